This is an optimization exercise on Yosys and OpenROAD, whose aim is small area, not a production implementation. RTL that was checked went through simulation tests only; none was proved equivalent to the original. Runs are listed by start time; runs that overlapped did not see each other's results, and the first one shown may already differ from the original design. Some runs may be left out. An edit can pass the tests and still lose a function that they never use. The RTL of runs 3, 4, 7, 9, 10, 17, 18 and 23 was laid out without a check of its function. The flow treats the clock pin as an ideal source, which a real chip does not have. No activity file was given, so power comes from the tool's default toggle rates.

--- flow/constraint.sdc ---
create_clock -name core_clock -period 10.0 [get_ports {clk}]
set_input_delay 2.0000 -clock core_clock [delete_from_list [all_inputs] [get_ports {clk}]]
set_output_delay 2.0000 -clock core_clock [all_outputs]
set_load 0.01 [all_outputs]
--- flow/run.sh ---
#!/bin/bash
# synth_recipe.tcl (not shown) runs the flow's synth.tcl, then flattens the netlist and writes it again
# the make line also repeats each setting of config.mk as NAME=value (left out here)
make -C /OpenROAD-flow-scripts/flow DESIGN_CONFIG=/design/flow/config.mk WORK_HOME=/design/flow/orfs CLKGATE_MAP_FILE= SYNTH_SCRIPT=/design/flow/synth_recipe.tcl finish
--- flow/config.mk ---
export PLATFORM = sky130hd
export DESIGN_NAME = mimaqi_hxh
export DESIGN_NICKNAME = mimaqi_hxh
export VERILOG_FILES = /design/flow/design.v
export SDC_FILE = /design/flow/constraint.sdc
export NUM_CORES = 4
export LEC_CHECK = 0
export CAP_MARGIN = 20
export CORE_MARGIN = 2
export CORE_UTILIZATION = 40
export SLEW_MARGIN = 20
--- flow/design.v ---
module jianpandujianma (
    input            clk,
    input            rst,
    input            scan_en,      
    input      [3:0] inrow,
    output     [3:0] outcol,
    output reg [4:0] key_value,
    output           key_ready
);
    localparam [15:0] KEY_HALF = 16'd6;    
    reg        clock;
    reg        key_flag;
    reg [3:0]  col;
    reg [3:0]  inrow_reg;
    reg [3:0]  outcol_reg;
    reg [2:0]  state;
    reg [15:0] count;
    always @(posedge clk)
        if (rst) begin
            count <= 16'd0;
            clock <= 1'b0;
        end else if (scan_en) begin
            count <= count + 16'd1;
            if (count >= KEY_HALF) begin
                clock <= ~clock;
                count <= 16'd0;
            end
        end
    wire tick = scan_en & (count >= KEY_HALF) & ~clock;    
    always @(posedge clk)
        if (rst) begin
            state      <= 3'd0;
            col        <= 4'b0000;
            key_flag   <= 1'b0;
            inrow_reg  <= 4'b1111;
            outcol_reg <= 4'b1111;
        end else if (tick) begin
            case (state)
            3'd0: begin
                col      <= 4'b0000;
                key_flag <= 1'b0;
                if (inrow != 4'b1111) begin
                    state <= 3'd1;
                    col   <= 4'b1110;
                end else state <= 3'd0;
            end
            3'd1: begin
                if (inrow != 4'b1111) state <= 3'd5;
                else begin
                    state <= 3'd2;
                    col   <= 4'b1101;
                end
            end
            3'd2: begin
                if (inrow != 4'b1111) state <= 3'd5;
                else begin
                    state <= 3'd3;
                    col   <= 4'b1011;
                end
            end
            3'd3: begin
                if (inrow != 4'b1111) state <= 3'd5;
                else begin
                    state <= 3'd4;
                    col   <= 4'b0111;
                end
            end
            3'd4: begin
                if (inrow != 4'b1111) state <= 3'd5;
                else state <= 3'd0;
            end
            3'd5: begin
                if (inrow != 4'b1111) begin
                    inrow_reg  <= inrow;
                    outcol_reg <= col;
                    key_flag   <= 1'b1;
                    state      <= 3'd5;
                end else state <= 3'd0;
            end
            default: ;
            endcase
        end
    always @(posedge clk)
        if (rst) key_value <= 5'd16;
        else if (tick && key_flag) begin
            case ({outcol_reg, inrow_reg})
            8'b1110_1110: key_value <= 5'd0;
            8'b1110_1101: key_value <= 5'd1;
            8'b1110_1011: key_value <= 5'd2;
            8'b1110_0111: key_value <= 5'd3;
            8'b1101_1110: key_value <= 5'd4;
            8'b1101_1101: key_value <= 5'd5;
            8'b1101_1011: key_value <= 5'd6;
            8'b1101_0111: key_value <= 5'd7;
            8'b1011_1110: key_value <= 5'd8;
            8'b1011_1101: key_value <= 5'd9;
            8'b1011_1011: key_value <= 5'd10;
            8'b1011_0111: key_value <= 5'd11;
            8'b0111_1110: key_value <= 5'd12;
            8'b0111_1101: key_value <= 5'd13;
            8'b0111_1011: key_value <= 5'd14;
            8'b0111_0111: key_value <= 5'd16;
            default:      key_value <= 5'd16;
            endcase
        end
    assign key_ready = key_flag;
    assign outcol    = col;
endmodule
module xianshiluoji (
    input        clk,
    input        rst,
    input        disp_en,        
    input        key_release,    
    input  [4:0] keycode,
    input        change_lemp,
    input        change_lemp1,
    input        flag_b,
    output [3:0] segData_1,
    output [3:0] segData_2,
    output [3:0] segData_3,
    output [3:0] segData_4
);
    reg [3:0]  segData_r1;
    reg [3:0]  segData_r2;
    reg [3:0]  segData_r3;
    reg [3:0]  segData_r4;
    reg [15:0] lednum;
    reg [1:0]  flagc;
    always @(posedge clk)
        if (rst) begin
            lednum <= 16'd0;
            flagc  <= 2'd0;
        end else if (key_release && keycode < 5'd10) begin
            if (flag_b == 1'b0)
                lednum <= {lednum[11:0], 4'd10};
            else if (flag_b == 1'b1 && change_lemp1 == 1'b0) begin
                case (flagc)
                2'b00: begin lednum <= {4'd13, 4'd13, 4'd13, keycode[3:0]}; flagc <= flagc + 2'd1; end
                2'b01: begin lednum[7:4]   <= keycode[3:0]; flagc <= flagc + 2'd1; end
                2'b10: begin lednum[11:8]  <= keycode[3:0]; flagc <= flagc + 2'd1; end
                2'b11: begin lednum[15:12] <= keycode[3:0]; flagc <= 2'd0; end
                endcase
            end else if (flag_b == 1'b1 && change_lemp == 1'b0)
                lednum <= {lednum[11:0], 4'd11};
        end
    always @(posedge clk)
        if (rst) begin
            segData_r1 <= 4'd0; segData_r2 <= 4'd0;
            segData_r3 <= 4'd0; segData_r4 <= 4'd0;
        end else if (disp_en) begin
            segData_r1 <= lednum[3:0];
            segData_r2 <= lednum[7:4];
            segData_r3 <= lednum[11:8];
            segData_r4 <= lednum[15:12];
        end
    assign segData_1 = segData_r1;
    assign segData_2 = segData_r2;
    assign segData_3 = segData_r3;
    assign segData_4 = segData_r4;
endmodule
module shumaguan (
    input            CLK,
    input            rst,
    output reg [7:0] segData,
    output reg [3:0] segCtl,
    input      [3:0] segData_1,
    input      [3:0] segData_2,
    input      [3:0] segData_3,
    input      [3:0] segData_4
);
    localparam [15:0] MS_HALF = 16'd9;    
    reg [7:0]  segDataReg;
    reg [3:0]  segCtlReg;
    reg [1:0]  segState;
    reg [15:0] cnt1ms;
    reg        clk1000Hz;
    always @(posedge CLK)
        if (rst) begin
            cnt1ms    <= 16'd0;
            clk1000Hz <= 1'b0;
        end else if (cnt1ms == MS_HALF) begin
            cnt1ms    <= 16'd0;
            clk1000Hz <= ~clk1000Hz;
        end else
            cnt1ms <= cnt1ms + 16'd1;
    wire ms_rise = (cnt1ms == MS_HALF) & ~clk1000Hz;
    always @(posedge CLK)
        if (rst) begin
            segState   <= 2'b00;
            segCtlReg  <= 4'b0000;
            segDataReg <= 8'd0;
        end else if (ms_rise) begin
            case (segState)
            2'b00: begin segCtlReg <= 4'b0001; segState <= segState + 2'b01; segDataReg <= {4'd0, segData_1}; end
            2'b01: begin segCtlReg <= 4'b0010; segState <= segState + 2'b01; segDataReg <= {4'd0, segData_2}; end
            2'b10: begin segCtlReg <= 4'b0100; segState <= segState + 2'b01; segDataReg <= {4'd0, segData_3}; end
            2'b11: begin segCtlReg <= 4'b1000; segState <= 2'b00;            segDataReg <= {4'd0, segData_4}; end
            endcase
        end
    always @(posedge CLK)
        if (rst) begin
            segCtl  <= 4'b0000;
            segData <= 8'b1111_1111;
        end else begin
            segCtl <= segCtlReg;
            case (segDataReg)
            8'd13: segData <= 8'b1111_0111;
            8'd12: segData <= 8'b1111_1111;
            8'd11: segData <= 8'b1100_0110;
            8'd10: segData <= 8'b0111_1111;
            8'd9:  segData <= 8'b1001_0000;
            8'd8:  segData <= 8'b1000_0000;
            8'd7:  segData <= 8'b1111_1000;
            8'd6:  segData <= 8'b1000_0010;
            8'd5:  segData <= 8'b1001_0010;
            8'd4:  segData <= 8'b1001_1001;
            8'd3:  segData <= 8'b1011_0000;
            8'd2:  segData <= 8'b1010_0100;
            8'd1:  segData <= 8'b1111_1001;
            8'd0:  segData <= 8'b1100_0000;
            default: ;
            endcase
        end
endmodule
module mimabaocunyanzheng (
    input            clk,
    input            rst,
    input            key_release,    
    input      [4:0] keycode,
    input            k1,
    output reg       flag_b,
    output reg       led_1,
    output reg       led_2,
    output reg       led_3,
    output reg       led_22,
    output reg       led_33,
    output reg       led_333,
    output reg       led_0,
    output reg       led_00,
    output reg       led_000,
    output reg       led_0000,
    output reg       led_00000,
    output reg       led_000000,
    output reg       led_0000000,
    output reg       change_lemp,
    output reg       change_lemp1,
    output reg [2:0] flag_time
);
    localparam [15:0] MS_HALF = 16'd9;    
    reg [4:0]  password_1;
    reg [4:0]  password_2;
    reg [4:0]  password_3;
    reg [4:0]  password_4;
    reg [15:0] count_15;
    reg        k2;
    reg [15:0] cnt1ms;
    reg        flagz;
    reg        clk1000Hz;
    always @(posedge clk)
        if (rst) begin
            cnt1ms    <= 16'd0;
            clk1000Hz <= 1'b0;
        end else if (cnt1ms == MS_HALF) begin
            cnt1ms    <= 16'd0;
            clk1000Hz <= ~clk1000Hz;
        end else
            cnt1ms <= cnt1ms + 16'd1;
    wire ms_rise = (cnt1ms == MS_HALF) & ~clk1000Hz;
    wire ms_fall = (cnt1ms == MS_HALF) &  clk1000Hz;
    reg [4:0] password_input_1;
    reg [4:0] password_input_2;
    reg [4:0] password_input_3;
    reg [4:0] password_input_4;
    reg [4:0] password_change_1;
    reg [4:0] password_change_2;
    reg [4:0] password_change_3;
    reg [4:0] password_change_4;
    reg [2:0] ft;
    reg       fb, cl, cl1, kk2, fz;
    always @(posedge clk) begin
        ft  = flag_time;
        fb  = flag_b;
        cl  = change_lemp;
        cl1 = change_lemp1;
        kk2 = k2;
        fz  = flagz;
        if (rst) begin
            flag_time    <= 3'd1;
            flag_b       <= 1'b0;
            change_lemp  <= 1'b0;
            change_lemp1 <= 1'b0;
            k2           <= 1'b0;
            flagz        <= 1'b0;
            password_1 <= 5'd8; password_2 <= 5'd8;
            password_3 <= 5'd8; password_4 <= 5'd8;
            password_input_1 <= 5'd0; password_input_2 <= 5'd0;
            password_input_3 <= 5'd0; password_input_4 <= 5'd0;
            password_change_1 <= 5'd0; password_change_2 <= 5'd0;
            password_change_3 <= 5'd0; password_change_4 <= 5'd0;
        end else if (key_release) begin
            if (count_15 == 16'd1) begin ft = ft + 3'd1; kk2 = 1'b1; end
            if (keycode < 5'd10) begin
                fz = 1'b0;
                password_input_4 <= keycode;
                password_input_3 <= password_input_4;
                password_input_2 <= password_input_3;
                password_input_1 <= password_input_2;
            end else if (keycode == 5'hc) begin           
                fb = ~fb;
                if (fb == 1'b0) begin
                    cl  = 1'b0;
                    ft  = 3'd1;
                    cl1 = 1'b0;
                    kk2 = 1'b0;
                    fz  = 1'b1;
                end
            end else if (k1 == 1'b1) begin
                ft = 3'd1;
            end else if (keycode == 5'ha && fb == 1'b0 && fz == 1'b0) begin
                if ((password_input_1 == password_1) && (password_input_2 == password_2) &&
                    (password_input_3 == password_3) && (password_input_4 == password_4))
                    fb = 1'b1;
                else begin
                    fb = 1'b0;
                    ft = ft + 3'd1;
                end
            end else if (keycode == 5'hb && fb == 1'b1) begin
                cl1 = 1'b1;
                password_change_1 <= password_input_1;
                password_change_2 <= password_input_2;
                password_change_3 <= password_input_3;
                password_change_4 <= password_input_4;
            end else if (keycode == 5'ha && fb == 1'b1) begin
                if ((password_change_1 == password_input_1) && (password_change_2 == password_input_2) &&
                    (password_change_3 == password_input_3) && (password_change_4 == password_input_4)) begin
                    cl = 1'b1;
                    password_1 <= password_change_1;
                    password_2 <= password_change_2;
                    password_3 <= password_change_3;
                    password_4 <= password_change_4;
                end
            end
            flag_time    <= ft;
            flag_b       <= fb;
            change_lemp  <= cl;
            change_lemp1 <= cl1;
            k2           <= kk2;
            flagz        <= fz;
        end
    end
    always @(posedge clk)
        if (rst) count_15 <= 16'd0;
        else if (ms_rise) begin
            if (k2 == 1'b1) count_15 <= 16'd0;
            else if ((flag_b == 1'b0) && (keycode == 5'hb)) count_15 <= 16'd15000;
            else if (count_15 != 16'd1) count_15 <= count_15 - 16'd1;
        end
    always @(posedge clk)
        if (rst) begin
            led_1 <= 1'b1; led_2 <= 1'b1; led_3 <= 1'b1;
            led_22 <= 1'b1; led_33 <= 1'b1; led_333 <= 1'b1;
            led_0 <= 1'b1; led_00 <= 1'b1; led_000 <= 1'b1; led_0000 <= 1'b1;
            led_00000 <= 1'b1; led_000000 <= 1'b1; led_0000000 <= 1'b1;
        end else if (ms_fall) begin
            if (flag_time == 3'd1) begin
                led_1 <= 1'b1; led_2 <= 1'b1; led_3 <= 1'b1;
                led_22 <= 1'b1; led_33 <= 1'b1; led_333 <= 1'b1;
                led_0 <= 1'b1; led_00 <= 1'b1; led_000 <= 1'b1; led_0000 <= 1'b1;
                led_00000 <= 1'b1; led_000000 <= 1'b1; led_0000000 <= 1'b1;
            end else if (flag_time == 3'd2) begin
                led_1 <= 1'b0; led_2 <= 1'b1; led_3 <= 1'b1;
            end else if (flag_time == 3'd3) begin
                led_1 <= 1'b0; led_2 <= 1'b0; led_22 <= 1'b0; led_3 <= 1'b1;
            end else begin
                led_1 <= ~led_1; led_2 <= ~led_2; led_3 <= ~led_3;
                led_33 <= ~led_33; led_333 <= ~led_333;
            end
        end
endmodule
module shengyin (
    input      [4:0] keycode,
    input            key_ready,
    input            clk,
    input            rst,
    input      [2:0] flag_time,
    output reg       k1,
    input            flag_b,
    output reg       bee
);
    localparam [15:0] MS_HALF = 16'd9;    
    reg [15:0] count_05;
    reg [15:0] count_20;
    reg [15:0] cnt1ms;
    reg        clk1000Hz;
    always @(posedge clk)
        if (rst) begin
            cnt1ms    <= 16'd0;
            clk1000Hz <= 1'b0;
        end else if (cnt1ms == MS_HALF) begin
            cnt1ms    <= 16'd0;
            clk1000Hz <= ~clk1000Hz;
        end else
            cnt1ms <= cnt1ms + 16'd1;
    wire ms_rise = (cnt1ms == MS_HALF) & ~clk1000Hz;
    always @(posedge clk)
        if (rst) begin
            count_05 <= 16'd0;
            count_20 <= 16'd0;
            k1       <= 1'b0;
            bee      <= 1'b1;
        end else if (ms_rise) begin
            if (key_ready == 1'b1) count_05 <= 16'd100;
            else if (count_05 != 16'd0) count_05 <= count_05 - 16'd1;
            if (count_20 != 16'd0) begin
                count_20 <= count_20 - 16'd1;
                k1       <= (count_20 != 16'd1);
            end else if ((flag_time[2] == 1'b1) && (k1 == 1'b0))
                count_20 <= 16'd10000;
            if ((count_20 != 16'd0) || (count_05 != 16'd0)) bee <= ~bee;
            else bee <= 1'b1;
        end
endmodule
module mimaqi_hxh (
        input         clk,
        input         rst,
        input  [3:0]  inrow,
        output [3:0]  outcol,
        output [7:0]  segData,
        output [3:0]  segCtl,
        output        led_1,
        output        led_2,
        output        led_3,
        output        led_22,
        output        led_33,
        output        led_333,
        output        led_0,
        output        led_00,
        output        led_000,
        output        led_0000,
        output        led_00000,
        output        led_000000,
        output        led_0000000,
        output        change_lemp,
        output        change_lemp1,
        output        flag_b,
        output        bee
    );
    wire [3:0] segData_1;
    wire [3:0] segData_2;
    wire [3:0] segData_3;
    wire [3:0] segData_4;
    wire [4:0] key_value;
    wire       key_ready;
    wire [2:0] flag_time;
    wire       k1;
    reg [6:0] cnt;
    always @(posedge clk)
        if (rst) cnt <= 7'd0;
        else     cnt <= cnt + 7'd1;
    wire scan_en = ~cnt[0];            
    wire disp_en = (cnt == 7'h3f);     
    reg key_ready_d;
    always @(posedge clk)
        if (rst) key_ready_d <= 1'b0;
        else     key_ready_d <= key_ready;
    wire key_release = key_ready_d & ~key_ready;
    xianshiluoji A1 (
        .clk(clk), .rst(rst), .disp_en(disp_en), .key_release(key_release),
        .keycode(key_value),
        .segData_1(segData_1), .segData_2(segData_2),
        .segData_3(segData_3), .segData_4(segData_4),
        .change_lemp(change_lemp), .change_lemp1(change_lemp1),
        .flag_b(flag_b)
    );
    jianpandujianma A3 (
        .clk(clk), .rst(rst), .scan_en(scan_en),
        .inrow(inrow), .outcol(outcol),
        .key_value(key_value), .key_ready(key_ready)
    );
    shumaguan A2 (
        .CLK(clk), .rst(rst),
        .segCtl(segCtl), .segData(segData),
        .segData_1(segData_1), .segData_2(segData_2),
        .segData_3(segData_3), .segData_4(segData_4)
    );
    mimabaocunyanzheng A5 (
        .clk(clk), .rst(rst), .key_release(key_release),
        .keycode(key_value),
        .change_lemp(change_lemp), .change_lemp1(change_lemp1),
        .flag_b(flag_b), .flag_time(flag_time), .k1(k1),
        .led_0(led_0), .led_00(led_00), .led_000(led_000), .led_0000(led_0000),
        .led_00000(led_00000), .led_000000(led_000000), .led_0000000(led_0000000),
        .led_1(led_1), .led_2(led_2), .led_3(led_3),
        .led_22(led_22), .led_33(led_33), .led_333(led_333)
    );
    shengyin A4 (
        .clk(clk), .rst(rst),
        .keycode(key_value), .key_ready(key_ready),
        .flag_time(flag_time), .flag_b(flag_b),
        .k1(k1), .bee(bee)
    );
endmodule
==> impl_metrics.yaml, run 1 <==
status:
  outcome: "no timing/DRC/antenna violations"
cells_and_area:
  final_nets: 1528
  register_area_mm2: 0.005545
  multi_input_area_mm2: 0.006684
  fillCellCount: 3050
  stdcell_area_mm2: 0.01434
  area.growth.synth_to_final_pct: 13.08
  insertedDiodeCount: 0
  layout-drive-gt1-share_pct: 5.937
detailed_routing:
  routedWlPerCell_um: 13.81
  wl_um: 26480
  num_vias: 9904
  postRouteAntennaNets: 0
  drt_iter0_drc: 630
  drcViolationCount: 0
  vias_per_cell: 5.164
  dr.pass1.iters: 5
cts:
  cts_max_level: 1
  cts_resized: 0
  postCtsHoldBufs: 0
  clk_path_buf_depth: 3
  cts_sinks: 277
  cts-root-buf: "clkbuf_16"
  post_cts_buffers: 0
  tritoncts: "yes"
  cts.clk_slew.worst_paths_ns: 0.06
  cts_buffers: 31
  clk_latency_ns: 0.55
run:
  max-cap-violations: 0
die:
  num_rows: 65
  ioPinCount: 39
  initial_utilization_pct: 40.41
  design.core.area_mm2: 0.03139
  dieWidth_um: 182.1
  die_area_mm2: 0.03315
  die_h_um: 182.1
synth:
  ys.flop_type: "dfxtp_1"
  synth_edf_count: 0
  synthesis.area_mm2: 0.01268
  async_flop_share_pct: 0
  ys_seq_area_share_pct: 43.72
  postSynthAreaPerCell_um2: 8.519
  syn_inst: 1489
  yosysWarnings: 6
  synth.distinct_cells: 75
  synth-seq-cells: 277
sta:
  post-route-period-util_pct: 39.68
  setup_violations: 0
  skew_ns: 0.01125
  hold_violations: 0
  worstMarginPinSlew_ns: 0.9412
  tns_ns: 0
  relSlewSlack_pct: 37.10
  rsz0062_at_grt: "false"
  slew_viol_final: 0
  fmax_ghz: 0.2520
  finalCriticalPeriod_ns: 3.968
worst_setup_path:
  crit_type: "reg2out"
  cp-end-kind: "primary output"
  cp.arrival_ns: 1.97
  r2r_start: "A3.key_value[1]"
  cp.required_ns: 8.00
  reg2reg_setup_slack_ns: 7.12
  max_stage_delay_ns: 0.73
  worst-path-max-fanout: 18
  r2r_end: "A1.lednum[12]"
  crit_start: "A5.flag_b"
  worst_path_max_delay_cell: "dfxtp_1"
  cp_num_buf_inv: 1
  path_delay_family: "flip-flops"
  crit_path_cell_trace: "clkdlybuf4s50_1"
  start_kind: "flop"
  reg2regPathDepth: 6
placement:
  routabilityCongestion: 0.7947
  io_buffers: 31
  placed_area_mm2: 0.01325
  dp_hpwl_um: 17510
hold_path:
  min-delay-path-class: "reg2reg"
  min_from: "A4.count_05[4]"
  min_to: "A4.count_05[4]"
  whs_path_depth: 2
grt:
  antenna_found_initial: 0
  grt_pass1_wl_um: 45270
  grt_usage_pct: 15.85
  grt_max_degree: 84
  grt_pass1_vias: 9400
  grt_overflow: 0
power:
  power_density_mw_per_mm2: 164.6
  vdd_drop_max_uv: 134.1
  p_leak_nw: 5.405
## tightest hold or removal path: cells and delay by family, from the launching register on
family	cells	cell delay, ns
AND/OR/NAND/NOR	1	0.05
AO/OA/AOI/OAI	1	0.05
flip-flops	1	0.30
## routing by layer
layer	routed length, µm	vias up	track usage [%]
met5	0	-	0
met4	417	0	3.484
met3	968	27	2.355
met2	11950	144	26.69
met1	13150	4601	21.56
li1	-	5132	-
## kinds of logic after synthesis
logic type / after synthesis / share of synthesized area, %
xor gates and xnor gates: 128 / 8.838
buffers and inverters: 114 / 3.857
AOI/OAI and AO/OA: 233 / 11.44
DFF: 277 / 43.72
muxes: 63 / 4.971
and+or+nand+nor: 642 / 24.09
other: 1 / 0.02956
adders and majority gates: 31 / 3.058
## layout make-up
class,count,area share [%]
Clock buffer,41,6.089
Clock inverter,17,1.535
Inverter,36,0.9421
Multi-Input combinational cell,1104,46.60
Sequential cell,277,38.66
Tap cell,402,3.507
Timing Repair Buffer,41,2.669
## layout by cell type, fill, tap and decap left out, types with 6 or more instances in the layout
cell / synthesis / final
a211oi_1: 14 / 14
a21oi_1: 102 / 102
a311o_1: 6 / 6
a31oi_1: 14 / 14
and3_1: 23 / 23
buf_4: 7 / 11
clkbuf_16: 0 / 31
clkbuf_8: 0 / 6
clkdlybuf4s50_1: 0 / 30
clkinv_2: 0 / 9
conb_1: 1 / 7
dfxtp_1: 277 / 277
ha_1: 31 / 31
inv_1: 35 / 35
mux2i_1: 63 / 63
nand2_1: 190 / 190
nand2b_1: 8 / 8
nand3_1: 45 / 45
nand3b_1: 6 / 6
nand4_1: 35 / 35
nand4b_1: 8 / 8
nor2_1: 212 / 212
nor2b_1: 18 / 18
nor3_1: 24 / 23
nor4_1: 17 / 17
nor4b_1: 10 / 10
o21ai_0: 43 / 43
or2_2: 6 / 6
or3_1: 10 / 10
or4_1: 6 / 6
xnor2_1: 42 / 42
xor2_1: 86 / 86
## synth_stat cells, types with 7 or more instances
master,count,area [µm²]
a211oi_1,14,105.1
a21oi_1,102,510.5
a31oi_1,14,87.58
and3_1,23,143.9
buf_2,9,45.04
buf_4,7,52.55
clkbuf_1,53,198.9
dfxtp_1,277,5545
ha_1,31,387.9
inv_1,35,131.4
mux2i_1,63,630.6
nand2_1,190,713.2
nand2b_1,8,50.05
nand3_1,45,225.2
nand4_1,35,219.0
nand4b_1,8,70.07
nor2_1,212,795.8
nor2b_1,18,112.6
nor3_1,24,120.1
nor4_1,17,106.4
nor4b_1,10,87.58
o21ai_0,43,215.2
or3_1,10,62.56
xnor2_1,42,367.9
xor2_1,86,753.2
## through the flow
stage,power [mW],hold WS [ns],util [%],std cells,setup slack [ns]
2_1_floorplan,1.175,0.4285,-,1495,6.872
3_3_place_gp,1.187,0.4394,42.21,1860,5.991
3_5_place_dp,1.188,0.4494,42.21,1860,5.967
4_1_cts,2.396,0.4580,45.69,1918,6.013
5_1_grt,2.445,0.4705,45.69,1918,5.911
6_report,2.361,0.4539,45.69,1918,6.032
## where the power goes
group	switching (mW)	internal, mW	total [mW]
Clock	0.458	0.741	1.20
Sequential	0.00858	1.11	1.12
Combinational	0.0298	0.0139	0.0437
## worst max-delay path by stage
stage | depth (start not counted) | slack [ns] | end
CTS | 1 | 6.01 | flag_b
finish | 1 | 6.03 | flag_b
detailed placement | 5 | 5.97 | A5.change_lemp
global placement | 5 | 5.99 | A5.change_lemp
floorplan | 5 | 6.87 | A3.key_flag
global route | 1 | 5.91 | flag_b
==> inputs of run 2 (changes only) <==
==> flow/design.v (replaced) <==
module mimaqi_hxh (
        input         clk,
        input         rst,
        input  [3:0]  inrow,
        output [3:0]  outcol,
        output [7:0]  segData,
        output [3:0]  segCtl,
        output        led_1,
        output        led_2,
        output        led_3,
        output        led_22,
        output        led_33,
        output        led_333,
        output        led_0,
        output        led_00,
        output        led_000,
        output        led_0000,
        output        led_00000,
        output        led_000000,
        output        led_0000000,
        output        change_lemp,
        output        change_lemp1,
        output        flag_b,
        output        bee
    );
    reg [6:0] cnt;
    reg [2:0] m7;
    reg [2:0] m5;
    always @(posedge clk)
        if (rst) begin
            cnt <= 7'd0;
            m7  <= 3'd0;
            m5  <= 3'd0;
        end else begin
            cnt <= cnt + 7'd1;
            m7  <= (m7 == 3'd6) ? 3'd0 : m7 + 3'd1;
            m5  <= (m5 == 3'd4) ? 3'd0 : m5 + 3'd1;
        end
    wire tick    = (cnt[1:0] == 2'd0) & (m7 == 3'd5);
    wire ms_rise = (cnt[1:0] == 2'd1) & (m5 == 3'd4);
    wire ms_fall = (cnt[1:0] == 2'd3) & (m5 == 3'd4);
    wire seg_upd = (cnt[1:0] == 2'd2) & (m5 == 3'd0);
    wire disp_en = (cnt == 7'h3f);
    reg [1:0] mode;
    reg [1:0] c;
    reg       key_flag;
    reg [3:0] pend;        
    reg [3:0] kc;          
    reg       key_flag_d;
    assign outcol = (mode == 2'd0) ? 4'b0000 : ~(4'b0001 << c);
    wire any = (inrow != 4'b1111);
    reg [1:0] row;
    reg       one;
    always @* begin
        one = 1'b1;
        row = 2'd0;
        case (inrow)
        4'b1110: row = 2'd0;
        4'b1101: row = 2'd1;
        4'b1011: row = 2'd2;
        4'b0111: row = 2'd3;
        default: one = 1'b0;
        endcase
    end
    wire [3:0] dec = (one && !(c == 2'd3 && row == 2'd3)) ? {c, row} : 4'd15;
    always @(posedge clk)
        if (rst) begin
            mode     <= 2'd0;
            c        <= 2'd0;
            key_flag <= 1'b0;
            pend     <= 4'd15;
            kc       <= 4'd15;
        end else if (tick) begin
            if (key_flag) kc <= pend;
            case (mode)
            2'd0, 2'd1: begin
                key_flag <= 1'b0;
                c        <= 2'd0;
                mode     <= any ? 2'd2 : 2'd0;
            end
            2'd2: begin
                if (any) mode <= 2'd3;
                else if (c == 2'd3) mode <= 2'd1;
                else c <= c + 2'd1;
            end
            2'd3: begin
                if (any) begin
                    pend     <= dec;
                    key_flag <= 1'b1;
                end else mode <= 2'd1;
            end
            endcase
        end
    always @(posedge clk)
        if (rst) key_flag_d <= 1'b0;
        else     key_flag_d <= key_flag;
    wire rel = key_flag_d & ~key_flag;
    wire is_dig = (kc < 4'd10);
    wire is_a   = (kc == 4'd10);
    wire is_b   = (kc == 4'd11);
    wire is_c   = (kc == 4'd12);
    reg [15:0] pw, pin, pch;
    reg [15:0] c15;
    reg [2:0]  ft;
    reg        fb, cl, cl1, k2, fz;
    reg        k1;
    assign flag_b       = fb;
    assign change_lemp  = cl;
    assign change_lemp1 = cl1;
    reg [2:0] nft;
    reg       nfb, ncl, ncl1, nk2, nfz;
    always @* begin
        nft = ft; nfb = fb; ncl = cl; ncl1 = cl1; nk2 = k2; nfz = fz;
        if (c15 == 16'd1) begin nft = nft + 3'd1; nk2 = 1'b1; end
        if (is_dig) nfz = 1'b0;
        else if (is_c) begin
            nfb = ~fb;
            if (fb) begin
                ncl = 1'b0; nft = 3'd1; ncl1 = 1'b0; nk2 = 1'b0; nfz = 1'b1;
            end
        end else if (k1) nft = 3'd1;
        else if (is_a && !fb && !fz) begin
            if (pin == pw) nfb = 1'b1;
            else nft = nft + 3'd1;
        end else if (is_b && fb) ncl1 = 1'b1;
        else if (is_a && fb) begin
            if (pch == pin) ncl = 1'b1;
        end
    end
    wire st_pch = !is_dig && !is_c && !k1 && is_b && fb;
    wire st_pw  = !is_dig && !is_c && !k1 && is_a && fb && (pch == pin);
    always @(posedge clk)
        if (rst) begin
            ft <= 3'd1; fb <= 1'b0; cl <= 1'b0; cl1 <= 1'b0; k2 <= 1'b0; fz <= 1'b0;
            pw  <= 16'h8888;
            pin <= 16'h0000;
            pch <= 16'h0000;
        end else if (rel) begin
            ft <= nft; fb <= nfb; cl <= ncl; cl1 <= ncl1; k2 <= nk2; fz <= nfz;
            if (is_dig) pin <= {pin[11:0], kc};
            if (st_pch) pch <= pin;
            if (st_pw)  pw  <= pch;
        end
    always @(posedge clk)
        if (rst) c15 <= 16'd0;
        else if (ms_rise) begin
            if (k2) c15 <= 16'd0;
            else if (!fb && is_b) c15 <= 16'd15000;
            else if (c15 != 16'd1) c15 <= c15 - 16'd1;
        end
    reg l1, l2, l3, l22, l33;
    always @(posedge clk)
        if (rst) begin
            l1 <= 1'b1; l2 <= 1'b1; l3 <= 1'b1; l22 <= 1'b1; l33 <= 1'b1;
        end else if (ms_fall) begin
            if (ft == 3'd1) begin
                l1 <= 1'b1; l2 <= 1'b1; l3 <= 1'b1; l22 <= 1'b1; l33 <= 1'b1;
            end else if (ft == 3'd2) begin
                l1 <= 1'b0; l2 <= 1'b1; l3 <= 1'b1;
            end else if (ft == 3'd3) begin
                l1 <= 1'b0; l2 <= 1'b0; l22 <= 1'b0; l3 <= 1'b1;
            end else begin
                l1 <= ~l1; l2 <= ~l2; l3 <= ~l3; l33 <= ~l33;
            end
        end
    assign led_1 = l1;
    assign led_2 = l2;
    assign led_3 = l3;
    assign led_22 = l22;
    assign led_33 = l33;
    assign led_333 = l33;
    assign led_0 = 1'b1;
    assign led_00 = 1'b1;
    assign led_000 = 1'b1;
    assign led_0000 = 1'b1;
    assign led_00000 = 1'b1;
    assign led_000000 = 1'b1;
    assign led_0000000 = 1'b1;
    reg [6:0]  c05;
    reg [13:0] c20;
    reg        bz;
    always @(posedge clk)
        if (rst) begin
            c05 <= 7'd0; c20 <= 14'd0; k1 <= 1'b0; bz <= 1'b1;
        end else if (ms_rise) begin
            if (key_flag) c05 <= 7'd100;
            else if (c05 != 7'd0) c05 <= c05 - 7'd1;
            if (c20 != 14'd0) begin
                c20 <= c20 - 14'd1;
                k1  <= (c20 != 14'd1);
            end else if (ft[2] && !k1) c20 <= 14'd10000;
            if (c20 != 14'd0 || c05 != 7'd0) bz <= ~bz;
            else bz <= 1'b1;
        end
    assign bee = bz;
    reg [15:0] lednum;
    reg [1:0]  flagc;
    always @(posedge clk)
        if (rst) begin
            lednum <= 16'd0;
            flagc  <= 2'd0;
        end else if (rel && is_dig) begin
            if (!fb) lednum <= {lednum[11:0], 4'd10};
            else if (!cl1) begin
                case (flagc)
                2'd0: lednum <= {4'd13, 4'd13, 4'd13, kc};
                2'd1: lednum[7:4]   <= kc;
                2'd2: lednum[11:8]  <= kc;
                2'd3: lednum[15:12] <= kc;
                endcase
                flagc <= flagc + 2'd1;
            end else if (!cl) lednum <= {lednum[11:0], 4'd11};
        end
    reg [15:0] snap;
    always @(posedge clk)
        if (rst) snap <= 16'd0;
        else if (disp_en) snap <= lednum;
    reg [3:0] ctl;
    reg [3:0] sg;
    wire [3:0] nctl = (ctl == 4'd0) ? 4'b0001 : {ctl[2:0], ctl[3]};
    wire [3:0] nsg  = ({4{nctl[0]}} & snap[3:0])  | ({4{nctl[1]}} & snap[7:4]) |
                      ({4{nctl[2]}} & snap[11:8]) | ({4{nctl[3]}} & snap[15:12]);
    always @(posedge clk)
        if (rst) begin
            ctl <= 4'd0;
            sg  <= 4'd12;
        end else if (seg_upd) begin
            ctl <= nctl;
            sg  <= nsg;
        end else if (sg == 4'd12)
            sg <= 4'd0;
    assign segCtl = ctl;
    assign segData =
        (sg == 4'd0)  ? 8'b1100_0000 :
        (sg == 4'd1)  ? 8'b1111_1001 :
        (sg == 4'd2)  ? 8'b1010_0100 :
        (sg == 4'd3)  ? 8'b1011_0000 :
        (sg == 4'd4)  ? 8'b1001_1001 :
        (sg == 4'd5)  ? 8'b1001_0010 :
        (sg == 4'd6)  ? 8'b1000_0010 :
        (sg == 4'd7)  ? 8'b1111_1000 :
        (sg == 4'd8)  ? 8'b1000_0000 :
        (sg == 4'd9)  ? 8'b1001_0000 :
        (sg == 4'd10) ? 8'b0111_1111 :
        (sg == 4'd11) ? 8'b1100_0110 :
        (sg == 4'd13) ? 8'b1111_0111 :
                        8'b1111_1111;
endmodule
==> run 2 against run 1 <==
Still clean; sequential power decreased by 38%; setup slack got worse by 0.076 ns; sequential share of layout area decreased by 2.4 points; clock-buffer cell count decreased by 22; final cell count decreased by 31%; fmax decreased by 1.9%; register-to-register slack got worse by 0.56 ns; largest cell class unchanged.
==> impl_metrics.yaml, run 2 <==
status:
  outcome: "no timing/DRC/antenna violations"
sta:
  slew_viol_final: 0
  worstMarginPinSlew_ns: 1.018
  setup_violations: 0
  finalCriticalPeriod_ns: 4.044
  whs_ns: 0.4548
  fmax_ghz: 0.2473
  hold_violations: 0
  tns_ns: 0
  skew_ns: 0.009758
  relSlewSlack_pct: 31.74
  post-route-period-util_pct: 40.44
  rsz0062_at_grt: "false"
worst_setup_path:
  path_delay_family: "buffers and inverters"
  cp.arrival_ns: 4.37
  cp-end-kind: "flop"
  worst_path_max_delay_cell: "clkinv_1"
  start_kind: "input port"
  crit_type: "in2reg"
  crit_path_cell_trace: "buf_4, clkinv_1, nand2_1, o21ba_2"
  cp.required_ns: 10.33
  worst-path-max-fanout: 60
  max_stage_delay_ns: 1.01
  cp_num_buf_inv: 2
  reg2reg_setup_slack_ns: 6.56
grt:
  grt_pass1_vias: 6619
  antenna_found_initial: 0
  grt_overflow: 0
  grt_usage_pct: 17.97
  grt_pass1_wl_um: 32750
  grt_max_degree: 65
hold_path:
  min-delay-path-class: "reg2reg"
detailed_routing:
  routedWlPerCell_um: 14.67
  drt_iter0_drc: 501
  postRouteAntennaNets: 0
  vias_per_cell: 5.443
  dr.pass1.iters: 5
  num_vias: 7212
  drcViolationCount: 0
  wl_um: 19440
cts:
  postCtsHoldBufs: 0
  cts.clk_slew.worst_paths_ns: 0.06
  cts_resized: 0
  clk_latency_ns: 0.43
  post_cts_buffers: 0
  cts_buffers: 17
  clk_path_buf_depth: 2
  cts_max_level: 4
  tritoncts: "yes"
  cts-root-buf: "clkbuf_16"
  cts_sinks: 169
synth:
  ys_seq_area_share_pct: 40.69
  synth_area_leaders: "dfxtp_1 41%, a21oi_1 7.4%, nand2_1 7.2%"
  synth_edf_count: 0
  yosysWarnings: 1
  synthesis.area_mm2: 0.008315
  syn_inst: 1044
  async_flop_share_pct: 0
  postSynthAreaPerCell_um2: 7.965
  synth-seq-cells: 169
  ys.flop_type: "dfxtp_1"
  yosysTopAreaCell: "dfxtp_1"
  synth.most_common_cell: "dfxtp_1"
  synth.distinct_cells: 65
  yosys-top-cells-count: "169 x dfxtp_1, 159 x nand2_1, 123 x a21oi_1"
  synth_top_cell_area_share_pct: 40.69
die:
  die_h_um: 148.2
  design.core.area_mm2: 0.02030
  num_rows: 52
  initial_utilization_pct: 40.96
  dieWidth_um: 148.2
  die_area_mm2: 0.02196
  ioPinCount: 39
cells_and_area:
  insertedDiodeCount: 0
  layout-drive-gt1-share_pct: 5.687
  final_nets: 1075
  register_area_mm2: 0.003383
  area.growth.synth_to_final_pct: 12.26
  fillCellCount: 2062
  fin_cells: 1325
  multi_input_area_mm2: 0.004578
  layout_commonest_cell: "dfxtp_1"
  final_cell_mix: "169 x dfxtp_1, 159 x nand2_1, 123 x a21oi_1, 83 x nor2_1, 55 x o21ai_0"
power:
  power.total_mw: 1.419
  power_density_mw_per_mm2: 152.0
  vdd_drop_max_uv: 97.78
  p_leak_nw: 3.365
run:
  max-cap-violations: 0
placement:
  placed_cells: 1293
  routabilityCongestion: 0.7795
  io_buffers: 31
  dp_hpwl_um: 12720
[run 2: cell count changes in the layout (fill, tap and decap cells not counted), moves of 26 or more]
cell and delta:
mux2i_1 -52, xor2_1 -64, nand2_1 -31, dfxtp_1 -108, nor2_1 -129, nand4_1 -26
[run 2: metrics by stage]
stage	cell area (µm²)	util, %	worst slack, ns
floorplan	8338	-	6.644
global placement	8771	43.21	5.415
detailed placement	8771	43.21	5.427
CTS	9334	45.98	5.858
global route	9335	45.99	5.659
finish	9335	45.99	5.956
[run 2: logic make-up (layout without fill, tap and decap cells)]
logic type                 Yosys count  in the layout  share of synthesized area [%]
buffers and inverters               95            100                          4.679
xor gates and xnor gates            45             45                          4.740
other                                1              7                        0.04510
muxes                               14             14                          1.730
AOI/OAI and AO/OA                  281            281                          20.66
and+or+nand+nor                    412            412                          23.40
adders and majority gates           27             27                          4.063
DFF                                169            169                          40.69
[run 2: path summary, 6_finish.rpt]
check               start  endpoint  cells past startpoint
setup / recovery      rst    c15[8]                      4
hold / removal    snap[3]   snap[3]                      2
setup reg to reg   c15[1]    c15[7]                      7
hold reg to reg   snap[3]   snap[3]                      2
[run 2: area by class of cell]
class / instances / share of cell area, %
inverters: 30 / 1.206
clock inverters: 13 / 1.287
clock buffers: 19 / 4.745
well taps: 270 / 3.619
repair buffers: 38 / 3.860
flip-flops and latches: 169 / 36.24
multi-input cells: 786 / 49.04
[run 2: report_power, final]
| group | switching (mW) | internal (mW) |
|---|---|---|
| Clock | 0.286 | 0.352 |
| Combinational | 0.0509 | 0.0376 |
| Sequential | 0.0119 | 0.681 |
| Total | 0.348 | 1.07 |
[run 2: worst min-delay path, cell delays in order, from the launching register on]
cell and delay, ns:
dfxtp_1 0.31, nand2_1 0.05, a21oi_1 0.05
[run 2: routing by layer]
| metal | part of all wire [%] | GRT usage, % |
|---|---|---|
| met1 | 49 | 25.05 |
| met2 | 46 | 28.73 |
| met3 | 4.6 | 3.466 |
| met4 | 0.85 | 4.476 |
| met5 | 0 | 0 |
==> inputs of run 3 (changes only) <==
--- a/flow/design.v
+++ b/flow/design.v
@@ -30,15 +30,19 @@
         if (rst) begin
             cnt <= 7'd0;
-            m7  <= 3'd0;
-            m5  <= 3'd0;
+            m7  <= 3'b001;
+            m5  <= 3'b000;
         end else begin
             cnt <= cnt + 7'd1;
-            m7  <= (m7 == 3'd6) ? 3'd0 : m7 + 3'd1;
-            m5  <= (m5 == 3'd4) ? 3'd0 : m5 + 3'd1;
-        end
-    wire tick    = (cnt[1:0] == 2'd0) & (m7 == 3'd5);
-    wire ms_rise = (cnt[1:0] == 2'd1) & (m5 == 3'd4);
-    wire ms_fall = (cnt[1:0] == 2'd3) & (m5 == 3'd4);
-    wire seg_upd = (cnt[1:0] == 2'd2) & (m5 == 3'd0);
+            m7  <= {m7[1:0], m7[2] ^ m7[1]};
+            m5  <= {m5[1:0], ~(m5[2] | m5[1])};
+        end
+    wire [1:0] ph = cnt[1:0];
+    wire m7_5 = m7[2] & m7[1] & ~m7[0];      
+    wire m5_4 = m5[2] & ~m5[1];              
+    wire m5_0 = ~m5[2] & ~m5[0];             
+    wire tick    = (ph == 2'd0) & m7_5;
+    wire ms_rise = (ph == 2'd1) & m5_4;
+    wire ms_fall = (ph == 2'd3) & m5_4;
+    wire seg_upd = (ph == 2'd2) & m5_0;
     wire disp_en = (cnt == 7'h3f);
     reg [1:0] mode;
@@ -65,9 +69,10 @@
     wire [3:0] dec = (one && !(c == 2'd3 && row == 2'd3)) ? {c, row} : 4'd15;
     always @(posedge clk)
+        if (tick && mode == 2'd3 && any) pend <= dec;
+    always @(posedge clk)
         if (rst) begin
             mode     <= 2'd0;
             c        <= 2'd0;
             key_flag <= 1'b0;
-            pend     <= 4'd15;
             kc       <= 4'd15;
         end else if (tick) begin
@@ -85,8 +90,6 @@
             end
             2'd3: begin
-                if (any) begin
-                    pend     <= dec;
-                    key_flag <= 1'b1;
-                end else mode <= 2'd1;
+                if (any) key_flag <= 1'b1;
+                else mode <= 2'd1;
             end
             endcase
@@ -101,16 +104,26 @@
     wire is_c   = (kc == 4'd12);
     reg [15:0] pw, pin, pch;
-    reg [15:0] c15;
+    reg [15:0] u15;        
     reg [2:0]  ft;
     reg        fb, cl, cl1, k2, fz;
     reg        k1;
+    reg        mw, mc;
     assign flag_b       = fb;
     assign change_lemp  = cl;
     assign change_lemp1 = cl1;
+    wire mis_w = (pin[3:0] != pw[3:0]);
+    wire mis_c = (pin[3:0] != pch[3:0]);
+    always @(posedge clk) begin
+        mw <= (ph == 2'd1) ? 1'b0 : (mw | mis_w);
+        mc <= (ph == 2'd1) ? 1'b0 : (mc | mis_c);
+    end
+    wire eq_w = ~(mw | mis_w);
+    wire eq_c = ~(mc | mis_c);
+    wire c15_1 = &u15;
     reg [2:0] nft;
     reg       nfb, ncl, ncl1, nk2, nfz;
     always @* begin
         nft = ft; nfb = fb; ncl = cl; ncl1 = cl1; nk2 = k2; nfz = fz;
-        if (c15 == 16'd1) begin nft = nft + 3'd1; nk2 = 1'b1; end
+        if (c15_1) begin nft = nft + 3'd1; nk2 = 1'b1; end
         if (is_dig) nfz = 1'b0;
         else if (is_c) begin
@@ -121,31 +134,36 @@
         end else if (k1) nft = 3'd1;
         else if (is_a && !fb && !fz) begin
-            if (pin == pw) nfb = 1'b1;
+            if (eq_w) nfb = 1'b1;
             else nft = nft + 3'd1;
         end else if (is_b && fb) ncl1 = 1'b1;
         else if (is_a && fb) begin
-            if (pch == pin) ncl = 1'b1;
+            if (eq_c) ncl = 1'b1;
         end
     end
-    wire st_pch = !is_dig && !is_c && !k1 && is_b && fb;
-    wire st_pw  = !is_dig && !is_c && !k1 && is_a && fb && (pch == pin);
+    wire sh_pin = rel && is_dig;
+    wire st_pch = rel && !k1 && is_b && fb;
+    wire st_pw  = rel && !k1 && is_a && fb && eq_c;
     always @(posedge clk)
         if (rst) begin
             ft <= 3'd1; fb <= 1'b0; cl <= 1'b0; cl1 <= 1'b0; k2 <= 1'b0; fz <= 1'b0;
+        end else if (rel) begin
+            ft <= nft; fb <= nfb; cl <= ncl; cl1 <= ncl1; k2 <= nk2; fz <= nfz;
+        end
+    always @(posedge clk)
+        if (rst) begin
             pw  <= 16'h8888;
             pin <= 16'h0000;
             pch <= 16'h0000;
-        end else if (rel) begin
-            ft <= nft; fb <= nfb; cl <= ncl; cl1 <= ncl1; k2 <= nk2; fz <= nfz;
-            if (is_dig) pin <= {pin[11:0], kc};
-            if (st_pch) pch <= pin;
-            if (st_pw)  pw  <= pch;
-        end
-    always @(posedge clk)
-        if (rst) c15 <= 16'd0;
+        end else begin
+            pin <= sh_pin ? {pin[15:12], kc, pin[7:0]} : {pin[3:0], pin[15:4]};
+            pch <= st_pch ? {pin[3:0], pin[15:4]} : {pch[3:0], pch[15:4]};
+            pw  <= st_pw  ? {pch[3:0], pch[15:4]} : {pw[3:0], pw[15:4]};
+        end
+    always @(posedge clk)
+        if (rst) u15 <= 16'd0;
         else if (ms_rise) begin
-            if (k2) c15 <= 16'd0;
-            else if (!fb && is_b) c15 <= 16'd15000;
-            else if (c15 != 16'd1) c15 <= c15 - 16'd1;
+            if (k2) u15 <= 16'd0;
+            else if (!fb && is_b) u15 <= 16'hC568;
+            else u15 <= u15 + {15'd0, ~c15_1};
         end
     reg l1, l2, l3, l22, l33;
@@ -177,18 +195,19 @@
     assign led_000000 = 1'b1;
     assign led_0000000 = 1'b1;
-    reg [6:0]  c05;
-    reg [13:0] c20;
+    reg [6:0]  v05;
+    reg [13:0] w20;
     reg        bz;
-    always @(posedge clk)
-        if (rst) begin
-            c05 <= 7'd0; c20 <= 14'd0; k1 <= 1'b0; bz <= 1'b1;
+    wire c05_0 = &v05;
+    wire c20_0 = &w20;
+    always @(posedge clk)
+        if (rst) begin
+            v05 <= 7'h7f; w20 <= 14'h3fff; k1 <= 1'b0; bz <= 1'b1;
         end else if (ms_rise) begin
-            if (key_flag) c05 <= 7'd100;
-            else if (c05 != 7'd0) c05 <= c05 - 7'd1;
-            if (c20 != 14'd0) begin
-                c20 <= c20 - 14'd1;
-                k1  <= (c20 != 14'd1);
-            end else if (ft[2] && !k1) c20 <= 14'd10000;
-            if (c20 != 14'd0 || c05 != 7'd0) bz <= ~bz;
+            if (key_flag) v05 <= 7'd27;
+            else v05 <= v05 + {6'd0, ~c05_0};
+            if (!c20_0) k1 <= (w20 != 14'h3ffe);
+            if (c20_0 && ft[2] && !k1) w20 <= 14'd6383;
+            else w20 <= w20 + {13'd0, ~c20_0};
+            if (!c20_0 || !c05_0) bz <= ~bz;
             else bz <= 1'b1;
         end
--- a/flow/config.mk
+++ b/flow/config.mk
@@ -8,4 +8,7 @@
 export CAP_MARGIN = 20
 export CORE_MARGIN = 2
-export CORE_UTILIZATION = 40
+export CORE_UTILIZATION = 50
+export CTS_BUF_LIST = sky130_fd_sc_hd__clkbuf_8
+export CTS_CLUSTER_DIAMETER = 60
+export CTS_CLUSTER_SIZE = 25
 export SLEW_MARGIN = 20
==> run 3 against run 2 <==
Die area decreased by 24%; clock skew about the same; clock-buffer cell count unchanged; critical path depth unchanged; core utilization increased by 10 points; design area decreased by 8.8%; wire length decreased by 16%; synthesized area decreased by 6.1%; clock power decreased by 23%; register-to-register slack improved by 0.85 ns; setup slack got worse by 0.040 ns.
==> impl_metrics.yaml, run 3 <==
detailed_routing:
  postRouteAntennaNets: 0
  routedWlPerCell_um: 14.21
  top_layer: "met4"
  route.met2.wl_um: 7520
  wl_met3_um: 598
  wl_met1_um: 7857
  vias_per_cell: 5.493
  num_vias: 6290
  drcViolationCount: 0
  wl_um: 16270
  dr.pass1.iters: 6
  drt_iter0_drc: 397
hold_path:
  whs_path_depth: 1
  min-delay-path-class: "reg2reg"
  min_from: "pw[15]"
  min_to: "pw[11]"
synth:
  synth-seq-cells: 171
  syn_inst: 948
  postSynthAreaPerCell_um2: 8.233
  yosysTopAreaCell: "dfxtp_1"
  synth.distinct_cells: 64
  ys_seq_area_share_pct: 44.37
  synth_edf_count: 4
  synth.most_common_cell: "dfxtp_1"
  synth_top_cell_area_share_pct: 42.83
  yosysWarnings: 1
  async_flop_share_pct: 0
  ys.flop_type: "dfxtp_1"
  yosys-top-cells-count: "167 x dfxtp_1, 166 x nand2_1, 99 x nor2_1"
  synth_area_leaders: "dfxtp_1 43%, nand2_1 8.0%, a21oi_1 6.0%"
  synthesis.area_mm2: 0.007805
cts:
  clk_path_buf_depth: 2
  cts.clk_slew.worst_paths_ns: 0.09
  cts_sinks: 171
  tritoncts: "yes"
  cts_buffers: 17
  postCtsHoldBufs: 0
  cts-root-buf: "clkbuf_8"
  cts_max_level: 4
  clk_latency_ns: 0.45
  cts_resized: 0
  post_cts_buffers: 0
power:
  p_sw_mw: 0.2948
  power.total_mw: 1.247
  p_sw_share_pct: 23.64
  p_seq_share_pct: 55.9
  comb_power_share_pct: 5.0
  p_clk_share_pct: 39.1
  intPower_mw: 0.9522
  p_leak_nw: 3.077
  power_density_mw_per_mm2: 146.5
  vdd_drop_max_uv: 79.30
sta:
  hold_violations: 0
  rsz0062_at_grt: "false"
  finalCriticalPeriod_ns: 4.084
  setup_ws_ns: 5.916
  skew_ns: 0.009736
  whs_ns: 0.4395
  fmax_ghz: 0.2449
  slew_viol_final: 0
  post-route-period-util_pct: 40.84
  worstMarginPinSlew_ns: 0.8964
  relSlewSlack_pct: 39.91
  tns_ns: 0
  setup_violations: 0
run:
  max-cap-violations: 0
die:
  die_h_um: 128.9
  dieWidth_um: 128.9
  num_rows: 45
  design.core.area_mm2: 0.01520
  die_area_mm2: 0.01663
  initial_utilization_pct: 51.34
  ioPinCount: 39
cells_and_area:
  stdcell_area_mm2: 0.008513
  multi_input_area_mm2: 0.003985
  layout-drive-gt1-share_pct: 5.852
  area.growth.synth_to_final_pct: 9.073
  insertedDiodeCount: 0
  final_cell_mix: "167 x dfxtp_1, 166 x nand2_1, 99 x nor2_1, 93 x a21oi_1, 31 x nand3_1"
  fin_cells: 1145
  fillCellCount: 1409
  register_area_mm2: 0.003463
  final_nets: 974
  fin_util_pct: 56.00
  layout_commonest_cell: "dfxtp_1"
worst_setup_path:
  cp.required_ns: 8.00
  worst-path-max-fanout: 13
  reg2regPathDepth: 9
  cp_num_buf_inv: 1
  cp.arrival_ns: 2.08
  max_stage_delay_ns: 0.55
  crit_path_cell_trace: "nor2b_1, a211oi_1, a31oi_1, clkdlybuf4s50_1"
  r2r_start: "u15[6]"
  path_delay_family: "flip-flops"
  r2r_end: "u15[13]"
  start_kind: "flop"
  worst_path_max_delay_cell: "dfxtp_1"
  crit_type: "reg2out"
  cp-end-kind: "primary output"
  reg2reg_setup_slack_ns: 7.41
grt:
  grt_usage_pct: 20.65
  grt_pass1_wl_um: 28150
  grt_pass1_vias: 5993
  antenna_found_initial: 0
  grt_overflow: 0
  grt_max_degree: 77
placement:
  dp_hpwl_um: 11060
  placed_area_mm2: 0.008100
  io_buffers: 31
  pre_cts_slack_ns: 6.057
  placed_cells: 1113
  routabilityCongestion: 0.7708
status:
  outcome: "no timing/DRC/antenna violations"
-- run 3: cell type report --
cell class,count,area share [%]
inverter,26,1.146
timing repair buffer,34,3.880
multi-input combinational,694,46.81
tap,188,2.763
sequential,171,40.68
clock buffer,19,3.072
clock inverter,13,1.646
-- run 3: logic make-up (layout without fill, tap and decap cells) --
family / after synthesis / after routing / synth area share (%)
AO/OA/AOI/OAI: 208 / 208 / 16.66
adder cells (fa/ha/maj): 24 / 24 / 3.847
buffers and inverters: 89 / 92 / 5.002
AND/OR/NAND/NOR: 402 / 402 / 23.85
other: 1 / 7 / 0.04805
multiplexers: 17 / 17 / 2.180
flip-flops: 171 / 171 / 44.37
XOR/XNOR: 36 / 36 / 4.040
-- run 3: worst reg2reg max path, delay by kind of cell (launching register included) --
kind | cells | cell delay (ns)
fa+ha+maj | 1 | 0.42
flops | 1 | 0.42
compound gates | 2 | 0.25
simple gates | 6 | 1.37
-- run 3: how the worst max path moves through the flow --
stage,start,to,slack [ns],depth (start not counted)
after CTS,sg[0],segData[0],5.87,5
after global routing,sg[0],segData[0],5.73,5
after detailed placement,rst,ft[2],6.06,5
after global placement,rst,ft[2],6.10,5
after floorplan,sg[0],segData[0],6.83,5
final,sg[2],segData[4],5.92,4
-- run 3: power groups by stage --
stage                     logic (mW)  registers, mW  clock network, mW
final                         0.0619          0.697              0.488
after global routing          0.0694          0.699              0.530
after CTS                     0.0625          0.697              0.503
after detailed placement      0.0624          0.713                  0
after global placement        0.0604          0.713                  0
after floorplan               0.0451          0.709                  0
-- run 3: layer usage --
metal  global-route usage [%]  up-vias
li1                         -     3237
met1                    27.24     2914
met2                    33.99      116
met3                    3.867       23
met4                    7.353        0
met5                        0        -
==> inputs of run 4 (changes only) <==
--- a/flow/config.mk
+++ b/flow/config.mk
@@ -8,7 +8,4 @@
 export CAP_MARGIN = 20
 export CORE_MARGIN = 2
-export CORE_UTILIZATION = 50
-export CTS_BUF_LIST = sky130_fd_sc_hd__clkbuf_8
-export CTS_CLUSTER_DIAMETER = 60
-export CTS_CLUSTER_SIZE = 25
+export CORE_UTILIZATION = 40
 export SLEW_MARGIN = 20
==> run 4 against run 3 <==
Combinational power down 0.6%; first-iteration DRC count fell by 15%; synthesized area stayed put.
==> impl_metrics.yaml, run 4 <==
status:
  outcome: "no timing/DRC/antenna violations"
grt:
  grt_pass1_vias: 5687
  grtUsageMet3_pct: 3.299
  grt_overflow: 0
  antenna_found_initial: 0
  grt_pass1_wl_um: 27490
  grt_util_met1_pct: 22.62
  grt_usage_pct: 16.44
  top_usage_layer: "met2"
  grt_max_degree: 85
  use_met2_pct: 25.81
run:
  max-cap-violations: 0
synth:
  synth_top_cell_area_share_pct: 42.83
  yosysTopAreaCell: "dfxtp_1"
  synthesis.area_mm2: 0.007805
  ys_seq_area_share_pct: 44.37
  synth.most_common_cell: "dfxtp_1"
  syn_inst: 948
  yosysWarnings: 1
  yosys-top-cells-count: "167 x dfxtp_1, 166 x nand2_1, 99 x nor2_1"
  synth.distinct_cells: 64
  postSynthAreaPerCell_um2: 8.233
  async_flop_share_pct: 0
  synth-seq-cells: 171
  ys.flop_type: "dfxtp_1"
  synth_area_leaders: "dfxtp_1 43%, nand2_1 8.0%, a21oi_1 6.0%"
  synth_edf_count: 4
power:
  intPower_mw: 1.118
  p_leak_nw: 3.176
  p_seq_share_pct: 48.4
  power.total_mw: 1.441
  power_density_mw_per_mm2: 163.5
  p_clk_share_pct: 47.3
  vdd_drop_max_uv: 112.0
  p_sw_mw: 0.3232
  comb_power_share_pct: 4.3
  p_sw_share_pct: 22.42
cts:
  cts_buffers: 17
  clk_latency_ns: 0.43
  cts_sinks: 171
  postCtsHoldBufs: 0
  cts_max_level: 4
  clk_path_buf_depth: 2
  post_cts_buffers: 0
  cts_resized: 0
  cts.clk_slew.worst_paths_ns: 0.06
  tritoncts: "yes"
  cts-root-buf: "clkbuf_16"
worst_setup_path:
  reg2reg_setup_slack_ns: 7.41
  worst-path-max-fanout: 13
  crit_type: "reg2out"
  start_kind: "flop"
  cp.required_ns: 8.00
  cp-end-kind: "primary output"
  cp.arrival_ns: 2.04
sta:
  relSlewSlack_pct: 36.93
  rsz0062_at_grt: "false"
  tns_ns: 0
  setup_violations: 0
  skew_ns: 0.01399
  post-route-period-util_pct: 40.35
  worstMarginPinSlew_ns: 0.9409
  fmax_ghz: 0.2478
  hold_violations: 0
  slew_viol_final: 0
  finalCriticalPeriod_ns: 4.035
cells_and_area:
  multi_input_area_mm2: 0.003985
  fin_util_pct: 45.60
  register_area_mm2: 0.003463
  layout_commonest_cell: "dfxtp_1"
  area.growth.synth_to_final_pct: 12.95
  layout-drive-gt1-share_pct: 5.747
  final_nets: 974
  final_cell_mix: "167 x dfxtp_1, 166 x nand2_1, 99 x nor2_1, 93 x a21oi_1, 31 x nand3_1"
  insertedDiodeCount: 0
  fillCellCount: 1894
detailed_routing:
  drcViolationCount: 0
  wl_um: 16100
  routedWlPerCell_um: 13.17
  drt_iter0_drc: 339
  postRouteAntennaNets: 0
  dr.pass1.iters: 5
  vias_per_cell: 5.054
  num_vias: 6176
die:
  num_rows: 51
  dieWidth_um: 143.7
  design.core.area_mm2: 0.01933
  initial_utilization_pct: 40.37
  ioPinCount: 39
  die_h_um: 143.7
  die_area_mm2: 0.02065
hold_path:
  min-delay-path-class: "reg2reg"
placement:
  io_buffers: 31
  routabilityCongestion: 0.7564
  dp_hpwl_um: 10650
## run 4: cell counts after synthesis
No cell type changed its count.
## run 4: power groups by stage
stage               Combinational (mW)  Clock (mW)  Sequential, mW
floorplan                       0.0451           0           0.709
global placement                0.0613           0           0.713
detailed placement              0.0620           0           0.713
CTS                             0.0622       0.697           0.698
global route                    0.0689       0.724           0.699
finish                          0.0615       0.682           0.698
## run 4: path summary, 6_finish.rpt
check / from / end / cells after the start
worst max-delay path: sg[2] / segData[4] / 4
worst min-delay path: pw[11] / pw[7] / 1
worst max register to register: u15[2] / u15[13] / 9
worst min register to register: pw[11] / pw[7] / 1
## run 4: cell type report
type                    count  area share, %
multi-input cells         694          45.20
clock inverters            13          1.873
repair buffers             34          3.747
inverters                  26          1.107
clock buffers              19          5.024
flip-flops and latches    171          39.28
well taps                 265          3.761
## run 4: worst max-delay path: stages, from the launching register on
cell	delay [ns]
dfxtp_1	0.54
nor2b_1	0.27
a211oi_1	0.10
a31oi_1	0.16
clkdlybuf4s50_1	0.55
## run 4: kinds of logic (layout without fill, tap and decap cells)
family	Yosys count	count (layout)	synth area share [%]
flip-flops	171	171	44.37
AND/OR/NAND/NOR	402	402	23.85
buffers and inverters	89	92	5.002
adder cells (fa/ha/maj)	24	24	3.847
AO/OA/AOI/OAI	208	208	16.66
other	1	7	0.04805
multiplexers	17	17	2.180
XOR/XNOR	36	36	4.040
## run 4: metal layers
| layer | wire [µm] | vias to the layer above |
|---|---|---|
| met2 | 7181 | 65 |
| li1 | - | 3247 |
| met1 | 8213 | 2850 |
| met4 | 238 | 0 |
| met3 | 464 | 14 |
| met5 | 0 | - |
## run 4: stage by stage
stage / instance area, µm² / setup slack (ns) / hold slack (ns) / instances
after detailed placement: 8202 / 6.025 / 0.4196 / 1190
final: 8816 / 5.965 / 0.4346 / 1222
after global routing: 8816 / 5.802 / 0.4548 / 1222
after global placement: 8197 / 6.025 / 0.4185 / 1190
after CTS: 8810 / 5.951 / 0.4341 / 1222
after floorplan: 7828 / 6.833 / 0.4120 / 954
==> inputs of run 5 (changes only) <==
--- a/flow/design.v
+++ b/flow/design.v
@@ -150,14 +150,15 @@
             ft <= nft; fb <= nfb; cl <= ncl; cl1 <= ncl1; k2 <= nk2; fz <= nfz;
         end
-    always @(posedge clk)
-        if (rst) begin
-            pw  <= 16'h8888;
-            pin <= 16'h0000;
-            pch <= 16'h0000;
-        end else begin
-            pin <= sh_pin ? {pin[15:12], kc, pin[7:0]} : {pin[3:0], pin[15:4]};
-            pch <= st_pch ? {pin[3:0], pin[15:4]} : {pch[3:0], pch[15:4]};
-            pw  <= st_pw  ? {pch[3:0], pch[15:4]} : {pw[3:0], pw[15:4]};
-        end
+    reg clr;
+    always @(posedge clk) clr <= rst | (clr & (ph != 2'd2));
+    wire zap = rst | clr;
+    wire [15:0] pin_n = sh_pin ? {pin[15:12], kc, pin[7:0]} : {pin[3:0], pin[15:4]};
+    wire [15:0] pch_n = st_pch ? {pin[3:0], pin[15:4]} : {pch[3:0], pch[15:4]};
+    wire [15:0] pw_n  = st_pw  ? {pch[3:0], pch[15:4]} : {pw[3:0], pw[15:4]};
+    always @(posedge clk) begin
+        pin <= {zap ? 4'd0 : pin_n[15:12], pin_n[11:0]};
+        pch <= {zap ? 4'd0 : pch_n[15:12], pch_n[11:0]};
+        pw  <= {zap ? 4'd8 : pw_n[15:12],  pw_n[11:0]};
+    end
     always @(posedge clk)
         if (rst) u15 <= 16'd0;
@@ -215,29 +216,33 @@
     reg [15:0] lednum;
     reg [1:0]  flagc;
-    always @(posedge clk)
-        if (rst) begin
-            lednum <= 16'd0;
-            flagc  <= 2'd0;
-        end else if (rel && is_dig) begin
-            if (!fb) lednum <= {lednum[11:0], 4'd10};
-            else if (!cl1) begin
-                case (flagc)
-                2'd0: lednum <= {4'd13, 4'd13, 4'd13, kc};
-                2'd1: lednum[7:4]   <= kc;
-                2'd2: lednum[11:8]  <= kc;
-                2'd3: lednum[15:12] <= kc;
-                endcase
-                flagc <= flagc + 2'd1;
-            end else if (!cl) lednum <= {lednum[11:0], 4'd11};
-        end
+    wire dop = rel && is_dig;
+    wire op_sh10 = dop && !fb;
+    wire op_wr   = dop && fb && !cl1;
+    wire op_sh11 = dop && fb && cl1 && !cl;
+    wire op_sh   = op_sh10 | op_sh11;
+    wire [3:0] shv = fb ? 4'd11 : 4'd10;
+    wire w0 = op_wr && flagc == 2'd0;
+    wire w1 = op_wr && flagc == 2'd1;
+    wire w2 = op_wr && flagc == 2'd2;
+    wire w3 = op_wr && flagc == 2'd3;
+    wire [3:0] l0 = lednum[3:0], l1s = lednum[7:4], l2s = lednum[11:8], l3s = lednum[15:12];
+    wire [3:0] n0 = op_sh ? l0  : w0 ? 4'd13 : w2 ? kc : l1s;
+    wire [3:0] n1 = op_sh ? l1s : w0 ? 4'd13 : w3 ? kc : l2s;
+    wire [3:0] n2 = op_sh ? shv : w0 ? kc    : l3s;
+    wire [3:0] n3 = op_sh ? l3s : w0 ? 4'd13 : w1 ? kc : l0;
+    always @(posedge clk) begin
+        lednum <= {zap ? 4'd0 : n3, n2, n1, n0};
+        if (rst) flagc <= 2'd0;
+        else if (op_wr) flagc <= flagc + 2'd1;
+    end
     reg [15:0] snap;
-    always @(posedge clk)
-        if (rst) snap <= 16'd0;
-        else if (disp_en) snap <= lednum;
+    wire [15:0] snap_n = disp_en ? {lednum[3:0], lednum[15:4]} : {snap[3:0], snap[15:4]};
+    always @(posedge clk)
+        snap <= {zap ? 4'd0 : snap_n[15:12], snap_n[11:0]};
     reg [3:0] ctl;
     reg [3:0] sg;
     wire [3:0] nctl = (ctl == 4'd0) ? 4'b0001 : {ctl[2:0], ctl[3]};
-    wire [3:0] nsg  = ({4{nctl[0]}} & snap[3:0])  | ({4{nctl[1]}} & snap[7:4]) |
-                      ({4{nctl[2]}} & snap[11:8]) | ({4{nctl[3]}} & snap[15:12]);
+    wire [3:0] nsg  = ({4{nctl[0]}} & snap[11:8]) | ({4{nctl[1]}} & snap[15:12]) |
+                      ({4{nctl[2]}} & snap[3:0])  | ({4{nctl[3]}} & snap[7:4]);
     always @(posedge clk)
         if (rst) begin
--- a/flow/config.mk
+++ b/flow/config.mk
@@ -8,4 +8,7 @@
 export CAP_MARGIN = 20
 export CORE_MARGIN = 2
-export CORE_UTILIZATION = 40
+export CORE_UTILIZATION = 50
+export CTS_BUF_LIST = sky130_fd_sc_hd__clkbuf_8 sky130_fd_sc_hd__clkbuf_16
+export CTS_CLUSTER_DIAMETER = 300
+export CTS_CLUSTER_SIZE = 60
 export SLEW_MARGIN = 20
==> run 5 against run 4 <==
Clock skew is 0.0041 ns lower; highest routed layer unchanged; wire length down 2.5%; combinational power decreased by 3.7%; design area down 3.5%; critical path type unchanged; clock power shrank 5.3%; largest power group unchanged; fmax grew 1.0%; critical endpoint is now segData[3].
==> impl_metrics.yaml, run 5 <==
synth:
  postSynthAreaPerCell_um2: 9.268
  synth.most_common_cell: "dfxtp_1"
  syn_inst: 813
  synth_top_cell_area_share_pct: 40.39
  ys_seq_area_share_pct: 48.36
  synth_area_leaders: "dfxtp_1 40%, edfxtp_1 8.0%, mux2_2 5.7%"
  yosysTopAreaCell: "dfxtp_1"
  async_flop_share_pct: 0
  synth_edf_count: 20
  yosys-top-cells-count: "152 x dfxtp_1, 99 x nand2_1, 87 x nor2_1"
  yosysWarnings: 1
  synth-seq-cells: 172
  synthesis.area_mm2: 0.007535
  synth.distinct_cells: 62
  ys.flop_type: "dfxtp_1"
cells_and_area:
  layout_commonest_cell: "dfxtp_1"
  layout-drive-gt1-share_pct: 10.57
  insertedDiodeCount: 0
  final_cell_mix: "152 x dfxtp_1, 99 x nand2_1, 87 x nor2_1, 50 x a21oi_1, 43 x nand3_1"
  final_nets: 859
  stdcell_area_mm2: 0.008511
  area.growth.synth_to_final_pct: 12.95
hold_path:
  whs_path_depth: 0
  min_from: "pin[10]"
  min-delay-path-class: "reg2reg"
  min_to: "pin[6]"
worst_setup_path:
  worst-path-max-fanout: 11
  crit_cells: 3
  crit_path_cell_trace: "or3_1, a31oi_1, clkdlybuf4s50_1"
  max_stage_delay_ns: 0.56
  path_delay_family: "buffers and inverters"
  reg2reg_setup_slack_ns: 7.17
  crit_type: "reg2out"
  r2r_start: "key_flag"
  reg2regPathDepth: 7
  start_kind: "flop"
  cp-end-kind: "primary output"
  cp_num_buf_inv: 1
  worst_path_max_delay_cell: "clkdlybuf4s50_1"
  cp.arrival_ns: 1.99
  cp.required_ns: 8.00
  r2r_end: "lednum[13]"
power:
  power_density_mw_per_mm2: 166.4
  vdd_drop_max_uv: 156.3
  p_leak_nw: 3.272
die:
  design.core.area_mm2: 0.01464
  die_h_um: 126.8
  ioPinCount: 39
  die_area_mm2: 0.01607
  dieWidth_um: 126.8
  initial_utilization_pct: 51.45
  num_rows: 44
sta:
  post-route-period-util_pct: 39.94
  worstMarginPinSlew_ns: 0.9852
  rsz0062_at_grt: "false"
  slew_viol_final: 0
  finalCriticalPeriod_ns: 3.994
  whs_ns: 0.4434
  fmax_ghz: 0.2504
  skew_ns: 0.009915
  hold_violations: 0
  relSlewSlack_pct: 33.81
  tns_ns: 0
  setup_violations: 0
detailed_routing:
  drcViolationCount: 0
  postRouteAntennaNets: 0
  routedWlPerCell_um: 15.29
  dr.pass1.iters: 5
  drt_iter0_drc: 373
  num_vias: 5758
  wl_um: 15690
  vias_per_cell: 5.612
placement:
  routabilityCongestion: 0.7979
  dp_hpwl_um: 10770
  placed_area_mm2: 0.007910
  io_buffers: 31
grt:
  antenna_found_initial: 0
  grt_max_degree: 46
  grt_usage_pct: 20.65
  grt_overflow: 0
  grt_pass1_vias: 5653
  grt_pass1_wl_um: 26940
cts:
  clk_latency_ns: 0.43
  postCtsHoldBufs: 0
  cts_max_level: 4
  cts_buffers: 17
  cts_sinks: 172
  cts-root-buf: "clkbuf_16"
  clk_path_buf_depth: 2
  cts.clk_slew.worst_paths_ns: 0.07
  cts_resized: 0
  tritoncts: "yes"
  post_cts_buffers: 0
status:
  outcome: "no timing/DRC/antenna violations"
run:
  max-cap-violations: 0
## run 5: cell count changes after synthesis, moves of 12 or more
cell	previous run	this run
edfxtp_1	4	20
dfxtp_1	167	152
nand2_1	166	99
mux2_2	0	38
a21oi_1	93	50
nor2_1	99	87
## run 5: routing by layer
metal	vias to the layer above	GRT usage, %	part of all wire (%)
met5	-	0	0
met3	22	4.850	3.4
met4	0	7.434	1.8
li1	2877	-	-
met2	94	33.58	47
met1	2765	27.05	48
## run 5: kinds of logic (layout without fill, tap and decap cells)
group	after synthesis	after routing	synth area share, %
XOR/XNOR	37	37	4.301
adder cells (fa/ha/maj)	24	24	3.985
other	1	7	0.04977
buffers and inverters	67	90	4.002
flip-flops	172	172	48.36
AND/OR/NAND/NOR	322	322	20.13
AO/OA/AOI/OAI	136	136	11.31
multiplexers	54	54	7.871
## run 5: report_power, final
part	leakage [nW]	switching [mW]	internal [mW]	total, mW
combinational	1.52	0.0320	0.0271	0.0592
clock	0.286	0.284	0.362	0.646
sequential	1.46	0.00829	0.703	0.711
## run 5: final cells by class
type                            instances  area [µm²]
Clock inverter                         14       135.1
Timing Repair Buffer                   35       347.8
Inverter                               23       86.33
Sequential cell                       172        3643
Fill cell                            1306        6133
Tap cell                              184       230.2
Clock buffer                           18       450.4
Multi-Input combinational cell        580        3617
## run 5: through the flow
step / util (%) / instances / power [mW] / setup WS [ns]
after floorplan: - / 819 / 0.7629 / 6.742
after global placement: 54.02 / 993 / 0.7839 / 5.996
after detailed placement: 54.02 / 993 / 0.7860 / 5.911
after CTS: 58.01 / 1025 / 1.432 / 5.978
after global routing: 58.12 / 1026 / 1.471 / 5.879
final: 58.12 / 1026 / 1.416 / 6.006
## run 5: worst max path at each step
stage                        start          to  slack (ns)
final                        sg[1]  segData[3]        6.01
after global routing         sg[3]  segData[0]        5.88
after CTS                    sg[1]  segData[3]        5.98
after detailed placement       rst      u15[9]        5.91
after global placement         rst     u15[12]        6.00
after floorplan           inrow[2]        c[0]        6.74
==> inputs of run 6 (changes only) <==
--- a/flow/config.mk
+++ b/flow/config.mk
@@ -9,6 +9,6 @@
 export CORE_MARGIN = 2
 export CORE_UTILIZATION = 50
-export CTS_BUF_LIST = sky130_fd_sc_hd__clkbuf_8 sky130_fd_sc_hd__clkbuf_16
-export CTS_CLUSTER_DIAMETER = 300
-export CTS_CLUSTER_SIZE = 60
+export CTS_BUF_LIST = sky130_fd_sc_hd__clkbuf_8
+export CTS_CLUSTER_DIAMETER = 200
+export CTS_CLUSTER_SIZE = 40
 export SLEW_MARGIN = 20
==> run 6 against run 5 <==
Synthesized cell count stayed put; still clean; setup slack got worse by 0.025 ns; critical endpoint unchanged; flip-flop and latch count stayed put; first-iteration DRC count down 11%.
==> impl_metrics.yaml, run 6 <==
hold_path:
  whs_path_depth: 0
  min_to: "pin[6]"
  min-delay-path-class: "reg2reg"
  min_from: "pin[10]"
cells_and_area:
  insertedDiodeCount: 0
  fillCellCount: 1343
  area.growth.synth_to_final_pct: 10.43
  final_cell_mix: "152 x dfxtp_1, 99 x nand2_1, 87 x nor2_1, 50 x a21oi_1, 43 x nand3_1"
  final_nets: 859
  layout_commonest_cell: "dfxtp_1"
  fin_util_pct: 56.82
  layout-drive-gt1-share_pct: 10.57
power:
  power_density_mw_per_mm2: 151.3
  power.total_mw: 1.259
  p_leak_nw: 3.185
  vdd_drop_max_uv: 140.6
synth:
  ys_seq_area_share_pct: 48.36
  synth.distinct_cells: 62
  synthesis.area_mm2: 0.007535
  synth.most_common_cell: "dfxtp_1"
  synth_edf_count: 20
  yosysTopAreaCell: "dfxtp_1"
  synth_area_leaders: "dfxtp_1 40%, edfxtp_1 8.0%, mux2_2 5.7%"
  synth_top_cell_area_share_pct: 40.39
  ys.flop_type: "dfxtp_1"
  yosys-top-cells-count: "152 x dfxtp_1, 99 x nand2_1, 87 x nor2_1"
  yosysWarnings: 1
  postSynthAreaPerCell_um2: 9.268
  syn_inst: 813
  synth-seq-cells: 172
  async_flop_share_pct: 0
run:
  max-cap-violations: 0
worst_setup_path:
  worst_path_max_delay_cell: "clkdlybuf4s50_1"
  crit_path_cell_trace: "or3_1, a31oi_1, clkdlybuf4s50_1"
  crit_type: "reg2out"
  reg2regPathDepth: 7
  cp.arrival_ns: 2.02
  reg2reg_setup_slack_ns: 7.16
  cp.required_ns: 8.00
  start_kind: "flop"
  cp-end-kind: "primary output"
  max_stage_delay_ns: 0.56
  crit_start: "sg[1]"
  worst-path-max-fanout: 11
  r2r_end: "lednum[13]"
  r2r_start: "key_flag"
detailed_routing:
  num_vias: 5762
  dr.pass1.iters: 5
  route.met2.wl_um: 7296
  postRouteAntennaNets: 0
  vias_per_cell: 5.616
  wl_um: 15700
  drt_iter0_drc: 333
  drcViolationCount: 0
  wl_met1_um: 7612
  top_layer: "met4"
  routedWlPerCell_um: 15.30
  wl_met3_um: 522
cts:
  cts-root-buf: "clkbuf_8"
  clk_latency_ns: 0.45
  cts.clk_slew.worst_paths_ns: 0.09
  clk_path_buf_depth: 2
  post_cts_buffers: 0
  cts_max_level: 4
  tritoncts: "yes"
  cts_sinks: 172
  cts_buffers: 17
  postCtsHoldBufs: 0
  cts_resized: 0
die:
  dieWidth_um: 126.8
  ioPinCount: 39
  design.core.area_mm2: 0.01464
  num_rows: 44
  initial_utilization_pct: 51.45
  die_h_um: 126.8
  die_area_mm2: 0.01607
status:
  outcome: "no timing/DRC/antenna violations"
sta:
  finalCriticalPeriod_ns: 4.019
  tns_ns: 0
  setup_violations: 0
  worstMarginPinSlew_ns: 0.9353
  post-route-period-util_pct: 40.19
  skew_ns: 0.01624
  rsz0062_at_grt: "false"
  relSlewSlack_pct: 37.17
  hold_violations: 0
  fmax_ghz: 0.2488
  setup_ws_ns: 5.981
  whs_ns: 0.4526
  slew_viol_final: 0
grt:
  grt_usage_pct: 20.39
  antenna_found_initial: 0
  grt_pass1_vias: 5655
  grt_overflow: 0
  grt_pass1_wl_um: 26810
  grt_max_degree: 46
placement:
  io_buffers: 31
  routabilityCongestion: 0.7979
  dp_hpwl_um: 10770
  pre_cts_slack_ns: 5.911
[run 6: cell counts after synthesis]
No cell type changed its count.
[run 6: final cells by class]
class	instances	area, µm²	share of cell area [%]
flip-flops and latches	172	3643	43.79
multi-input cells	580	3617	43.47
repair buffers	35	344.1	4.135
clock buffers	17	234.0	2.812
well taps	184	230.2	2.767
clock inverters	15	165.2	1.985
inverters	23	86.33	1.038
[run 6: where the power goes]
group          switching [mW]  leakage [nW]  internal, mW
registers             0.00827          1.46         0.702
clock network           0.262         0.201         0.227
logic                  0.0322          1.52        0.0272
total                   0.303          3.18         0.956
[run 6: kinds of logic after synthesis]
family	Yosys count	synth area share (%)
XOR/XNOR	37	4.301
adder cells (fa/ha/maj)	24	3.985
other	1	0.04977
AO/OA/AOI/OAI	136	11.31
buffers and inverters	67	4.002
multiplexers	54	7.871
AND/OR/NAND/NOR	322	20.13
flip-flops	172	48.36
[run 6: worst max-delay path by stage]
stage | to | slack (ns)
floorplan | c[0] | 6.74
finish | segData[3] | 5.98
detailed placement | u15[9] | 5.91
global route | segData[0] | 5.83
global placement | u15[12] | 6.00
CTS | segData[3] | 5.94
[run 6: through the flow]
stage	instance area, µm²	cells
final	8320	1026
after global routing	8320	1026
after CTS	8309	1025
after detailed placement	7910	993
after global placement	7910	993
after floorplan	7557	819
[run 6: routing by layer]
layer  vias up  global-route usage [%]
met5         -                       0
met4         0                   6.076
met3        16                   4.766
met2       100                   33.51
met1      2777                   26.95
li1       2869                       -
[run 6: critical path: cells and delay by family (launching register included)]
family                 cells  cell delay, ns
AND/OR/NAND/NOR            1            0.43
AO/OA/AOI/OAI              1            0.18
flip-flops                 1            0.41
buffers and inverters      1            0.56
==> inputs of run 7 (changes only) <==
--- a/flow/design.v
+++ b/flow/design.v
@@ -104,5 +104,5 @@
     wire is_c   = (kc == 4'd12);
     reg [15:0] pw, pin, pch;
-    reg [15:0] u15;        
+    reg [20:0] q15;        
     reg [2:0]  ft;
     reg        fb, cl, cl1, k2, fz;
@@ -120,5 +120,7 @@
     wire eq_w = ~(mw | mis_w);
     wire eq_c = ~(mc | mis_c);
-    wire c15_1 = &u15;
+    wire q15_lz = ~|q15[19:0];
+    wire c15_1  = q15_lz & ~q15[20];
+    wire q15_f  = q15[20] ^ q15[18] ^ (q15_lz & q15[20]);
     reg [2:0] nft;
     reg       nfb, ncl, ncl1, nk2, nfz;
@@ -162,10 +164,8 @@
     end
     always @(posedge clk)
-        if (rst) u15 <= 16'd0;
-        else if (ms_rise) begin
-            if (k2) u15 <= 16'd0;
-            else if (!fb && is_b) u15 <= 16'hC568;
-            else u15 <= u15 + {15'd0, ~c15_1};
-        end
+        if (rst) q15 <= 21'h00194a;                           
+        else if (ms_rise && k2) q15 <= 21'h021006;            
+        else if (ms_rise && !fb && is_b) q15 <= 21'h183940;   
+        else q15 <= {q15[19:0], q15_f};
     reg l1, l2, l3, l22, l33;
     always @(posedge clk)
@@ -197,17 +197,22 @@
     assign led_0000000 = 1'b1;
     reg [6:0]  v05;
-    reg [13:0] w20;
+    reg [17:0] q20;
     reg        bz;
-    wire c05_0 = &v05;
-    wire c20_0 = &w20;
-    always @(posedge clk)
-        if (rst) begin
-            v05 <= 7'h7f; w20 <= 14'h3fff; k1 <= 1'b0; bz <= 1'b1;
+    wire c05_0  = &v05;
+    wire q20_lz = ~|q20[16:0];
+    wire c20_0  = q20_lz & ~q20[17];
+    wire c20_1  = q20_lz & q20[17];
+    wire q20_f  = q20[17] ^ q20[10] ^ (q20_lz & q20[17]);
+    always @(posedge clk)
+        if (rst) q20 <= 18'd0;
+        else if (ms_rise && c20_0 && ft[2] && !k1) q20 <= 18'h22b08;    
+        else q20 <= {q20[16:0], q20_f};
+    always @(posedge clk)
+        if (rst) begin
+            v05 <= 7'h7f; k1 <= 1'b0; bz <= 1'b1;
         end else if (ms_rise) begin
             if (key_flag) v05 <= 7'd27;
             else v05 <= v05 + {6'd0, ~c05_0};
-            if (!c20_0) k1 <= (w20 != 14'h3ffe);
-            if (c20_0 && ft[2] && !k1) w20 <= 14'd6383;
-            else w20 <= w20 + {13'd0, ~c20_0};
+            if (!c20_0) k1 <= !c20_1;
             if (!c20_0 || !c05_0) bz <= ~bz;
             else bz <= 1'b1;
==> flow/flow/run.sh (new file) <==
#!/bin/bash
# Own layout flow: the standard synthesis, then an area-oriented re-mapping
# of the combinational logic only (every flip-flop instance, its name and its
# cell type stay as the standard synthesis made them), then the standard
# layout steps with a leaner clock tree (no dummy loads, larger sink clusters).
# Each tool's full output goes to a log file of its own in the work folder.
set -euo pipefail
W=$PWD
R=$W/orfs/results/$FLOW_PLATFORM/mimaqi_hxh/base

bash standard.sh synth > "$W/log_1_standard_synth.log" 2>&1

cp "$R/1_2_yosys.v" "$W/standard_1_2_yosys.v"
REMAP_LIB=$FLOW_HOME/platforms/$FLOW_PLATFORM/lib/sky130_fd_sc_hd__tt_025C_1v80.lib \
REMAP_IN=$W/standard_1_2_yosys.v \
REMAP_OUT=$R/1_2_yosys.v \
REMAP_STAT=$W/remap_stat.txt \
REMAP_TOP=$FLOW_TOP \
REMAP_DONT_USE="sky130_fd_sc_hd__probe_p_8 sky130_fd_sc_hd__probec_p_8 sky130_fd_sc_hd__lpflow_*" \
REMAP_SCRIPT=$W/flow/remap.abc \
  yosys -c "$W/flow/remap.tcl" > "$W/log_2_remap.log" 2>&1
touch "$R/1_2_yosys.v"

export CTS_ARGS="${OWN_CTS_ARGS:--sink_clustering_enable -repair_clock_nets -dont_use_dummy_load -sink_clustering_size 30 -sink_clustering_max_diameter 120 -buf_list sky130_fd_sc_hd__clkbuf_8}"
bash standard.sh > "$W/log_3_standard_layout.log" 2>&1
==> flow/flow/remap.abc (new file) <==
strash
dc2
dch -f
map -a
strash
dc2
dch -f
map -a
topo
==> flow/flow/remap.tcl (new file) <==
# Re-map the combinational logic of the standard synthesis for area. Flip-flops
# and tie cells are kept as they are (same instances, names and cell types).
yosys -import
set lib $::env(REMAP_LIB)
read_liberty -ignore_miss_func $lib
read_verilog $::env(REMAP_IN)
hierarchy -top $::env(REMAP_TOP)
setattr -mod -set keep_hierarchy 1 sky130_fd_sc_hd__*df* sky130_fd_sc_hd__conb_1
flatten
opt_clean -purge $::env(REMAP_TOP)
set dont {}
foreach c $::env(REMAP_DONT_USE) { lappend dont -dont_use $c }
abc -liberty $lib {*}$dont -script $::env(REMAP_SCRIPT) $::env(REMAP_TOP)
opt_clean -purge $::env(REMAP_TOP)
hilomap -singleton -hicell sky130_fd_sc_hd__conb_1 HI -locell sky130_fd_sc_hd__conb_1 LO $::env(REMAP_TOP)
insbuf -buf sky130_fd_sc_hd__buf_4 A X $::env(REMAP_TOP)
blackbox A:keep_hierarchy
tee -o $::env(REMAP_STAT) stat -liberty $lib -top $::env(REMAP_TOP)
write_verilog -noattr -nohex -nodec -selected $::env(REMAP_OUT)
==> flow/standard.sh (new file) <==
#!/bin/bash
# synth_recipe.tcl (not shown) runs the flow's synth.tcl, then flattens the netlist and writes it again
# the make line also repeats each setting of config.mk as NAME=value (left out here)
make -C /OpenROAD-flow-scripts/flow DESIGN_CONFIG=/design/flow/config.mk WORK_HOME=/design/flow/orfs CLKGATE_MAP_FILE= SYNTH_SCRIPT=/design/flow/synth_recipe.tcl "${@:-finish}"
--- a/flow/config.mk
+++ b/flow/config.mk
@@ -8,7 +8,4 @@
 export CAP_MARGIN = 20
 export CORE_MARGIN = 2
-export CORE_UTILIZATION = 50
-export CTS_BUF_LIST = sky130_fd_sc_hd__clkbuf_8
-export CTS_CLUSTER_DIAMETER = 200
-export CTS_CLUSTER_SIZE = 40
+export CORE_UTILIZATION = 40
 export SLEW_MARGIN = 20
removed: flow/run.sh
==> run 7 against run 6 <==
Still clean on timing, DRC and antenna; sequential share of layout area up 6.7 points; clock-buffer cell count is the same; setup slack lost 0.14 ns; sequential power rose by 5.4%; final cell count rose by 6.9%; wire length shrank 9.6%; register-to-register slack lost 0.76 ns; critical path depth up 4; global-route usage decreased by 3.5 points; fmax fell by 3.5%; highest routed layer unchanged.
==> impl_metrics.yaml, run 7 <==
hold_path:
  min_from: "q15[4]"
  whs_path_depth: 2
  min-delay-path-class: "reg2reg"
placement:
  io_buffers: 31
  pre_cts_slack_ns: 5.337
  dp_hpwl_um: 10130
  routabilityCongestion: 0.8286
  placed_area_mm2: 0.007341
sta:
  slew_viol_final: 0
  whs_ns: 0.4206
  setup_violations: 0
  tns_ns: 0
  relSlewSlack_pct: 33.95
  rsz0062_at_grt: "false"
  fmax_ghz: 0.2402
  finalCriticalPeriod_ns: 4.163
  skew_ns: 0.02171
  worstMarginPinSlew_ns: 0.9847
  post-route-period-util_pct: 41.63
  hold_violations: 0
  setup_ws_ns: 5.837
detailed_routing:
  wl_um: 14190
  vias_per_cell: 4.938
  drcViolationCount: 0
  postRouteAntennaNets: 0
  dr.pass1.iters: 4
  num_vias: 5417
  drt_iter0_drc: 376
  routedWlPerCell_um: 12.93
grt:
  antenna_found_initial: 0
  grt_pass1_vias: 4993
  grt_usage_pct: 16.86
  grt_pass1_wl_um: 24310
  grt_max_degree: 32
  grt_overflow: 0
synth:
  postSynthAreaPerCell_um2: 8.175
  syn_inst: 830
  yosysWarnings: 1
  synthesis.area_mm2: 0.006785
status:
  outcome: "no timing/DRC/antenna violations"
cts:
  clk_path_buf_depth: 2
  postCtsHoldBufs: 0
  cts-root-buf: "clkbuf_8"
  cts_sinks: 181
  cts.clk_slew.worst_paths_ns: 0.09
  cts_resized: 0
  post_cts_buffers: 0
  clk_latency_ns: 0.45
  cts_max_level: 4
  tritoncts: "yes"
  cts_buffers: 17
worst_setup_path:
  r2r_start: "kc[1]"
  crit_cells: 7
  worst-path-max-fanout: 31
  max_stage_delay_ns: 0.86
  cp-end-kind: "flop"
  reg2regPathDepth: 8
  start_kind: "input port"
  cpMostUsedCell: "clkinv_1"
  crit_start: "rst"
  cp.arrival_ns: 4.46
  crit_path_cell_trace: "clkdlybuf4s50_1, buf_4, clkinv_1, nand2_1, nor2_1, clkinv_1, o21ai_0"
  cp_num_buf_inv: 4
  crit_type: "in2reg"
  worst_path_max_delay_cell: "clkinv_1"
  cp.required_ns: 10.30
  path_delay_family: "buffers and inverters"
power:
  p_leak_nw: 2.815
  p_seq_share_pct: 64.1
  p_sw_mw: 0.2532
  power_density_mw_per_mm2: 154.0
  p_sw_share_pct: 21.69
  p_clk_share_pct: 31.3
  vdd_drop_max_uv: 84.16
  intPower_mw: 0.9143
  comb_power_share_pct: 4.6
cells_and_area:
  final_cell_mix: "161 x dfxtp_1, 143 x clkinv_1, 118 x nand2_1, 115 x nor2_1, 83 x o21ai_0"
  register_area_mm2: 0.003824
  multi_input_area_mm2: 0.002370
  fillCellCount: 1691
  insertedDiodeCount: 0
  biggestRegsByFlops: "q15 x21, q20 x18"
  final_nets: 885
  layout_commonest_cell: "dfxtp_1"
  regMostFlops: "q15"
  layout-drive-gt1-share_pct: 2.737
  area.growth.synth_to_final_pct: 11.71
  largest_reg_flops: 21
  stdcell_area_mm2: 0.007580
run:
  max-cap-violations: 0
die:
  design.core.area_mm2: 0.01658
  num_rows: 47
  die_h_um: 134.2
  dieWidth_um: 134.2
  ioPinCount: 39
  die_area_mm2: 0.01802
  initial_utilization_pct: 40.92
==> run 7: cell count changes in the layout (fill, tap and decap cells not counted), sizes merged, moves of 24 or more <==
cell	change
clkinv	+135
ha	-24
a21oi	+32
nor2	+28
o21ai	+54
mux2	-39
inv	-26
nand3	-29
==> run 7: area by class of cell <==
type / count / share of cell area, %
timing repair buffer: 35 / 4.490
inverter: 143 / 7.082
tap: 220 / 3.632
clock buffer: 17 / 3.087
sequential: 181 / 50.45
multi-input combinational: 501 / 31.26
==> run 7: per-layer routing <==
layer	share of wire, %	wire, µm	vias to the layer above	track usage [%]
met3	3.9	549	14	3.930
met4	1.2	164	0	5.556
li1	-	-	2820	-
met1	51	7197	2491	23.38
met5	0	0	-	0
met2	44	6278	92	25.99
==> run 7: stage by stage <==
| step | cells | power [mW] | utilization, % |
|---|---|---|---|
| after CTS | 1097 | 1.182 | 45.68 |
| after floorplan | 836 | 0.7961 | - |
| after detailed placement | 1080 | 0.8189 | 44.27 |
| after global placement | 1080 | 0.8189 | 44.27 |
| after global routing | 1097 | 1.218 | 45.71 |
| final | 1097 | 1.167 | 45.71 |
==> run 7: worst register-to-register path, cell delays in order, from the launching register on <==
cell,delay (ns)
dfxtp_1,0.37
o21ai_0,0.33
clkinv_1,0.15
nor2_1,0.51
clkinv_1,0.66
a21oi_1,0.53
clkinv_1,0.51
o21ai_0,0.30
a221oi_1,0.07
==> run 7: path summary, 6_finish.rpt <==
path	endpoint	slack, ns
max	q15[3]	5.84
max reg2reg	lednum[15]	6.40
min reg2reg	q15[5]	0.42
min	q15[5]	0.42
==> run 7: power groups by stage <==
stage | Sequential (mW) | Clock, mW | Combinational (mW)
floorplan | 0.763 | 0 | 0.0330
global placement | 0.765 | 0 | 0.0538
detailed placement | 0.765 | 0 | 0.0540
CTS | 0.748 | 0.380 | 0.0542
global route | 0.750 | 0.407 | 0.0603
finish | 0.748 | 0.365 | 0.0539
==> inputs of run 8 (changes only) <==
--- a/flow/design.v
+++ b/flow/design.v
@@ -104,5 +104,5 @@
     wire is_c   = (kc == 4'd12);
     reg [15:0] pw, pin, pch;
-    reg [20:0] q15;        
+    reg [15:0] u15;        
     reg [2:0]  ft;
     reg        fb, cl, cl1, k2, fz;
@@ -120,7 +120,5 @@
     wire eq_w = ~(mw | mis_w);
     wire eq_c = ~(mc | mis_c);
-    wire q15_lz = ~|q15[19:0];
-    wire c15_1  = q15_lz & ~q15[20];
-    wire q15_f  = q15[20] ^ q15[18] ^ (q15_lz & q15[20]);
+    wire c15_1 = &u15;
     reg [2:0] nft;
     reg       nfb, ncl, ncl1, nk2, nfz;
@@ -164,8 +162,10 @@
     end
     always @(posedge clk)
-        if (rst) q15 <= 21'h00194a;                           
-        else if (ms_rise && k2) q15 <= 21'h021006;            
-        else if (ms_rise && !fb && is_b) q15 <= 21'h183940;   
-        else q15 <= {q15[19:0], q15_f};
+        if (rst) u15 <= 16'd0;
+        else if (ms_rise) begin
+            if (k2) u15 <= 16'd0;
+            else if (!fb && is_b) u15 <= 16'hC568;
+            else u15 <= u15 + {15'd0, ~c15_1};
+        end
     reg l1, l2, l3, l22, l33;
     always @(posedge clk)
@@ -197,22 +197,17 @@
     assign led_0000000 = 1'b1;
     reg [6:0]  v05;
-    reg [17:0] q20;
+    reg [13:0] w20;
     reg        bz;
-    wire c05_0  = &v05;
-    wire q20_lz = ~|q20[16:0];
-    wire c20_0  = q20_lz & ~q20[17];
-    wire c20_1  = q20_lz & q20[17];
-    wire q20_f  = q20[17] ^ q20[10] ^ (q20_lz & q20[17]);
-    always @(posedge clk)
-        if (rst) q20 <= 18'd0;
-        else if (ms_rise && c20_0 && ft[2] && !k1) q20 <= 18'h22b08;    
-        else q20 <= {q20[16:0], q20_f};
-    always @(posedge clk)
-        if (rst) begin
-            v05 <= 7'h7f; k1 <= 1'b0; bz <= 1'b1;
+    wire c05_0 = &v05;
+    wire c20_0 = &w20;
+    always @(posedge clk)
+        if (rst) begin
+            v05 <= 7'h7f; w20 <= 14'h3fff; k1 <= 1'b0; bz <= 1'b1;
         end else if (ms_rise) begin
             if (key_flag) v05 <= 7'd27;
             else v05 <= v05 + {6'd0, ~c05_0};
-            if (!c20_0) k1 <= !c20_1;
+            if (!c20_0) k1 <= (w20 != 14'h3ffe);
+            if (c20_0 && ft[2] && !k1) w20 <= 14'd6383;
+            else w20 <= w20 + {13'd0, ~c20_0};
             if (!c20_0 || !c05_0) bz <= ~bz;
             else bz <= 1'b1;
==> run 8 against run 7 <==
Highest routed layer unchanged; fmax increased by 1.5%; non-clock buffer count increased by 3; via count increased by 5.6%; first-iteration DRC count increased by 6.4%; synthesized area increased by 1.9%; synthesized cell count increased by 8.3%; largest power group unchanged; still clean; critical path depth unchanged; sequential share of layout area decreased by 3.4 points; global-route usage increased by 0.27 points.
==> impl_metrics.yaml, run 8 <==
grt:
  antenna_found_initial: 0
  grt_pass1_wl_um: 24900
  grt_overflow: 0
  grt_usage_pct: 17.14
  grt_pass1_vias: 5299
  grt_max_degree: 32
sta:
  fmax_ghz: 0.2438
  tns_ns: 0
  finalCriticalPeriod_ns: 4.102
  hold_violations: 0
  slew_viol_final: 0
  skew_ns: 0.02297
  relSlewSlack_pct: 30.45
  rsz0062_at_grt: "false"
  worstMarginPinSlew_ns: 1.035
  post-route-period-util_pct: 41.02
  setup_violations: 0
cells_and_area:
  final_nets: 957
  layout_commonest_cell: "nor2_1"
  fin_util_pct: 45.25
  fin_cells: 1174
  insertedDiodeCount: 0
  final_cell_mix: "163 x nor2_1, 152 x dfxtp_1, 147 x clkinv_1, 117 x nand2_1, 102 x o21ai_0"
  area.growth.synth_to_final_pct: 12.00
  layout-drive-gt1-share_pct: 2.950
worst_setup_path:
  r2r_end: "lednum[15]"
  cp_num_buf_inv: 4
  crit_path_cell_trace: "clkinv_1, nor2_1, clkinv_1, nor2_1, clkinv_1, nand3_1, clkdlybuf4s50_1"
  cp.required_ns: 8.00
  crit_type: "reg2out"
  r2r_start: "kc[2]"
  cp-end-kind: "primary output"
  path_delay_family: "buffers and inverters"
  start_kind: "flop"
  reg2reg_setup_slack_ns: 6.04
  worst-path-max-fanout: 6
  cpMostUsedCell: "clkinv_1"
  reg2regPathDepth: 8
  worst_path_max_delay_cell: "clkdlybuf4s50_1"
  max_stage_delay_ns: 0.53
  cp.arrival_ns: 2.10
cts:
  cts_max_level: 4
  cts_sinks: 172
  cts_resized: 0
  postCtsHoldBufs: 0
  post_cts_buffers: 0
  clk_path_buf_depth: 2
  cts.clk_slew.worst_paths_ns: 0.09
  cts-root-buf: "clkbuf_8"
  cts_buffers: 17
  tritoncts: "yes"
  clk_latency_ns: 0.46
detailed_routing:
  routedWlPerCell_um: 12.53
  drcViolationCount: 0
  wl_um: 14710
  dr.pass1.iters: 5
  vias_per_cell: 4.871
  postRouteAntennaNets: 0
  num_vias: 5718
  drt_iter0_drc: 400
hold_path:
  whs_path_depth: 0
  min_from: "pin[10]"
  min-delay-path-class: "reg2reg"
  min_to: "pin[6]"
die:
  initial_utilization_pct: 40.40
  ioPinCount: 39
  design.core.area_mm2: 0.01712
  dieWidth_um: 135.5
  num_rows: 48
  die_area_mm2: 0.01836
  die_h_um: 135.5
synth:
  yosysWarnings: 1
  synthesis.area_mm2: 0.006915
  postSynthAreaPerCell_um2: 7.692
  syn_inst: 899
power:
  p_clk_share_pct: 32.1
  vdd_drop_max_uv: 100.1
  comb_power_share_pct: 4.8
  p_seq_share_pct: 63.1
  p_sw_mw: 0.2477
  power_density_mw_per_mm2: 144.9
  p_leak_nw: 2.866
  p_sw_share_pct: 22.06
  intPower_mw: 0.8749
run:
  max-cap-violations: 0
placement:
  io_buffers: 31
  dp_hpwl_um: 10600
  routabilityCongestion: 0.8306
  placed_cells: 1157
status:
  outcome: "no timing/DRC/antenna violations"
[run 8: how the worst max path moves through the flow]
| stage | from | end | cells past startpoint |
|---|---|---|---|
| 2_1_floorplan | pin[2] | pw[14] | 9 |
| 3_3_place_gp | rst | c[0] | 5 |
| 3_5_place_dp | rst | c[0] | 5 |
| 4_1_cts | sg[1] | segData[5] | 7 |
| 5_1_grt | kc[2] | lednum[14] | 8 |
| 6_report | sg[1] | segData[5] | 7 |
[run 8: routing by layer]
layer | track usage, % | share of wire, %
met5 | 0 | 0
met4 | 5.787 | 1.5
met3 | 4.377 | 3.4
met2 | 27.52 | 45
met1 | 22.56 | 51
[run 8: final cells by class]
cell class	count	area, µm²
clock buffers	17	234.0
fillers	1729	9371
inverters	147	551.8
multi-input cells	575	2671
flip-flops and latches	172	3643
well taps	225	281.5
repair buffers	38	362.8
[run 8: metrics by stage]
stage                     power [mW]  cell area, µm²  worst slack [ns]  hold slack (ns)
after floorplan               0.7550            6938             5.906           0.3975
after global placement        0.7781            7511             5.594           0.4099
after detailed placement      0.7782            7511             5.555           0.4117
after CTS                      1.136            7745             5.860           0.4079
after global routing           1.171            7745             5.631           0.4231
final                          1.123            7745             5.898           0.4053
[run 8: power by group through the flow]
stage                     Clock (mW)  Combinational [mW]  Sequential [mW]
after floorplan                    0              0.0327            0.722
after CTS                      0.374              0.0545            0.708
after global placement             0              0.0541            0.724
after detailed placement           0              0.0543            0.724
after global routing           0.401              0.0608            0.709
final                          0.361              0.0540            0.708
==> inputs of run 9 (changes only) <==
--- a/flow/design.v
+++ b/flow/design.v
@@ -104,5 +104,5 @@
     wire is_c   = (kc == 4'd12);
     reg [15:0] pw, pin, pch;
-    reg [15:0] u15;        
+    reg [20:0] q15;        
     reg [2:0]  ft;
     reg        fb, cl, cl1, k2, fz;
@@ -120,5 +120,7 @@
     wire eq_w = ~(mw | mis_w);
     wire eq_c = ~(mc | mis_c);
-    wire c15_1 = &u15;
+    wire q15_lz = ~|q15[19:0];
+    wire c15_1  = q15_lz & ~q15[20];
+    wire q15_f  = q15[20] ^ q15[18] ^ (q15_lz & q15[20]);
     reg [2:0] nft;
     reg       nfb, ncl, ncl1, nk2, nfz;
@@ -162,10 +164,8 @@
     end
     always @(posedge clk)
-        if (rst) u15 <= 16'd0;
-        else if (ms_rise) begin
-            if (k2) u15 <= 16'd0;
-            else if (!fb && is_b) u15 <= 16'hC568;
-            else u15 <= u15 + {15'd0, ~c15_1};
-        end
+        if (rst) q15 <= 21'h00194a;                           
+        else if (ms_rise && k2) q15 <= 21'h021006;            
+        else if (ms_rise && !fb && is_b) q15 <= 21'h183940;   
+        else q15 <= {q15[19:0], q15_f};
     reg l1, l2, l3, l22, l33;
     always @(posedge clk)
@@ -197,17 +197,22 @@
     assign led_0000000 = 1'b1;
     reg [6:0]  v05;
-    reg [13:0] w20;
+    reg [17:0] q20;
     reg        bz;
-    wire c05_0 = &v05;
-    wire c20_0 = &w20;
-    always @(posedge clk)
-        if (rst) begin
-            v05 <= 7'h7f; w20 <= 14'h3fff; k1 <= 1'b0; bz <= 1'b1;
+    wire c05_0  = &v05;
+    wire q20_lz = ~|q20[16:0];
+    wire c20_0  = q20_lz & ~q20[17];
+    wire c20_1  = q20_lz & q20[17];
+    wire q20_f  = q20[17] ^ q20[10] ^ (q20_lz & q20[17]);
+    always @(posedge clk)
+        if (rst) q20 <= 18'd0;
+        else if (ms_rise && c20_0 && ft[2] && !k1) q20 <= 18'h22b08;    
+        else q20 <= {q20[16:0], q20_f};
+    always @(posedge clk)
+        if (rst) begin
+            v05 <= 7'h7f; k1 <= 1'b0; bz <= 1'b1;
         end else if (ms_rise) begin
             if (key_flag) v05 <= 7'd27;
             else v05 <= v05 + {6'd0, ~c05_0};
-            if (!c20_0) k1 <= (w20 != 14'h3ffe);
-            if (c20_0 && ft[2] && !k1) w20 <= 14'd6383;
-            else w20 <= w20 + {13'd0, ~c20_0};
+            if (!c20_0) k1 <= !c20_1;
             if (!c20_0 || !c05_0) bz <= ~bz;
             else bz <= 1'b1;
@@ -245,15 +250,18 @@
     wire [3:0] nsg  = ({4{nctl[0]}} & snap[11:8]) | ({4{nctl[1]}} & snap[15:12]) |
                       ({4{nctl[2]}} & snap[3:0])  | ({4{nctl[3]}} & snap[7:4]);
-    always @(posedge clk)
+    reg blank;             
+    always @(posedge clk) begin
+        blank <= rst;
         if (rst) begin
             ctl <= 4'd0;
-            sg  <= 4'd12;
+            sg  <= 4'd0;
         end else if (seg_upd) begin
             ctl <= nctl;
             sg  <= nsg;
-        end else if (sg == 4'd12)
-            sg <= 4'd0;
+        end
+    end
     assign segCtl = ctl;
     assign segData =
+        blank         ? 8'b1111_1111 :
         (sg == 4'd0)  ? 8'b1100_0000 :
         (sg == 4'd1)  ? 8'b1111_1001 :
==> flow/flow/remap.abc (replaced) <==
strash
dc2
dc2
dch -f
amap
topo
==> run 9 against run 8 <==
Critical path type unchanged; core utilization increased by 0.34 points; largest cell class unchanged; critical endpoint is now segData[0]; wire length decreased by 0.75%; setup slack got worse by 0.081 ns; design area decreased by 3.1%; sequential share of layout area increased by 4.2 points; final cell count decreased by 17%; clock power increased by 2%; largest power group unchanged; synthesized cell count decreased by 21%.
==> impl_metrics.yaml, run 9 <==
worst_setup_path:
  max_stage_delay_ns: 0.55
  path_delay_family: "buffers and inverters"
  cp_num_buf_inv: 2
  worst-path-max-fanout: 7
  crit_path_cell_trace: "clkinv_1, o21ai_0, o21a_1, o21bai_1, clkdlybuf4s50_1"
  cp-end-kind: "primary output"
  crit_type: "reg2out"
  worst_path_max_delay_cell: "clkdlybuf4s50_1"
  cp.arrival_ns: 2.18
  start_kind: "flop"
  cp.required_ns: 8.00
cts:
  cts-root-buf: "clkbuf_8"
  tritoncts: "yes"
  cts_sinks: 182
  clk_path_buf_depth: 2
  cts_resized: 0
  cts.clk_slew.worst_paths_ns: 0.08
  cts_max_level: 4
  clk_latency_ns: 0.46
  postCtsHoldBufs: 0
  cts_buffers: 17
  post_cts_buffers: 0
power:
  vdd_drop_max_uv: 83.17
  power_density_mw_per_mm2: 153.2
  power.total_mw: 1.150
  p_leak_nw: 2.679
cells_and_area:
  fillCellCount: 1579
  final_nets: 768
  largest_reg_flops: 21
  area.growth.synth_to_final_pct: 11.92
  insertedDiodeCount: 0
  stdcell_area_mm2: 0.007507
  layout_commonest_cell: "dfxtp_1"
  regMostFlops: "q15"
  biggestRegsByFlops: "q15 x21, q20 x18"
  layout-drive-gt1-share_pct: 3.158
  final_cell_mix: "162 x dfxtp_1, 130 x nor2_1, 79 x clkinv_1, 37 x o21ai_0, 36 x o22a_1"
detailed_routing:
  num_vias: 5235
  vias_per_cell: 5.342
  routedWlPerCell_um: 14.89
  wl_um: 14600
  drt_iter0_drc: 427
  top_layer: "met4"
  postRouteAntennaNets: 0
  wl_met3_um: 622
  dr.pass1.iters: 6
  wl_met1_um: 6900
  drcViolationCount: 0
  route.met2.wl_um: 6926
sta:
  worstMarginPinSlew_ns: 0.7208
  tns_ns: 0
  post-route-period-util_pct: 41.83
  relSlewSlack_pct: 51.77
  setup_violations: 0
  slew_viol_final: 0
  skew_ns: 0.02145
  rsz0062_at_grt: "false"
  finalCriticalPeriod_ns: 4.183
  hold_violations: 0
  fmax_ghz: 0.2390
die:
  die_h_um: 133.5
  num_rows: 47
  design.core.area_mm2: 0.01647
  initial_utilization_pct: 40.74
  dieWidth_um: 133.5
  die_area_mm2: 0.01782
  ioPinCount: 39
placement:
  placed_area_mm2: 0.007273
  routabilityCongestion: 0.8644
  dp_hpwl_um: 10460
  io_buffers: 31
hold_path:
  min-delay-path-class: "reg2reg"
grt:
  grt_max_degree: 47
  antenna_found_initial: 0
  grt_overflow: 0
  grt_usage_pct: 17.14
  grt_pass1_vias: 5089
  grt_pass1_wl_um: 24520
synth:
  syn_inst: 711
  postSynthAreaPerCell_um2: 9.434
  yosysWarnings: 1
  synthesis.area_mm2: 0.006708
status:
  outcome: "no timing/DRC/antenna violations"
run:
  max-cap-violations: 0
-- run 9: cell type report --
| type | instances | area, µm² | area share, % |
|---|---|---|---|
| clock buffer | 17 | 234.0 | 3.117 |
| inverter | 79 | 296.5 | 3.950 |
| multi-input combinational | 445 | 2507 | 33.40 |
| sequential | 182 | 3844 | 51.20 |
| tap | 220 | 275.3 | 3.667 |
| timing repair buffer | 37 | 350.3 | 4.667 |
-- run 9: worst paths after layout --
| path | startpoint | to | slack [ns] | cells past startpoint |
|---|---|---|---|---|
| setup / recovery | sg[3] | segData[0] | 5.82 | 5 |
| hold / removal | q20[14] | q20[15] | 0.42 | 2 |
| setup reg to reg | kc[3] | lednum[15] | 6.86 | 10 |
| hold reg to reg | q20[14] | q20[15] | 0.42 | 2 |
-- run 9: worst register-to-register path: stages, from the launching register on --
cell and delay, ns:
dfxtp_1 0.40, clkinv_1 0.20, o22ai_1 0.16, nor2_1 0.58, clkinv_1 0.73, nor2_1 0.33
a31oi_1 0.06, buf_4 0.23, clkinv_1 0.11, o21ai_0 0.12, a21oi_1 0.14
-- run 9: per-layer routing --
layer	track usage, %	vias to the layer above
met2	28.24	107
met4	4.846	0
li1	-	2615
met5	0	-
met1	22.78	2497
met3	3.805	16
-- run 9: report_power, final --
| part | internal, mW | total [mW] | switching (mW) |
|---|---|---|---|
| Sequential | 0.743 | 0.749 | 0.00520 |
| Combinational | 0.0127 | 0.0330 | 0.0203 |
| Clock | 0.150 | 0.368 | 0.218 |
-- run 9: stage by stage --
step	hold slack, ns	std cells	setup WS [ns]	util [%]
2_1_floorplan	0.3981	717	6.776	-
3_3_place_gp	0.4118	963	5.563	44.17
3_5_place_dp	0.4144	963	5.519	44.17
4_1_cts	0.4273	980	5.805	45.59
5_1_grt	0.4420	980	5.687	45.59
6_report	0.4222	980	5.817	45.59
==> inputs of run 10 (changes only) <==
--- a/flow/config.mk
+++ b/flow/config.mk
@@ -8,4 +8,4 @@
 export CAP_MARGIN = 20
 export CORE_MARGIN = 2
-export CORE_UTILIZATION = 40
+export CORE_UTILIZATION = 50
 export SLEW_MARGIN = 20
==> run 10 against run 9 <==
Design area is 0.73% lower; clock-buffer cell count stayed put; non-clock buffer count is 1 lower; fmax is 1.3% higher; worst hold slack worse by 0.015 ns; via count is 0.17% lower; combinational power is 1% lower; register-to-register slack worse by 0.02 ns; power is 0.30% lower; largest cell class unchanged.
==> impl_metrics.yaml, run 10 <==
status:
  outcome: "no timing/DRC/antenna violations"
grt:
  grt_pass1_wl_um: 24030
  grt_max_degree: 47
  grt_usage_pct: 21.17
  grt_overflow: 0
  grt_pass1_vias: 4966
  antenna_found_initial: 0
worst_setup_path:
  cp-end-kind: "primary output"
  worst_path_max_delay_cell: "clkdlybuf4s50_1"
  crit_type: "reg2out"
  worst-path-max-fanout: 7
  start_kind: "flop"
  crit_path_cell_trace: "clkinv_1, o21ai_0, o21a_1, o21bai_1, clkdlybuf4s50_1"
  reg2reg_setup_slack_ns: 6.84
  max_stage_delay_ns: 0.55
  cp.arrival_ns: 2.13
  cp.required_ns: 8.00
cts:
  tritoncts: "yes"
  post_cts_buffers: 0
  postCtsHoldBufs: 0
  cts-root-buf: "clkbuf_8"
  clk_path_buf_depth: 2
  cts_resized: 0
  cts_sinks: 182
  clk_latency_ns: 0.45
  cts_max_level: 4
  cts.clk_slew.worst_paths_ns: 0.09
  cts_buffers: 17
power:
  power.total_mw: 1.146
  vdd_drop_max_uv: 95.47
  p_leak_nw: 2.674
  power_density_mw_per_mm2: 153.8
synth:
  yosysWarnings: 1
  synthesis.area_mm2: 0.006708
  syn_inst: 711
  postSynthAreaPerCell_um2: 9.434
die:
  die_area_mm2: 0.01436
  die_h_um: 119.8
  num_rows: 42
  ioPinCount: 39
  initial_utilization_pct: 50.85
  dieWidth_um: 119.8
  design.core.area_mm2: 0.01319
detailed_routing:
  top_layer: "met4"
  vias_per_cell: 5.589
  route.met2.wl_um: 6605
  drt_iter0_drc: 446
  wl_um: 14350
  num_vias: 5226
  routedWlPerCell_um: 15.35
  wl_met3_um: 598
  postRouteAntennaNets: 0
  drcViolationCount: 0
  dr.pass1.iters: 7
  wl_met1_um: 6948
cells_and_area:
  insertedDiodeCount: 0
  stdcell_area_mm2: 0.007452
  layout_commonest_cell: "dfxtp_1"
  largest_reg_flops: 21
  layout-drive-gt1-share_pct: 3.294
  biggestRegsByFlops: "q15 x21, q20 x18"
  final_nets: 767
  regMostFlops: "q15"
  fillCellCount: 1182
  area.growth.synth_to_final_pct: 11.10
  final_cell_mix: "162 x dfxtp_1, 129 x nor2_1, 79 x clkinv_1, 37 x o21ai_0, 36 x o22a_1"
placement:
  placed_area_mm2: 0.007218
  dp_hpwl_um: 10160
  routabilityCongestion: 0.8745
  io_buffers: 31
sta:
  post-route-period-util_pct: 41.30
  tns_ns: 0
  relSlewSlack_pct: 29.03
  rsz0062_at_grt: "false"
  worstMarginPinSlew_ns: 1.063
  finalCriticalPeriod_ns: 4.130
  setup_violations: 0
  slew_viol_final: 0
  hold_violations: 0
  skew_ns: 0.02294
  fmax_ghz: 0.2421
hold_path:
  min-delay-path-class: "reg2reg"
run:
  max-cap-violations: 0
==> run 10: changes by cell type in the layout (fill, tap and decap cells not counted), sizes merged <==
cell,delta
buf,-1
==> run 10: report_power, final <==
group	switching (mW)	internal, mW	total, mW
clock	0.215	0.150	0.365
combinational	0.0201	0.0125	0.0326
sequential	0.00509	0.744	0.749
total	0.240	0.906	1.15
==> run 10: cell type report <==
cell class | instances | area, µm² | share of cell area [%]
well taps | 176 | 220.2 | 2.955
repair buffers | 36 | 342.8 | 4.600
flip-flops and latches | 182 | 3844 | 51.58
inverters | 79 | 296.5 | 3.979
clock buffers | 17 | 234.0 | 3.140
multi-input cells | 445 | 2515 | 33.75
==> run 10: critical path, delay by kind of cell (launching register included) <==
family          cells  cell delay (ns)
flops               1             0.44
compound gates      3             0.57
buf+inv             2             0.67
==> run 10: metrics by stage <==
| stage | utilization (%) | hold WS [ns] | instances | setup WS [ns] |
|---|---|---|---|---|
| global placement | 54.72 | 0.4118 | 918 | 5.556 |
| finish | 56.50 | 0.4074 | 935 | 5.870 |
| CTS | 56.50 | 0.4071 | 935 | 5.835 |
| floorplan | - | 0.3981 | 717 | 6.776 |
| global route | 56.50 | 0.4321 | 935 | 5.683 |
| detailed placement | 54.72 | 0.4160 | 918 | 5.455 |
==> run 10: final timing paths <==
| kind | from | cells past startpoint | to |
|---|---|---|---|
| min | q20[14] | 2 | q20[15] |
| min reg2reg | q20[14] | 2 | q20[15] |
| max reg2reg | kc[3] | 10 | lednum[15] |
| max | sg[3] | 5 | segData[0] |
==> run 10: metal layers <==
layer | vias to the layer above | track usage, %
li1 | 2608 | -
met1 | 2498 | 28.94
met2 | 107 | 33.46
met3 | 13 | 4.943
met4 | 0 | 6.544
met5 | - | 0
==> inputs of run 11 (changes only) <==
--- a/flow/design.v
+++ b/flow/design.v
@@ -168,22 +168,22 @@
         else if (ms_rise && !fb && is_b) q15 <= 21'h183940;   
         else q15 <= {q15[19:0], q15_f};
-    reg l1, l2, l3, l22, l33;
-    always @(posedge clk)
-        if (rst) begin
-            l1 <= 1'b1; l2 <= 1'b1; l3 <= 1'b1; l22 <= 1'b1; l33 <= 1'b1;
+    reg l1, l2, l22, l33;
+    always @(posedge clk)
+        if (rst) begin
+            l1 <= 1'b1; l2 <= 1'b1; l22 <= 1'b1; l33 <= 1'b1;
         end else if (ms_fall) begin
             if (ft == 3'd1) begin
-                l1 <= 1'b1; l2 <= 1'b1; l3 <= 1'b1; l22 <= 1'b1; l33 <= 1'b1;
+                l1 <= 1'b1; l2 <= 1'b1; l22 <= 1'b1; l33 <= 1'b1;
             end else if (ft == 3'd2) begin
-                l1 <= 1'b0; l2 <= 1'b1; l3 <= 1'b1;
+                l1 <= 1'b0; l2 <= 1'b1;
             end else if (ft == 3'd3) begin
-                l1 <= 1'b0; l2 <= 1'b0; l22 <= 1'b0; l3 <= 1'b1;
+                l1 <= 1'b0; l2 <= 1'b0; l22 <= 1'b0;
             end else begin
-                l1 <= ~l1; l2 <= ~l2; l3 <= ~l3; l33 <= ~l33;
+                l1 <= ~l1; l2 <= ~l2; l33 <= ~l33;
             end
         end
     assign led_1 = l1;
     assign led_2 = l2;
-    assign led_3 = l3;
+    assign led_3 = l1 ? (l2 & l22) : (l2 | ~l22);
     assign led_22 = l22;
     assign led_33 = l33;
--- a/flow/config.mk
+++ b/flow/config.mk
@@ -8,4 +8,4 @@
 export CAP_MARGIN = 20
 export CORE_MARGIN = 2
-export CORE_UTILIZATION = 50
+export CORE_UTILIZATION = 40
 export SLEW_MARGIN = 20
==> run 11 against run 10 <==
Design area grew 1.2%; clock-buffer cell count is the same; highest routed layer unchanged; die area grew 24%; global-route usage shrank 3.9 points.
==> impl_metrics.yaml, run 11 <==
worst_setup_path:
  r2r_start: "kc[3]"
  crit_type: "reg2out"
  cp.required_ns: 8.00
  cp.arrival_ns: 2.38
  r2r_end: "lednum[14]"
  reg2regPathDepth: 10
  start_kind: "flop"
  cp-end-kind: "primary output"
  worst-path-max-fanout: 7
  reg2reg_setup_slack_ns: 6.83
cells_and_area:
  layout-drive-gt1-share_pct: 3.571
  fillCellCount: 1533
  final_cell_mix: "161 x dfxtp_1, 111 x nor2_1, 81 x clkinv_1, 43 x o21ai_0, 37 x o22a_1"
  biggestRegsByFlops: "q15 x21, q20 x18"
  multi_input_area_mm2: 0.002545
  insertedDiodeCount: 0
  largest_reg_flops: 21
  layout_commonest_cell: "dfxtp_1"
  final_nets: 764
  area.growth.synth_to_final_pct: 12.17
  register_area_mm2: 0.003824
  regMostFlops: "q15"
  stdcell_area_mm2: 0.007540
cts:
  cts_max_level: 4
  cts_resized: 0
  post_cts_buffers: 0
  postCtsHoldBufs: 0
  cts-root-buf: "clkbuf_8"
  cts.clk_slew.worst_paths_ns: 0.09
  tritoncts: "yes"
  cts_buffers: 17
  clk_latency_ns: 0.46
  cts_sinks: 181
  clk_path_buf_depth: 2
grt:
  grt_pass1_wl_um: 24830
  antenna_found_initial: 0
  grt_pass1_vias: 5179
  grt_usage_pct: 17.24
  grt_max_degree: 49
  grt_overflow: 0
placement:
  routabilityCongestion: 0.8433
  dp_hpwl_um: 10460
  pre_cts_slack_ns: 5.592
  placed_area_mm2: 0.007300
  io_buffers: 31
detailed_routing:
  vias_per_cell: 5.445
  drcViolationCount: 0
  num_vias: 5314
  wl_um: 14720
  dr.pass1.iters: 5
  postRouteAntennaNets: 0
  drt_iter0_drc: 529
  routedWlPerCell_um: 15.08
status:
  outcome: "no timing/DRC/antenna violations"
sta:
  tns_ns: 0
  post-route-period-util_pct: 43.76
  finalCriticalPeriod_ns: 4.376
  hold_violations: 0
  rsz0062_at_grt: "false"
  setup_violations: 0
  fmax_ghz: 0.2285
  slew_viol_final: 0
  whs_ns: 0.4244
  skew_ns: 0.02586
  setup_ws_ns: 5.624
  worstMarginPinSlew_ns: 0.6873
  relSlewSlack_pct: 52.99
synth:
  yosysWarnings: 1
  postSynthAreaPerCell_um2: 9.520
  syn_inst: 706
  synthesis.area_mm2: 0.006721
hold_path:
  min_from: "q20[4]"
  min_to: "q20[5]"
  whs_path_depth: 2
  min-delay-path-class: "reg2reg"
die:
  num_rows: 47
  initial_utilization_pct: 40.68
  die_h_um: 133.6
  design.core.area_mm2: 0.01652
  die_area_mm2: 0.01786
  ioPinCount: 39
  dieWidth_um: 133.6
run:
  max-cap-violations: 0
power:
  vdd_drop_max_uv: 81.16
  power_density_mw_per_mm2: 152.0
  p_leak_nw: 2.660
-- run 11: cell types whose count changed in the layout (fill, tap and decap cells not counted), sizes merged, moves of 3 or more --
cell / previous run / this run
or2: 7 / 13
or4: 4 / 1
o221a: 15 / 10
o21ai: 37 / 43
o31ai: 3 / 0
a211oi: 4 / 8
a21oi: 35 / 30
o221ai: 7 / 10
a31oi: 4 / 10
o21a: 1 / 5
nand2: 33 / 28
nor2: 130 / 111
-- run 11: stage by stage --
stage	utilization, %	power (mW)	instances
after floorplan	-	0.7816	712
after global placement	44.17	0.7957	959
after detailed placement	44.17	0.7969	959
after CTS	45.59	1.159	976
after global routing	45.63	1.190	976
final	45.63	1.146	976
-- run 11: layout make-up --
cell class,count,share of cell area (%)
clock buffers,17,3.103
inverters,81,4.033
multi-input cells,439,33.75
flip-flops and latches,181,50.71
well taps,220,3.651
repair buffers,38,4.746
-- run 11: worst max-delay path by stage --
stage,cells after the start,startpoint,endpoint
after detailed placement,6,rst,q15[3]
after global routing,4,sg[1],segData[3]
final,4,sg[1],segData[3]
after CTS,4,sg[1],segData[3]
after floorplan,8,pin[2],pw[12]
after global placement,6,rst,q15[3]
-- run 11: per-layer routing --
metal  up-vias  GRT usage [%]  share of wire, %
met2       134          28.81                48
met4         0          6.974               1.5
met5         -              0                 0
li1       2619              -                 -
met1      2538          21.73                46
met3        23          3.729               4.3
-- run 11: power by group --
part | switching, mW | total, mW | internal [mW]
logic | 0.0213 | 0.0346 | 0.0133
registers | 0.00590 | 0.746 | 0.740
clock network | 0.216 | 0.366 | 0.150
total | 0.243 | 1.15 | 0.903
-- run 11: critical path, cell delays in order (launching register included) --
cell,delay [ns]
dfxtp_1,0.47
clkinv_1,0.18
a2111oi_0,0.64
nor2_1,0.13
clkdlybuf4s50_1,0.51
==> inputs of run 12 (changes only) <==
==> flow/flow/remap.abc (replaced) <==
strash
&get -n
&deepsyn -J 100 -T 300
&put
amap
topo
==> run 12 against run 11 <==
Register-to-register slack lost 0.09 ns; first-iteration DRC count is 37% lower; critical endpoint is now segData[5]; still clean; global-route usage decreased by 0.92 points; worst hold slack worse by 0.0037 ns; fmax shrank 4.3%; clock power is essentially flat; setup slack worse by 0.20 ns; synthesized area down 3.4%; die area decreased by 3.3%; highest routed layer unchanged.
==> impl_metrics.yaml, run 12 <==
sta:
  post-route-period-util_pct: 45.74
  setup_violations: 0
  whs_ns: 0.4208
  slew_viol_final: 0
  fmax_ghz: 0.2186
  worstMarginPinSlew_ns: 0.9079
  rsz0062_at_grt: "false"
  tns_ns: 0
  skew_ns: 0.02462
  setup_ws_ns: 5.426
  finalCriticalPeriod_ns: 4.574
  relSlewSlack_pct: 39.25
  hold_violations: 0
cts:
  tritoncts: "yes"
  cts_sinks: 181
  post_cts_buffers: 0
  cts_max_level: 4
  clk_latency_ns: 0.46
  cts_resized: 0
  cts-root-buf: "clkbuf_8"
  cts_buffers: 17
  postCtsHoldBufs: 0
  cts.clk_slew.worst_paths_ns: 0.08
  clk_path_buf_depth: 2
placement:
  placed_cells: 936
  routabilityCongestion: 0.8545
  pre_cts_slack_ns: 5.659
  placed_area_mm2: 0.007051
  dp_hpwl_um: 9998
  io_buffers: 31
worst_setup_path:
  reg2regPathDepth: 9
  cp-end-kind: "primary output"
  crit_start: "sg[1]"
  r2r_start: "key_flag"
  start_kind: "flop"
  cp.required_ns: 8.00
  reg2reg_setup_slack_ns: 6.74
  worst-path-max-fanout: 7
  crit_path_end: "segData[5]"
  r2r_end: "lednum[12]"
  cp.arrival_ns: 2.57
  crit_type: "reg2out"
grt:
  grt_usage_pct: 16.32
  grt_max_degree: 42
  grt_pass1_vias: 4689
  grt_overflow: 0
  grt_pass1_wl_um: 22800
  antenna_found_initial: 0
hold_path:
  whs_path_depth: 2
  min-delay-path-class: "reg2reg"
status:
  outcome: "no timing/DRC/antenna violations"
detailed_routing:
  routedWlPerCell_um: 14.34
  num_vias: 4951
  wl_um: 13670
  dr.pass1.iters: 5
  drt_iter0_drc: 334
  vias_per_cell: 5.195
  drcViolationCount: 0
  postRouteAntennaNets: 0
power:
  vdd_drop_max_uv: 104.8
  power_density_mw_per_mm2: 157.6
  power.total_mw: 1.148
  p_leak_nw: 2.629
cells_and_area:
  layout_commonest_cell: "dfxtp_1"
  insertedDiodeCount: 0
  final_cell_mix: "161 x dfxtp_1, 105 x clkinv_1, 93 x nor2_1, 47 x nand2_1, 40 x o21ai_0"
  stdcell_area_mm2: 0.007284
  area.growth.synth_to_final_pct: 12.18
  largest_reg_flops: 21
  fillCellCount: 1592
  fin_util_pct: 45.86
  regMostFlops: "q15"
  fin_cells: 953
  biggestRegsByFlops: "q15 x21, q20 x18"
  register_area_mm2: 0.003824
  layout-drive-gt1-share_pct: 2.985
  final_nets: 745
  multi_input_area_mm2: 0.002222
synth:
  syn_inst: 690
  synthesis.area_mm2: 0.006494
  yosysWarnings: 1
  postSynthAreaPerCell_um2: 9.411
die:
  design.core.area_mm2: 0.01589
  num_rows: 46
  initial_utilization_pct: 40.88
  die_area_mm2: 0.01727
  die_h_um: 131.4
  ioPinCount: 39
  dieWidth_um: 131.4
run:
  max-cap-violations: 0
[run 12: changes by cell type in the layout (fill, tap and decap cells not counted), moves of 8 or more]
cell,change
a21oi_1,-9
a22o_1,+20
a31oi_1,-8
clkinv_1,+24
nand2_1,+19
nor2_1,-18
o221a_1,-10
o22a_1,-28
o22ai_1,+15
[run 12: worst min path at each step]
stage / start / endpoint
floorplan: q20[6] / q20[7]
global placement: q20[3] / q20[4]
detailed placement: q20[3] / q20[4]
CTS: q20[3] / q20[4]
global route: q20[4] / q20[5]
finish: q20[3] / q20[4]
[run 12: metal layers]
metal	vias up	global-route usage, %	wire (µm)
li1	2479	-	-
met1	2356	21.71	6545
met2	104	25.86	6362
met3	12	4.205	582
met4	0	5.556	179
met5	-	0	0
[run 12: cell type report]
class	count	area share, %
clock buffers	17	3.212
inverters	105	5.411
repair buffers	35	4.672
flip-flops and latches	181	52.49
well taps	216	3.710
multi-input cells	399	30.50
[run 12: worst max-delay path, cell delays in order (launching register included)]
cell and delay [ns]:
dfxtp_1 0.46, clkinv_1 0.13, nor2_1 0.16, clkinv_1 0.10, o21ai_0 0.11, nor2b_1 0.10
nor3_1 0.20, o21ai_0 0.17, nand2_1 0.12, o21ai_0 0.09, clkdlybuf4s50_1 0.49
[run 12: where the power goes]
| group | internal [mW] | switching (mW) |
|---|---|---|
| sequential | 0.740 | 0.00560 |
| combinational | 0.0157 | 0.0214 |
| clock | 0.150 | 0.214 |
| total | 0.906 | 0.241 |
==> inputs of run 13 (changes only) <==
--- a/flow/flow/run.sh
+++ b/flow/flow/run.sh
@@ -3,5 +3,5 @@
 # of the combinational logic only (every flip-flop instance, its name and its
 # cell type stay as the standard synthesis made them), then the standard
-# layout steps with a leaner clock tree (no dummy loads, larger sink clusters).
+# layout steps, except that the clock tree is a small manual one (my_cts.tcl).
 # Each tool's full output goes to a log file of its own in the work folder.
 set -euo pipefail
@@ -22,4 +22,5 @@
 touch "$R/1_2_yosys.v"
 
-export CTS_ARGS="${OWN_CTS_ARGS:--sink_clustering_enable -repair_clock_nets -dont_use_dummy_load -sink_clustering_size 30 -sink_clustering_max_diameter 120 -buf_list sky130_fd_sc_hd__clkbuf_8}"
-bash standard.sh > "$W/log_3_standard_layout.log" 2>&1
+bash standard.sh place > "$W/log_3_standard_place.log" 2>&1
+bash standard.sh run RUN_SCRIPT="$W/flow/my_cts.tcl" RUN_LOG_NAME_STEM=4_1_cts_manual > "$W/log_4_manual_cts.log" 2>&1
+bash standard.sh > "$W/log_5_standard_finish.log" 2>&1
==> flow/flow/manual_tree.tcl (new file) <==
# Manual clock tree: the clock net's register pins are split into COLS x ROWS
# groups by location (columns by x, then rows by y within each column); each
# group gets a leaf clock buffer at its centroid, and one root buffer drives
# the leaf buffers.
proc manual_clock_tree { clk_net_name leaf_cell root_cell cols rows } {
  set block [ord::get_db_block]
  set net [$block findNet $clk_net_name]
  set items {}
  foreach it [$net getITerms] {
    if { [$it isInputSignal] || [$it isClocked] || [[$it getMTerm] getSigType] == "CLOCK" || 1 } {
      set inst [$it getInst]
      set bb [$inst getBBox]
      set x [expr {([$bb xMin] + [$bb xMax]) / 2}]
      set y [expr {([$bb yMin] + [$bb yMax]) / 2}]
      lappend items [list $x $y "[$inst getName]/[[$it getMTerm] getName]" $it]
    }
  }
  set n [llength $items]
  set items [lsort -integer -index 0 $items]
  set per_col [expr {int(ceil(double($n) / $cols))}]
  set groups {}
  for {set c 0} {$c < $cols} {incr c} {
    set col [lrange $items [expr {$c * $per_col}] [expr {($c + 1) * $per_col - 1}]]
    if {[llength $col] == 0} continue
    set col [lsort -integer -index 1 $col]
    set m [llength $col]
    set per_row [expr {int(ceil(double($m) / $rows))}]
    for {set r 0} {$r < $rows} {incr r} {
      set g [lrange $col [expr {$r * $per_row}] [expr {($r + 1) * $per_row - 1}]]
      if {[llength $g]} { lappend groups $g }
    }
  }
  set dbu [$block getDbUnitsPerMicron]
  set leaves {}
  set i 0
  foreach g $groups {
    set sx 0; set sy 0; set pins {}
    foreach e $g {
      set sx [expr {$sx + [lindex $e 0]}]
      set sy [expr {$sy + [lindex $e 1]}]
      lappend pins [get_pins [lindex $e 2]]
    }
    set k [llength $g]
    set cx [expr {double($sx) / $k / $dbu}]
    set cy [expr {double($sy) / $k / $dbu}]
    insert_buffer -buffer_cell $leaf_cell -net $clk_net_name -load_pins $pins \
      -location [list $cx $cy] -buffer_name clkbuf_leaf_$i -net_name clknet_leaf_$i
    # the new buffer drives the group's net now (its name may be uniquified)
    set drv [[[lindex [lindex $g 0] 3] getNet] getFirstOutput]
    lappend leaves [list $cx $cy "[[$drv getInst] getName]/A"]
    incr i
  }
  set sx 0; set sy 0; set pins {}
  foreach l $leaves {
    set sx [expr {$sx + [lindex $l 0]}]
    set sy [expr {$sy + [lindex $l 1]}]
    lappend pins [get_pins [lindex $l 2]]
  }
  set k [llength $leaves]
  insert_buffer -buffer_cell $root_cell -net $clk_net_name -load_pins $pins \
    -location [list [expr {$sx / $k}] [expr {$sy / $k}]] -buffer_name clkbuf_root -net_name clknet_root
  set nload [llength [$net getITerms]]
  set drv [[lindex [$net getITerms] 0] getInst]
  puts "manual clock tree: $n sinks, [llength $groups] leaf buffers, root [$drv getName] ([[$drv getMaster] getName]); clock net now has $nload cell pins"
  if { $nload > 1 } { error "manual clock tree: the clock net still drives $nload cell pins" }
}
==> flow/flow/my_cts.tcl (new file) <==
# The standard flow's CTS step (ORFS scripts/cts.tcl) with clock_tree_synthesis replaced
# by a small manual clock tree (manual_tree.tcl): one root buffer at the
# clock port's net feeding 3 x 4 leaf buffers, each next to its group of
# registers. Everything after the tree is as in ORFS's cts.tcl.
utl::set_metrics_stage "cts__{}"
source $::env(SCRIPTS_DIR)/load.tcl
erase_non_stage_variables cts
load_design 3_place.odb 3_place.sdc

repair_clock_inverters

source [file join [file dirname [info script]] manual_tree.tcl]
# the clock port's net has the port's name
set clk_net ""
foreach clock [all_clocks] {
  foreach src [get_property $clock sources] {
    set clk_net [get_full_name $src]
  }
}
manual_clock_tree $clk_net sky130_fd_sc_hd__clkbuf_8 sky130_fd_sc_hd__clkbuf_8 3 4
set_propagated_clock [all_clocks]

utl::push_metrics_stage "cts__{}__pre_repair_timing"
log_cmd estimate_parasitics -placement
utl::pop_metrics_stage

set_placement_padding -global \
  -left $::env(CELL_PAD_IN_SITES_DETAIL_PLACEMENT) \
  -right $::env(CELL_PAD_IN_SITES_DETAIL_PLACEMENT)
detailed_placement
log_cmd estimate_parasitics -placement

if { !$::env(SKIP_CTS_REPAIR_TIMING) } {
  repair_timing_helper
  detailed_placement
  check_placement -verbose
}

report_metrics 4 "cts final"

orfs_write_db $::env(RESULTS_DIR)/4_1_cts.odb
orfs_write_sdc $::env(RESULTS_DIR)/4_cts.sdc
==> run 13 against run 12 <==
Power down 3.4%; combinational power about the same; synthesized cell count unchanged; sequential power is essentially flat; global-route usage decreased by 0.99 points; largest power group unchanged; synthesized area did not move; highest routed layer unchanged; sequential share of layout area grew 0.40 points; core utilization is 0.35 points lower.
==> impl_metrics.yaml, run 13 <==
worst_setup_path:
  cp.required_ns: 8.00
  r2r_start: "key_flag"
  reg2regPathDepth: 9
  worst-path-max-fanout: 7
  start_kind: "flop"
  crit_type: "reg2out"
  r2r_end: "lednum[12]"
  reg2reg_setup_slack_ns: 6.83
  cp.arrival_ns: 2.59
  cp-end-kind: "primary output"
cells_and_area:
  fin_util_pct: 45.51
  regMostFlops: "q15"
  layout-drive-gt1-share_pct: 2.456
  stdcell_area_mm2: 0.007229
  biggestRegsByFlops: "q15 x21, q20 x18"
  area.growth.synth_to_final_pct: 11.33
  final_nets: 741
  layout_commonest_cell: "dfxtp_1"
  largest_reg_flops: 21
  insertedDiodeCount: 0
  final_cell_mix: "161 x dfxtp_1, 105 x clkinv_1, 93 x nor2_1, 47 x nand2_1, 40 x o21ai_0"
cts:
  cts.clk_slew.worst_paths_ns: 0.08
  clk_latency_ns: 0.44
synth:
  syn_inst: 690
  yosysWarnings: 1
  synthesis.area_mm2: 0.006494
  postSynthAreaPerCell_um2: 9.411
die:
  ioPinCount: 39
  design.core.area_mm2: 0.01589
  die_area_mm2: 0.01727
  die_h_um: 131.4
  num_rows: 46
  initial_utilization_pct: 40.88
  dieWidth_um: 131.4
grt:
  grt_usage_pct: 15.33
  grt_overflow: 0
  grt_pass1_vias: 4692
  antenna_found_initial: 0
  grt_max_degree: 42
  grt_pass1_wl_um: 22760
placement:
  placed_area_mm2: 0.007051
  io_buffers: 31
  routabilityCongestion: 0.8545
  dp_hpwl_um: 9998
sta:
  relSlewSlack_pct: 39.13
  tns_ns: 0
  finalCriticalPeriod_ns: 4.586
  whs_ns: 0.4208
  skew_ns: 0.01271
  hold_violations: 0
  slew_viol_final: 0
  worstMarginPinSlew_ns: 0.9047
  setup_violations: 0
  post-route-period-util_pct: 45.86
  rsz0062_at_grt: "false"
  fmax_ghz: 0.2181
power:
  p_leak_nw: 2.600
  power_density_mw_per_mm2: 153.4
  vdd_drop_max_uv: 92.26
run:
  max-cap-violations: 0
detailed_routing:
  vias_per_cell: 5.192
  num_vias: 4927
  wl_um: 13620
  drcViolationCount: 0
  routedWlPerCell_um: 14.35
  postRouteAntennaNets: 0
  drt_iter0_drc: 419
  dr.pass1.iters: 6
hold_path:
  min-delay-path-class: "reg2reg"
  whs_path_depth: 2
  min_from: "q20[3]"
  min_to: "q20[4]"
status:
  outcome: "no timing/DRC/antenna violations"
run 13: through the flow:
stage | power, mW | std cells | worst slack [ns]
after floorplan | 0.7847 | 696 | 6.486
after global placement | 0.7993 | 936 | 5.827
after detailed placement | 0.8000 | 936 | 5.659
after global routing | 1.153 | 949 | 5.139
final | 1.109 | 949 | 5.414
run 13: cell type report, without the clock buffers:
cell class                 instances  area, µm²
inverter                         105      394.1
sequential                       181       3824
timing repair buffer              35      340.3
tap                              216      270.3
multi-input combinational        399       2222
fill                            1588       8656
run 13: worst max-delay path by stage:
| stage | from | endpoint | slack (ns) | cells after the start |
|---|---|---|---|---|
| 3_3_place_gp | rst | sg[3] | 5.83 | 8 |
| 4_1_cts | sg[1] | segData[5] | 5.39 | 10 |
| 2_1_floorplan | sg[1] | segData[5] | 6.49 | 9 |
| 5_1_grt | sg[1] | segData[5] | 5.14 | 10 |
| 3_5_place_dp | rst | sg[1] | 5.66 | 8 |
| 6_report | sg[1] | segData[5] | 5.41 | 10 |
run 13: where the power goes:
| part | leakage [nW] | internal (mW) | switching, mW | total [mW] |
|---|---|---|---|---|
| clock network | 0.0935 | 0.116 | 0.210 | 0.326 |
| registers | 1.54 | 0.740 | 0.00564 | 0.746 |
| logic | 0.970 | 0.0157 | 0.0213 | 0.0371 |
| total | 2.60 | 0.872 | 0.237 | 1.11 |
run 13: per-layer routing:
| metal | wire length [µm] | global-route usage [%] |
|---|---|---|
| met1 | 6481 | 21.62 |
| met5 | 0 | 0 |
| met4 | 319 | 3.382 |
| met2 | 6210 | 25.71 |
| met3 | 608 | 1.312 |
run 13: worst max-delay path: stages, from the launching register on:
cell             delay (ns)
dfxtp_1                0.47
clkinv_1               0.14
nor2_1                 0.16
clkinv_1               0.10
o21ai_0                0.11
nor2b_1                0.10
nor3_1                 0.20
o21ai_0                0.17
nand2_1                0.13
o21ai_0                0.09
clkdlybuf4s50_1        0.49
==> inputs of run 14 (changes only) <==
--- a/flow/flow/my_cts.tcl
+++ b/flow/flow/my_cts.tcl
@@ -18,5 +18,5 @@
   }
 }
-manual_clock_tree $clk_net sky130_fd_sc_hd__clkbuf_8 sky130_fd_sc_hd__clkbuf_8 3 4
+manual_clock_tree $clk_net sky130_fd_sc_hd__clkbuf_4 sky130_fd_sc_hd__clkbuf_8 4 5
 set_propagated_clock [all_clocks]
 
==> run 14 against run 13 <==
Still clean on timing, DRC and antenna; combinational power is essentially flat; first-iteration DRC count fell by 7.4%; sequential share of layout area up 0.11 points; sequential power about the same; via count grew 0.85%; final cell count is 0.84% higher; critical path type unchanged; critical endpoint unchanged.
==> impl_metrics.yaml, run 14 <==
status:
  outcome: "no timing/DRC/antenna violations"
power:
  power.total_mw: 1.096
  power_density_mw_per_mm2: 152.0
  p_leak_nw: 2.606
  vdd_drop_max_uv: 93.00
die:
  die_h_um: 131.4
  ioPinCount: 39
  dieWidth_um: 131.4
  num_rows: 46
  die_area_mm2: 0.01727
  design.core.area_mm2: 0.01589
  initial_utilization_pct: 40.88
detailed_routing:
  dr.pass1.iters: 5
  wl_met1_um: 6480
  top_layer: "met4"
  wl_um: 13760
  route.met2.wl_um: 6291
  drt_iter0_drc: 388
  drcViolationCount: 0
  routedWlPerCell_um: 14.38
  vias_per_cell: 5.192
  postRouteAntennaNets: 0
  wl_met3_um: 635
  num_vias: 4969
cells_and_area:
  largest_reg_flops: 21
  fillCellCount: 1604
  biggestRegsByFlops: "q15 x21, q20 x18"
  regMostFlops: "q15"
  final_cell_mix: "161 x dfxtp_1, 105 x clkinv_1, 93 x nor2_1, 47 x nand2_1, 40 x o21ai_0"
  area.growth.synth_to_final_pct: 11.10
  multi_input_area_mm2: 0.002222
  fin_cells: 957
  final_nets: 749
  layout-drive-gt1-share_pct: 3.509
  insertedDiodeCount: 0
  fin_util_pct: 45.42
  layout_commonest_cell: "dfxtp_1"
  stdcell_area_mm2: 0.007214
  register_area_mm2: 0.003824
sta:
  post-route-period-util_pct: 45.88
  setup_ws_ns: 5.412
  whs_ns: 0.4193
  tns_ns: 0
  finalCriticalPeriod_ns: 4.588
  skew_ns: 0.02996
  fmax_ghz: 0.2180
  setup_violations: 0
  worstMarginPinSlew_ns: 0.9024
  relSlewSlack_pct: 39.29
  rsz0062_at_grt: "false"
  slew_viol_final: 0
  hold_violations: 0
worst_setup_path:
  worst-path-max-fanout: 7
  worst_path_max_delay_cell: "clkdlybuf4s50_1"
  crit_type: "reg2out"
  cpMostUsedCell: "o21ai_0"
  start_kind: "flop"
  max_stage_delay_ns: 0.49
  cp.arrival_ns: 2.59
  cp-end-kind: "primary output"
  crit_path_cell_trace: "clkinv_1, nor2_1, clkinv_1, o21ai_0, nor2b_1, nor3_1, o21ai_0, nand2_1, o21ai_0, clkdlybuf4s50_1"
  crit_start: "sg[1]"
  cp.required_ns: 8.00
  r2r_start: "key_flag"
placement:
  placed_cells: 936
  routabilityCongestion: 0.8545
  io_buffers: 31
  dp_hpwl_um: 9998
  pre_cts_slack_ns: 5.659
  placed_area_mm2: 0.007051
grt:
  grt_usage_pct: 15.52
  grt_pass1_vias: 4745
  grt_overflow: 0
  grt_pass1_wl_um: 22990
  grt_max_degree: 42
  antenna_found_initial: 0
hold_path:
  min-delay-path-class: "reg2reg"
  min_from: "q20[3]"
cts:
  cts.clk_slew.worst_paths_ns: 0.07
  clk_latency_ns: 0.48
synth:
  postSynthAreaPerCell_um2: 9.411
  yosysWarnings: 1
  syn_inst: 690
  synthesis.area_mm2: 0.006494
run:
  max-cap-violations: 0
run 14: per-layer routing:
metal	track usage [%]	up-vias
met1	21.76	2335
met5	0	-
met4	3.804	0
met2	25.86	112
li1	-	2496
met3	1.505	26
run 14: path summary, 6_finish.rpt:
path	to	slack [ns]	cells after the start
worst max-delay path	segData[5]	5.41	10
worst min-delay path	q20[4]	0.42	2
worst max register to register	lednum[12]	6.81	9
worst min register to register	q20[4]	0.42	2
run 14: final cells by class, without the clock buffers:
cell class / count / area share, %
sequential: 181 / 53.00
multi-input combinational: 399 / 30.80
inverter: 105 / 5.463
timing repair buffer: 35 / 4.717
tap: 216 / 3.746
run 14: power by group:
| group | switching (mW) | internal, mW | leakage, nW |
|---|---|---|---|
| Sequential | 0.00559 | 0.740 | 1.54 |
| Clock | 0.212 | 0.101 | 0.0992 |
| Combinational | 0.0214 | 0.0157 | 0.970 |
run 14: critical path, delay by kind of cell, from the launching register on:
family	cells	cell delay, ns
buffers and inverters	3	0.73
AOI/OAI and AO/OA	3	0.37
DFF	1	0.46
and+or+nand+nor	4	0.58
==> inputs of run 15 (changes only) <==
--- a/flow/flow/my_cts.tcl
+++ b/flow/flow/my_cts.tcl
@@ -1,5 +1,5 @@
 # The standard flow's CTS step (ORFS scripts/cts.tcl) with clock_tree_synthesis replaced
-# by a small manual clock tree (manual_tree.tcl): one root buffer at the
-# clock port's net feeding 3 x 4 leaf buffers, each next to its group of
+# by a small manual clock tree (manual_tree.tcl): one clkbuf_8 root buffer at the
+# clock port's net feeding 4 x 5 clkbuf_4 leaf buffers, each next to its group of
 # registers. Everything after the tree is as in ORFS's cts.tcl.
 utl::set_metrics_stage "cts__{}"
==> run 15 against run 14 <==
Still clean on timing, DRC and antenna; fmax stayed put; final cell count stayed put; setup slack stayed put; first-iteration DRC count stayed put; wire length stayed put; sequential power hardly changed; combinational power hardly changed; core utilization stayed put; die area stayed put; highest routed layer unchanged.
==> impl_metrics.yaml, run 15 <==
status:
  outcome: "no timing/DRC/antenna violations"
worst_setup_path:
  crit_path_cell_trace: "clkinv_1, nor2_1, clkinv_1, o21ai_0, nor2b_1, nor3_1, o21ai_0, nand2_1, o21ai_0, clkdlybuf4s50_1"
  worst-path-max-fanout: 7
  reg2regPathDepth: 9
  start_kind: "flop"
  path_delay_family: "buffers and inverters"
  cpMostUsedCell: "o21ai_0"
  cp_num_buf_inv: 3
  reg2reg_setup_slack_ns: 6.81
  r2r_end: "lednum[12]"
  cp-end-kind: "primary output"
  worst_path_max_delay_cell: "clkdlybuf4s50_1"
  crit_type: "reg2out"
  crit_cells: 10
  cp.required_ns: 8.00
  max_stage_delay_ns: 0.49
  r2r_start: "key_flag"
  cp.arrival_ns: 2.59
sta:
  finalCriticalPeriod_ns: 4.588
  relSlewSlack_pct: 39.29
  setup_violations: 0
  hold_violations: 0
  tns_ns: 0
  worstMarginPinSlew_ns: 0.9024
  fmax_ghz: 0.2180
  slew_viol_final: 0
  post-route-period-util_pct: 45.88
  rsz0062_at_grt: "false"
  skew_ns: 0.02996
cells_and_area:
  largest_reg_flops: 21
  area.growth.synth_to_final_pct: 11.10
  biggestRegsByFlops: "q15 x21, q20 x18"
  final_cell_mix: "161 x dfxtp_1, 105 x clkinv_1, 93 x nor2_1, 47 x nand2_1, 40 x o21ai_0"
  register_area_mm2: 0.003824
  layout-drive-gt1-share_pct: 3.509
  layout_commonest_cell: "dfxtp_1"
  fin_cells: 957
  regMostFlops: "q15"
  fillCellCount: 1604
  multi_input_area_mm2: 0.002222
  insertedDiodeCount: 0
  final_nets: 749
synth:
  yosysWarnings: 1
  syn_inst: 690
  synthesis.area_mm2: 0.006494
  postSynthAreaPerCell_um2: 9.411
placement:
  placed_cells: 936
  dp_hpwl_um: 9998
  routabilityCongestion: 0.8545
  io_buffers: 31
die:
  die_h_um: 131.4
  ioPinCount: 39
  num_rows: 46
  dieWidth_um: 131.4
  design.core.area_mm2: 0.01589
  initial_utilization_pct: 40.88
  die_area_mm2: 0.01727
grt:
  grt_pass1_vias: 4745
  grt_overflow: 0
  grt_pass1_wl_um: 22990
  grt_usage_pct: 15.52
  grt_max_degree: 42
  antenna_found_initial: 0
detailed_routing:
  postRouteAntennaNets: 0
  drt_iter0_drc: 388
  num_vias: 4969
  wl_um: 13760
  vias_per_cell: 5.192
  drcViolationCount: 0
  dr.pass1.iters: 5
  routedWlPerCell_um: 14.38
hold_path:
  min_from: "q20[3]"
  whs_path_depth: 2
  min_to: "q20[4]"
  min-delay-path-class: "reg2reg"
cts:
  clk_latency_ns: 0.48
  cts.clk_slew.worst_paths_ns: 0.07
power:
  power_density_mw_per_mm2: 152.0
  vdd_drop_max_uv: 93.00
  p_leak_nw: 2.606
run:
  max-cap-violations: 0
[run 15: cell counts in the layout (fill, tap and decap cells not counted)]
Identical to the previous run, type by type.
[run 15: routing by layer]
metal	global-route usage [%]	part of all wire, %	vias up
li1	-	-	2496
met1	21.76	47	2335
met2	25.86	46	112
met3	1.505	4.6	26
met4	3.804	2.6	0
met5	0	0	-
[run 15: how the worst max path moves through the flow]
stage               startpoint          to  slack, ns
floorplan                sg[1]  segData[5]       6.49
global placement           rst       sg[3]       5.83
detailed placement         rst       sg[1]       5.66
CTS                      sg[1]  segData[5]       5.37
global route             sg[1]  segData[5]       5.13
finish                   sg[1]  segData[5]       5.41
[run 15: worst min-delay path: stages (launching register included)]
cell	delay, ns
dfxtp_1	0.30
clkinv_1	0.05
nor2_1	0.03
[run 15: where the power goes]
| part | total, mW | internal (mW) | switching [mW] |
|---|---|---|---|
| Sequential | 0.746 | 0.740 | 0.00559 |
| Combinational | 0.0372 | 0.0157 | 0.0214 |
| Clock | 0.313 | 0.101 | 0.212 |
[run 15: final cells by class, without the clock buffers]
cell class | count | area share [%]
repair buffers | 35 | 4.717
flip-flops and latches | 181 | 53.00
multi-input cells | 399 | 30.80
inverters | 105 | 5.463
well taps | 216 | 3.746
[run 15: through the flow]
stage | util (%) | power [mW] | cell area (µm²) | hold slack (ns) | setup WS, ns
after floorplan | - | 0.7847 | 6516 | 0.3975 | 6.486
after global placement | 44.38 | 0.7993 | 7051 | 0.4080 | 5.827
after detailed placement | 44.38 | 0.8000 | 7051 | 0.4140 | 5.659
after global routing | 45.42 | 1.144 | 7214 | 0.4263 | 5.131
final | 45.42 | 1.096 | 7214 | 0.4193 | 5.412
==> inputs of run 16 (changes only) <==
--- a/flow/design.v
+++ b/flow/design.v
@@ -153,5 +153,5 @@
         end
     reg clr;
-    always @(posedge clk) clr <= rst | (clr & (ph != 2'd2));
+    always @(posedge clk) clr <= rst | (clr & (cnt[3:0] != 4'd10));
     wire zap = rst | clr;
     wire [15:0] pin_n = sh_pin ? {pin[15:12], kc, pin[7:0]} : {pin[3:0], pin[15:4]};
@@ -245,20 +245,18 @@
     always @(posedge clk)
         snap <= {zap ? 4'd0 : snap_n[15:12], snap_n[11:0]};
-    reg [3:0] ctl;
+    reg [1:0] ss;
     reg [3:0] sg;
-    wire [3:0] nctl = (ctl == 4'd0) ? 4'b0001 : {ctl[2:0], ctl[3]};
-    wire [3:0] nsg  = ({4{nctl[0]}} & snap[11:8]) | ({4{nctl[1]}} & snap[15:12]) |
-                      ({4{nctl[2]}} & snap[3:0])  | ({4{nctl[3]}} & snap[7:4]);
-    reg blank;             
-    always @(posedge clk) begin
-        blank <= rst;
-        if (rst) begin
-            ctl <= 4'd0;
-            sg  <= 4'd0;
+    wire [3:0] nsg = (ss == 2'd0) ? snap[11:8] : (ss == 2'd1) ? snap[15:12] :
+                     (ss == 2'd2) ? snap[3:0]  : snap[7:4];
+    wire blank = clr & (cnt[3:0] == 4'd0);    
+    always @(posedge clk)
+        if (rst) begin
+            ss <= 2'd0;
+            sg <= 4'd0;
         end else if (seg_upd) begin
-            ctl <= nctl;
-            sg  <= nsg;
-        end
-    end
+            ss <= ss + 2'd1;
+            sg <= nsg;
+        end
+    wire [3:0] ctl = clr ? 4'b0000 : (4'b0001 << (ss - 2'd1));
     assign segCtl = ctl;
     assign segData =
==> run 16 against run 15 <==
First-iteration DRC count fell by 27%; synthesized area down 1.3%; largest power group unchanged; sequential power decreased by 1%; final cell count unchanged; power grew 0.60%; critical path depth is the same; setup slack worse by 0.52 ns; combinational power rose by 55%; die area down 1.2%; clock skew down 0.011 ns.
==> impl_metrics.yaml, run 16 <==
die:
  ioPinCount: 39
  design.core.area_mm2: 0.01577
  initial_utilization_pct: 40.65
  die_h_um: 130.6
  die_area_mm2: 0.01706
  num_rows: 46
  dieWidth_um: 130.6
power:
  p_clk_share_pct: 28.0
  p_seq_share_pct: 66.7
  p_sw_share_pct: 22.23
  p_sw_mw: 0.2452
  p_leak_nw: 2.631
  power_density_mw_per_mm2: 153.7
  intPower_mw: 0.8577
  comb_power_share_pct: 5.2
  vdd_drop_max_uv: 82.30
grt:
  grt_usage_pct: 15.85
  grtUsageMet3_pct: 1.466
  top_usage_layer: "met2"
  grt_max_degree: 40
  antenna_found_initial: 0
  use_met2_pct: 27.67
  grt_pass1_wl_um: 22300
  grt_overflow: 0
  grt_pass1_vias: 4680
  grt_util_met1_pct: 21.84
sta:
  relSlewSlack_pct: 30.54
  tns_ns: 0
  skew_ns: 0.01891
  rsz0062_at_grt: "false"
  post-route-period-util_pct: 51.10
  fmax_ghz: 0.1957
  whs_ns: 0.4158
  slew_viol_final: 0
  finalCriticalPeriod_ns: 5.110
  setup_violations: 0
  hold_violations: 0
  worstMarginPinSlew_ns: 1.032
status:
  outcome: "no timing/DRC/antenna violations"
detailed_routing:
  dr.pass1.iters: 5
  postRouteAntennaNets: 0
  vias_per_cell: 5.117
  num_vias: 4897
  routedWlPerCell_um: 14.11
  wl_um: 13510
  drt_iter0_drc: 285
  drcViolationCount: 0
cells_and_area:
  final_nets: 749
  insertedDiodeCount: 0
  largest_reg_flops: 21
  layout-drive-gt1-share_pct: 3.779
  biggestRegsByFlops: "q15 x21, q20 x18"
  area.growth.synth_to_final_pct: 11.96
  regMostFlops: "q15"
  final_cell_mix: "158 x dfxtp_1, 116 x nor2_1, 98 x clkinv_1, 39 x nand2_1, 39 x o22a_1"
  fin_cells: 957
  layout_commonest_cell: "dfxtp_1"
  fillCellCount: 1537
synth:
  yosysWarnings: 1
  synthesis.area_mm2: 0.006411
  syn_inst: 683
  postSynthAreaPerCell_um2: 9.387
cts:
  cts.clk_slew.worst_paths_ns: 0.10
  clk_latency_ns: 0.47
placement:
  io_buffers: 31
  routabilityCongestion: 0.8368
  dp_hpwl_um: 9957
  placed_cells: 936
worst_setup_path:
  cp-end-kind: "primary output"
  worst_path_max_delay_cell: "clkdlybuf4s50_1"
  max_stage_delay_ns: 0.55
  path_delay_family: "buffers and inverters"
  crit_type: "reg2out"
  cp.required_ns: 8.00
  start_kind: "flop"
  crit_cells: 10
  crit_path_cell_trace: "nor2_1, nand3_1, clkinv_1, nor3_1, a211oi_1, o21ai_0, clkinv_1, a22oi_1, o21bai_1, clkdlybuf4s50_1"
  reg2regPathDepth: 12
  cp.arrival_ns: 3.11
  cp_num_buf_inv: 3
  cpMostUsedCell: "clkinv_1"
  worst-path-max-fanout: 5
hold_path:
  min-delay-path-class: "reg2reg"
  whs_path_depth: 2
run:
  max-cap-violations: 0
==> run 16: worst paths after layout <==
check / startpoint / to / slack, ns
max reg2reg: kc[2] / pw[15] / 6.99
max: cnt[0] / segData[4] / 4.89
min reg2reg: q15[17] / q15[18] / 0.42
min: q15[17] / q15[18] / 0.42
==> run 16: metrics by stage <==
step                      area, µm²  worst slack (ns)  utilization [%]  power (mW)
after floorplan                6434             5.865                -      0.7845
after global placement         7014             5.534            44.48      0.8086
after detailed placement       7014             5.403            44.48      0.8107
after global routing           7178             4.595            45.52       1.151
final                          7178             4.890            45.52       1.103
==> run 16: routing by layer <==
metal  wire length, µm  part of all wire [%]  up-vias
met5                 0                     0        -
met4               214                   1.6        0
met1              6251                    46     2269
li1                  -                     -     2480
met2              6314                    47      130
met3               728                   5.4       18
==> run 16: worst reg2reg max path: stages (launching register included) <==
cell,delay (ns)
dfxtp_1,0.51
clkinv_1,0.18
nand3_1,0.15
nor2_1,0.07
nor2_1,0.14
clkinv_1,0.24
nor2_1,0.22
nand2_1,0.12
nor3_1,0.15
buf_4,0.26
clkinv_1,0.45
a21oi_1,0.27
o21ai_0,0.12
==> run 16: cell type report, without the clock buffers <==
type                            count  area [µm²]  area share (%)
Inverter                           98       367.9           5.125
Tap cell                          216       270.3           3.765
Timing Repair Buffer               38       362.8           5.055
Multi-Input combinational cell    406        2250           31.34
Sequential cell                   178        3764           52.43
==> run 16: power by group through the flow <==
stage | clock network, mW | registers, mW | logic [mW]
floorplan | 0 | 0.752 | 0.0323
global placement | 0 | 0.752 | 0.0561
detailed placement | 0 | 0.753 | 0.0579
CTS | 0.323 | 0.736 | 0.0580
global route | 0.348 | 0.738 | 0.0644
finish | 0.309 | 0.736 | 0.0575
==> inputs of run 17 (changes only) <==
--- a/flow/design.v
+++ b/flow/design.v
@@ -226,5 +226,5 @@
     wire op_sh11 = dop && fb && cl1 && !cl;
     wire op_sh   = op_sh10 | op_sh11;
-    wire [3:0] shv = fb ? 4'd11 : 4'd10;
+    wire [3:0] shv = fb ? 4'd14 : 4'd10;
     wire w0 = op_wr && flagc == 2'd0;
     wire w1 = op_wr && flagc == 2'd1;
@@ -232,8 +232,8 @@
     wire w3 = op_wr && flagc == 2'd3;
     wire [3:0] l0 = lednum[3:0], l1s = lednum[7:4], l2s = lednum[11:8], l3s = lednum[15:12];
-    wire [3:0] n0 = op_sh ? l0  : w0 ? 4'd13 : w2 ? kc : l1s;
-    wire [3:0] n1 = op_sh ? l1s : w0 ? 4'd13 : w3 ? kc : l2s;
+    wire [3:0] n0 = op_sh ? l0  : w0 ? 4'd12 : w2 ? kc : l1s;
+    wire [3:0] n1 = op_sh ? l1s : w0 ? 4'd12 : w3 ? kc : l2s;
     wire [3:0] n2 = op_sh ? shv : w0 ? kc    : l3s;
-    wire [3:0] n3 = op_sh ? l3s : w0 ? 4'd13 : w1 ? kc : l0;
+    wire [3:0] n3 = op_sh ? l3s : w0 ? 4'd12 : w1 ? kc : l0;
     always @(posedge clk) begin
         lednum <= {zap ? 4'd0 : n3, n2, n1, n0};
@@ -273,6 +273,6 @@
         (sg == 4'd9)  ? 8'b1001_0000 :
         (sg == 4'd10) ? 8'b0111_1111 :
-        (sg == 4'd11) ? 8'b1100_0110 :
-        (sg == 4'd13) ? 8'b1111_0111 :
+        (sg == 4'd14) ? 8'b1100_0110 :
+        (sg == 4'd12) ? 8'b1111_0111 :
                         8'b1111_1111;
 endmodule
==> run 17 against run 16 <==
Worst hold slack better by 0.0051 ns; design area rose by 0.16%; sequential power fell by 0.5%; clock skew decreased by 0.0053 ns; largest cell class unchanged; sequential share of layout area down 0.082 points; largest power group unchanged.
==> impl_metrics.yaml, run 17 <==
status:
  outcome: "no timing/DRC/antenna violations"
cells_and_area:
  fin_cells: 959
  layout_commonest_cell: "dfxtp_1"
  area.growth.synth_to_final_pct: 11.70
  insertedDiodeCount: 0
  largest_reg_flops: 21
  regMostFlops: "q15"
  biggestRegsByFlops: "q15 x21, q20 x18"
  fillCellCount: 1516
  final_nets: 751
  layout-drive-gt1-share_pct: 3.634
  final_cell_mix: "158 x dfxtp_1, 98 x clkinv_1, 95 x nor2_1, 55 x nand2_1, 39 x o21ai_0"
  fin_util_pct: 45.42
sta:
  hold_violations: 0
  worstMarginPinSlew_ns: 0.9501
  post-route-period-util_pct: 49.93
  tns_ns: 0
  rsz0062_at_grt: "false"
  setup_violations: 0
  fmax_ghz: 0.2003
  relSlewSlack_pct: 36.42
  finalCriticalPeriod_ns: 4.993
  slew_viol_final: 0
  skew_ns: 0.01364
synth:
  synthesis.area_mm2: 0.006436
  syn_inst: 688
  yosysWarnings: 1
  postSynthAreaPerCell_um2: 9.355
power:
  vdd_drop_max_uv: 82.16
  p_clk_share_pct: 28.9
  comb_power_share_pct: 3.9
  p_sw_share_pct: 22.29
  intPower_mw: 0.8470
  p_seq_share_pct: 67.2
  p_sw_mw: 0.2430
  p_leak_nw: 2.616
  power_density_mw_per_mm2: 151.6
grt:
  antenna_found_initial: 0
  grt_max_degree: 43
  grt_usage_pct: 16.58
  grt_pass1_wl_um: 23470
  grt_overflow: 0
  grt_pass1_vias: 4823
detailed_routing:
  routedWlPerCell_um: 14.82
  dr.pass1.iters: 6
  postRouteAntennaNets: 0
  drt_iter0_drc: 408
  wl_um: 14220
  num_vias: 4987
  drcViolationCount: 0
  vias_per_cell: 5.200
worst_setup_path:
  cp.arrival_ns: 2.99
  crit_path_cell_trace: "nor2_1, clkinv_1, nor4b_1, nor2_1, clkinv_1, nor2_1, a21oi_1, nand2_1, o21ai_0, clkdlybuf4s50_1"
  cp.required_ns: 8.00
  start_kind: "flop"
  cpMostUsedCell: "nor2_1"
  worst-path-max-fanout: 5
  cp-end-kind: "primary output"
  max_stage_delay_ns: 0.70
  crit_type: "reg2out"
  worst_path_max_delay_cell: "nor4b_1"
run:
  max-cap-violations: 0
die:
  ioPinCount: 39
  design.core.area_mm2: 0.01583
  dieWidth_um: 130.9
  initial_utilization_pct: 40.66
  die_h_um: 130.9
  die_area_mm2: 0.01712
  num_rows: 46
hold_path:
  min-delay-path-class: "reg2reg"
cts:
  cts.clk_slew.worst_paths_ns: 0.09
  clk_latency_ns: 0.48
placement:
  placed_cells: 938
  dp_hpwl_um: 10290
  routabilityCongestion: 0.8553
  io_buffers: 31
[run 17: changes by cell type in the layout (fill, tap and decap cells not counted), sizes merged, moves of 7 or more]
cell   before  now
o21ai      24   39
nor2      116   96
nand2      39   55
nor2b      16   23
o22a       39   10
a22o        0   18
a21oi      29   17
[run 17: final timing paths]
check | startpoint | end | slack (ns) | cells after the start
max | cnt[1] | segData[5] | 5.01 | 10
min | q20[4] | q20[5] | 0.42 | 2
max reg2reg | key_flag | lednum[6] | 6.76 | 14
min reg2reg | q20[4] | q20[5] | 0.42 | 2
[run 17: worst max-delay path, delay by kind of cell (launching register included)]
kind            cells  cell delay (ns)
simple gates        5             1.15
buf+inv             3             0.77
flops               1             0.35
compound gates      2             0.24
[run 17: metrics by stage]
stage          setup slack [ns]  power (mW)  instance area [µm²]  hold WS, ns
3_3_place_gp              5.651      0.7907                 7017       0.4118
5_1_grt                   4.858       1.134                 7189       0.4298
2_1_floorplan             6.342      0.7728                 6459       0.3975
6_report                  5.007       1.090                 7189       0.4209
3_5_place_dp              5.574      0.7920                 7017       0.4187
[run 17: final cells by class, without the clock buffers]
type,instances,area [µm²],area share (%)
multi-input combinational,411,2283,31.76
inverter,98,367.9,5.117
sequential,178,3764,52.35
tap,216,270.3,3.759
timing repair buffer,35,340.3,4.734
[run 17: power groups by stage]
stage                     Combinational [mW]  Sequential (mW)  Clock [mW]
after floorplan                       0.0251            0.748           0
after global placement                0.0420            0.749           0
after detailed placement              0.0431            0.749           0
after CTS                             0.0433            0.732       0.325
after global routing                  0.0479            0.734       0.352
final                                 0.0430            0.732       0.315
[run 17: layer usage]
metal / GRT usage, % / share of wire (%) / up-vias / routed length [µm]
met5: 0 / 0 / - / 0
met2: 28.65 / 47 / 138 / 6624
met4: 4.380 / 2.7 / 0 / 381
met3: 1.629 / 4.9 / 31 / 693
met1: 22.36 / 46 / 2314 / 6517
li1: - / - / 2504 / -
==> inputs of run 18 (changes only) <==
--- a/flow/config.mk
+++ b/flow/config.mk
@@ -6,6 +6,6 @@
 export NUM_CORES = 4
 export LEC_CHECK = 0
-export CAP_MARGIN = 20
+export CAP_MARGIN = 5
 export CORE_MARGIN = 2
 export CORE_UTILIZATION = 40
-export SLEW_MARGIN = 20
+export SLEW_MARGIN = 5
==> run 18 against run 17 <==
Combinational power about the same; sequential share of layout area increased by 0.064 points; fmax is essentially flat; worst hold slack worse by 0.0015 ns; still clean; core utilization down 0.055 points; register-to-register slack got worse by 0.17 ns; via count shrank 0.70%; first-iteration DRC count down 7.4%; synthesized cell count unchanged.
==> impl_metrics.yaml, run 18 <==
sta:
  hold_violations: 0
  finalCriticalPeriod_ns: 4.994
  worstMarginPinSlew_ns: 1.121
  rsz0062_at_grt: "false"
  tns_ns: 0
  setup_violations: 0
  skew_ns: 0.01386
  post-route-period-util_pct: 49.94
  fmax_ghz: 0.2003
  relSlewSlack_pct: 25.00
  slew_viol_final: 0
  setup_ws_ns: 5.006
die:
  design.core.area_mm2: 0.01583
  dieWidth_um: 130.9
  initial_utilization_pct: 40.66
  ioPinCount: 39
  num_rows: 46
  die_area_mm2: 0.01712
  die_h_um: 130.9
detailed_routing:
  drt_iter0_drc: 378
  num_vias: 4952
  routedWlPerCell_um: 14.72
  drcViolationCount: 0
  dr.pass1.iters: 5
  wl_um: 14120
  postRouteAntennaNets: 0
  vias_per_cell: 5.164
cells_and_area:
  regMostFlops: "q15"
  layout_commonest_cell: "dfxtp_1"
  insertedDiodeCount: 0
  final_cell_mix: "158 x dfxtp_1, 98 x clkinv_1, 96 x nor2_1, 55 x nand2_1, 39 x o21ai_0"
  fillCellCount: 1516
  biggestRegsByFlops: "q15 x21, q20 x18"
  layout-drive-gt1-share_pct: 3.365
  final_nets: 751
  largest_reg_flops: 21
  stdcell_area_mm2: 0.007181
  area.growth.synth_to_final_pct: 11.57
run:
  max-cap-violations: 0
grt:
  grt_usage_pct: 16.58
  grt_max_degree: 43
  grt_pass1_wl_um: 23470
  grt_overflow: 0
  grt_pass1_vias: 4823
  antenna_found_initial: 0
power:
  p_sw_mw: 0.2427
  p_leak_nw: 2.616
  comb_power_share_pct: 4.0
  intPower_mw: 0.8470
  p_sw_share_pct: 22.27
  vdd_drop_max_uv: 82.84
  p_clk_share_pct: 28.8
  power_density_mw_per_mm2: 151.7
  p_seq_share_pct: 67.2
worst_setup_path:
  worst-path-max-fanout: 5
  cp-end-kind: "primary output"
  cp.required_ns: 8.00
  cp.arrival_ns: 2.99
  start_kind: "flop"
  crit_type: "reg2out"
hold_path:
  min-delay-path-class: "reg2reg"
placement:
  pre_cts_slack_ns: 5.574
  routabilityCongestion: 0.8553
  dp_hpwl_um: 10290
  io_buffers: 31
  placed_area_mm2: 0.007017
synth:
  syn_inst: 688
  postSynthAreaPerCell_um2: 9.355
  synthesis.area_mm2: 0.006436
  yosysWarnings: 1
cts:
  cts.clk_slew.worst_paths_ns: 0.09
  clk_latency_ns: 0.48
status:
  outcome: "no timing/DRC/antenna violations"
==> run 18: final timing paths <==
path	start	to	slack (ns)	depth (start not counted)
min	q20[4]	q20[5]	0.42	2
max	cnt[1]	segData[5]	5.01	10
max reg2reg	fb	pch[14]	6.59	6
min reg2reg	q20[4]	q20[5]	0.42	2
==> run 18: through the flow <==
step	cells	util [%]	hold WS, ns	power, mW
finish	959	45.37	0.4194	1.090
global route	959	45.37	0.4298	1.134
detailed placement	938	44.33	0.4187	0.7920
global placement	938	44.33	0.4118	0.7907
floorplan	694	-	0.3975	0.7728
==> run 18: cell type report, without the clock buffers <==
| cell class | count | area, µm² | share of cell area, % |
|---|---|---|---|
| Multi-Input combinational cell | 411 | 2275 | 31.68 |
| Tap cell | 216 | 270.3 | 3.764 |
| Inverter | 98 | 367.9 | 5.123 |
| Timing Repair Buffer | 35 | 340.3 | 4.739 |
| Sequential cell | 178 | 3764 | 52.41 |
==> run 18: critical path: stages (launching register included) <==
cell and delay, ns:
dfxtp_1 0.35, nor2_1 0.18, clkinv_1 0.12, nor4b_1 0.70, nor2_1 0.15, clkinv_1 0.10, nor2_1 0.05, a21oi_1 0.18
nand2_1 0.07, o21ai_0 0.06, clkdlybuf4s50_1 0.55
==> run 18: metal layers <==
| layer | vias up | wire length [µm] | global-route usage (%) |
|---|---|---|---|
| li1 | 2498 | - | - |
| met1 | 2300 | 6567 | 22.36 |
| met2 | 123 | 6594 | 28.65 |
| met3 | 31 | 570 | 1.629 |
| met4 | 0 | 388 | 4.380 |
| met5 | - | 0 | 0 |
==> run 18: power groups by stage <==
stage,Sequential [mW],Combinational [mW],Clock (mW)
5_1_grt,0.734,0.0479,0.352
4_1_cts,0.732,0.0433,0.325
2_1_floorplan,0.748,0.0251,0
3_5_place_dp,0.749,0.0431,0
6_report,0.732,0.0431,0.314
3_3_place_gp,0.749,0.0420,0
==> inputs of run 19 (changes only) <==
--- a/flow/design.v
+++ b/flow/design.v
@@ -226,5 +226,5 @@
     wire op_sh11 = dop && fb && cl1 && !cl;
     wire op_sh   = op_sh10 | op_sh11;
-    wire [3:0] shv = fb ? 4'd14 : 4'd10;
+    wire [3:0] shv = fb ? 4'd11 : 4'd10;
     wire w0 = op_wr && flagc == 2'd0;
     wire w1 = op_wr && flagc == 2'd1;
@@ -232,8 +232,8 @@
     wire w3 = op_wr && flagc == 2'd3;
     wire [3:0] l0 = lednum[3:0], l1s = lednum[7:4], l2s = lednum[11:8], l3s = lednum[15:12];
-    wire [3:0] n0 = op_sh ? l0  : w0 ? 4'd12 : w2 ? kc : l1s;
-    wire [3:0] n1 = op_sh ? l1s : w0 ? 4'd12 : w3 ? kc : l2s;
+    wire [3:0] n0 = op_sh ? l0  : w0 ? 4'd13 : w2 ? kc : l1s;
+    wire [3:0] n1 = op_sh ? l1s : w0 ? 4'd13 : w3 ? kc : l2s;
     wire [3:0] n2 = op_sh ? shv : w0 ? kc    : l3s;
-    wire [3:0] n3 = op_sh ? l3s : w0 ? 4'd12 : w1 ? kc : l0;
+    wire [3:0] n3 = op_sh ? l3s : w0 ? 4'd13 : w1 ? kc : l0;
     always @(posedge clk) begin
         lednum <= {zap ? 4'd0 : n3, n2, n1, n0};
@@ -273,6 +273,6 @@
         (sg == 4'd9)  ? 8'b1001_0000 :
         (sg == 4'd10) ? 8'b0111_1111 :
-        (sg == 4'd14) ? 8'b1100_0110 :
-        (sg == 4'd12) ? 8'b1111_0111 :
+        (sg == 4'd11) ? 8'b1100_0110 :
+        (sg == 4'd13) ? 8'b1111_0111 :
                         8'b1111_1111;
 endmodule
--- a/flow/flow/run.sh
+++ b/flow/flow/run.sh
@@ -22,4 +22,5 @@
 touch "$R/1_2_yosys.v"
 
+export REMOVE_ABC_BUFFERS=1
 bash standard.sh place > "$W/log_3_standard_place.log" 2>&1
 bash standard.sh run RUN_SCRIPT="$W/flow/my_cts.tcl" RUN_LOG_NAME_STEM=4_1_cts_manual > "$W/log_4_manual_cts.log" 2>&1
--- a/flow/config.mk
+++ b/flow/config.mk
@@ -6,6 +6,7 @@
 export NUM_CORES = 4
 export LEC_CHECK = 0
-export CAP_MARGIN = 5
+export CAP_MARGIN = 20
 export CORE_MARGIN = 2
 export CORE_UTILIZATION = 40
-export SLEW_MARGIN = 5
+export GPL_TIMING_DRIVEN = 0
+export SLEW_MARGIN = 20
==> run 19 against run 18 <==
Still clean on timing, DRC and antenna; critical path depth unchanged; fmax shrank 5.0%; first-iteration DRC count shrank 10%; clock power about the same; wire length is 2.9% lower; largest cell class unchanged.
==> impl_metrics.yaml, run 19 <==
detailed_routing:
  vias_per_cell: 5.192
  routedWlPerCell_um: 14.42
  drt_iter0_drc: 339
  wl_um: 13710
  num_vias: 4938
  dr.pass1.iters: 5
  drcViolationCount: 0
  postRouteAntennaNets: 0
worst_setup_path:
  crit_type: "reg2out"
  crit_start: "cnt[0]"
  r2r_start: "kc[2]"
  cpMostUsedCell: "clkinv_1"
  start_kind: "flop"
  path_delay_family: "compound AO/OA/AOI/OAI gates"
  r2r_end: "pw[12]"
  cp.arrival_ns: 3.26
  cp.required_ns: 8.00
  reg2reg_setup_slack_ns: 6.11
  worst-path-max-fanout: 5
  max_stage_delay_ns: 0.55
  crit_path_cell_trace: "nor2_1, nand3_1, clkinv_1, nor3_1, a211oi_1, o21ai_0, clkinv_1, a22oi_1, o21bai_1, clkdlybuf4s50_1"
  worst_path_max_delay_cell: "clkdlybuf4s50_1"
  cp-end-kind: "primary output"
  cp_num_buf_inv: 3
  crit_cells: 10
  reg2regPathDepth: 11
  crit_path_end: "segData[4]"
cts:
  cts.clk_slew.worst_paths_ns: 0.10
  clk_latency_ns: 0.47
synth:
  yosysWarnings: 1
  syn_inst: 683
  postSynthAreaPerCell_um2: 9.387
  synthesis.area_mm2: 0.006411
sta:
  tns_ns: 0
  relSlewSlack_pct: 33.51
  rsz0062_at_grt: "false"
  worstMarginPinSlew_ns: 0.9882
  hold_violations: 0
  skew_ns: 0.01916
  fmax_ghz: 0.1902
  setup_violations: 0
  finalCriticalPeriod_ns: 5.256
  post-route-period-util_pct: 52.56
  slew_viol_final: 0
grt:
  top_usage_layer: "met2"
  grt_util_met1_pct: 21.01
  grt_max_degree: 40
  antenna_found_initial: 0
  grt_overflow: 0
  grt_pass1_vias: 4806
  grt_usage_pct: 16.11
  grt_pass1_wl_um: 22750
  grtUsageMet3_pct: 1.629
  use_met2_pct: 28.71
placement:
  dp_hpwl_um: 9991
  routabilityCongestion: 0.8084
  io_buffers: 31
  placed_area_mm2: 0.006975
die:
  design.core.area_mm2: 0.01577
  ioPinCount: 39
  die_area_mm2: 0.01706
  num_rows: 46
  dieWidth_um: 130.6
  initial_utilization_pct: 40.65
  die_h_um: 130.6
status:
  outcome: "no timing/DRC/antenna violations"
cells_and_area:
  register_area_mm2: 0.003764
  fillCellCount: 1565
  area.growth.synth_to_final_pct: 11.44
  stdcell_area_mm2: 0.007144
  final_cell_mix: "158 x dfxtp_1, 113 x nor2_1, 98 x clkinv_1, 39 x nand2_1, 39 x o22a_1"
  layout_commonest_cell: "dfxtp_1"
  regMostFlops: "q15"
  largest_reg_flops: 21
  final_nets: 743
  layout-drive-gt1-share_pct: 3.673
  insertedDiodeCount: 0
  multi_input_area_mm2: 0.002262
  biggestRegsByFlops: "q15 x21, q20 x18"
hold_path:
  min-delay-path-class: "reg2reg"
power:
  power_density_mw_per_mm2: 154.7
  vdd_drop_max_uv: 91.27
  p_leak_nw: 2.603
run:
  max-cap-violations: 0
[run 19: cell types whose count changed in the layout (fill, tap and decap cells not counted), moves of 3 or more]
cell	before	now
a21oi_1	17	29
a22o_1	18	0
buf_4	4	0
nand2_1	55	39
nand3_1	8	11
nor2_1	96	113
nor2_2	0	3
nor2b_1	23	16
o211ai_1	5	1
o21ai_0	39	23
o22a_1	10	39
o22ai_1	27	21
[run 19: metal layers]
layer	wire [µm]	share of wire (%)	vias to the layer above
met5	0	0	-
li1	-	-	2487
met1	6147	45	2322
met3	588	4.3	30
met4	363	2.6	0
met2	6612	48	99
[run 19: worst min-delay path by stage]
stage,start,end,slack [ns],cells after the start
CTS,q20[3],q20[4],0.43,2
floorplan,q20[11],q20[12],0.40,2
global placement,q20[13],q20[14],0.41,2
global route,q20[11],q20[12],0.44,2
detailed placement,q20[3],q20[4],0.42,2
finish,q20[11],q20[12],0.42,2
[run 19: cell type report, without the clock buffers]
| type | instances | share of cell area [%] |
|---|---|---|
| inverter | 98 | 5.149 |
| multi-input combinational | 406 | 31.66 |
| sequential | 178 | 52.68 |
| tap | 216 | 3.783 |
| timing repair buffer | 32 | 4.431 |
[run 19: worst register-to-register path, stage by stage, from the launching register on]
cell and delay, ns:
dfxtp_1 0.51, clkinv_1 0.16, nand3_1 0.16, nor2_1 0.08, nor2_2 0.54, clkinv_1 0.44
nor2_1 0.23, nand2_1 0.13, nor3_2 0.53, buf_6 0.24, clkinv_1 0.40, a32o_1 0.38
[run 19: per-stage QoR]
step / cells / hold WS, ns / util (%) / setup WS, ns / total power, mW
after global routing: 951 / 0.4416 / 45.30 / 4.376 / 1.157
final: 951 / 0.4225 / 45.30 / 4.744 / 1.106
after floorplan: 682 / 0.3975 / - / 5.865 / 0.7812
after global placement: 929 / 0.4054 / 44.14 / 4.237 / 0.8085
after detailed placement: 930 / 0.4161 / 44.23 / 5.259 / 0.8101
[run 19: report_power, final]
part | internal [mW] | switching (mW)
Combinational | 0.0267 | 0.0307
Clock | 0.101 | 0.211
Sequential | 0.730 | 0.00637
Total | 0.857 | 0.248
==> inputs of run 20 (changes only) <==
--- a/flow/flow/run.sh
+++ b/flow/flow/run.sh
@@ -1,8 +1,3 @@
 #!/bin/bash
-# Own layout flow: the standard synthesis, then an area-oriented re-mapping
-# of the combinational logic only (every flip-flop instance, its name and its
-# cell type stay as the standard synthesis made them), then the standard
-# layout steps, except that the clock tree is a small manual one (my_cts.tcl).
-# Each tool's full output goes to a log file of its own in the work folder.
 set -euo pipefail
 W=$PWD
==> run 20 against run 19 <==
Fmax stayed put; first-iteration DRC count stayed put; setup slack stayed put; critical path type unchanged; largest cell class unchanged.
==> impl_metrics.yaml, run 20 <==
sta:
  relSlewSlack_pct: 33.51
  skew_ns: 0.01916
  fmax_ghz: 0.1902
  tns_ns: 0
  post-route-period-util_pct: 52.56
  rsz0062_at_grt: "false"
  setup_violations: 0
  finalCriticalPeriod_ns: 5.256
  slew_viol_final: 0
  worstMarginPinSlew_ns: 0.9882
  hold_violations: 0
cells_and_area:
  layout-drive-gt1-share_pct: 3.673
  final_nets: 743
  final_cell_mix: "158 x dfxtp_1, 113 x nor2_1, 98 x clkinv_1, 39 x nand2_1, 39 x o22a_1"
  fin_util_pct: 45.30
  insertedDiodeCount: 0
  fillCellCount: 1565
  regMostFlops: "q15"
  fin_cells: 951
  biggestRegsByFlops: "q15 x21, q20 x18"
  area.growth.synth_to_final_pct: 11.44
  largest_reg_flops: 21
  layout_commonest_cell: "dfxtp_1"
die:
  num_rows: 46
  initial_utilization_pct: 40.65
  die_h_um: 130.6
  dieWidth_um: 130.6
  die_area_mm2: 0.01706
  ioPinCount: 39
  design.core.area_mm2: 0.01577
cts:
  clk_latency_ns: 0.47
  cts.clk_slew.worst_paths_ns: 0.10
placement:
  io_buffers: 31
  routabilityCongestion: 0.8084
  dp_hpwl_um: 9991
  placed_cells: 930
worst_setup_path:
  cp.required_ns: 8.00
  crit_type: "reg2out"
  start_kind: "flop"
  worst-path-max-fanout: 5
  cp.arrival_ns: 3.26
  cp-end-kind: "primary output"
detailed_routing:
  wl_um: 13710
  drt_iter0_drc: 339
  vias_per_cell: 5.192
  routedWlPerCell_um: 14.42
  dr.pass1.iters: 5
  drcViolationCount: 0
  postRouteAntennaNets: 0
  num_vias: 4938
power:
  power_density_mw_per_mm2: 154.7
  vdd_drop_max_uv: 91.27
  p_leak_nw: 2.603
grt:
  antenna_found_initial: 0
  grt_pass1_vias: 4806
  grt_max_degree: 40
  grt_usage_pct: 16.11
  grt_pass1_wl_um: 22750
  grt_overflow: 0
hold_path:
  min-delay-path-class: "reg2reg"
synth:
  synthesis.area_mm2: 0.006411
  yosysWarnings: 1
  syn_inst: 683
  postSynthAreaPerCell_um2: 9.387
run:
  max-cap-violations: 0
status:
  outcome: "no timing/DRC/antenna violations"
[run 20: cell type report, without the clock buffers]
cell class	instances	area (µm²)	share of cell area, %
sequential	178	3764	52.68
multi-input combinational	406	2262	31.66
inverter	98	367.9	5.149
timing repair buffer	32	316.6	4.431
tap	216	270.3	3.783
[run 20: path summary, 6_finish.rpt]
path / from / to / slack (ns) / cells after the start
setup / recovery: cnt[0] / segData[4] / 4.74 / 10
hold / removal: q20[11] / q20[12] / 0.42 / 2
setup reg to reg: kc[2] / pw[12] / 6.11 / 11
hold reg to reg: q20[11] / q20[12] / 0.42 / 2
[run 20: power by group]
part           switching [mW]  total [mW]  internal [mW]
Combinational          0.0307      0.0574         0.0267
Clock                   0.211       0.312          0.101
Sequential            0.00637       0.736          0.730
Total                   0.248        1.11          0.857
[run 20: metrics by stage]
stage / total power [mW] / hold slack [ns] / worst slack, ns / instance area, µm²
finish: 1.106 / 0.4225 / 4.744 / 7144
detailed placement: 0.8101 / 0.4161 / 5.259 / 6975
global route: 1.157 / 0.4416 / 4.376 / 7144
global placement: 0.8085 / 0.4054 / 4.237 / 6962
floorplan: 0.7812 / 0.3975 / 5.865 / 6381
[run 20: worst max-delay path, cell delays in order (launching register included)]
cell and delay [ns]:
dfxtp_1 0.40, nor2_1 0.12, nand3_1 0.19, clkinv_1 0.17, nor3_1 0.41, a211oi_1 0.20, o21ai_0 0.28, clkinv_1 0.10
a22oi_1 0.23, o21bai_1 0.14, clkdlybuf4s50_1 0.55
[run 20: metal layers]
metal | part of all wire (%) | routed length (µm) | global-route usage, %
met4 | 2.6 | 363 | 4.193
met5 | 0 | 0 | 0
met2 | 48 | 6612 | 28.71
met1 | 45 | 6147 | 21.01
met3 | 4.3 | 588 | 1.629
==> inputs of run 21 (changes only) <==
--- a/flow/flow/run.sh
+++ b/flow/flow/run.sh
@@ -18,4 +18,5 @@
 
 export REMOVE_ABC_BUFFERS=1
+export SKIP_REPAIR_TIE_FANOUT=1
 bash standard.sh place > "$W/log_3_standard_place.log" 2>&1
 bash standard.sh run RUN_SCRIPT="$W/flow/my_cts.tcl" RUN_LOG_NAME_STEM=4_1_cts_manual > "$W/log_4_manual_cts.log" 2>&1
--- a/flow/config.mk
+++ b/flow/config.mk
@@ -6,7 +6,7 @@
 export NUM_CORES = 4
 export LEC_CHECK = 0
-export CAP_MARGIN = 20
+export CAP_MARGIN = 5
 export CORE_MARGIN = 2
 export CORE_UTILIZATION = 40
 export GPL_TIMING_DRIVEN = 0
-export SLEW_MARGIN = 20
+export SLEW_MARGIN = 5
==> run 21 against run 20 <==
Combinational power about the same; flip-flop and latch count unchanged; sequential power about the same; first-iteration DRC count decreased by 24%; die area unchanged; design area decreased by 0.32%; via count decreased by 0.30%; synthesized area unchanged; largest cell class unchanged.
==> impl_metrics.yaml, run 21 <==
detailed_routing:
  route.met2.wl_um: 6520
  wl_met3_um: 633
  drt_iter0_drc: 256
  top_layer: "met4"
  vias_per_cell: 5.204
  wl_met1_um: 6253
  drcViolationCount: 0
  routedWlPerCell_um: 14.49
  wl_um: 13700
  num_vias: 4923
  postRouteAntennaNets: 0
  dr.pass1.iters: 6
worst_setup_path:
  start_kind: "flop"
  crit_path_cell_trace: "nor2_1, nand3_1, clkinv_1, nor3_1, a211oi_1, o21ai_0, clkinv_1, a22oi_1, o21bai_1, clkdlybuf4s50_1"
  cp_num_buf_inv: 3
  cp.required_ns: 8.00
  cp.arrival_ns: 3.30
  cpMostUsedCell: "clkinv_1"
  reg2reg_setup_slack_ns: 5.71
  cp-end-kind: "primary output"
  worst-path-max-fanout: 5
  worst_path_max_delay_cell: "clkdlybuf4s50_1"
  crit_type: "reg2out"
  path_delay_family: "compound AO/OA/AOI/OAI gates"
  max_stage_delay_ns: 0.55
cells_and_area:
  largest_reg_flops: 21
  final_cell_mix: "158 x dfxtp_1, 116 x nor2_1, 98 x clkinv_1, 39 x nand2_1, 39 x o22a_1"
  regMostFlops: "q15"
  area.growth.synth_to_final_pct: 11.09
  final_nets: 738
  insertedDiodeCount: 0
  biggestRegsByFlops: "q15 x21, q20 x18"
  layout-drive-gt1-share_pct: 3.425
  layout_commonest_cell: "dfxtp_1"
cts:
  cts.clk_slew.worst_paths_ns: 0.10
  clk_latency_ns: 0.48
die:
  die_h_um: 130.6
  die_area_mm2: 0.01706
  initial_utilization_pct: 40.65
  num_rows: 46
  ioPinCount: 39
  design.core.area_mm2: 0.01577
  dieWidth_um: 130.6
sta:
  worstMarginPinSlew_ns: 1.211
  skew_ns: 0.02363
  tns_ns: 0
  finalCriticalPeriod_ns: 5.298
  hold_violations: 0
  relSlewSlack_pct: 18.94
  setup_ws_ns: 4.702
  post-route-period-util_pct: 52.98
  fmax_ghz: 0.1888
  rsz0062_at_grt: "false"
  setup_violations: 0
  slew_viol_final: 0
placement:
  routabilityCongestion: 0.8531
  dp_hpwl_um: 9942
  pre_cts_slack_ns: 4.355
  io_buffers: 31
grt:
  antenna_found_initial: 0
  grt_pass1_wl_um: 22710
  grt_pass1_vias: 4749
  grt_overflow: 0
  grt_usage_pct: 16.04
  grt_max_degree: 40
power:
  p_leak_nw: 2.587
  power_density_mw_per_mm2: 155.7
  vdd_drop_max_uv: 82.96
hold_path:
  min-delay-path-class: "reg2reg"
status:
  outcome: "no timing/DRC/antenna violations"
synth:
  postSynthAreaPerCell_um2: 9.387
  yosysWarnings: 1
  synthesis.area_mm2: 0.006411
  syn_inst: 683
run:
  max-cap-violations: 0
[run 21: worst paths after layout]
check / startpoint / end / cells after the start
worst min-delay path: q20[13] / q20[14] / 2
worst max-delay path: cnt[0] / segData[4] / 10
worst min register to register: q20[13] / q20[14] / 2
worst max register to register: kc[2] / pw[15] / 12
[run 21: worst reg2reg max path, stage by stage (launching register included)]
cell and delay (ns):
dfxtp_1 0.53, clkinv_1 0.17, nand3_1 0.15, nor2_1 0.07, nor2_1 0.80, clkinv_1 0.53
nor2_1 0.24, nand2_1 0.13, nor3_2 0.54, buf_6 0.23, clkinv_1 0.39, a21oi_1 0.28
o21ai_0 0.11
[run 21: cell type report, without the clock buffers]
class,instances,area (µm²)
Multi-Input combinational cell,400,2232
Fill cell,1567,8648
Tap cell,216,270.3
Sequential cell,178,3764
Inverter,98,367.9
Timing Repair Buffer,33,324.1
[run 21: per-layer routing]
metal / track usage, % / vias to the layer above
met3: 1.954 / 21
met2: 27.73 / 95
met1: 21.69 / 2336
li1: - / 2471
met4: 3.504 / 0
met5: 0 / -
[run 21: power breakdown]
group          internal (mW)  leakage (nW)  switching, mW  total (mW)
Sequential             0.730          1.51        0.00644       0.736
Clock                  0.101        0.0992          0.214       0.315
Combinational         0.0266         0.975         0.0305      0.0572
[run 21: stage by stage]
step           power (mW)  cells  cell area [µm²]  hold WS [ns]  util, %
6_report            1.109    946             7122        0.4226    45.16
3_5_place_dp       0.8104    925             6963        0.4061    44.15
2_1_floorplan      0.7812    676             6359        0.3975        -
3_3_place_gp       0.8084    923             6939        0.4055    44.00
5_1_grt             1.155    946             7122        0.4536    45.16
==> inputs of run 22 (changes only) <==
--- a/flow/config.mk
+++ b/flow/config.mk
@@ -6,7 +6,7 @@
 export NUM_CORES = 4
 export LEC_CHECK = 0
-export CAP_MARGIN = 5
+export CAP_MARGIN = 20
 export CORE_MARGIN = 2
 export CORE_UTILIZATION = 40
 export GPL_TIMING_DRIVEN = 0
-export SLEW_MARGIN = 5
+export SLEW_MARGIN = 20
==> run 22 against run 21 <==
Synthesized cell count stayed put; synthesized area stayed put; fmax is 0.11% lower; die area stayed put; combinational power hardly changed; power is 0.43% lower; sequential power hardly changed; flip-flop and latch count stayed put; still clean on timing, DRC and antenna; largest power group unchanged; critical path type unchanged; sequential share of layout area hardly changed; wire length is 0.95% lower; clock power is 1% lower.
==> impl_metrics.yaml, run 22 <==
status:
  outcome: "no timing/DRC/antenna violations"
sta:
  fmax_ghz: 0.1885
  finalCriticalPeriod_ns: 5.304
  hold_violations: 0
  setup_violations: 0
  worstMarginPinSlew_ns: 1.080
  relSlewSlack_pct: 27.72
  post-route-period-util_pct: 53.04
  rsz0062_at_grt: "false"
  slew_viol_final: 0
  tns_ns: 0
  skew_ns: 0.02174
die:
  die_area_mm2: 0.01706
  num_rows: 46
  ioPinCount: 39
  die_h_um: 130.6
  design.core.area_mm2: 0.01577
  dieWidth_um: 130.6
  initial_utilization_pct: 40.65
synth:
  synthesis.area_mm2: 0.006411
  yosysWarnings: 1
  postSynthAreaPerCell_um2: 9.387
  syn_inst: 683
cts:
  cts.clk_slew.worst_paths_ns: 0.11
  clk_latency_ns: 0.47
grt:
  antenna_found_initial: 0
  grt_max_degree: 40
  grt_pass1_wl_um: 22850
  grt_pass1_vias: 4831
  grt_overflow: 0
  grt_usage_pct: 16.06
cells_and_area:
  stdcell_area_mm2: 0.007127
  fillCellCount: 1575
  insertedDiodeCount: 0
  final_cell_mix: "158 x dfxtp_1, 114 x nor2_1, 98 x clkinv_1, 39 x nand2_1, 39 x o22a_1"
  layout_commonest_cell: "dfxtp_1"
  regMostFlops: "q15"
  largest_reg_flops: 21
  layout-drive-gt1-share_pct: 3.699
  biggestRegsByFlops: "q15 x21, q20 x18"
  final_nets: 738
  area.growth.synth_to_final_pct: 11.16
detailed_routing:
  drcViolationCount: 0
  vias_per_cell: 5.197
  wl_um: 13570
  dr.pass1.iters: 5
  postRouteAntennaNets: 0
  drt_iter0_drc: 214
  num_vias: 4916
  routedWlPerCell_um: 14.35
power:
  power_density_mw_per_mm2: 154.9
  vdd_drop_max_uv: 91.69
  p_leak_nw: 2.588
placement:
  placed_area_mm2: 0.006960
  io_buffers: 31
  dp_hpwl_um: 9993
  routabilityCongestion: 0.8531
worst_setup_path:
  worst-path-max-fanout: 5
  crit_start: "cnt[0]"
  r2r_start: "kc[2]"
  start_kind: "flop"
  cp.required_ns: 8.00
  cp.arrival_ns: 3.30
  crit_type: "reg2out"
  cp-end-kind: "primary output"
hold_path:
  min_from: "q20[13]"
  min-delay-path-class: "reg2reg"
run:
  max-cap-violations: 0
[run 22: layer usage]
layer | GRT usage, % | vias up | wire length [µm]
li1 | - | 2484 | -
met1 | 21.31 | 2313 | 6159
met2 | 28.03 | 94 | 6448
met3 | 2.036 | 25 | 650
met4 | 3.817 | 0 | 314
met5 | 0 | - | 0
[run 22: power breakdown]
part	switching [mW]	internal, mW
clock network	0.210	0.101
registers	0.00642	0.730
logic	0.0305	0.0266
[run 22: cell type report, without the clock buffers]
| class | count | area [µm²] | area share, % |
|---|---|---|---|
| tap | 216 | 270.3 | 3.792 |
| timing repair buffer | 33 | 324.1 | 4.547 |
| multi-input combinational | 400 | 2237 | 31.39 |
| sequential | 178 | 3764 | 52.81 |
| inverter | 98 | 367.9 | 5.162 |
[run 22: through the flow]
stage | hold slack, ns | setup slack (ns) | utilization (%) | power, mW | cells
floorplan | 0.3975 | 5.865 | - | 0.7812 | 676
global placement | 0.4055 | 4.235 | 44.00 | 0.8084 | 923
detailed placement | 0.4075 | 5.236 | 44.14 | 0.8100 | 925
global route | 0.4473 | 4.342 | 45.19 | 1.155 | 946
finish | 0.4192 | 4.696 | 45.19 | 1.104 | 946
[run 22: critical path, cell delays in order, from the launching register on]
cell             delay [ns]
dfxtp_1                0.42
nor2_1                 0.11
nand3_1                0.20
clkinv_1               0.18
nor3_1                 0.40
a211oi_1               0.20
o21ai_0                0.29
clkinv_1               0.11
a22oi_1                0.23
o21bai_1               0.14
clkdlybuf4s50_1        0.55
[run 22: final timing paths]
check	to	slack [ns]	depth (start not counted)
hold / removal	q20[14]	0.42	2
hold reg to reg	q20[14]	0.42	2
setup reg to reg	pw[15]	6.10	12
setup / recovery	segData[4]	4.70	10
==> inputs of run 23 (changes only) <==
--- a/flow/design.v
+++ b/flow/design.v
@@ -196,8 +196,8 @@
     assign led_000000 = 1'b1;
     assign led_0000000 = 1'b1;
-    reg [6:0]  v05;
+    reg [6:0]  q05;
     reg [17:0] q20;
     reg        bz;
-    wire c05_0  = &v05;
+    wire c05_0  = &q05;
     wire q20_lz = ~|q20[16:0];
     wire c20_0  = q20_lz & ~q20[17];
@@ -210,8 +210,8 @@
     always @(posedge clk)
         if (rst) begin
-            v05 <= 7'h7f; k1 <= 1'b0; bz <= 1'b1;
+            q05 <= 7'h7f; k1 <= 1'b0; bz <= 1'b1;
         end else if (ms_rise) begin
-            if (key_flag) v05 <= 7'd27;
-            else v05 <= v05 + {6'd0, ~c05_0};
+            if (key_flag) q05 <= 7'h47;
+            else if (!c05_0) q05 <= {q05[5:0], q05[6] ^ q05[5]};
             if (!c20_0) k1 <= !c20_1;
             if (!c20_0 || !c05_0) bz <= ~bz;
==> run 23 against run 22 <==
Fmax rose by 7.3%; wire length down 2.2%; setup slack better by 0.36 ns; register-to-register slack better by 0.54 ns; design area fell by 0.26%; synthesized area about the same; still clean on timing, DRC and antenna.
==> impl_metrics.yaml, run 23 <==
cells_and_area:
  regMostFlops: "q15"
  layout_commonest_cell: "dfxtp_1"
  insertedDiodeCount: 0
  layout-drive-gt1-share_pct: 3.310
  fin_cells: 941
  area.growth.synth_to_final_pct: 10.83
  largest_reg_flops: 21
  biggestRegsByFlops: "q15 x21, q20 x18"
  final_cell_mix: "158 x dfxtp_1, 110 x clkinv_1, 71 x nor2_1, 53 x nand2_1, 43 x o22ai_1"
  final_nets: 733
worst_setup_path:
  cp_num_buf_inv: 2
  path_delay_family: "simple AND/OR/NAND/NOR gates"
  crit_type: "reg2out"
  cp.required_ns: 8.00
  cp.arrival_ns: 2.94
  max_stage_delay_ns: 0.48
  worst_path_max_delay_cell: "clkdlybuf4s50_1"
  r2r_start: "key_flag"
  cp-end-kind: "primary output"
  crit_start: "cnt[1]"
  r2r_end: "ft[2]"
  worst-path-max-fanout: 5
  crit_path_end: "segData[4]"
  start_kind: "flop"
  crit_cells: 9
  crit_path_cell_trace: "or2_0, nor3_1, clkinv_1, nand2_1, o32a_1, o21ai_0, o21bai_1, a211o_1, clkdlybuf4s50_1"
  reg2reg_setup_slack_ns: 6.64
  reg2regPathDepth: 11
sta:
  finalCriticalPeriod_ns: 4.945
  setup_ws_ns: 5.055
  tns_ns: 0
  fmax_ghz: 0.2022
  post-route-period-util_pct: 49.45
  setup_violations: 0
  relSlewSlack_pct: 30.82
  whs_ns: 0.4167
  worstMarginPinSlew_ns: 1.034
  skew_ns: 0.01561
  rsz0062_at_grt: "false"
  slew_viol_final: 0
  hold_violations: 0
detailed_routing:
  num_vias: 4872
  drt_iter0_drc: 244
  vias_per_cell: 5.177
  wl_um: 13280
  routedWlPerCell_um: 14.11
  postRouteAntennaNets: 0
  drcViolationCount: 0
  dr.pass1.iters: 4
cts:
  cts.clk_slew.worst_paths_ns: 0.10
  clk_latency_ns: 0.47
grt:
  grt_pass1_vias: 4664
  grt_usage_pct: 15.32
  grt_pass1_wl_um: 21710
  grt_overflow: 0
  grt_max_degree: 40
  antenna_found_initial: 0
hold_path:
  min-delay-path-class: "reg2reg"
synth:
  synthesis.area_mm2: 0.006414
  syn_inst: 679
  yosysWarnings: 1
  postSynthAreaPerCell_um2: 9.446
power:
  power_density_mw_per_mm2: 154.8
  power.total_mw: 1.100
  p_leak_nw: 2.507
  vdd_drop_max_uv: 83.06
status:
  outcome: "no timing/DRC/antenna violations"
placement:
  routabilityCongestion: 0.8756
  placed_cells: 919
  pre_cts_slack_ns: 5.557
  io_buffers: 31
  dp_hpwl_um: 9587
die:
  num_rows: 46
  dieWidth_um: 130.6
  ioPinCount: 39
  initial_utilization_pct: 40.67
  die_h_um: 130.6
  design.core.area_mm2: 0.01577
  die_area_mm2: 0.01706
run:
  max-cap-violations: 0
run 23: routing by layer:
metal / up-vias / share of wire [%] / track usage, %
li1: 2465 / - / -
met1: 2278 / 46 / 20.58
met2: 102 / 46 / 26.41
met3: 27 / 4.8 / 1.751
met4: 0 / 2.6 / 4.005
met5: - / 0 / 0
run 23: worst register-to-register path: cells and delay by family, from the launching register on:
family / cells / cell delay (ns)
flops: 1 / 0.34
simple gates: 5 / 1.42
compound gates: 4 / 0.89
buf+inv: 2 / 0.61
run 23: worst min-delay path by stage:
stage | start | to | slack, ns | cells after the start
3_3_place_gp | q20[13] | q20[14] | 0.40 | 2
4_1_cts | q20[9] | q20[10] | 0.42 | 2
3_5_place_dp | q20[9] | q20[10] | 0.41 | 2
2_1_floorplan | q20[9] | q20[10] | 0.40 | 2
6_report | q20[9] | q20[10] | 0.42 | 2
5_1_grt | q20[3] | q20[4] | 0.44 | 2
run 23: area by class of cell, without the clock buffers:
type / count / area [µm²]
inverters: 110 / 412.9
repair buffers: 32 / 310.3
fillers: 1550 / 8662
flip-flops and latches: 178 / 3764
multi-input cells: 384 / 2187
well taps: 216 / 270.3
run 23: through the flow:
step | instance area, µm² | util (%)
after floorplan | 6361 | -
after global placement | 6942 | 44.02
after detailed placement | 6939 | 44.00
after global routing | 7108 | 45.07
final | 7108 | 45.07
run 23: power breakdown:
group | total (mW) | internal [mW] | switching (mW)
sequential | 0.735 | 0.729 | 0.00620
clock | 0.312 | 0.101 | 0.211
combinational | 0.0533 | 0.0216 | 0.0318
total | 1.10 | 0.852 | 0.249
==> inputs of run 24 (changes only) <==
--- a/flow/design.v
+++ b/flow/design.v
@@ -226,5 +226,5 @@
     wire op_sh11 = dop && fb && cl1 && !cl;
     wire op_sh   = op_sh10 | op_sh11;
-    wire [3:0] shv = fb ? 4'd11 : 4'd10;
+    wire [3:0] shv = fb ? 4'd14 : 4'd10;
     wire w0 = op_wr && flagc == 2'd0;
     wire w1 = op_wr && flagc == 2'd1;
@@ -232,8 +232,8 @@
     wire w3 = op_wr && flagc == 2'd3;
     wire [3:0] l0 = lednum[3:0], l1s = lednum[7:4], l2s = lednum[11:8], l3s = lednum[15:12];
-    wire [3:0] n0 = op_sh ? l0  : w0 ? 4'd13 : w2 ? kc : l1s;
-    wire [3:0] n1 = op_sh ? l1s : w0 ? 4'd13 : w3 ? kc : l2s;
+    wire [3:0] n0 = op_sh ? l0  : w0 ? 4'd12 : w2 ? kc : l1s;
+    wire [3:0] n1 = op_sh ? l1s : w0 ? 4'd12 : w3 ? kc : l2s;
     wire [3:0] n2 = op_sh ? shv : w0 ? kc    : l3s;
-    wire [3:0] n3 = op_sh ? l3s : w0 ? 4'd13 : w1 ? kc : l0;
+    wire [3:0] n3 = op_sh ? l3s : w0 ? 4'd12 : w1 ? kc : l0;
     always @(posedge clk) begin
         lednum <= {zap ? 4'd0 : n3, n2, n1, n0};
@@ -273,6 +273,6 @@
         (sg == 4'd9)  ? 8'b1001_0000 :
         (sg == 4'd10) ? 8'b0111_1111 :
-        (sg == 4'd11) ? 8'b1100_0110 :
-        (sg == 4'd13) ? 8'b1111_0111 :
+        (sg == 4'd14) ? 8'b1100_0110 :
+        (sg == 4'd12) ? 8'b1111_0111 :
                         8'b1111_1111;
 endmodule
==> run 24 against run 23 <==
Die area fell by 0.83%; synthesized area fell by 0.86%; fmax rose by 7.2%; register-to-register slack improved by 0.15 ns; worst hold slack improved by 0.0029 ns; wire length barely moved; combinational power rose by about 40%; critical path depth did not move; flip-flop and latch count did not move; clock power barely moved; clock skew fell by 0.0030 ns; critical path type unchanged; largest power group unchanged; highest routed layer unchanged.
==> impl_metrics.yaml, run 24 <==
cells_and_area:
  fin_cells: 925
  insertedDiodeCount: 0
  biggestRegsByFlops: "q15 x21, q20 x18"
  fillCellCount: 1516
  final_nets: 717
  area.growth.synth_to_final_pct: 10.80
  stdcell_area_mm2: 0.007046
  largest_reg_flops: 21
  final_cell_mix: "158 x dfxtp_1, 104 x clkinv_1, 68 x nor2_1, 53 x nand2_1, 39 x o21ai_0"
  multi_input_area_mm2: 0.002152
  register_area_mm2: 0.003764
  layout-drive-gt1-share_pct: 3.103
  fin_util_pct: 44.84
  regMostFlops: "q15"
  layout_commonest_cell: "dfxtp_1"
sta:
  relSlewSlack_pct: 28.38
  hold_violations: 0
  skew_ns: 0.01256
  slew_viol_final: 0
  worstMarginPinSlew_ns: 1.070
  setup_violations: 0
  finalCriticalPeriod_ns: 4.612
  tns_ns: 0
  fmax_ghz: 0.2168
  rsz0062_at_grt: "false"
  whs_ns: 0.4196
  post-route-period-util_pct: 46.12
synth:
  postSynthAreaPerCell_um2: 9.576
  synthesis.area_mm2: 0.006359
  yosysWarnings: 1
  syn_inst: 664
detailed_routing:
  drt_iter0_drc: 230
  routedWlPerCell_um: 14.34
  drcViolationCount: 0
  vias_per_cell: 5.141
  num_vias: 4755
  dr.pass1.iters: 4
  postRouteAntennaNets: 0
  wl_um: 13270
worst_setup_path:
  crit_type: "reg2out"
  reg2regPathDepth: 8
  cp.arrival_ns: 2.61
  max_stage_delay_ns: 0.55
  cp.required_ns: 8.00
  start_kind: "flop"
  crit_path_cell_trace: "nor2_1, nand4_1, o21ai_0, a21oi_1, o22ai_1, or2_0, nor2_1, o21ai_0, clkdlybuf4s50_1"
  cp-end-kind: "primary output"
  worst_path_max_delay_cell: "clkdlybuf4s50_1"
  worst-path-max-fanout: 4
power:
  vdd_drop_max_uv: 87.43
  p_leak_nw: 2.481
  power_density_mw_per_mm2: 159.1
grt:
  grt_pass1_vias: 4680
  grt_max_degree: 44
  grt_usage_pct: 15.59
  grt_pass1_wl_um: 21880
  antenna_found_initial: 0
  grt_overflow: 0
die:
  design.core.area_mm2: 0.01571
  initial_utilization_pct: 40.47
  die_area_mm2: 0.01692
  die_h_um: 130.1
  dieWidth_um: 130.1
  ioPinCount: 39
  num_rows: 46
hold_path:
  whs_path_depth: 2
  min-delay-path-class: "reg2reg"
placement:
  routabilityCongestion: 0.8794
  placed_area_mm2: 0.006882
  io_buffers: 31
  dp_hpwl_um: 9628
  placed_cells: 904
status:
  outcome: "no timing/DRC/antenna violations"
cts:
  cts.clk_slew.worst_paths_ns: 0.10
  clk_latency_ns: 0.46
run:
  max-cap-violations: 0
## run 24: final timing paths
check             slack (ns)   start          to
setup / recovery        5.39  cnt[0]  segData[5]
hold / removal          0.42  q20[9]     q20[10]
setup reg to reg        6.79   kc[3]   lednum[8]
hold reg to reg         0.42  q20[9]     q20[10]
## run 24: final cells by class, without the clock buffers
cell class,count,share of cell area [%]
inverter,104,5.541
multi-input combinational,375,30.55
sequential,178,53.42
tap,216,3.836
timing repair buffer,31,4.333
## run 24: metrics by stage
stage	worst slack [ns]	power (mW)
global placement	4.756	0.8264
global route	5.117	1.174
floorplan	6.510	0.7972
detailed placement	5.915	0.8283
finish	5.388	1.121
## run 24: metal layers
metal | part of all wire [%] | up-vias | GRT usage (%)
met2 | 48 | 52 | 27.35
met1 | 47 | 2234 | 20.90
met4 | 2.7 | 0 | 3.922
met5 | 0 | - | 0
li1 | - | 2440 | -
met3 | 2.7 | 29 | 1.271
## run 24: critical path, delay by kind of cell (launching register included)
| kind | cells | cell delay, ns |
|---|---|---|
| and+or+nand+nor | 4 | 0.71 |
| DFF | 1 | 0.35 |
| buffers and inverters | 1 | 0.55 |
| AOI/OAI and AO/OA | 4 | 0.54 |
## run 24: report_power, final
part           internal [mW]  leakage (nW)  switching [mW]
logic                 0.0317         0.869          0.0429
clock network          0.101        0.0992           0.208
registers              0.730          1.51         0.00701

## static timing again, ports no longer ideal
The results above use ideal ports. As a check the final layouts listed here were re-extracted and re-timed, cells and wires unchanged. Step 1 assumes that a clkbuf_16 drives the clock port and a buf_2 every other input. Step 2 moves the port delays by t, midway between the first and last clock arrival at a register: inputs arrive t later, outputs are due t later. That takes back most of the time a late clock gives input paths. Three values: ideal ports, drivers, drivers and shift; two values: the first two.
run | t (ns) | slack for setup (ns) | worst slew at a driven data input, ns
run 1 | 0.596 | 6.032 / 5.982 / 5.923 | 0.03
run 2 | 0.476 | 5.956 / 5.962 / 5.504 | 0.03
run 3 | 0.486 | 5.916 / 5.879 / 6.037 | 0.03
run 4 | 0.470 | 5.965 / 5.919 / 6.028 | 0.04
run 5 | 0.467 | 6.006 / 5.964 / 5.913 | 0.03
run 6 | 0.479 | 5.981 / 5.943 / 5.912 | 0.03
run 7 | 0.480 | 5.837 / 5.835 / 5.371 | 0.03
run 8 | 0.488 | 5.898 / 5.859 / 5.587 | 0.03
run 9 | 0.478 | 5.817 / 5.780 / 5.542 | 0.03
run 10 | 0.483 | 5.870 / 5.832 / 5.458 | 0.03
run 11 | 0.483 | 5.624 / 5.586 / 5.565 | 0.03
run 12 | 0.484 | 5.426 / 5.389 / 5.667 | 0.03
run 13 | 0.474 | 5.414 / 5.377 / 5.661 | 0.03
run 14 | 0.498 | 5.412 / 5.376 / 5.646 | 0.03
run 15 | 0.498 | 5.412 / 5.376 / 5.646 | 0.03
run 16 | 0.502 | 4.890 / 4.851 / 5.353 | 0.03
run 17 | 0.510 | 5.007 / 4.971 / 5.481 | 0.03
run 18 | 0.510 | 5.006 / 4.970 / 5.480 | 0.03
run 19 | 0.498 | 4.744 / 4.711 / 5.209 | 0.04
run 20 | 0.498 | 4.744 / 4.711 / 5.209 | 0.04
run 21 | 0.501 | 4.702 / 4.667 / 5.168 | 0.03
run 22 | 0.494 | 4.696 / 4.663 / 5.157 | 0.03
run 23 | 0.506 | 5.055 / 5.017 / 5.523 | 0.03
run 24 | 0.492 | 5.388 / 5.355 / 5.847 | 0.03
After both steps every run listed still meets setup and hold. The setup slack of run 7, which loses most, moves by -0.002 ns with the drivers and by -0.466 ns with both steps.
